Context: an optimization exercise on an open-source flow, tuned for small area. The choices shown serve that exercise and are no tape-out recipe. RTL that was checked went through simulation tests only; none was proved equivalent to the original. Order is by start time. A run may have started before the one above it ended, and the first run may already hold edits. Some runs may be left out. An edit can pass the tests and still lose a function that they never use. Function not checked in runs 2, 3, 22 and 28: the RTL went through the layout flow alone. Power and IR drop assume default switching activity.

`flow/run.sh`:
```
#!/bin/bash
# synth_recipe.tcl (not shown) runs the flow's synth.tcl, then flattens the netlist and writes it again
# the make line also repeats each setting of config.mk as NAME=value (left out here)
make -C /OpenROAD-flow-scripts/flow DESIGN_CONFIG=/design/flow/config.mk WORK_HOME=/design/flow/orfs CLKGATE_MAP_FILE= SYNTH_SCRIPT=/design/flow/synth_recipe.tcl finish
```
`flow/config.mk`:
```
export PLATFORM = sky130hd
export DESIGN_NAME = Datapath
export DESIGN_NICKNAME = Datapath
export VERILOG_FILES = /design/flow/design.v
export SDC_FILE = /design/flow/constraint.sdc
export NUM_CORES = 4
export LEC_CHECK = 0
export CAP_MARGIN = 20
export CORE_MARGIN = 2
export CORE_UTILIZATION = 40
export SLEW_MARGIN = 20
```
`flow/constraint.sdc`:
```
create_clock -name core_clock -period 45.0 [get_ports {clk}]
set_input_delay 9.0000 -clock core_clock [delete_from_list [all_inputs] [get_ports {clk}]]
set_output_delay 9.0000 -clock core_clock [all_outputs]
set_load 0.01 [all_outputs]
```
`flow/design.v`:
```
`timescale 1ns / 1ps
module PC(
    input clk,                  
    input rst,                  
    input load,                 
    input [15:0] data,          
    output reg [15:0] count     
);
    always @(posedge clk or posedge rst) begin
        if (rst) begin
            count <= 16'b0;     
        end else if (load) begin
            count <= data;      
        end else begin
            count <= count + 1;  
        end
    end
endmodule
module ControlUnit (
    input [3:0] opcode,       
    output reg mem_read,      
    output reg mem_write,     
    output reg reg_write,     
    output reg [3:0] alu_op,  
    output reg pc_write,      
    output reg branch_eq,     
    output reg branch_ne,     
    output reg imm_load       
);
    always @(*) begin
        mem_read = 0;
        mem_write = 0;
        reg_write = 0;
        alu_op = 4'b0000;
        pc_write = 0;
        branch_eq = 0;
        branch_ne = 0;
        imm_load = 0;
        case (opcode)
            4'b0000: begin  
                alu_op = 4'b0000;  
                reg_write = 1;
            end
            4'b0001: begin  
                alu_op = 4'b0001;  
                reg_write = 1;
            end
            4'b0010: begin  
                alu_op = 4'b0010;  
                reg_write = 1;
            end
            4'b0011: begin  
                alu_op = 4'b0011;  
                reg_write = 1;
            end
            4'b0100: begin  
                alu_op = 4'b0100;  
                reg_write = 1;
            end
            4'b0101: begin  
                alu_op = 4'b0101;  
                reg_write = 1;
            end
            4'b0110: begin  
                alu_op = 4'b0110;  
                reg_write = 1;
            end
            4'b0111: begin  
                alu_op = 4'b0111;  
                reg_write = 1;
            end
            4'b1000: begin  
                alu_op = 4'b1000;  
                mem_read = 1;
                reg_write = 1;
            end
            4'b1001: begin  
                alu_op = 4'b1001;  
                mem_write = 1;
            end
            4'b1010: begin  
                alu_op = 4'b1010;  
                reg_write = 1;
            end
            4'b1011: begin  
                imm_load = 1;
                reg_write = 1;
            end
            4'b1100: begin  
                alu_op = 4'b1100;  
                pc_write = 1;
            end
            4'b1101: begin  
                alu_op = 4'b1101;  
                branch_eq = 1;
            end
            4'b1110: begin  
                alu_op = 4'b1110;  
                branch_ne = 1;
            end
            4'b1111: begin  
            end
            default: begin
                alu_op = 4'b0000;
            end
        endcase
        if (mem_write) begin
            pc_write = 0;  
        end
        if (mem_read) begin
            pc_write = 0;  
        end
    end
endmodule
`timescale 1ns / 1ps
module RegisterFile(
    input clk,                      
    input rst,                      
    input [3:0] read_addr1,         
    input [3:0] read_addr2,         
    input [3:0] write_addr,         
    input [15:0] write_data,        
    input write_enable,             
    output reg [15:0] read_data1,   
    output reg [15:0] read_data2    
);
    reg [15:0] registers [0:15];
    always @(*) begin
        read_data1 = registers[read_addr1];
        read_data2 = registers[read_addr2];
    end
    always @(posedge clk or posedge rst) begin
        if (rst) begin
         integer i;
            for (i = 0; i < 16; i = i + 1) begin
                registers[i] <= 16'b0;
            end
        end else if (write_enable) begin
            registers[write_addr] <= write_data;
        end
    end
endmodule
`timescale 1ns / 1ps
module alu(
    input clk,                
    input rst,                
    input load,               
    input en,                 
    input wr_en,              
    input [3:0] OPsel,        
    input [15:0] A,           
    input [15:0] B,           
    output reg [15:0] result,  
    output reg Z,             
    output reg N,             
    output reg C,             
    output reg V,             
    output [15:0] pc_out,     
    output [15:0] mem_data,   
    output        mem_en,      
    output        mem_wr_en,   
    output [15:0] mem_addr,    
    output [15:0] mem_wr_data, 
    input  [15:0] mem_rd_data  
);
    reg pc_load;  
    PC pc_inst(
        .clk(clk),
        .rst(rst),
        .load(pc_load),
        .data(B),        
        .count(pc_out)   
    );
    reg [15:0] wr_data;  
    assign mem_en      = en;
    assign mem_wr_en   = wr_en;
    assign mem_addr    = B;        
    assign mem_wr_data = wr_data;
    assign mem_data    = mem_rd_data;  
    always @(*) begin
        result = 16'b0;
        wr_data = A;
        pc_load = 0;
        Z = 0;
        N = 0;
        C = 0;
        V = 0;
        case (OPsel)
            4'b0000: begin  
                {C, result} = A + B;                 
                V = (~A[15] & ~B[15] & result[15]) | (A[15] & B[15] & ~result[15]);  
            end
            4'b0001: begin  
                {C, result} = A - B;                 
                V = (A[15] & ~B[15] & ~result[15]) | (~A[15] & B[15] & result[15]);  
            end
            4'b0010: result = A * B;                 
            4'b0011: result = (B != 0) ? A / B : 16'b0;  
            4'b0100: result = A & B;                 
            4'b0101: result = A | B;                 
            4'b0110: result = A ^ B;                 
            4'b0111: result = ~A;                    
            4'b1000: result = mem_data;              
            4'b1001: wr_data = A;                    
            4'b1100: begin                           
                pc_load = 1;                         
            end
            4'b1101: begin                           
                if (!Z)
                    pc_load = 1;                     
            end
            4'b1110: begin                           
                if (Z)
                    pc_load = 1;                     
            end
            4'b1111: ;                               
            default: result = 16'b0;                 
        endcase
        Z = (result == 16'b0) ? 1'b1 : 1'b0;   
        N = result[15];                        
    end
endmodule
`timescale 1ns / 1ps
module Datapath(
    input clk,
    input rst,
    input [15:0] gpio_in,
    output [15:0] gpio_out,
    output [15:0] imem_addr,
    input  [15:0] imem_rdata,
    output        dmem_en,
    output        dmem_we,
    output [15:0] dmem_addr,
    output [15:0] dmem_wdata,
    input  [15:0] dmem_rdata
);
    wire [15:0] instruction;
    wire [3:0] opcode;
    wire [3:0] rs1, rs2, rd;
    wire [15:0] imm;
    wire [15:0] A, B;
    wire [15:0] alu_result;
    wire [15:0] mem_data;
    wire [15:0] pc_out;
    wire mem_read, mem_write, reg_write, pc_write, branch_eq, branch_ne, imm_load;
    wire [3:0] alu_op;
    PC pc_inst (
        .clk(clk),
        .rst(rst),
        .load(pc_write),
        .data(alu_result),    
        .count(pc_out)
    );
    assign imem_addr = pc_out;
    assign instruction = imem_rdata;
    assign opcode = instruction[15:12];
    assign rs1 = instruction[11:8];
    assign rs2 = instruction[7:4];
    assign rd = instruction[3:0];
    assign imm = instruction[7:0];  
    ControlUnit cu (
        .opcode(opcode),
        .mem_read(mem_read),
        .mem_write(mem_write),
        .reg_write(reg_write),
        .alu_op(alu_op),
        .pc_write(pc_write),
        .branch_eq(branch_eq),
        .branch_ne(branch_ne),
        .imm_load(imm_load)
    );
    RegisterFile rf (
        .clk(clk),
        .rst(rst),
        .read_addr1(rs1),
        .read_addr2(rs2),
        .write_addr(rd),
        .write_data(alu_result),    
        .write_enable(reg_write),
        .read_data1(A),
        .read_data2(B)
    );
    alu alu_inst (
        .clk(clk),
        .rst(rst),
        .load(pc_write),
        .en(mem_read | mem_write),
        .wr_en(mem_write),
        .OPsel(alu_op),
        .A(A),
        .B(B),
        .result(alu_result),
        .Z(),
        .N(),
        .C(),
        .V(),
        .pc_out(),      
        .mem_data(mem_data),
        .mem_en(dmem_en),
        .mem_wr_en(dmem_we),
        .mem_addr(dmem_addr),
        .mem_wr_data(dmem_wdata),
        .mem_rd_data(dmem_rdata)
    );
    assign gpio_out = A;   
endmodule
```
==> results of run 1 <==
[cells by family after synthesis]
group | share of synthesized area
XOR/XNOR | 0.0380
adder cells (fa/ha/maj) | 0.162
AO/OA/AOI/OAI | 0.242
multiplexers | 0.0547
buffers and inverters | 0.0709
flip-flops | 0.241
AND/OR/NAND/NOR | 0.192
[cell type report]
type	count	area, um^2	share of cell area
repair buffers	238	2060	0.0653
inverters	215	821	0.0260
multi-input cells	2732	19700	0.623
diodes	4	10.0	0.000317
clock buffers	36	802	0.0254
clock inverters	16	221	0.00702
flip-flops and latches	272	6810	0.216
well taps	940	1180	0.0373
[worst register-to-register path: cells and delay by family (launching register included)]
| kind | cells | cell delay [ns] |
|---|---|---|
| compound gates | 85 | 19.11 |
| fa+ha+maj | 15 | 4.74 |
| buf+inv | 8 | 1.50 |
| flops | 1 | 0.41 |
| mux | 5 | 1.44 |
| simple gates | 30 | 6.34 |
[per-stage QoR]
step	hold slack, ns	cells	setup TNS (ns)	setup slack [ns]
finish	0.502	4453	0	2.37
global route	0.527	4449	-1.22	-0.120
CTS	0.501	4443	0	1.60
detailed placement	0.486	4391	0	1.21
global placement	0.478	4391	0	1.37
floorplan	0.458	3449	0	5.12
[state kept, by name, indices dropped and copies added (netlist names)]
register and cells:
pc_inst.count 16, rf.registers 256
[routing by layer]
metal  part of all wire  wire (um)  vias to the layer above
met2               0.43      48600                     1461
li1                   -          -                    12486
met5           0.000062          7                        -
met4              0.043       4880                        2
met1               0.43      48600                    13362
met3              0.095      10700                      297
[placed cells by master (no fill, tap or decap), types with 12 or more instances in the layout]
master             n
xnor2_1           75
o211ai_1          14
nor3_1            79
inv_1            197
o22ai_1           22
buf_4            134
nand3b_1          52
nor2b_1           41
nand2_1          399
clkbuf_16         29
fa_1              81
a32o_1            12
a32oi_1           14
or2_2             19
nor2_1           294
mux4_2            14
xor2_1            33
o21a_1            59
and2_1            18
and3_1            22
a22o_1            20
dfrtp_1          272
mux2_2            51
nand4_1           16
a22oi_1           40
a21oi_1          218
nand2b_1          26
clkdlybuf4s50_1   91
a221oi_1          31
or3_1             25
o21ai_1           14
a211oi_1          15
o21ai_0          307
nand3_1           66
ha_1             236
a31oi_1           34
a21o_1            34
mux2i_1           62
[worst min path at each step]
stage,from,slack (ns),cells past startpoint,endpoint
2_1_floorplan,rf.registers[6][8]$_DFFE_PP0P_,0.46,2,rf.registers[6][8]$_DFFE_PP0P_
3_3_place_gp,rf.registers[4][9]$_DFFE_PP0P_,0.48,2,rf.registers[4][9]$_DFFE_PP0P_
3_5_place_dp,rf.registers[6][8]$_DFFE_PP0P_,0.49,2,rf.registers[6][8]$_DFFE_PP0P_
4_1_cts,rf.registers[6][8]$_DFFE_PP0P_,0.50,2,rf.registers[6][8]$_DFFE_PP0P_
5_1_grt,rf.registers[7][5]$_DFFE_PP0P_,0.53,2,rf.registers[7][5]$_DFFE_PP0P_
6_report,rf.registers[6][8]$_DFFE_PP0P_,0.50,2,rf.registers[6][8]$_DFFE_PP0P_
[repair_timing]
action	CTS	global route
buffers inserted	0	5
gates resized for setup	0	24
endpoints found under the setup margin	0	16
==> impl_metrics.env, run 1 <==
export IMPL_async_flop_share=1.00
export IMPL_hold_buffers=0
export IMPL_clk_path_buf_depth=3
export IMPL_synthFlopType="dfrtp_1"
export IMPL_critPathLaunch="imem_rdata[7]"
export IMPL_synth_top_area_frac=0.241
export IMPL_hold_violations=0
export IMPL_yosysMostFrequentCell="nand2_1"
export IMPL_syn_area_um2=28300
export IMPL_place_congestion=0.968
export IMPL_synth_cell_type_count=120
export IMPL_synth_cells=3449
export IMPL_numCtsBuffers=28
export IMPL_seq_area_frac_synth=0.241
export IMPL_grt_pass1_wl_um=169000
export IMPL_final_area_um2=31600
export IMPL_grt_max_degree=139
export IMPL_end_kind="flop"
export IMPL_period_minus_slack_ns=42.63
export IMPL_drt_iter0_markers=3092
export IMPL_dp_hpwl_um=78500
export IMPL_cp_max_fo=60
export IMPL_yosys_warnings=5
export IMPL_vias=27608
export IMPL_ant_nets=0
export IMPL_drv_cap=0
export IMPL_worst_path_buf_inv=13
export IMPL_endpoint="rf.registers[7][0]$_DFFE_PP0P_"
export IMPL_r2r_setup_slack_ns=11.35
export IMPL_track_usage=0.302
export IMPL_fin_util=0.451
export IMPL_critPathTopFamily="compound AO/OA/AOI/OAI gates"
export IMPL_arrival_ns=43.05
export IMPL_cp_required_ns=45.43
export IMPL_fp_row_count=97
export IMPL_top_usage_layer="met2"
export IMPL_slew_violations=0
export IMPL_coreArea_um2=70000
export IMPL_cts_tree="yes"
export IMPL_reg2reg_to="rf.registers[7][0]$_DFFE_PP0P_"
export IMPL_htreeDepth=1
export IMPL_crit_top_cell="o21a_1"
export IMPL_synth_edf_count=0
export IMPL_use_met2=0.459
export IMPL_slowest_stage="a2111oi_1"
export IMPL_clk_pin_slew_ns=0.07
export IMPL_max_stage_delay_ns=0.56
export IMPL_regToRegStartpoint="rf.registers[13][5]$_DFFE_PP0P_"
export IMPL_drt_first_pass_iters=6
export IMPL_critical_path_class="input pin to flop"
export IMPL_root_buffer="clkbuf_16"
export IMPL_grt_remaining_overflow=0
export IMPL_drt_wl_total_um=113000
export IMPL_grt_pass1_vias=26226
export IMPL_synth_seq_cells=272
export IMPL_rr_worst_depth=143
export IMPL_start_kind="input pin"
export IMPL_chipHeight_um=270
export IMPL_grtUsageMet1=0.424
export IMPL_ys_top_cells_by_count="400 x nand2_1, 309 x o21ai_0, 296 x nor2_1, 272 x dfrtp_1, 236 x ha_1"
export IMPL_fmax_mhz=23.5
export IMPL_yosysTopAreaCell="dfrtp_1"
export IMPL_place_area_um2=30400
export IMPL_finClkSkew_ns=0.0316
export IMPL_worstSetupPathDepth=148
export IMPL_viasPerCell=6.20
export IMPL_cts_sinks=272
export IMPL_min_path_type="flop to flop"
export IMPL_met3_usage=0.0553
export IMPL_tightest_slew_ns=1.16
export IMPL_start_util=0.404
export IMPL_synthTopCellsByArea="dfrtp_1 24%, ha_1 10%, fa_1 5.7%"
export IMPL_drive_gt1_frac=0.108
export IMPL_insertion_delay_ns=0.59
export IMPL_io_buffers=99
export IMPL_finalSetupViolations=0
export IMPL_die_w_um=270
export IMPL_grt_antenna_before_repair=3
export IMPL_period_share=0.947
export IMPL_synth_area_per_cell_um2=8.20
export IMPL_area_delta_synth_final_pct=11.5
export IMPL_status="finished clean"
export IMPL_relSlewSlack=0.223
export IMPL_wl_per_cell_um=25.3
export IMPL_ios=116
export IMPL_nets=3854
export IMPL_syn_num_nets=3816
export IMPL_fp_dieArea_um2=72900
export IMPL_drc=0
export IMPL_fillCellCount=6980
Power of run 1 is not shown: the default activity estimate is doubtful for this run.
==> inputs of run 2 (changes only) <==
==> flow/design.v (replaced) <==
`timescale 1ns / 1ps
module PC(
    input clk,
    input rst,
    input jmp,
    output reg [15:0] count
);
    always @(posedge clk or posedge rst) begin
        if (rst)
            count <= 16'b0;
        else if (jmp)
            count <= 16'b0;
        else
            count <= count + 16'd1;
    end
endmodule
module ControlUnit (
    input  [3:0] opcode,
    output reg_write,    
    output addsub,       
    output inv,          
    output sel_mul,
    output sel_div,
    output sel_arr,      
    output sel_and,
    output sel_or,
    output sel_xor,
    output sel_not,
    output sel_ld,
    output mem_en,
    output mem_we,
    output jmp
);
    wire [15:0] d = 16'b1 << opcode;
    assign addsub    = d[0] | d[1] | d[11];
    assign inv       = d[1] | d[3];
    assign sel_mul   = d[2];
    assign sel_div   = d[3];
    assign sel_arr   = d[0] | d[1] | d[2] | d[11];
    assign sel_and   = d[4];
    assign sel_or    = d[5];
    assign sel_xor   = d[6];
    assign sel_not   = d[7];
    assign sel_ld    = d[8];
    assign mem_en    = d[8] | d[9];
    assign mem_we    = d[9];
    assign jmp       = d[12];
    assign reg_write = ~(d[9] | d[12] | d[13] | d[14] | d[15]);
endmodule
`timescale 1ns / 1ps
module RegisterFile(
    input clk,
    input rst,
    input [3:0] read_addr1,
    input [3:0] read_addr2,
    input [3:0] write_addr,
    input [15:0] write_data,
    input write_enable,
    output [15:0] read_data1,
    output [15:0] read_data2
);
    reg [15:0] registers [0:15];
    reg [15:0] valid;
    wire [15:0] wsel = write_enable ? (16'b1 << write_addr) : 16'b0;
    wire [15:0] r1sel = (16'b1 << read_addr1) & valid;
    wire [15:0] r2sel = (16'b1 << read_addr2) & valid;
    always @(posedge clk or posedge rst) begin
        if (rst)
            valid <= 16'b0;
        else
            valid <= valid | wsel;
    end
    integer k;
    always @(posedge clk) begin
        for (k = 0; k < 16; k = k + 1)
            if (wsel[k]) registers[k] <= write_data;
    end
    reg [15:0] d1, d2;
    always @(*) begin
        d1 = 16'b0;
        d2 = 16'b0;
        for (k = 0; k < 16; k = k + 1) begin
            d1 = d1 | (registers[k] & {16{r1sel[k]}});
            d2 = d2 | (registers[k] & {16{r2sel[k]}});
        end
    end
    assign read_data1 = d1;
    assign read_data2 = d2;
endmodule
`timescale 1ns / 1ps
module addrow #(parameter W = 16) (
    input  [W-1:0] x,
    input  [W-1:0] y,
    input  cin,
    output [W-1:0] s,
    output cout
);
    localparam integer L = (W <= 1) ? 0 : $clog2(W);
    wire [W-1:0] p = x ^ y;
    wire [W-1:0] g0 = x & y;
    wire [W-1:0] G [0:L];
    wire [W-1:0] P [0:L];
    assign G[0] = {g0[W-1:1], g0[0] | (p[0] & cin)};
    assign P[0] = p;
    genvar l, j;
    generate
        for (l = 0; l < L; l = l + 1) begin : g_lvl
            for (j = 0; j < W; j = j + 1) begin : g_bit
                if (j & (1 << l)) begin : g_comb
                    localparam integer K = ((j >> (l + 1)) << (l + 1)) + (1 << l) - 1;
                    assign G[l+1][j] = G[l][j] | (P[l][j] & G[l][K]);
                    assign P[l+1][j] = P[l][j] & P[l][K];
                end else begin : g_pass
                    assign G[l+1][j] = G[l][j];
                    assign P[l+1][j] = P[l][j];
                end
            end
        end
    endgenerate
    wire [W:0] c = {G[L], cin};
    assign s = p ^ c[W-1:0];
    assign cout = c[W];
endmodule
module muldiv(
    input  [15:0] A,
    input  [15:0] B,
    input  mul,
    input  div,
    input  addsub,
    input  inv,
    output [15:0] v0,    
    output [15:0] q      
);
    wire [15:0] by = B ^ {16{inv}};
    wire [16:0] hz;
    assign hz[16] = 1'b1;
    genvar i, j;
    generate
        for (i = 15; i >= 0; i = i - 1) begin : g_hz
            assign hz[i] = hz[i+1] & ~B[i];
        end
    endgenerate
    wire [15:0] v [0:16];
    assign v[16] = 16'b0;
    wire [15:0] qq;
    generate
        for (i = 15; i >= 0; i = i - 1) begin : g_row
            localparam integer W = 16 - i;
            wire xin = A[i] & ~mul;
            wire [W-1:0] x;
            if (W == 1) begin : g_x1
                assign x = xin;
            end else begin : g_xn
                assign x = {v[i+1][W-2:0], xin};
            end
            wire [W-1:0] s;
            wire co;
            addrow #(.W(W)) u_add(.x(x), .y(by[W-1:0]), .cin(inv), .s(s), .cout(co));
            assign qq[i] = hz[W] & co;
            wire take;
            if (i > 0) begin : g_tk
                assign take = div ? qq[i] : mul ? A[i] : ~addsub;
            end else begin : g_tk0
                assign take = div ? qq[i] : mul ? A[i] : 1'b1;
            end
            wire [W-1:0] r = take ? s : x;
            if (W < 16) begin : g_r
                assign v[i][15:W] = 0;
            end
            assign v[i][W-1:0] = r;
        end
    endgenerate
    assign v0 = v[0];
    assign q = qq & {16{~hz[0]}};
endmodule
module alu(
    input  [15:0] A,
    input  [15:0] B,
    input  [15:0] mem_rd_data,
    input  addsub, inv, sel_mul, sel_div, sel_arr, sel_and, sel_or, sel_xor, sel_not, sel_ld,
    output [15:0] result
);
    wire [15:0] v0, quot;
    muldiv u_md(.A(A), .B(B), .mul(sel_mul), .div(sel_div), .addsub(addsub), .inv(inv),
                .v0(v0), .q(quot));
    assign result = ({16{sel_arr}} & v0)
                  | ({16{sel_div}} & quot)
                  | ({16{sel_and}} & (A & B))
                  | ({16{sel_or}}  & (A | B))
                  | ({16{sel_xor}} & (A ^ B))
                  | ({16{sel_not}} & ~A)
                  | ({16{sel_ld}}  & mem_rd_data);
endmodule
`timescale 1ns / 1ps
module Datapath(
    input clk,
    input rst,
    input [15:0] gpio_in,
    output [15:0] gpio_out,
    output [15:0] imem_addr,
    input  [15:0] imem_rdata,
    output        dmem_en,
    output        dmem_we,
    output [15:0] dmem_addr,
    output [15:0] dmem_wdata,
    input  [15:0] dmem_rdata
);
    wire [3:0] opcode = imem_rdata[15:12];
    wire [3:0] rs1 = imem_rdata[11:8];
    wire [3:0] rs2 = imem_rdata[7:4];
    wire [3:0] rd  = imem_rdata[3:0];
    wire [15:0] A, B, result;
    wire reg_write, addsub, inv, sel_mul, sel_div, sel_arr;
    wire sel_and, sel_or, sel_xor, sel_not, sel_ld, jmp;
    ControlUnit cu(
        .opcode(opcode), .reg_write(reg_write), .addsub(addsub), .inv(inv),
        .sel_mul(sel_mul), .sel_div(sel_div), .sel_arr(sel_arr),
        .sel_and(sel_and), .sel_or(sel_or), .sel_xor(sel_xor), .sel_not(sel_not),
        .sel_ld(sel_ld), .mem_en(dmem_en), .mem_we(dmem_we), .jmp(jmp)
    );
    PC pc_inst(.clk(clk), .rst(rst), .jmp(jmp), .count(imem_addr));
    RegisterFile rf(
        .clk(clk), .rst(rst),
        .read_addr1(rs1), .read_addr2(rs2), .write_addr(rd),
        .write_data(result), .write_enable(reg_write),
        .read_data1(A), .read_data2(B)
    );
    alu alu_inst(
        .A(A), .B(B), .mem_rd_data(dmem_rdata),
        .addsub(addsub), .inv(inv), .sel_mul(sel_mul), .sel_div(sel_div), .sel_arr(sel_arr),
        .sel_and(sel_and), .sel_or(sel_or), .sel_xor(sel_xor), .sel_not(sel_not),
        .sel_ld(sel_ld), .result(result)
    );
    assign gpio_out   = A;
    assign dmem_addr  = B;
    assign dmem_wdata = A;
endmodule
==> run 2 against run 1 <==
Net effect:
- largest cell class unchanged
- critical endpoint is now rf.registers[7][9]$_DFFE_PP_
- global-route usage up 2.0 points
- fmax down 1.2%
- final cell count down 27%
- critical path type unchanged
==> impl_metrics.env, run 2 <==
export IMPL_track_usage=0.323
export IMPL_synth_cells=2226
export IMPL_synth_top_area_frac=0.352
export IMPL_final_common_cell="buf_4"
export IMPL_area_delta_synth_final_pct=23.5
export IMPL_critical_path_class="input pin to flop"
export IMPL_max_stage_delay_ns=0.59
export IMPL_ys_top_cells_by_count="256 x edfxtp_1, 233 x nand2_1, 161 x nor2_1, 135 x ha_1, 92 x a22oi_1"
export IMPL_finalWorstSetupSlack_ns=1.86
export IMPL_seq_area_frac_synth=0.388
export IMPL_yosysTopAreaCell="edfxtp_1"
export IMPL_hold_violations=0
export IMPL_synth_area_per_cell_um2=9.82
export IMPL_fmax_mhz=23.2
export IMPL_ios=116
export IMPL_status="finished clean"
export IMPL_fp_dieArea_um2=56500
export IMPL_clk_path_buf_depth=3
export IMPL_rr_worst_depth=162
export IMPL_die_w_um=238
export IMPL_relSlewSlack=0.259
export IMPL_yosysMostFrequentCell="edfxtp_1"
export IMPL_synth_seq_cells=288
export IMPL_grt_pass1_wl_um=135000
export IMPL_syn_area_um2=21900
export IMPL_grt_remaining_overflow=0
export IMPL_dp_hpwl_um=68100
export IMPL_top_regs="rf.registers (256), pc_inst.count (16), rf.valid (16)"
export IMPL_clk_pin_slew_ns=0.06
export IMPL_root_buffer="clkbuf_16"
export IMPL_async_flop_share=0.111
export IMPL_synth_edf_count=256
export IMPL_cp_max_fo=18
export IMPL_coreArea_um2=53900
export IMPL_wl_per_cell_um=28.5
export IMPL_syn_num_nets=2460
export IMPL_chipHeight_um=238
export IMPL_grt_max_degree=33
export IMPL_cts_sinks=288
export IMPL_drv_cap=0
export IMPL_slew_violations=0
export IMPL_nets=2773
export IMPL_fp_row_count=85
export IMPL_cp_required_ns=45.32
export IMPL_mostFrequentLayoutCells="305 x buf_4, 256 x edfxtp_1, 232 x nand2_1"
export IMPL_drive_gt1_frac=0.197
export IMPL_place_congestion=1.01
export IMPL_stdcell_count=3259
export IMPL_dp_slack_ns=-0.865
export IMPL_vias=21065
export IMPL_finalSetupViolations=0
export IMPL_drt_iter0_markers=2819
export IMPL_synthTopCellsByArea="edfxtp_1 35%, ha_1 7.7%, fa_1 4.5%"
export IMPL_fillCellCount=4839
export IMPL_numCtsBuffers=30
export IMPL_ant_nets=0
export IMPL_drc=0
export IMPL_cts_tree="yes"
export IMPL_arrival_ns=43.45
export IMPL_start_kind="input pin"
export IMPL_drt_wl_total_um=92900
export IMPL_place_inst=3193
export IMPL_start_util=0.405
export IMPL_top_register="rf.registers"
export IMPL_insertion_delay_ns=0.62
export IMPL_min_path_type="flop to flop"
export IMPL_viasPerCell=6.46
export IMPL_hold_depth=1
export IMPL_period_share=0.959
export IMPL_finClkSkew_ns=0.0574
export IMPL_tightest_slew_ns=1.11
export IMPL_largest_reg_flops=256
export IMPL_synth_cell_type_count=108
export IMPL_period_minus_slack_ns=43.14
export IMPL_critPathTopFamily="compound AO/OA/AOI/OAI gates"
export IMPL_drt_first_pass_iters=6
export IMPL_register_area_um2=8490
export IMPL_multi_input_area_um2=12800
export IMPL_end_kind="flop"
export IMPL_grt_antenna_before_repair=1
export IMPL_yosys_warnings=21
export IMPL_synthFlopType="edfxtp_1"
export IMPL_io_buffers=99
export IMPL_worst_path_buf_inv=19
export IMPL_htreeDepth=1
export IMPL_worstSetupPathDepth=163
export IMPL_slowest_stage="or4_1"
export IMPL_grt_pass1_vias=20674
==> run 2: routing by layer <==
metal | track usage | routed length (um)
met1 | 0.403 | 34300
met2 | 0.518 | 41800
met3 | 0.0743 | 10800
met4 | 0.176 | 5980
met5 | 0 | 0
==> run 2: final timing paths <==
check	start	to	slack, ns
min in group asynchronous	rst	rf.valid[12]$_DFF_PP0_	8.82
max in group asynchronous	rst	rf.valid[7]$_DFF_PP0_	35.81
max reg2reg	rf.valid[11]$_DFF_PP0_	rf.registers[7][9]$_DFFE_PP_	10.07
min reg2reg	pc_inst.count[0]$_DFF_PP0_	pc_inst.count[0]$_DFF_PP0_	0.51
min	pc_inst.count[0]$_DFF_PP0_	pc_inst.count[0]$_DFF_PP0_	0.51
max	imem_rdata[7]	rf.registers[7][9]$_DFFE_PP_	1.86
==> run 2: per-stage QoR <==
stage | setup TNS [ns] | util | hold WS [ns] | cell area (um^2)
after global placement | -92.44 | 0.476 | 0.493 | 25600
after CTS | 0 | 0.495 | 0.514 | 26700
after global routing | -0.158 | 0.500 | 0.544 | 27000
after detailed placement | -181.46 | 0.476 | 0.505 | 25700
after floorplan | 0 | - | 0.499 | 21900
final | 0 | 0.501 | 0.509 | 27000
==> run 2: cells by family (layout without fill, tap and decap cells) <==
kind of cell,Yosys count,after routing,synth area share
XOR/XNOR,98,98,0.0393
adder cells (fa/ha/maj),184,184,0.122
flip-flops,288,288,0.388
buffers and inverters,222,557,0.0433
other,0,2,0
AND/OR/NAND/NOR,776,776,0.187
multiplexers,32,32,0.0156
AO/OA/AOI/OAI,626,626,0.205
==> run 2: worst register-to-register path: cells and delay by family (launching register included) <==
family | cells | cell delay (ns)
AO/OA/AOI/OAI | 79 | 15.54
multiplexers | 4 | 1.22
adder cells (fa/ha/maj) | 18 | 6.05
flip-flops | 1 | 0.79
buffers and inverters | 19 | 3.03
AND/OR/NAND/NOR | 42 | 7.98
==> run 2: timing repair <==
action / CTS / global route
setup buffers: 0 / 10
endpoints found under the setup margin: 256 / 256
pin swaps: 0 / 6
hold buffers: 0 / 0
resized for setup: 9 / 58
==> run 2: cell type report <==
cell class / instances / share of cell area
multi-input combinational: 1716 / 0.474
sequential: 288 / 0.314
timing repair buffer: 417 / 0.131
tap: 696 / 0.0323
clock buffer: 38 / 0.0297
inverter: 86 / 0.0120
clock inverter: 16 / 0.00644
antenna: 2 / 0.000185
Power of run 2 is not shown: default switching activity piles up to over one toggle a cycle in this logic, so the estimate is an artifact.
==> inputs of run 3 (changes only) <==
--- a/flow/config.mk
+++ b/flow/config.mk
@@ -7,2 +7,3 @@
 export LEC_CHECK = 0
+export ABC_AREA = 1
 export CAP_MARGIN = 20
==> run 3 against run 2 <==
Net effect:
- sequential share of layout area increased by 2.5 points
- final cell count increased by 3.9%
- via count decreased by 6.9%
- register-to-register slack improved by 0.78 ns
- first-iteration DRC count decreased by 21%
- utilization decreased by 2.5 points
- hold slack got worse by 0.023 ns
- count of clock-buffer cells in the layout decreased by 4
- flip-flop and latch count unchanged
- fmax increased by 1.5%
- synthesized area decreased by 2.9%
- worst setup slack improved by 0.63 ns
==> impl_metrics.env, run 3 <==
export IMPL_status="finished clean"
export IMPL_final_area_um2=25000
export IMPL_cts_sinks=288
export IMPL_finClkSkew_ns=0.0155
export IMPL_fmax_mhz=23.5
export IMPL_synthFlopType="edfxtp_1"
export IMPL_rr_worst_depth=211
export IMPL_vias=19616
export IMPL_track_usage=0.301
export IMPL_ant_nets=0
export IMPL_drt_first_pass_iters=6
export IMPL_crit_top_cell="nand2_1"
export IMPL_mostFrequentLayoutCells="640 x nand2_1, 256 x edfxtp_1, 251 x inv_1"
export IMPL_synth_cells=2481
export IMPL_fin_util=0.475
export IMPL_relSlewSlack=0.176
export IMPL_final_common_cell="nand2_1"
export IMPL_grt_pass1_wl_um=121000
export IMPL_critical_path_class="input pin to flop"
export IMPL_regToRegStartpoint="rf.valid[5]$_DFF_PP0_"
export IMPL_slowest_stage="clkdlybuf4s50_1"
export IMPL_htreeDepth=1
export IMPL_r2r_setup_slack_ns=10.85
export IMPL_dp_hpwl_um=58600
export IMPL_finalSetupViolations=0
export IMPL_ys_top_cells_by_count="645 x nand2_1, 256 x edfxtp_1, 251 x inv_1, 177 x nor2_1, 144 x nand3_1"
export IMPL_die_w_um=234
export IMPL_period_share=0.945
export IMPL_viasPerCell=5.79
export IMPL_hold_start="pc_inst.count[0]$_DFF_PP0_"
export IMPL_ios=116
export IMPL_synth_cell_type_count=59
export IMPL_yosysTopAreaCell="edfxtp_1"
export IMPL_synth_edf_count=256
export IMPL_worst_path_buf_inv=21
export IMPL_async_flop_share=0.111
export IMPL_grt_pass1_vias=19333
export IMPL_wl_per_cell_um=24.5
export IMPL_chipHeight_um=234
export IMPL_syn_area_um2=21200
export IMPL_root_buffer="clkbuf_16"
export IMPL_drv_cap=0
export IMPL_tightest_slew_ns=1.23
export IMPL_largest_reg_flops=256
export IMPL_arrival_ns=42.74
export IMPL_area_delta_synth_final_pct=17.7
export IMPL_fp_dieArea_um2=54900
export IMPL_cp_max_fo=16
export IMPL_reg2reg_to="rf.registers[14][14]$_DFFE_PP_"
export IMPL_top_regs="rf.registers (256), pc_inst.count (16), rf.valid (16)"
export IMPL_place_area_um2=23800
export IMPL_clk_path_buf_depth=3
export IMPL_fillCellCount=5017
export IMPL_min_path_type="flop to flop"
export IMPL_insertion_delay_ns=0.59
export IMPL_max_stage_delay_ns=0.61
export IMPL_hold_violations=0
export IMPL_critPathTopFamily="compound AO/OA/AOI/OAI gates"
export IMPL_drt_wl_total_um=82800
export IMPL_synthTopCellsByArea="edfxtp_1 36%, nand2_1 11%, ha_1 8.0%"
export IMPL_hold_depth=1
export IMPL_synth_seq_cells=288
export IMPL_place_congestion=0.969
export IMPL_drc=0
export IMPL_nets=2909
export IMPL_holdPathEnd="pc_inst.count[0]$_DFF_PP0_"
export IMPL_drive_gt1_frac=0.146
export IMPL_io_buffers=99
export IMPL_clk_pin_slew_ns=0.06
export IMPL_period_minus_slack_ns=42.51
export IMPL_finalSetupTns_ns=0
export IMPL_fp_row_count=84
export IMPL_grt_max_degree=33
export IMPL_coreArea_um2=52600
export IMPL_start_kind="input pin"
export IMPL_synth_top_area_frac=0.362
export IMPL_drt_iter0_markers=2235
export IMPL_synth_area_per_cell_um2=8.55
export IMPL_grt_remaining_overflow=0
export IMPL_slew_violations=0
export IMPL_grt_antenna_before_repair=1
export IMPL_numCtsBuffers=30
export IMPL_cp_required_ns=45.24
export IMPL_yosys_warnings=21
export IMPL_syn_num_nets=2715
export IMPL_yosysMostFrequentCell="nand2_1"
export IMPL_start_util=0.404
export IMPL_top_register="rf.registers"
export IMPL_cts_tree="yes"
export IMPL_seq_area_frac_synth=0.400
export IMPL_end_kind="flop"
[run 3: cell count changes in the layout (fill, tap and decap cells not counted), moves of 41 or more]
cell	delta
a21oi_1	-41
a22oi_1	-76
buf_4	-166
inv_1	+166
nand2_1	+408
nand3_1	+82
o22ai_1	-44
[run 3: final cells by class]
| cell class | count | area (um^2) | area share |
|---|---|---|---|
| clock inverter | 19 | 181 | 0.00727 |
| multi-input combinational | 1842 | 11600 | 0.464 |
| clock buffer | 34 | 766 | 0.0307 |
| inverter | 272 | 1020 | 0.0409 |
| tap | 688 | 861 | 0.0345 |
| antenna | 1 | 2.50 | 0.000100 |
| sequential | 288 | 8490 | 0.340 |
| timing repair buffer | 241 | 2060 | 0.0826 |
[run 3: how the worst max path moves through the flow]
stage,from,cells past startpoint,endpoint,slack (ns)
final,imem_rdata[9],209,rf.registers[14][14]$_DFFE_PP_,2.49
after global routing,imem_rdata[5],220,rf.registers[12][6]$_DFFE_PP_,-0.05
after CTS,imem_rdata[6],211,rf.registers[3][5]$_DFFE_PP_,0.13
after detailed placement,imem_rdata[6],213,rf.registers[3][5]$_DFFE_PP_,-0.37
after global placement,imem_rdata[7],215,rf.registers[1][10]$_DFFE_PP_,-0.09
after floorplan,imem_rdata[5],206,rf.registers[0][5]$_DFFE_PP_,4.55
[run 3: metal layers]
layer | GRT usage | up-vias | wire length [um]
met5 | 0 | - | 0
met4 | 0.174 | 0 | 5250
met3 | 0.0569 | 296 | 8680
met2 | 0.489 | 1154 | 37600
met1 | 0.374 | 9340 | 31300
li1 | - | 8826 | -
[run 3: cells by family (layout without fill, tap and decap cells)]
logic type      after synthesis  in the layout  synth area share
compound gates              367            367             0.113
other cells                   0              1                 0
flops                       288            288             0.400
xor+xnor                     86             86            0.0355
simple gates               1204           1205             0.256
buf+inv                     352            566            0.0693
fa+ha+maj                   184            184             0.126
[run 3: timing repair]
item | 4_1_cts | 5_1_grt
hold buffers | 0 | 0
setup endpoints to repair | 0 | 256
buffers inserted | 0 | 8
resized for setup | 0 | 64
[run 3: per-stage QoR]
stage                     hold WS (ns)  setup WS [ns]  instances
after floorplan                  0.433           4.55       2481
after global placement           0.471        -0.0898       3321
after detailed placement         0.482         -0.367       3321
after CTS                        0.490          0.134       3374
after global routing             0.515        -0.0460       3384
final                            0.486           2.49       3385
[run 3: worst register-to-register path, delay by kind of cell (launching register included)]
kind	cells	cell delay [ns]
compound gates	78	13.21
xor+xnor	3	0.48
fa+ha+maj	18	6.31
buf+inv	19	2.29
flops	1	0.42
simple gates	93	11.11
Power of run 3 is left out for the same reason.
==> inputs of run 4 (changes only) <==
--- a/flow/design.v
+++ b/flow/design.v
@@ -97,3 +97,3 @@
 );
-    localparam integer L = (W <= 1) ? 0 : $clog2(W);
+    localparam integer L = (W > 8) ? 4 : (W > 4) ? 3 : (W > 2) ? 2 : (W > 1) ? 1 : 0;
     wire [W-1:0] p = x ^ y;
==> run 4 against run 3 <==
Net effect:
- hold slack is the same
- synthesized cell count stayed put
- critical path depth unchanged
- via count did not move
- final cell count unchanged
- critical endpoint unchanged
- highest routed layer unchanged
==> impl_metrics.env, run 4 <==
export IMPL_cp_max_fo=16
export IMPL_synth_cell_type_count=59
export IMPL_grt_pass1_vias=19333
export IMPL_drive_gt1_frac=0.146
export IMPL_largest_reg_flops=256
export IMPL_grt_antenna_before_repair=1
export IMPL_syn_area_um2=21200
export IMPL_coreArea_um2=52600
export IMPL_period_minus_slack_ns=42.51
export IMPL_worst_path_buf_inv=21
export IMPL_status="finished clean"
export IMPL_critPathTopFamily="compound AO/OA/AOI/OAI gates"
export IMPL_ant_nets=0
export IMPL_chipHeight_um=234
export IMPL_synthFlopType="edfxtp_1"
export IMPL_period_share=0.945
export IMPL_track_usage=0.301
export IMPL_clk_pin_slew_ns=0.06
export IMPL_cp_required_ns=45.24
export IMPL_drt_wl_total_um=82800
export IMPL_relSlewSlack=0.176
export IMPL_synth_area_per_cell_um2=8.55
export IMPL_grt_remaining_overflow=0
export IMPL_ys_top_cells_by_count="645 x nand2_1, 256 x edfxtp_1, 251 x inv_1, 177 x nor2_1, 144 x nand3_1"
export IMPL_die_w_um=234
export IMPL_vias=19616
export IMPL_mostFrequentLayoutCells="640 x nand2_1, 256 x edfxtp_1, 251 x inv_1"
export IMPL_fp_dieArea_um2=54900
export IMPL_arrival_ns=42.74
export IMPL_start_util=0.404
export IMPL_place_area_um2=23800
export IMPL_synthTopCellsByArea="edfxtp_1 36%, nand2_1 11%, ha_1 8.0%"
export IMPL_synth_top_area_frac=0.362
export IMPL_cts_tree="yes"
export IMPL_hold_violations=0
export IMPL_critical_path_class="input pin to flop"
export IMPL_syn_num_nets=2715
export IMPL_clk_path_buf_depth=3
export IMPL_start_kind="input pin"
export IMPL_htreeDepth=1
export IMPL_grt_pass1_wl_um=121000
export IMPL_top_register="rf.registers"
export IMPL_io_buffers=99
export IMPL_drt_iter0_markers=2235
export IMPL_cts_sinks=288
export IMPL_drt_first_pass_iters=6
export IMPL_fillCellCount=5017
export IMPL_finalSetupViolations=0
export IMPL_area_delta_synth_final_pct=17.7
export IMPL_register_area_um2=8490
export IMPL_place_congestion=0.969
export IMPL_finClkSkew_ns=0.0155
export IMPL_final_common_cell="nand2_1"
export IMPL_nets=2909
export IMPL_yosys_warnings=21
export IMPL_synth_seq_cells=288
export IMPL_slowest_stage="clkdlybuf4s50_1"
export IMPL_fmax_mhz=23.5
export IMPL_drv_cap=0
export IMPL_grt_max_degree=33
export IMPL_final_area_um2=25000
export IMPL_synth_edf_count=256
export IMPL_top_regs="rf.registers (256), pc_inst.count (16), rf.valid (16)"
export IMPL_tightest_slew_ns=1.23
export IMPL_yosysTopAreaCell="edfxtp_1"
export IMPL_dp_hpwl_um=58600
export IMPL_yosysMostFrequentCell="nand2_1"
export IMPL_numCtsBuffers=30
export IMPL_min_path_type="flop to flop"
export IMPL_ios=116
export IMPL_crit_top_cell="nand2_1"
export IMPL_viasPerCell=5.79
export IMPL_hold_buffers=0
export IMPL_async_flop_share=0.111
export IMPL_seq_area_frac_synth=0.400
export IMPL_drc=0
export IMPL_end_kind="flop"
export IMPL_fp_row_count=84
export IMPL_synth_cells=2481
export IMPL_slew_violations=0
export IMPL_multi_input_area_um2=11600
export IMPL_max_stage_delay_ns=0.61
export IMPL_insertion_delay_ns=0.59
export IMPL_wl_per_cell_um=24.5
export IMPL_root_buffer="clkbuf_16"
## run 4: cell counts after synthesis
Identical to the previous run, type by type.
## run 4: area by class of cell
class,instances,share of cell area
Multi-Input combinational cell,1842,0.464
Clock buffer,34,0.0307
Timing Repair Buffer,241,0.0826
Clock inverter,19,0.00727
Tap cell,688,0.0345
Inverter,272,0.0409
Antenna cell,1,0.000100
Sequential cell,288,0.340
## run 4: stage by stage
step                utilization  std cells  TNS, ns  hold WS [ns]  setup WS, ns
floorplan                     -       2481        0         0.433          4.55
global placement          0.452       3321    -1.43         0.471       -0.0898
global route              0.475       3384   -0.750         0.515       -0.0460
detailed placement        0.452       3321   -27.94         0.482        -0.367
CTS                       0.470       3374        0         0.490         0.134
finish                    0.475       3385        0         0.486          2.49
## run 4: logic make-up (layout without fill, tap and decap cells)
kind of cell	Yosys count	in the layout	share of synthesized area
buf+inv	352	566	0.0693
fa+ha+maj	184	184	0.126
simple gates	1204	1205	0.256
flops	288	288	0.400
xor+xnor	86	86	0.0355
other cells	0	1	0
compound gates	367	367	0.113
## run 4: worst reg2reg max path: cells and delay by family (launching register included)
kind,cells,cell delay (ns)
flops,1,0.42
xor+xnor,3,0.48
fa+ha+maj,18,6.31
buf+inv,19,2.29
compound gates,78,13.21
simple gates,93,11.11
## run 4: repair_timing
item                       in CTS  in global routing
setup endpoints to repair       0                256
buffers inserted                0                  8
resized for setup               0                 64
## run 4: per-layer routing
metal,track usage,vias up,routed length [um]
li1,-,8826,-
met1,0.374,9340,31300
met2,0.489,1154,37600
met3,0.0569,296,8680
met4,0.174,0,5250
met5,0,-,0
## run 4: worst paths after layout
kind,startpoint,end,slack [ns],depth (start not counted)
max,imem_rdata[9],rf.registers[14][14]$_DFFE_PP_,2.49,209
min in group asynchronous,rst,pc_inst.count[15]$_DFF_PP0_,8.82,3
min,pc_inst.count[0]$_DFF_PP0_,pc_inst.count[0]$_DFF_PP0_,0.49,1
max reg2reg,rf.valid[5]$_DFF_PP0_,rf.registers[14][14]$_DFFE_PP_,10.85,211
max in group asynchronous,rst,rf.valid[10]$_DFF_PP0_,35.86,3
min reg2reg,pc_inst.count[0]$_DFF_PP0_,pc_inst.count[0]$_DFF_PP0_,0.49,1
Power of run 4 is left out for the same reason.
==> inputs of run 5 (changes only) <==
--- a/flow/config.mk
+++ b/flow/config.mk
@@ -10,3 +10,4 @@
 export CORE_MARGIN = 2
-export CORE_UTILIZATION = 40
+export CORE_UTILIZATION = 55
+export CTS_BUF_LIST = sky130_fd_sc_hd__clkbuf_8
 export SLEW_MARGIN = 20
==> run 5 against run 4 <==
Net effect:
- clock skew is 0.014 ns higher
- still clean on timing, DRC and antenna
- sequential share of layout area hardly changed
- via count is 1.7% higher
- flip-flop and latch count stayed put
==> impl_metrics.env, run 5 <==
export IMPL_min_path_type="flop to flop"
export IMPL_stdcell_count=3256
export IMPL_track_usage=0.400
export IMPL_ys_top_cells_by_count="645 x nand2_1, 256 x edfxtp_1, 251 x inv_1, 177 x nor2_1, 144 x nand3_1"
export IMPL_grt_pass1_wl_um=119000
export IMPL_hold_violations=0
export IMPL_finalSetupViolations=0
export IMPL_hold_start="pc_inst.count[0]$_DFF_PP0_"
export IMPL_cp_max_fo=18
export IMPL_root_buffer="clkbuf_8"
export IMPL_period_minus_slack_ns=42.52
export IMPL_synth_area_per_cell_um2=8.55
export IMPL_coreArea_um2=37800
export IMPL_synth_cell_type_count=59
export IMPL_synth_cells=2481
export IMPL_grt_remaining_overflow=0
export IMPL_period_share=0.945
export IMPL_yosysMostFrequentCell="nand2_1"
export IMPL_clk_pin_slew_ns=0.06
export IMPL_largest_reg_flops=256
export IMPL_slowest_stage="clkdlybuf4s50_1"
export IMPL_chipHeight_um=200
export IMPL_diodes=0
export IMPL_grt_pass1_vias=19220
export IMPL_drc=0
export IMPL_clk_path_buf_depth=3
export IMPL_io_buffers=99
export IMPL_htreeDepth=2
export IMPL_grt_max_degree=33
export IMPL_place_congestion=0.964
export IMPL_fp_row_count=71
export IMPL_syn_num_nets=2715
export IMPL_finClkSkew_ns=0.0291
export IMPL_relSlewSlack=0.126
export IMPL_synth_edf_count=256
export IMPL_synthFlopType="edfxtp_1"
export IMPL_viasPerCell=6.12
export IMPL_drt_iter0_markers=2612
export IMPL_start_util=0.561
export IMPL_use_met2=0.652
export IMPL_fmax_mhz=23.5
export IMPL_numCtsBuffers=48
export IMPL_seq_area_frac_synth=0.400
export IMPL_met3_usage=0.0869
export IMPL_yosys_warnings=21
export IMPL_syn_area_um2=21200
export IMPL_end_kind="flop"
export IMPL_fp_dieArea_um2=40200
export IMPL_place_inst=3157
export IMPL_vias=19942
export IMPL_crit_top_cell="nand2_1"
export IMPL_fin_hold_ws_ns=0.500
export IMPL_tightest_slew_ns=1.31
export IMPL_max_stage_delay_ns=0.55
export IMPL_start_kind="input pin"
export IMPL_ant_nets=0
export IMPL_ios=116
export IMPL_insertion_delay_ns=0.64
export IMPL_top_usage_layer="met2"
export IMPL_mostFrequentLayoutCells="638 x nand2_1, 265 x inv_1, 256 x edfxtp_1"
export IMPL_dp_hpwl_um=57200
export IMPL_top_register="rf.registers"
export IMPL_regToRegStartpoint="rf.valid[6]$_DFF_PP0_"
export IMPL_drt_wl_total_um=82000
export IMPL_synth_seq_cells=288
export IMPL_rr_worst_depth=220
export IMPL_hold_depth=1
export IMPL_final_common_cell="nand2_1"
export IMPL_hold_buffers=0
export IMPL_grtUsageMet1=0.489
export IMPL_grt_antenna_before_repair=3
export IMPL_die_w_um=200
export IMPL_synthTopCellsByArea="edfxtp_1 36%, nand2_1 11%, ha_1 8.0%"
export IMPL_async_flop_share=0.111
export IMPL_nets=2948
export IMPL_status="finished clean"
export IMPL_drive_gt1_frac=0.157
export IMPL_fillCellCount=3260
export IMPL_drt_first_pass_iters=7
export IMPL_wl_per_cell_um=25.2
export IMPL_top_regs="rf.registers (256), pc_inst.count (16), rf.valid (16)"
export IMPL_cts_tree="yes"
export IMPL_critical_path_class="input pin to flop"
export IMPL_critPathLaunch="imem_rdata[4]"
export IMPL_synth_top_area_frac=0.362
export IMPL_drv_cap=0
export IMPL_cp_required_ns=45.48
export IMPL_cts_sinks=288
export IMPL_arrival_ns=43.01
export IMPL_slew_violations=0
export IMPL_area_delta_synth_final_pct=17.7
export IMPL_yosysTopAreaCell="edfxtp_1"
==> run 5: cell counts after synthesis <==
No cell type changed its count.
==> run 5: cell type report <==
type / count / area (um^2) / share of cell area
inverter: 272 / 1030 / 0.0412
clock inverter: 33 / 175 / 0.00702
timing repair inverter: 2 / 15.0 / 0.000602
sequential: 288 / 8490 / 0.340
clock buffer: 48 / 661 / 0.0265
multi-input combinational: 1844 / 11700 / 0.470
tap: 511 / 639 / 0.0256
timing repair buffer: 258 / 2230 / 0.0895
==> run 5: metrics by stage <==
stage,instance area [um^2],worst slack (ns),util,setup TNS [ns]
global route,25000,-0.227,0.660,-28.75
global placement,23600,0.0568,0.624,0
finish,25000,2.48,0.660,0
CTS,24500,0.0228,0.647,0
floorplan,21200,4.55,-,0
detailed placement,23600,-0.822,0.625,-116.14
==> run 5: worst max-delay path, delay by kind of cell <==
kind / cells / cell delay (ns)
AOI/OAI and AO/OA: 82 / 13.25
and+or+nand+nor: 93 / 10.23
adders and majority gates: 18 / 6.38
buffers and inverters: 26 / 3.93
xor gates and xnor gates: 1 / 0.12
==> run 5: final timing paths <==
path / to / slack [ns]
setup / recovery: rf.registers[8][7]$_DFFE_PP_ / 2.48
hold / removal: pc_inst.count[0]$_DFF_PP0_ / 0.50
setup reg to reg: rf.registers[8][7]$_DFFE_PP_ / 11.09
hold reg to reg: pc_inst.count[0]$_DFF_PP0_ / 0.50
max in group asynchronous: pc_inst.count[13]$_DFF_PP0_ / 35.86
min in group asynchronous: rf.valid[11]$_DFF_PP0_ / 8.81
==> run 5: kinds of logic (layout without fill, tap and decap cells) <==
| logic type | after synthesis | count (layout) | synth area share |
|---|---|---|---|
| compound gates | 367 | 370 | 0.113 |
| flops | 288 | 288 | 0.400 |
| fa+ha+maj | 184 | 184 | 0.126 |
| buf+inv | 352 | 613 | 0.0693 |
| simple gates | 1204 | 1204 | 0.256 |
| xor+xnor | 86 | 86 | 0.0355 |
==> run 5: metal layers <==
layer,share of wire,vias up
met3,0.12,363
met2,0.45,1358
li1,-,8908
met4,0.071,2
met1,0.36,9311
met5,0.00016,-
==> run 5: repair_timing <==
action                                  CTS  global route
buffers inserted                          0            12
pin swaps                                 0            17
resized for setup                         2            85
gates cloned                              0             6
endpoints found under the setup margin   96           256
Power of run 5 is left out for the same reason.
==> inputs of run 6 (changes only) <==
==> flow/flow/run.sh (new file) <==
#!/bin/bash
# The standard layout, except that ports are buffered with
# sky130_fd_sc_hd__buf_1 instead of ORFS's default buffer choice.
# The make/ORFS output goes to standard.log here (and ORFS's own logs/).
set -euo pipefail
W=$(pwd)
bash "$W/standard.sh" "BUFFER_PORTS_ARGS=-buffer_cell sky130_fd_sc_hd__buf_1" finish > "$W/standard.log" 2>&1
==> flow/standard.sh (new file) <==
#!/bin/bash
# synth_recipe.tcl (not shown) runs the flow's synth.tcl, then flattens the netlist and writes it again
# the make line also repeats each setting of config.mk as NAME=value (left out here)
make -C /OpenROAD-flow-scripts/flow DESIGN_CONFIG=/design/flow/config.mk WORK_HOME=/design/flow/orfs CLKGATE_MAP_FILE= SYNTH_SCRIPT=/design/flow/synth_recipe.tcl "${@:-finish}"
removed: flow/run.sh
==> run 6 against run 5 <==
Net effect:
- fmax barely moved
- first-iteration DRC count decreased by 9.0%
- synthesized cell count unchanged
- global-route usage grew 0.12 points
- wire length fell by 0.55%
- flip-flop and latch count is the same
- non-clock buffer count fell by 21
- worst setup slack improved by 0.023 ns
- die area is the same
- critical path depth fell by 16
- critical path type unchanged
==> impl_metrics.env, run 6 <==
export IMPL_status="finished clean"
export IMPL_relSlewSlack=0.232
export IMPL_min_path_type="flop to flop"
export IMPL_period_minus_slack_ns=42.50
export IMPL_slowest_stage="fa_1"
export IMPL_regToRegStartpoint="rf.valid[7]$_DFF_PP0_"
export IMPL_grt_max_degree=33
export IMPL_synth_cell_type_count=59
export IMPL_ios=116
export IMPL_fp_dieArea_um2=40200
export IMPL_area_delta_synth_final_pct=13.8
export IMPL_start_kind="input pin"
export IMPL_coreArea_um2=37800
export IMPL_viasPerCell=6.14
export IMPL_holdPathEnd="pc_inst.count[0]$_DFF_PP0_"
export IMPL_largest_reg_flops=256
export IMPL_yosys_warnings=21
export IMPL_finClkSkew_ns=0.0470
export IMPL_seq_area_frac_synth=0.400
export IMPL_place_congestion=0.976
export IMPL_synth_compound_area_frac=0.113
export IMPL_insertion_delay_ns=0.66
export IMPL_synth_adder_area_share=0.126
export IMPL_critical_path_class="input pin to flop"
export IMPL_async_flop_share=0.111
export IMPL_mostFrequentLayoutCells="638 x nand2_1, 265 x inv_1, 256 x edfxtp_1"
export IMPL_synth_top_area_frac=0.362
export IMPL_end_kind="flop"
export IMPL_yosysMostFrequentCell="nand2_1"
export IMPL_htreeDepth=2
export IMPL_fillCellCount=3396
export IMPL_critPathTopFamily="compound AO/OA/AOI/OAI gates"
export IMPL_period_share=0.944
export IMPL_arrival_ns=42.81
export IMPL_dp_hpwl_um=57200
export IMPL_grt_pass1_wl_um=119000
export IMPL_fmax_mhz=23.5
export IMPL_synth_cells=2481
export IMPL_hold_depth=1
export IMPL_worst_path_buf_inv=16
export IMPL_tightest_slew_ns=1.15
export IMPL_final_common_cell="nand2_1"
export IMPL_top_register="rf.registers"
export IMPL_rr_worst_depth=208
export IMPL_io_buffers=99
export IMPL_cts_tree="yes"
export IMPL_top_regs="rf.registers (256), pc_inst.count (16), rf.valid (16)"
export IMPL_synth_edf_count=256
export IMPL_synth_area_per_cell_um2=8.55
export IMPL_ys_top_cells_by_count="645 x nand2_1, 256 x edfxtp_1, 251 x inv_1, 177 x nor2_1, 144 x nand3_1"
export IMPL_drive_gt1_frac=0.149
export IMPL_synth_xor_area_frac=0.0355
export IMPL_drt_first_pass_iters=6
export IMPL_root_buffer="clkbuf_8"
export IMPL_fp_row_count=71
export IMPL_register_area_um2=8490
export IMPL_syn_num_nets=2715
export IMPL_wl_per_cell_um=25.2
export IMPL_cp_required_ns=45.31
export IMPL_hold_start="pc_inst.count[0]$_DFF_PP0_"
export IMPL_synthMuxAreaShare=0
export IMPL_synthTopCellsByArea="edfxtp_1 36%, nand2_1 11%, ha_1 8.0%"
export IMPL_r2r_setup_slack_ns=10.58
export IMPL_syn_area_um2=21200
export IMPL_numCtsBuffers=50
export IMPL_track_usage=0.401
export IMPL_diodes=0
export IMPL_grt_remaining_overflow=0
export IMPL_clk_pin_slew_ns=0.06
export IMPL_drt_wl_total_um=81600
export IMPL_slew_violations=0
export IMPL_grt_pass1_vias=19147
export IMPL_drv_cap=0
export IMPL_finalSetupViolations=0
export IMPL_hold_violations=0
export IMPL_vias=19880
export IMPL_reg2reg_to="rf.registers[13][14]$_DFFE_PP_"
export IMPL_chipHeight_um=200
export IMPL_max_stage_delay_ns=0.47
export IMPL_synth_top_family_by_area="simple AND/OR/NAND/NOR gates"
export IMPL_nets=2924
export IMPL_drc=0
export IMPL_start_util=0.561
export IMPL_synthFlopType="edfxtp_1"
export IMPL_clk_path_buf_depth=3
export IMPL_finalSetupTns_ns=0
export IMPL_die_w_um=200
export IMPL_rsz0062_at_grt="false"
export IMPL_multi_input_area_um2=11600
export IMPL_yosysTopAreaCell="edfxtp_1"
export IMPL_cts_sinks=288
export IMPL_crit_top_cell="nand2_1"
export IMPL_synth_simple_area_share=0.256
export IMPL_grt_antenna_before_repair=0
export IMPL_ant_nets=0
export IMPL_drt_iter0_markers=2376
export IMPL_synth_seq_cells=288
export IMPL_cp_max_fo=16
[run 6: cell counts after synthesis]
Identical to the previous run, type by type.
[run 6: cell type report]
cell class | count | share of cell area
repair buffers | 237 | 0.0588
well taps | 511 | 0.0265
inverters | 272 | 0.0423
clock inverters | 41 | 0.0109
multi-input cells | 1841 | 0.481
flip-flops and latches | 288 | 0.352
clock buffers | 50 | 0.0285
[run 6: how the worst max path moves through the flow]
stage               slack, ns  cells after the start          start                             end
finish                   2.50                    204  imem_rdata[5]  rf.registers[13][14]$_DFFE_PP_
floorplan                4.55                    206  imem_rdata[5]    rf.registers[0][5]$_DFFE_PP_
global route             0.03                    218  imem_rdata[7]    rf.registers[7][6]$_DFFE_PP_
global placement       -0.006                    209  imem_rdata[5]    rf.registers[5][9]$_DFFE_PP_
detailed placement      -0.60                    207  imem_rdata[5]   rf.registers[12][9]$_DFFE_PP_
CTS                      0.22                    207  imem_rdata[5]   rf.registers[15][9]$_DFFE_PP_
[run 6: metrics by stage]
stage               instances  setup slack [ns]  area [um^2]  hold WS, ns  utilization
CTS                      3227             0.216        23800        0.496        0.629
detailed placement       3136            -0.600        22900        0.484        0.604
finish                   3240              2.50        24100        0.500        0.638
global route             3240            0.0315        24100        0.521        0.638
floorplan                2481              4.55        21200        0.433            -
global placement         3136          -0.00615        22800        0.471        0.604
[run 6: timing repair]
action / in CTS / in global routing
resized for setup: 1 / 59
setup endpoints to repair: 32 / 256
cloned: 0 / 0
endpoints found under the hold margin: 0 / 0
pin swaps: 0 / 6
hold buffers: 0 / 0
setup buffers: 0 / 13
[run 6: cells by family after synthesis]
kind of cell,Yosys count
AOI/OAI and AO/OA,367
xor gates and xnor gates,86
adders and majority gates,184
buffers and inverters,352
DFF,288
and+or+nand+nor,1204
[run 6: per-layer routing]
metal | GRT usage | vias to the layer above | share of wire
met4 | 0.252 | 0 | 0.075
met1 | 0.501 | 9361 | 0.36
met2 | 0.647 | 1279 | 0.46
met3 | 0.0737 | 375 | 0.11
li1 | - | 8865 | -
met5 | 0 | - | 0
[run 6: worst reg2reg max path, delay by kind of cell, from the launching register on]
family | cells | cell delay [ns]
buffers and inverters | 16 | 1.99
AO/OA/AOI/OAI | 76 | 12.93
flip-flops | 1 | 0.36
XOR/XNOR | 7 | 1.12
AND/OR/NAND/NOR | 91 | 10.50
adder cells (fa/ha/maj) | 18 | 7.11
Power of run 6 is left out for the same reason.
==> inputs of run 7 (changes only) <==
--- a/flow/design.v
+++ b/flow/design.v
@@ -95,3 +95,5 @@
     output [W-1:0] s,
-    output cout
+    output cout,
+    output [W-1:0] pp,    
+    output [W-1:0] gg     
 );
@@ -119,2 +121,4 @@
     endgenerate
+    assign pp = p;
+    assign gg = g0;
     wire [W:0] c = {G[L], cin};
@@ -128,6 +132,8 @@
     input  div,
-    input  addsub,
     input  inv,
     output [15:0] v0,    
-    output [15:0] q      
+    output [15:0] q,     
+    output [15:0] px,    
+    output [15:0] gx,    
+    output bnz           
 );
@@ -155,5 +161,6 @@
             end
-            wire [W-1:0] s;
+            wire [W-1:0] s, rp, rg;
             wire co;
-            addrow #(.W(W)) u_add(.x(x), .y(by[W-1:0]), .cin(inv), .s(s), .cout(co));
+            addrow #(.W(W)) u_add(.x(x), .y(by[W-1:0]), .cin(inv), .s(s), .cout(co),
+                                  .pp(rp), .gg(rg));
             assign qq[i] = hz[W] & co;
@@ -161,5 +168,7 @@
             if (i > 0) begin : g_tk
-                assign take = div ? qq[i] : mul ? A[i] : ~addsub;
+                assign take = (div & qq[i]) | (mul & A[i]);
             end else begin : g_tk0
-                assign take = div ? qq[i] : mul ? A[i] : 1'b1;
+                assign take = ~mul | A[i];
+                assign px = rp;
+                assign gx = rg;
             end
@@ -173,3 +182,4 @@
     assign v0 = v[0];
-    assign q = qq & {16{~hz[0]}};
+    assign q = qq;
+    assign bnz = ~hz[0];
 endmodule
@@ -182,10 +192,11 @@
 );
-    wire [15:0] v0, quot;
-    muldiv u_md(.A(A), .B(B), .mul(sel_mul), .div(sel_div), .addsub(addsub), .inv(inv),
-                .v0(v0), .q(quot));
+    wire [15:0] v0, quot, px, gx;
+    wire bnz;
+    muldiv u_md(.A(A), .B(B), .mul(sel_mul), .div(sel_div), .inv(inv),
+                .v0(v0), .q(quot), .px(px), .gx(gx), .bnz(bnz));
     assign result = ({16{sel_arr}} & v0)
-                  | ({16{sel_div}} & quot)
-                  | ({16{sel_and}} & (A & B))
-                  | ({16{sel_or}}  & (A | B))
-                  | ({16{sel_xor}} & (A ^ B))
+                  | ({16{sel_div & bnz}} & quot)
+                  | ({16{sel_and}} & gx)
+                  | ({16{sel_or}}  & (px | gx))
+                  | ({16{sel_xor}} & px)
                   | ({16{sel_not}} & ~A)
==> flow/flow/run.sh (replaced) <==
#!/bin/bash
# The standard layout with two changes:
#  - synthesis is the standard flow's own script (synth_recipe.tcl and ORFS's synth.tcl),
#    except that ABC maps the logic with flow/area.script (area-oriented
#    mapping, then ABC's buffering and sizing) instead of ORFS's script;
#  - ports are buffered with sky130_fd_sc_hd__buf_1.
# make/ORFS output goes to standard.log here (and to ORFS's logs/).
set -euo pipefail
W=$(pwd)
F=$W/flow
sed "s|log_cmd abc {\*}\$abc_args|log_cmd abc {*}[lreplace \$abc_args 1 1 $F/area.script]|" \
    "$FLOW_HOME/scripts/synth.tcl" > "$W/synth_custom.tcl"
grep -q "$F/area.script" "$W/synth_custom.tcl"
sed "s|\$::env(SCRIPTS_DIR)/synth.tcl|$W/synth_custom.tcl|" "$W/synth_recipe.tcl" > "$W/my_synth.tcl"
grep -q "synth_custom.tcl" "$W/my_synth.tcl"
bash "$W/standard.sh" SYNTH_SCRIPT="$W/my_synth.tcl" \
    "BUFFER_PORTS_ARGS=-buffer_cell sky130_fd_sc_hd__buf_1" finish > "$W/standard.log" 2>&1
==> flow/flow/area.script (new file) <==
strash
dch
map -a
topo
buffer -c
upsize -c
dnsize -c
stime -c
--- a/flow/config.mk
+++ b/flow/config.mk
@@ -11,3 +11,4 @@
 export CORE_UTILIZATION = 55
-export CTS_BUF_LIST = sky130_fd_sc_hd__clkbuf_8
+export CTS_BUF_LIST = sky130_fd_sc_hd__clkbuf_16
+export CTS_CLUSTER_SIZE = 30
 export SLEW_MARGIN = 20
==> run 7 against run 6 <==
Net effect:
- register-to-register slack worse by 0.31 ns
- flip-flop and latch count stayed put
- final cell count is 6.0% lower
- critical path depth is 35 higher
- synthesized cell count is 18% lower
- sequential share of layout area is 1.9 points lower
- fmax is 1.2% lower
- via count is 6.0% lower
- wire length is 13% lower
- die area is 8.3% lower
- non-clock buffer count is 341 higher
==> impl_metrics.env, run 7 <==
export IMPL_cp_required_ns=45.32
export IMPL_swShare=0.351
export IMPL_numCtsBuffers=31
export IMPL_viasPerCell=6.14
export IMPL_final_common_cell="buf_4"
export IMPL_r2r_setup_slack_ns=10.27
export IMPL_crit_top_cell="nor2_1"
export IMPL_die_w_um=192
export IMPL_drt_wl_total_um=71100
export IMPL_tightest_slew_ns=1.19
export IMPL_track_usage=0.383
export IMPL_synth_cell_type_count=62
export IMPL_finalSetupViolations=0
export IMPL_regToRegStartpoint="rf.valid[1]$_DFF_PP0_"
export IMPL_fin_hold_ws_ns=0.493
export IMPL_ios=116
export IMPL_power_frac_seq=0.306
export IMPL_vias=18683
export IMPL_dp_hpwl_um=51200
export IMPL_seq_area_frac_synth=0.437
export IMPL_p_leak_uw=0.0108
export IMPL_area_delta_synth_final_pct=31.5
export IMPL_syn_num_nets=2254
export IMPL_period_minus_slack_ns=43.03
export IMPL_ys_top_cells_by_count="327 x nand2_1, 256 x edfxtp_1, 220 x inv_1, 156 x nor2_1, 121 x ha_1"
export IMPL_insertion_delay_ns=0.59
export IMPL_cts_tree="yes"
export IMPL_synth_seq_cells=288
export IMPL_critical_path_class="input pin to flop"
export IMPL_hold_violations=0
export IMPL_top_register="rf.registers"
export IMPL_place_congestion=0.964
export IMPL_p_int_uw=693
export IMPL_fmax_mhz=23.2
export IMPL_start_kind="input pin"
export IMPL_start_util=0.561
export IMPL_finClkSkew_ns=0.0254
export IMPL_relSlewSlack=0.208
export IMPL_drive_gt1_frac=0.299
export IMPL_clk_pin_slew_ns=0.06
export IMPL_drv_cap=0
export IMPL_root_buffer="clkbuf_16"
export IMPL_grt_pass1_wl_um=105000
export IMPL_hold_depth=2
export IMPL_rr_worst_depth=237
export IMPL_synth_top_area_frac=0.396
export IMPL_fin_util=0.737
export IMPL_drt_iter0_markers=1840
export IMPL_peakVddDrop_uv=35.9
export IMPL_largest_reg_flops=256
export IMPL_cts_sinks=288
export IMPL_yosysTopAreaCell="edfxtp_1"
export IMPL_nets=2785
export IMPL_coreArea_um2=34600
export IMPL_reg2reg_to="rf.registers[6][14]$_DFFE_PP_"
export IMPL_clkPwrFrac=0.241
export IMPL_critPathLaunch="imem_rdata[6]"
export IMPL_synth_area_per_cell_um2=9.55
export IMPL_fp_dieArea_um2=36800
export IMPL_htreeDepth=1
export IMPL_power_share_combinational=0.453
export IMPL_p_sw_uw=375
export IMPL_async_flop_share=0.111
export IMPL_grt_max_degree=33
export IMPL_arrival_ns=43.35
export IMPL_clk_path_buf_depth=3
export IMPL_chipHeight_um=192
export IMPL_wl_per_cell_um=23.4
export IMPL_grt_remaining_overflow=0
export IMPL_drt_first_pass_iters=8
export IMPL_mostFrequentLayoutCells="464 x buf_4, 317 x nand2_1, 256 x edfxtp_1"
export IMPL_endpoint="rf.registers[6][14]$_DFFE_PP_"
export IMPL_yosysMostFrequentCell="nand2_1"
export IMPL_min_path_type="flop to flop"
export IMPL_drc=0
export IMPL_top_regs="rf.registers (256), pc_inst.count (16), rf.valid (16)"
export IMPL_power_uw=1070
export IMPL_power_density_nw_per_um2=41.8
export IMPL_grt_antenna_before_repair=0
export IMPL_diodes=0
export IMPL_synthFlopType="edfxtp_1"
export IMPL_period_share=0.956
export IMPL_status="finished clean"
export IMPL_fp_row_count=68
export IMPL_max_stage_delay_ns=0.39
export IMPL_synth_cells=2034
export IMPL_cp_max_fo=16
export IMPL_yosys_warnings=21
export IMPL_synthTopCellsByArea="edfxtp_1 40%, ha_1 7.8%, nand2_1 6.3%"
export IMPL_end_kind="flop"
export IMPL_syn_area_um2=19400
export IMPL_ant_nets=0
export IMPL_grt_pass1_vias=18088
export IMPL_io_buffers=99
export IMPL_slowest_stage="fa_2"
export IMPL_synth_edf_count=256
export IMPL_slew_violations=0
run 7: changes by cell type in the layout (fill, tap and decap cells not counted), sizes merged, moves of 44 or more:
cell | before | now
buf | 234 | 575
nand2 | 667 | 335
nand3 | 157 | 35
a22oi | 16 | 109
inv | 287 | 236
nor2 | 205 | 161
run 7: cell families after synthesis:
| group | synth area share |
|---|---|
| xor gates and xnor gates | 0.0338 |
| and+or+nand+nor | 0.145 |
| muxes | 0.00696 |
| AOI/OAI and AO/OA | 0.184 |
| buffers and inverters | 0.0651 |
| DFF | 0.437 |
| adders and majority gates | 0.128 |
run 7: what timing repair did:
action                     in CTS  in global routing
buffers inserted                4                 47
hold buffers                    0                  0
hold endpoints to repair        0                  0
cloned                          0                  1
setup endpoints to repair     192                256
gates resized for setup        24                166
pin swaps                       6                 72
run 7: layer usage:
layer | vias to the layer above | track usage | routed length [um]
met1 | 8982 | 0.482 | 26700
met4 | 0 | 0.175 | 3540
met2 | 1101 | 0.636 | 33600
met3 | 234 | 0.0817 | 7220
li1 | 8366 | - | -
met5 | - | 0 | 0
run 7: power groups by stage:
stage | logic, uW | registers (uW) | clock network, uW
2_1_floorplan | 234 | 333 | 0
3_3_place_gp | 417 | 332 | 0
5_1_grt | 532 | 328 | 267
3_5_place_dp | 434 | 332 | 0
6_report | 484 | 327 | 257
4_1_cts | 441 | 327 | 258
run 7: cell type report:
type / instances / area [um^2]
clock buffers: 31 / 776
multi-input cells: 1431 / 10500
clock inverters: 26 / 250
flip-flops and latches: 288 / 8490
repair buffers: 578 / 4100
inverters: 235 / 891
well taps: 455 / 569
fillers: 2547 / 9090
run 7: per-stage QoR:
stage,TNS [ns],area (um^2),setup slack [ns],std cells
5_1_grt,-22.64,25500,-0.460,3044
3_5_place_dp,-238.92,23500,-2.03,2935
6_report,0,25500,1.97,3044
4_1_cts,0,24600,0.00547,2996
3_3_place_gp,-99.49,23500,-1.20,2934
2_1_floorplan,0,19400,0.666,2034
run 7: worst min-delay path by stage:
stage                      startpoint                endpoint  slack (ns)
4_1_cts        rf.valid[12]$_DFF_PP0_  rf.valid[12]$_DFF_PP0_        0.50
2_1_floorplan   rf.valid[2]$_DFF_PP0_   rf.valid[2]$_DFF_PP0_        0.44
3_5_place_dp   rf.valid[12]$_DFF_PP0_  rf.valid[12]$_DFF_PP0_        0.48
6_report       rf.valid[12]$_DFF_PP0_  rf.valid[12]$_DFF_PP0_        0.49
5_1_grt         rf.valid[7]$_DFF_PP0_   rf.valid[7]$_DFF_PP0_        0.55
3_3_place_gp   rf.valid[12]$_DFF_PP0_  rf.valid[12]$_DFF_PP0_        0.48
run 7: critical path, delay by kind of cell:
family	cells	cell delay (ns)
mux	3	0.94
simple gates	95	9.45
compound gates	91	14.68
buf+inv	28	3.17
xor+xnor	4	0.68
fa+ha+maj	18	5.33
==> inputs of run 8 (changes only) <==
--- a/flow/flow/run.sh
+++ b/flow/flow/run.sh
@@ -1,6 +1,7 @@
 #!/bin/bash
-# The standard layout with two changes:
+# The standard layout with these changes:
 #  - synthesis is the standard flow's own script (synth_recipe.tcl and ORFS's synth.tcl),
 #    except that ABC maps the logic with flow/area.script (area-oriented
-#    mapping, then ABC's buffering and sizing) instead of ORFS's script;
+#    mapping) instead of ORFS's script, and ORFS's full-adder extraction is
+#    off (ADDER_MAP_FILE empty), so ABC maps the adders too;
 #  - ports are buffered with sky130_fd_sc_hd__buf_1.
@@ -15,3 +16,3 @@
 grep -q "synth_custom.tcl" "$W/my_synth.tcl"
-bash "$W/standard.sh" SYNTH_SCRIPT="$W/my_synth.tcl" \
+bash "$W/standard.sh" SYNTH_SCRIPT="$W/my_synth.tcl" ADDER_MAP_FILE= \
     "BUFFER_PORTS_ARGS=-buffer_cell sky130_fd_sc_hd__buf_1" finish > "$W/standard.log" 2>&1
==> flow/flow/area.script (replaced) <==
strash
dch
map -a
topo
stime -c
==> run 8 against run 7 <==
Net effect:
- still clean on timing, DRC and antenna
- cell area fell by 13%
- global-route usage is essentially flat
- combinational power down about 20%
- synthesized cell count increased by 20%
- sequential share of layout area grew 4.8 points
- total power is 10% lower
- largest cell class unchanged
==> impl_metrics.env, run 8 <==
export IMPL_yosysTopAreaCell="edfxtp_1"
export IMPL_clk_pin_slew_ns=0.06
export IMPL_largest_reg_flops=256
export IMPL_max_stage_delay_ns=0.51
export IMPL_peakVddDrop_uv=38.2
export IMPL_synth_cell_type_count=43
export IMPL_reg2reg_to="rf.registers[7][14]$_DFFE_PP_"
export IMPL_critical_path_class="input pin to flop"
export IMPL_ios=116
export IMPL_seq_area_frac_synth=0.439
export IMPL_area_delta_synth_final_pct=15.5
export IMPL_crit_top_cell="nand2_1"
export IMPL_cts_tree="yes"
export IMPL_async_flop_share=0.111
export IMPL_end_kind="flop"
export IMPL_slowest_stage="o41ai_4"
export IMPL_top_register="rf.registers"
export IMPL_hold_violations=0
export IMPL_cts_sinks=288
export IMPL_fin_hold_ws_ns=0.483
export IMPL_yosysMostFrequentCell="nand2_1"
export IMPL_tightest_slew_ns=1.11
export IMPL_die_w_um=191
export IMPL_relSlewSlack=0.256
export IMPL_status="finished clean"
export IMPL_drt_first_pass_iters=7
export IMPL_track_usage=0.383
export IMPL_register_area_um2=8490
export IMPL_htreeDepth=1
export IMPL_period_share=0.920
export IMPL_regToRegStartpoint="rf.valid[0]$_DFF_PP0_"
export IMPL_arrival_ns=41.71
export IMPL_drt_wl_total_um=70800
export IMPL_grt_antenna_before_repair=0
export IMPL_synth_edf_count=256
export IMPL_place_congestion=1.01
export IMPL_io_buffers=99
export IMPL_fp_dieArea_um2=36700
export IMPL_diodes=0
export IMPL_drc=0
export IMPL_final_common_cell="nand2_1"
export IMPL_grt_pass1_wl_um=105000
export IMPL_fillCellCount=2958
export IMPL_holdPathEnd="pc_inst.count[0]$_DFF_PP0_"
export IMPL_syn_num_nets=2484
export IMPL_dp_hpwl_um=49500
export IMPL_synth_seq_cells=288
export IMPL_worst_path_buf_inv=40
export IMPL_fin_util=0.646
export IMPL_finClkSkew_ns=0.0203
export IMPL_chipHeight_um=191
export IMPL_grt_remaining_overflow=0
export IMPL_numCtsBuffers=29
export IMPL_start_util=0.560
export IMPL_top_regs="rf.registers (256), pc_inst.count (16), rf.valid (16)"
export IMPL_synthTopCellsByArea="edfxtp_1 40%, nand2_1 9.9%, nor2_1 7.3%"
export IMPL_r2r_setup_slack_ns=12.17
export IMPL_drive_gt1_frac=0.102
export IMPL_hold_start="pc_inst.count[0]$_DFF_PP0_"
export IMPL_yosys_warnings=21
export IMPL_nets=2694
export IMPL_root_buffer="clkbuf_16"
export IMPL_finalSetupViolations=0
export IMPL_viasPerCell=6.31
export IMPL_multi_input_area_um2=9980
export IMPL_cp_max_fo=21
export IMPL_start_kind="input pin"
export IMPL_period_minus_slack_ns=41.42
export IMPL_coreArea_um2=34500
export IMPL_synthFlopType="edfxtp_1"
export IMPL_final_area_um2=22300
export IMPL_stdcell_count=3121
export IMPL_syn_area_um2=19300
export IMPL_hold_depth=1
export IMPL_place_area_um2=21100
export IMPL_cp_required_ns=45.29
export IMPL_synth_cells=2434
export IMPL_ys_top_cells_by_count="511 x nand2_1, 378 x nor2_1, 316 x clkinv_1, 256 x edfxtp_1, 170 x o21ai_0"
export IMPL_critPathTopFamily="compound AO/OA/AOI/OAI gates"
export IMPL_clk_path_buf_depth=3
export IMPL_rr_worst_depth=187
export IMPL_power_frac_seq=0.337
export IMPL_fmax_mhz=24.1
export IMPL_p_sw_uw=367
export IMPL_vias=19703
export IMPL_p_leak_uw=0.00836
export IMPL_grt_max_degree=33
export IMPL_min_path_type="flop to flop"
export IMPL_mostFrequentLayoutCells="510 x nand2_1, 368 x nor2_1, 318 x clkinv_1"
export IMPL_swShare=0.383
export IMPL_synth_area_per_cell_um2=7.94
export IMPL_insertion_delay_ns=0.56
export IMPL_fp_row_count=68
export IMPL_place_inst=3063
export IMPL_clkPwrFrac=0.262
export IMPL_wl_per_cell_um=22.7
export IMPL_drv_cap=0
export IMPL_power_share_combinational=0.401
export IMPL_p_int_uw=592
export IMPL_ant_nets=0
export IMPL_power_density_nw_per_um2=43.0
export IMPL_drt_iter0_markers=2049
export IMPL_grt_pass1_vias=18317
export IMPL_synth_top_area_frac=0.398
export IMPL_slew_violations=0
==> run 8: changes by cell type after synthesis, sizes merged, moves of 19 or more <==
cell,previous run,this run
inv,228,0
fa,49,0
clkinv,7,316
nand2,335,511
a22oi,109,141
nor2,161,378
ha,121,0
a21oi,68,112
o21ai,151,170
xor2,57,95
clkbuf,49,0
==> run 8: layout make-up <==
class,count,area share
clock buffers,29,0.0325
repair buffers,195,0.0495
inverters,316,0.0535
multi-input cells,1814,0.447
flip-flops and latches,288,0.380
clock inverters,24,0.0117
well taps,455,0.0255
==> run 8: through the flow <==
step,worst slack [ns],setup TNS (ns),power (uW)
after floorplan,4.83,0,589
after CTS,0.335,0,940
final,3.58,0,959
after global routing,-0.00573,-0.0217,1010
after detailed placement,-0.0221,-0.348,692
after global placement,0.225,0,681
==> run 8: logic make-up after synthesis <==
group / share of synthesized area
AOI/OAI and AO/OA: 0.207
xor gates and xnor gates: 0.0571
adders and majority gates: 0.00104
buffers and inverters: 0.0676
DFF: 0.439
muxes: 0.000518
and+or+nand+nor: 0.227
==> run 8: power groups by stage <==
stage / logic (uW) / clock network, uW / registers [uW]
after detailed placement: 363 / 0 / 329
after global placement: 352 / 0 / 329
after global routing: 424 / 262 / 324
final: 385 / 251 / 323
after floorplan: 260 / 0 / 329
after CTS: 365 / 251 / 323
==> run 8: per-layer routing <==
metal / track usage / vias up / routed length [um]
li1: - / 9021 / -
met1: 0.463 / 9240 / 26000
met2: 0.634 / 1154 / 33100
met3: 0.0613 / 288 / 6880
met4: 0.252 / 0 / 4880
met5: 0 / - / 0
==> run 8: worst max path at each step <==
stage	startpoint	endpoint	depth (start not counted)
final	imem_rdata[7]	rf.registers[7][14]$_DFFE_PP_	187
after floorplan	imem_rdata[6]	rf.registers[0][14]$_DFFE_PP_	178
after detailed placement	imem_rdata[7]	rf.registers[6][0]$_DFFE_PP_	178
after global placement	imem_rdata[7]	rf.registers[7][14]$_DFFE_PP_	182
after global routing	imem_rdata[6]	rf.registers[7][14]$_DFFE_PP_	196
after CTS	imem_rdata[7]	rf.registers[0][0]$_DFFE_PP_	178
==> run 8: what timing repair did <==
action                     in CTS  in global routing
hold buffers                    0                  0
buffers inserted                0                  5
setup endpoints to repair       0                256
gates resized for setup         0                 70
==> inputs of run 9 (changes only) <==
==> flow/flow/area.script (replaced) <==
strash
dch
map -a
topo
buffer -c
upsize -c
dnsize -c
stime -c
==> run 9 against run 8 <==
Net effect:
- global-route usage fell by 1.5 points
- hold slack improved by 0.0035 ns
- largest power group unchanged
- critical path depth fell by 10
- highest routed layer unchanged
- clock skew fell by 0.0012 ns
- still clean on timing, DRC and antenna
==> impl_metrics.env, run 9 <==
export IMPL_cts_tree="yes"
export IMPL_fp_dieArea_um2=37900
export IMPL_synth_cell_type_count=76
export IMPL_drc=0
export IMPL_dp_hpwl_um=49700
export IMPL_synth_seq_cells=288
export IMPL_syn_area_um2=20000
export IMPL_yosys_warnings=21
export IMPL_finalSetupViolations=0
export IMPL_synth_edf_count=256
export IMPL_drt_wl_total_um=70900
export IMPL_cp_required_ns=45.15
export IMPL_holdPathEnd="pc_inst.count[0]$_DFF_PP0_"
export IMPL_status="finished clean"
export IMPL_nets=2674
export IMPL_synth_top_area_frac=0.384
export IMPL_drive_gt1_frac=0.109
export IMPL_synth_cells=2512
export IMPL_rr_worst_depth=177
export IMPL_r2r_setup_slack_ns=11.64
export IMPL_io_buffers=99
export IMPL_hold_depth=1
export IMPL_multi_input_area_um2=10100
export IMPL_cts_sinks=288
export IMPL_grt_pass1_vias=18292
export IMPL_largest_reg_flops=256
export IMPL_end_kind="flop"
export IMPL_critical_path_class="input pin to flop"
export IMPL_register_area_um2=8490
export IMPL_p_leak_uw=0.00932
export IMPL_slew_violations=0
export IMPL_rsz0062_at_grt="false"
export IMPL_hold_buffers=0
export IMPL_ant_nets=0
export IMPL_finClkSkew_ns=0.0190
export IMPL_coreArea_um2=35700
export IMPL_fmax_mhz=23.9
export IMPL_grt_max_degree=33
export IMPL_mostFrequentLayoutCells="505 x nand2_1, 357 x nor2_1, 278 x inv_1"
export IMPL_insertion_delay_ns=0.57
export IMPL_finalSetupTns_ns=0
export IMPL_drt_first_pass_iters=8
export IMPL_top_register="rf.registers"
export IMPL_yosysTopAreaCell="edfxtp_1"
export IMPL_power_density_nw_per_um2=41.9
export IMPL_async_flop_share=0.111
export IMPL_synthFlopType="edfxtp_1"
export IMPL_min_path_type="flop to flop"
export IMPL_cts_setup_buffers=0
export IMPL_syn_num_nets=2562
export IMPL_start_kind="input pin"
export IMPL_ios=116
export IMPL_grt_antenna_before_repair=0
export IMPL_drt_iter0_markers=1907
export IMPL_fillCellCount=3199
export IMPL_seq_area_frac_synth=0.424
export IMPL_synthTopCellsByArea="edfxtp_1 38%, nand2_1 9.5%, nor2_1 6.9%"
export IMPL_vias=19449
export IMPL_tightest_slew_ns=1.16
export IMPL_period_share=0.930
export IMPL_die_w_um=195
export IMPL_fin_util=0.622
export IMPL_track_usage=0.368
export IMPL_crit_top_cell="nand2_1"
export IMPL_htreeDepth=1
export IMPL_hold_start="pc_inst.count[0]$_DFF_PP0_"
export IMPL_post_cts_resized=0
export IMPL_numCtsBuffers=30
export IMPL_grt_remaining_overflow=0
export IMPL_peakVddDrop_uv=33.6
export IMPL_start_util=0.560
export IMPL_clk_pin_slew_ns=0.06
export IMPL_regToRegStartpoint="rf.valid[0]$_DFF_PP0_"
export IMPL_clk_path_buf_depth=3
export IMPL_hold_violations=0
export IMPL_wl_per_cell_um=22.8
export IMPL_max_stage_delay_ns=0.62
export IMPL_diodes=0
export IMPL_yosysMostFrequentCell="nand2_1"
export IMPL_final_common_cell="nand2_1"
export IMPL_slowest_stage="o41ai_2"
export IMPL_drv_cap=0
export IMPL_cp_max_fo=26
export IMPL_viasPerCell=6.26
export IMPL_place_congestion=0.961
export IMPL_period_minus_slack_ns=41.83
export IMPL_arrival_ns=41.98
export IMPL_area_delta_synth_final_pct=11.0
export IMPL_fp_row_count=69
export IMPL_grt_pass1_wl_um=106000
export IMPL_ys_top_cells_by_count="505 x nand2_1, 366 x nor2_1, 271 x inv_1, 256 x edfxtp_1, 138 x a22oi_1"
export IMPL_chipHeight_um=195
export IMPL_relSlewSlack=0.226
export IMPL_synth_area_per_cell_um2=7.97
export IMPL_reg2reg_to="rf.registers[10][0]$_DFFE_PP_"
export IMPL_top_regs="rf.registers (256), pc_inst.count (16), rf.valid (16)"
export IMPL_root_buffer="clkbuf_16"
export IMPL_fin_hold_ws_ns=0.487
run 9: cell families after synthesis:
group	after synthesis	synth area share
buffers and inverters	410	0.0824
AND/OR/NAND/NOR	1079	0.224
flip-flops	288	0.424
XOR/XNOR	126	0.0551
adder cells (fa/ha/maj)	2	0.00106
multiplexers	1	0.000500
AO/OA/AOI/OAI	606	0.213
run 9: worst max-delay path, delay by kind of cell:
kind                     cells  cell delay (ns)
buffers and inverters       26             3.15
adder cells (fa/ha/maj)      1             0.36
XOR/XNOR                     2             0.45
AO/OA/AOI/OAI               68            17.19
AND/OR/NAND/NOR             80            11.70
run 9: worst max-delay path by stage:
stage                              from                       endpoint  slack, ns
final                     imem_rdata[7]  rf.registers[10][0]$_DFFE_PP_       3.17
after global routing      imem_rdata[7]   rf.registers[7][0]$_DFFE_PP_       0.41
after CTS                 imem_rdata[7]   rf.registers[6][0]$_DFFE_PP_       3.66
after detailed placement  imem_rdata[7]  rf.registers[0][15]$_DFFE_PP_       3.18
after global placement    imem_rdata[7]   rf.registers[6][0]$_DFFE_PP_       4.03
after floorplan           imem_rdata[7]  rf.registers[0][14]$_DFFE_PP_      12.55
run 9: final cells by class:
class,instances,area share
Sequential cell,288,0.382
Timing Repair Buffer,174,0.0421
Tap cell,461,0.0260
Clock inverter,24,0.00586
Inverter,316,0.0535
Clock buffer,31,0.0349
Multi-Input combinational cell,1814,0.456
run 9: stage by stage:
stage | instance area, um^2 | setup slack, ns | total power [uW] | std cells
floorplan | 20000 | 12.55 | 606 | 2512
global placement | 21300 | 4.03 | 690 | 3052
detailed placement | 21300 | 3.18 | 701 | 3052
CTS | 22200 | 3.66 | 928 | 3107
global route | 22200 | 0.413 | 986 | 3108
finish | 22200 | 3.17 | 932 | 3108
run 9: metal layers:
layer / share of wire / routed length [um] / track usage / vias to the layer above
li1: - / - / - / 8985
met1: 0.38 / 26900 / 0.459 / 9108
met2: 0.46 / 32700 / 0.613 / 1095
met3: 0.097 / 6860 / 0.0576 / 261
met4: 0.063 / 4440 / 0.209 / 0
met5: 0 / 0 / 0 / -
run 9: where the power goes:
group | switching, uW | internal (uW) | leakage (uW) | total [uW]
combinational | 259 | 120 | 0.00614 | 379
clock | 104 | 125 | 0.000473 | 229
sequential | 5.64 | 318 | 0.00270 | 324
==> inputs of run 10 (changes only) <==
==> flow/flow/run.sh (replaced) <==
#!/bin/bash
# The standard layout, except that ports are buffered with
# sky130_fd_sc_hd__buf_1 instead of ORFS's default buffer choice.
# The make/ORFS output goes to standard.log here (and ORFS's own logs/).
set -euo pipefail
W=$(pwd)
bash "$W/standard.sh" "BUFFER_PORTS_ARGS=-buffer_cell sky130_fd_sc_hd__buf_1" finish > "$W/standard.log" 2>&1
removed: flow/flow/area.script
==> run 10 against run 9 <==
Net effect:
- still clean on timing, DRC and antenna
- global-route usage rose by 2.1 points
- register-to-register slack got worse by 0.47 ns
- final cell count fell by 1.6%
- utilization is 0.65 points higher
- synthesized area increased by 4.4%
- total power up 5.7%
- critical endpoint is now rf.registers[13][15]$_DFFE_PP_
- largest power group unchanged
==> impl_metrics.env, run 10 <==
export IMPL_p_leak_uw=0.0101
export IMPL_peakVddDrop_uv=35.1
export IMPL_area_delta_synth_final_pct=12.9
export IMPL_numCtsBuffers=30
export IMPL_top_register="rf.registers"
export IMPL_arrival_ns=42.43
export IMPL_wl_per_cell_um=25.0
export IMPL_ios=116
export IMPL_met3_usage=0.0649
export IMPL_finClkSkew_ns=0.0241
export IMPL_seq_area_frac_synth=0.406
export IMPL_yosysMostFrequentCell="nand2_1"
export IMPL_fp_dieArea_um2=39600
export IMPL_diodes=0
export IMPL_dp_slack_ns=0.440
export IMPL_mostFrequentLayoutCells="535 x nand2_1, 278 x inv_1, 256 x edfxtp_1"
export IMPL_min_path_type="flop to flop"
export IMPL_drt_iter0_markers=2118
export IMPL_start_kind="input pin"
export IMPL_async_flop_share=0.111
export IMPL_coreArea_um2=37600
export IMPL_critPathTopFamily="simple AND/OR/NAND/NOR gates"
export IMPL_drt_first_pass_iters=6
export IMPL_hold_violations=0
export IMPL_syn_num_nets=2581
export IMPL_dp_hpwl_um=54600
export IMPL_synth_cell_type_count=69
export IMPL_start_util=0.556
export IMPL_relSlewSlack=0.187
export IMPL_drc=0
export IMPL_end_kind="flop"
export IMPL_period_minus_slack_ns=42.19
export IMPL_cts_sinks=288
export IMPL_period_share=0.938
export IMPL_finalSetupViolations=0
export IMPL_finalWorstSetupSlack_ns=2.81
export IMPL_slowest_stage="fa_1"
export IMPL_crit_top_cell="nand2_1"
export IMPL_insertion_delay_ns=0.58
export IMPL_ant_nets=0
export IMPL_grt_antenna_before_repair=0
export IMPL_grt_max_degree=33
export IMPL_largest_reg_flops=256
export IMPL_final_common_cell="nand2_1"
export IMPL_viasPerCell=6.12
export IMPL_cts_tree="yes"
export IMPL_grt_remaining_overflow=0
export IMPL_chipHeight_um=199
export IMPL_synthFlopType="edfxtp_1"
export IMPL_power_density_nw_per_um2=41.7
export IMPL_top_usage_layer="met2"
export IMPL_grtUsageMet1=0.500
export IMPL_clk_path_buf_depth=3
export IMPL_yosysTopAreaCell="edfxtp_1"
export IMPL_slew_violations=0
export IMPL_critical_path_class="input pin to flop"
export IMPL_drt_wl_total_um=76400
export IMPL_cp_required_ns=45.23
export IMPL_clk_pin_slew_ns=0.06
export IMPL_root_buffer="clkbuf_16"
export IMPL_synth_top_area_frac=0.368
export IMPL_io_buffers=99
export IMPL_tightest_slew_ns=1.21
export IMPL_worst_path_buf_inv=23
export IMPL_htreeDepth=1
export IMPL_synth_seq_cells=288
export IMPL_place_inst=2982
export IMPL_place_congestion=0.976
export IMPL_yosys_warnings=21
export IMPL_fp_row_count=71
export IMPL_power_uw=985
export IMPL_top_regs="rf.registers (256), pc_inst.count (16), rf.valid (16)"
export IMPL_ys_top_cells_by_count="537 x nand2_1, 282 x inv_1, 256 x edfxtp_1, 154 x nor2_1, 121 x ha_1"
export IMPL_max_stage_delay_ns=0.48
export IMPL_synth_edf_count=256
export IMPL_grt_pass1_vias=17758
export IMPL_cp_max_fo=16
export IMPL_finalSetupTns_ns=0
export IMPL_synth_area_per_cell_um2=8.86
export IMPL_synthTopCellsByArea="edfxtp_1 37%, nand2_1 9.6%, ha_1 7.2%"
export IMPL_grt_pass1_wl_um=111000
export IMPL_status="finished clean"
export IMPL_drive_gt1_frac=0.151
export IMPL_rsz0062_at_grt="false"
export IMPL_track_usage=0.390
export IMPL_fmax_mhz=23.7
export IMPL_stdcell_count=3057
export IMPL_use_met2=0.629
export IMPL_vias=18700
export IMPL_syn_area_um2=20900
export IMPL_drv_cap=0
export IMPL_synth_cells=2361
export IMPL_nets=2745
export IMPL_die_w_um=199
-- run 10: cell count changes in the layout (fill, tap and decap cells not counted), moves of 58 or more --
cell     delta
nand3_1    +78
o21ai_1    -58
nor2_1    -220
a22oi_1   -111
ha_1      +121
xor2_1     -63
-- run 10: layout make-up --
| class | count | area (um^2) |
|---|---|---|
| Clock buffer | 33 | 826 |
| Sequential cell | 288 | 8490 |
| Inverter | 312 | 1200 |
| Tap cell | 511 | 639 |
| Fill cell | 3320 | 14000 |
| Multi-Input combinational cell | 1695 | 11000 |
| Clock inverter | 20 | 209 |
| Timing Repair Buffer | 198 | 1200 |
-- run 10: cells by family after synthesis --
| logic type | share of synthesized area |
|---|---|
| fa+ha+maj | 0.119 |
| mux | 0.000658 |
| compound gates | 0.137 |
| xor+xnor | 0.0300 |
| buf+inv | 0.0765 |
| flops | 0.406 |
| simple gates | 0.230 |
-- run 10: layer usage --
metal	vias to the layer above	part of all wire	routed length, um
li1	8446	-	-
met2	1150	0.45	34500
met5	-	0	0
met1	8784	0.37	28600
met4	0	0.070	5360
met3	320	0.11	8050
-- run 10: final timing paths --
| path | depth (start not counted) | from | slack [ns] | end |
|---|---|---|---|---|
| worst min-delay path | 1 | pc_inst.count[15]$_DFF_PP0_ | 0.46 | pc_inst.count[15]$_DFF_PP0_ |
| worst max-delay path | 210 | imem_rdata[5] | 2.81 | rf.registers[13][15]$_DFFE_PP_ |
| worst min register to register | 1 | pc_inst.count[15]$_DFF_PP0_ | 0.46 | pc_inst.count[15]$_DFF_PP0_ |
| max in group asynchronous | 3 | rst | 36.18 | rf.valid[13]$_DFF_PP0_ |
| worst max register to register | 208 | rf.valid[0]$_DFF_PP0_ | 11.17 | rf.registers[13][15]$_DFFE_PP_ |
| min in group asynchronous | 3 | rst | 8.49 | pc_inst.count[15]$_DFF_PP0_ |
-- run 10: repair_timing --
item                                    in CTS  in global routing
hold buffers                                 0                  0
resized for setup                            0                 47
buffers inserted                             0                 22
endpoints found under the setup margin       0                240
-- run 10: per-stage QoR --
step	util	hold WS, ns	area, um^2
after detailed placement	0.590	0.460	22200
after global placement	0.590	0.446	22200
after floorplan	-	0.439	20900
final	0.628	0.463	23600
after global routing	0.628	0.499	23600
after CTS	0.618	0.468	23200
-- run 10: report_power, final --
part / leakage [uW] / switching, uW / internal, uW
registers: 0.00271 / 7.17 / 328
logic: 0.00688 / 253 / 136
clock network: 0.000522 / 106 / 154
total: 0.0101 / 366 / 619
-- run 10: worst register-to-register path, delay by kind of cell (launching register included) --
family          cells  cell delay (ns)
buf+inv            24             2.68
fa+ha+maj          18             7.29
xor+xnor            3             0.56
simple gates       93            11.25
flops               1             0.34
compound gates     70            11.34
==> inputs of run 11 (changes only) <==
--- a/flow/design.v
+++ b/flow/design.v
@@ -7,2 +7,11 @@
 );
+    wire [16:0] c;
+    assign c[0] = 1'b1;
+    genvar i;
+    generate
+        for (i = 0; i < 16; i = i + 1) begin : g_inc
+            assign c[i+1] = c[i] & count[i];
+        end
+    endgenerate
+    wire [15:0] next = count ^ c[15:0];
     always @(posedge clk or posedge rst) begin
@@ -13,3 +22,3 @@
         else
-            count <= count + 16'd1;
+            count <= next;
     end
@@ -104,3 +113,4 @@
     wire [W-1:0] P [0:L];
-    assign G[0] = {g0[W-1:1], g0[0] | (p[0] & cin)};
+    wire [W-1:0] cinv = cin;
+    assign G[0] = g0 | (p & cinv);
     assign P[0] = p;
==> flow/flow/run.sh (replaced) <==
#!/bin/bash
# The standard layout with these changes:
#  - synthesis is the standard flow's own script (synth_recipe.tcl and ORFS's synth.tcl),
#    except that ABC maps the logic with flow/area.script (area-oriented
#    mapping) instead of ORFS's script, and ORFS's full-adder extraction is
#    off (ADDER_MAP_FILE empty), so ABC maps the adders too;
#  - ports are buffered with sky130_fd_sc_hd__buf_1.
# make/ORFS output goes to standard.log here (and to ORFS's logs/).
set -euo pipefail
W=$(pwd)
F=$W/flow
sed "s|log_cmd abc {\*}\$abc_args|log_cmd abc {*}[lreplace \$abc_args 1 1 $F/area.script]|" \
    "$FLOW_HOME/scripts/synth.tcl" > "$W/synth_custom.tcl"
grep -q "$F/area.script" "$W/synth_custom.tcl"
sed "s|\$::env(SCRIPTS_DIR)/synth.tcl|$W/synth_custom.tcl|" "$W/synth_recipe.tcl" > "$W/my_synth.tcl"
grep -q "synth_custom.tcl" "$W/my_synth.tcl"
bash "$W/standard.sh" SYNTH_SCRIPT="$W/my_synth.tcl" ADDER_MAP_FILE= \
    "BUFFER_PORTS_ARGS=-buffer_cell sky130_fd_sc_hd__buf_1" finish > "$W/standard.log" 2>&1
==> flow/flow/area.script (new file) <==
strash
dch
map -a
topo
buffer -c
upsize -c
dnsize -c
stime -c
--- a/flow/config.mk
+++ b/flow/config.mk
@@ -11,4 +11,5 @@
 export CORE_UTILIZATION = 55
-export CTS_BUF_LIST = sky130_fd_sc_hd__clkbuf_16
-export CTS_CLUSTER_SIZE = 30
+export CTS_BUF_LIST = sky130_fd_sc_hd__clkbuf_8
+export CTS_CLUSTER_DIAMETER = 200
+export CTS_CLUSTER_SIZE = 12
 export SLEW_MARGIN = 20
==> run 11 against run 10 <==
Net effect:
- still clean
- hold slack better by 0.022 ns
- register-to-register slack better by 1.0 ns
- total power down 12%
- critical path depth down 19
- combinational power up 2%
- critical path type unchanged
- critical endpoint is now rf.registers[4][14]$_DFFE_PP_
- largest power group unchanged
==> impl_metrics.env, run 11 <==
export IMPL_grt_pass1_vias=18389
export IMPL_place_area_um2=21700
export IMPL_ys_top_cells_by_count="495 x nand2_1, 375 x nor2_1, 256 x edfxtp_1, 236 x inv_1, 134 x a22oi_1"
export IMPL_area_delta_synth_final_pct=7.24
export IMPL_synth_cell_type_count=89
export IMPL_track_usage=0.362
export IMPL_slowest_stage="o41ai_2"
export IMPL_grt_max_degree=33
export IMPL_yosys_warnings=20
export IMPL_final_common_cell="nand2_1"
export IMPL_rr_worst_depth=191
export IMPL_drc=0
export IMPL_drive_gt1_frac=0.139
export IMPL_numCtsBuffers=28
export IMPL_diodes=0
export IMPL_syn_area_um2=20700
export IMPL_final_area_um2=22200
export IMPL_synth_edf_count=256
export IMPL_wl_per_cell_um=22.5
export IMPL_period_minus_slack_ns=41.47
export IMPL_start_kind="input pin"
export IMPL_drv_cap=0
export IMPL_synth_cells=2526
export IMPL_post_cts_resized=0
export IMPL_grt_remaining_overflow=0
export IMPL_die_w_um=198
export IMPL_finClkSkew_ns=0.0198
export IMPL_status="finished clean"
export IMPL_root_buffer="clkbuf_8"
export IMPL_max_stage_delay_ns=0.75
export IMPL_ant_nets=0
export IMPL_top_regs="rf.registers (256), pc_inst.count (16), rf.valid (16)"
export IMPL_insertion_delay_ns=0.61
export IMPL_critPathLaunch="imem_rdata[7]"
export IMPL_finalSetupViolations=0
export IMPL_yosysTopAreaCell="edfxtp_1"
export IMPL_async_flop_share=0.111
export IMPL_drt_iter0_markers=1740
export IMPL_relSlewSlack=0.241
export IMPL_io_buffers=99
export IMPL_cts_sinks=288
export IMPL_fp_row_count=71
export IMPL_drt_wl_total_um=71200
export IMPL_power_density_nw_per_um2=39.1
export IMPL_ios=116
export IMPL_yosysMostFrequentCell="nand2_1"
export IMPL_cts_tree="yes"
export IMPL_grt_pass1_wl_um=106000
export IMPL_regToRegStartpoint="rf.valid[1]$_DFF_PP0_"
export IMPL_htreeDepth=1
export IMPL_seq_area_frac_synth=0.410
export IMPL_synthFlopType="edfxtp_1"
export IMPL_r2r_setup_slack_ns=12.21
export IMPL_hold_violations=0
export IMPL_peakVddDrop_uv=26.5
export IMPL_rsz0062_at_grt="false"
export IMPL_top_register="rf.registers"
export IMPL_fp_dieArea_um2=39200
export IMPL_grt_antenna_before_repair=0
export IMPL_synthTopCellsByArea="edfxtp_1 37%, nand2_1 9.0%, nor2_1 6.8%"
export IMPL_clk_pin_slew_ns=0.08
export IMPL_cp_max_fo=25
export IMPL_cp_required_ns=45.34
export IMPL_slew_violations=0
export IMPL_stdcell_count=3160
export IMPL_largest_reg_flops=256
export IMPL_start_util=0.554
export IMPL_syn_num_nets=2576
export IMPL_mostFrequentLayoutCells="495 x nand2_1, 373 x nor2_1, 256 x edfxtp_1"
export IMPL_synth_area_per_cell_um2=8.20
export IMPL_cts_setup_buffers=0
export IMPL_min_path_type="flop to flop"
export IMPL_crit_top_cell="nand2_1"
export IMPL_period_share=0.922
export IMPL_synth_top_area_frac=0.371
export IMPL_hold_buffers=0
export IMPL_nets=2689
export IMPL_chipHeight_um=198
export IMPL_tightest_slew_ns=1.13
export IMPL_fmax_mhz=24.1
export IMPL_critical_path_class="input pin to flop"
export IMPL_vias=19185
export IMPL_fin_hold_ws_ns=0.485
export IMPL_p_leak_uw=0.00903
export IMPL_synth_seq_cells=288
export IMPL_endpoint="rf.registers[4][14]$_DFFE_PP_"
export IMPL_viasPerCell=6.07
export IMPL_arrival_ns=41.81
export IMPL_coreArea_um2=37400
export IMPL_clk_path_buf_depth=3
export IMPL_end_kind="flop"
export IMPL_place_inst=3119
export IMPL_reg2reg_to="rf.registers[4][14]$_DFFE_PP_"
export IMPL_place_congestion=0.949
export IMPL_drt_first_pass_iters=6
export IMPL_dp_hpwl_um=50200
export IMPL_finalSetupTns_ns=0
## run 11: cell count changes after synthesis, sizes merged, moves of 22 or more
cell,change
nor2,+221
ha,-121
a22oi,+107
nand3,-90
a21oi,+59
xor2,+51
fa,-49
nand2,-47
o21ai,+40
clkbuf,+37
nor3,+30
o22ai,-25
a21o,-24
or2,-22
## run 11: critical path: cells and delay by family
kind	cells	cell delay (ns)
simple gates	87	12.02
buf+inv	27	3.36
compound gates	74	16.37
xor+xnor	1	0.21
fa+ha+maj	2	0.73
## run 11: routing by layer
metal  vias up  wire [um]  GRT usage
met5         -          0          0
met4         0       3960      0.194
met3       233       5660     0.0475
met2       889      33900      0.622
met1      9078      27700      0.444
li1       8985          -          -
## run 11: final cells by class
class / instances / area [um^2]
sequential: 288 / 8490
clock inverter: 12 / 81.3
tap: 511 / 639
multi-input combinational: 1832 / 10400
timing repair buffer: 174 / 935
clock buffer: 28 / 385
fill: 3387 / 15200
inverter: 315 / 1240
## run 11: worst min-delay path by stage
stage | start | depth (start not counted) | to | slack [ns]
after floorplan | rf.valid[10]$_DFF_PP0_ | 2 | rf.valid[10]$_DFF_PP0_ | 0.44
final | pc_inst.count[0]$_DFF_PP0_ | 1 | pc_inst.count[0]$_DFF_PP0_ | 0.49
after global routing | rf.valid[13]$_DFF_PP0_ | 2 | rf.valid[13]$_DFF_PP0_ | 0.52
after detailed placement | rf.valid[13]$_DFF_PP0_ | 2 | rf.valid[13]$_DFF_PP0_ | 0.48
after global placement | pc_inst.count[0]$_DFF_PP0_ | 1 | pc_inst.count[0]$_DFF_PP0_ | 0.48
after CTS | pc_inst.count[0]$_DFF_PP0_ | 1 | pc_inst.count[0]$_DFF_PP0_ | 0.49
## run 11: kinds of logic (layout without fill, tap and decap cells)
group | after synthesis | in the layout | synth area share
fa+ha+maj | 4 | 4 | 0.00211
flops | 288 | 288 | 0.410
simple gates | 1105 | 1105 | 0.232
compound gates | 606 | 606 | 0.212
buf+inv | 406 | 529 | 0.0935
xor+xnor | 117 | 117 | 0.0506
## run 11: metrics by stage
stage | total power, uW | setup WS (ns) | util
floorplan | 621 | 12.02 | -
global placement | 704 | 3.93 | 0.581
detailed placement | 715 | 3.48 | 0.581
CTS | 864 | 4.03 | 0.593
global route | 921 | 0.624 | 0.594
finish | 869 | 3.53 | 0.594
## run 11: where the power goes
group          leakage (uW)  switching, uW  internal, uW
clock network      0.000272           88.9          63.0
logic               0.00606            271           124
registers           0.00270           5.23           317
total               0.00903            365           504
==> inputs of run 12 (changes only) <==
==> flow/flow/area.script (replaced) <==
strash
dch
map -a
topo
stime -c
==> run 12 against run 11 <==
Net effect:
- still clean
- utilization is 4.0 points higher
- fmax is 2.1% lower
- synthesized area is 6.8% lower
- critical path type unchanged
==> impl_metrics.env, run 12 <==
export IMPL_slew_violations=0
export IMPL_fmax_mhz=23.6
export IMPL_power_share_combinational=0.447
export IMPL_die_w_um=191
export IMPL_synth_seq_cells=288
export IMPL_r2r_setup_slack_ns=11.12
export IMPL_start_util=0.559
export IMPL_area_delta_synth_final_pct=13.5
export IMPL_rr_worst_depth=186
export IMPL_diodes=0
export IMPL_syn_num_nets=2501
export IMPL_track_usage=0.397
export IMPL_critical_path_class="input pin to flop"
export IMPL_finalWorstSetupSlack_ns=2.66
export IMPL_drive_gt1_frac=0.104
export IMPL_hold_violations=0
export IMPL_drv_cap=0
export IMPL_top_register="rf.registers"
export IMPL_cp_required_ns=45.32
export IMPL_clkPwrFrac=0.175
export IMPL_p_sw_uw=355
export IMPL_end_kind="flop"
export IMPL_drt_wl_total_um=73900
export IMPL_place_inst=3094
export IMPL_grt_max_degree=33
export IMPL_fillCellCount=3003
export IMPL_max_stage_delay_ns=0.63
export IMPL_clk_path_buf_depth=3
export IMPL_cp_max_fo=17
export IMPL_synth_top_area_frac=0.398
export IMPL_drt_iter0_markers=1873
export IMPL_nets=2731
export IMPL_synth_area_per_cell_um2=7.88
export IMPL_drc=0
export IMPL_viasPerCell=6.29
export IMPL_yosysTopAreaCell="edfxtp_1"
export IMPL_synth_edf_count=256
export IMPL_wl_per_cell_um=23.5
export IMPL_arrival_ns=42.67
export IMPL_hold_buffers=0
export IMPL_syn_area_um2=19300
export IMPL_p_leak_uw=0.00817
export IMPL_coreArea_um2=34500
export IMPL_status="finished clean"
export IMPL_htreeDepth=1
export IMPL_cts_tree="yes"
export IMPL_root_buffer="clkbuf_8"
export IMPL_start_kind="input pin"
export IMPL_period_minus_slack_ns=42.34
export IMPL_yosysMostFrequentCell="nand2_1"
export IMPL_period_share=0.941
export IMPL_fp_row_count=68
export IMPL_mostFrequentLayoutCells="521 x nand2_1, 389 x nor2_1, 310 x clkinv_1"
export IMPL_ant_nets=0
export IMPL_grt_remaining_overflow=0
export IMPL_cts_sinks=288
export IMPL_synthTopCellsByArea="edfxtp_1 40%, nand2_1 10%, nor2_1 7.8%"
export IMPL_largest_reg_flops=256
export IMPL_place_congestion=0.942
export IMPL_finClkSkew_ns=0.0657
export IMPL_slowest_stage="nand4_1"
export IMPL_insertion_delay_ns=0.64
export IMPL_peakVddDrop_uv=31.9
export IMPL_io_buffers=99
export IMPL_reg2reg_to="rf.registers[1][14]$_DFFE_PP_"
export IMPL_min_path_type="flop to flop"
export IMPL_finalSetupViolations=0
export IMPL_numCtsBuffers=28
export IMPL_synth_cells=2451
export IMPL_grt_pass1_vias=18305
export IMPL_hold_start="pc_inst.count[0]$_DFF_PP0_"
export IMPL_dp_hpwl_um=51400
export IMPL_ios=116
export IMPL_grt_pass1_wl_um=108000
export IMPL_vias=19789
export IMPL_seq_area_frac_synth=0.440
export IMPL_top_regs="rf.registers (256), pc_inst.count (16), rf.valid (16)"
export IMPL_ys_top_cells_by_count="524 x nand2_1, 399 x nor2_1, 315 x clkinv_1, 256 x edfxtp_1, 175 x o21ai_0"
export IMPL_holdPathEnd="pc_inst.count[0]$_DFF_PP0_"
export IMPL_dp_slack_ns=-1.20
export IMPL_swShare=0.416
export IMPL_relSlewSlack=0.216
export IMPL_fp_dieArea_um2=36600
export IMPL_synthFlopType="edfxtp_1"
export IMPL_stdcell_count=3147
export IMPL_chipHeight_um=191
export IMPL_regToRegStartpoint="rf.valid[0]$_DFF_PP0_"
export IMPL_power_density_nw_per_um2=38.9
export IMPL_yosys_warnings=20
export IMPL_grt_antenna_before_repair=0
export IMPL_async_flop_share=0.111
export IMPL_clk_pin_slew_ns=0.08
export IMPL_tightest_slew_ns=1.17
export IMPL_crit_top_cell="nand2_1"
export IMPL_final_common_cell="nand2_1"
export IMPL_hold_depth=1
export IMPL_drt_first_pass_iters=5
export IMPL_p_int_uw=498
export IMPL_synth_cell_type_count=43
export IMPL_power_frac_seq=0.378
==> run 12: changes by cell type in the layout (fill, tap and decap cells not counted), moves of 15 or more <==
cell / before / now
nor2_1: 373 / 389
buf_4: 74 / 113
nor2_2: 24 / 9
inv_2: 43 / 1
nand2_2: 23 / 3
o21ai_2: 31 / 1
o21ai_0: 70 / 136
nand2_1: 495 / 521
clkinv_1: 23 / 310
inv_1: 245 / 10
o21ai_1: 70 / 38
==> run 12: stage by stage <==
step	total power (uW)	TNS (ns)	instance area [um^2]	hold slack, ns	util
after global placement	675	-4.57	21100	0.462	0.611
after floorplan	584	0	19300	0.481	-
after detailed placement	687	-46.59	21100	0.468	0.612
after CTS	833	0	21600	0.481	0.626
final	853	0	21900	0.478	0.634
after global routing	902	-7.82	21900	0.509	0.634
==> run 12: what timing repair did <==
action                     4_1_cts  5_1_grt
setup endpoints to repair       32      256
gates cloned                     0        1
setup buffers                    2        7
resized for setup                3       82
pin swaps                        2        2
==> run 12: critical path: cells and delay by family <==
kind	cells	cell delay [ns]
compound gates	56	12.08
simple gates	91	14.15
fa+ha+maj	1	0.41
xor+xnor	2	0.61
buf+inv	38	6.25
==> run 12: cell type report <==
class	count	area, um^2	area share
clock inverter	11	48.8	0.00223
multi-input combinational	1833	9940	0.454
timing repair buffer	215	1250	0.0571
sequential	288	8490	0.387
clock buffer	30	413	0.0188
inverter	315	1190	0.0545
tap	455	569	0.0260
==> run 12: cell families (layout without fill, tap and decap cells) <==
| group | count (synthesis) | in the layout | share of synthesized area |
|---|---|---|---|
| and+or+nand+nor | 1105 | 1105 | 0.231 |
| AOI/OAI and AO/OA | 606 | 607 | 0.206 |
| buffers and inverters | 331 | 571 | 0.0675 |
| DFF | 288 | 288 | 0.440 |
| xor gates and xnor gates | 117 | 117 | 0.0531 |
| adders and majority gates | 4 | 4 | 0.00207 |
==> run 12: power groups by stage <==
stage,clock [uW],sequential (uW),combinational (uW)
floorplan,0,329,255
global placement,0,328,347
detailed placement,0,328,358
CTS,150,322,361
global route,159,323,420
finish,150,322,381
==> run 12: layer usage <==
metal / vias to the layer above / share of wire / wire, um / global-route usage
li1: 9089 / - / - / -
met1: 9122 / 0.35 / 26200 / 0.478
met2: 1240 / 0.45 / 33400 / 0.638
met3: 338 / 0.11 / 8260 / 0.0821
met4: 0 / 0.081 / 6000 / 0.278
met5: - / 0 / 0 / 0
==> run 12: how the worst max path moves through the flow <==
stage                             start                            end  slack [ns]  cells after the start
final                     imem_rdata[6]  rf.registers[1][14]$_DFFE_PP_        2.66                    188
after global routing      imem_rdata[6]  rf.registers[2][14]$_DFFE_PP_       -0.34                    204
after CTS                 imem_rdata[7]  rf.registers[2][14]$_DFFE_PP_        0.04                    193
after detailed placement  imem_rdata[7]  rf.registers[5][14]$_DFFE_PP_       -1.20                    186
after global placement    imem_rdata[7]  rf.registers[1][14]$_DFFE_PP_       -0.29                    188
after floorplan           imem_rdata[6]  rf.registers[0][14]$_DFFE_PP_        4.67                    190
==> inputs of run 13 (changes only) <==
--- a/flow/flow/run.sh
+++ b/flow/flow/run.sh
@@ -6,3 +6,4 @@
 #    off (ADDER_MAP_FILE empty), so ABC maps the adders too;
-#  - ports are buffered with sky130_fd_sc_hd__buf_1.
+#  - ports are buffered with sky130_fd_sc_hd__buf_1;
+#  - after global routing, non-critical cells are downsized (RECOVER_POWER).
 # make/ORFS output goes to standard.log here (and to ORFS's logs/).
@@ -16,3 +17,3 @@
 grep -q "synth_custom.tcl" "$W/my_synth.tcl"
-bash "$W/standard.sh" SYNTH_SCRIPT="$W/my_synth.tcl" ADDER_MAP_FILE= \
+bash "$W/standard.sh" SYNTH_SCRIPT="$W/my_synth.tcl" ADDER_MAP_FILE= RECOVER_POWER=100 \
     "BUFFER_PORTS_ARGS=-buffer_cell sky130_fd_sc_hd__buf_1" finish > "$W/standard.log" 2>&1
==> run 13 against run 12 <==
Net effect:
- the layout now fails its checks (capacitance limit, slew limit)
- count of clock-buffer cells in the layout did not move
- cell area fell by 0.49%
- synthesized cell count did not move
- clock skew fell by 0.013 ns
- worst setup slack got worse by 0.071 ns
- critical path depth rose by 2
- largest cell class unchanged
==> impl_metrics.env, run 13 <==
export IMPL_mostFrequentLayoutCells="521 x nand2_1, 391 x nor2_1, 310 x clkinv_1"
export IMPL_p_leak_uw=0.00807
export IMPL_drt_iter0_markers=1984
export IMPL_drive_gt1_frac=0.0936
export IMPL_viasPerCell=6.28
export IMPL_start_kind="input pin"
export IMPL_insertion_delay_ns=0.63
export IMPL_clk_pin_slew_ns=0.08
export IMPL_swShare=0.416
export IMPL_slowest_stage="nor3_1"
export IMPL_synthFlopType="edfxtp_1"
export IMPL_async_flop_share=0.111
export IMPL_root_buffer="clkbuf_8"
export IMPL_p_int_uw=498
export IMPL_max_stage_delay_ns=1.60
export IMPL_clkPwrFrac=0.176
export IMPL_status="complete, but fails checks"
export IMPL_grt_antenna_before_repair=0
export IMPL_fmax_mhz=23.6
export IMPL_area_delta_synth_final_pct=12.9
export IMPL_peakVddDrop_uv=32.2
export IMPL_drt_wl_total_um=73800
export IMPL_drt_first_pass_iters=8
export IMPL_ios=116
export IMPL_largest_reg_flops=256
export IMPL_end_kind="flop"
export IMPL_chipHeight_um=191
export IMPL_fp_dieArea_um2=36600
export IMPL_fillCellCount=3029
export IMPL_wl_per_cell_um=23.4
export IMPL_vias=19774
export IMPL_start_util=0.559
export IMPL_cts_sinks=288
export IMPL_grt_pass1_wl_um=108000
export IMPL_fp_row_count=68
export IMPL_dp_hpwl_um=51400
export IMPL_synth_cells=2451
export IMPL_tightest_slew_ns=2.07
export IMPL_min_path_type="flop to flop"
export IMPL_power_frac_seq=0.379
export IMPL_finalSetupTns_ns=0
export IMPL_coreArea_um2=34500
export IMPL_so_faults="capacitance limit, slew limit"
export IMPL_worst_path_buf_inv=39
export IMPL_synth_top_area_frac=0.398
export IMPL_seq_area_frac_synth=0.440
export IMPL_drv_cap=9
export IMPL_hold_violations=0
export IMPL_top_regs="rf.registers (256), pc_inst.count (16), rf.valid (16)"
export IMPL_final_common_cell="nand2_1"
export IMPL_yosysMostFrequentCell="nand2_1"
export IMPL_synth_cell_type_count=43
export IMPL_power_density_nw_per_um2=39.1
export IMPL_numCtsBuffers=28
export IMPL_arrival_ns=42.74
export IMPL_top_register="rf.registers"
export IMPL_cts_tree="yes"
export IMPL_critical_path_class="input pin to flop"
export IMPL_grt_pass1_vias=18305
export IMPL_synthTopCellsByArea="edfxtp_1 40%, nand2_1 10%, nor2_1 7.8%"
export IMPL_synth_area_per_cell_um2=7.88
export IMPL_clk_path_buf_depth=3
export IMPL_finClkSkew_ns=0.0530
export IMPL_synth_edf_count=256
export IMPL_yosys_warnings=20
export IMPL_cp_required_ns=45.33
export IMPL_ys_top_cells_by_count="524 x nand2_1, 399 x nor2_1, 315 x clkinv_1, 256 x edfxtp_1, 175 x o21ai_0"
export IMPL_io_buffers=99
export IMPL_cp_max_fo=17
export IMPL_period_share=0.943
export IMPL_crit_top_cell="nand2_1"
export IMPL_place_congestion=0.942
export IMPL_relSlewSlack=-0.383
export IMPL_finalSetupViolations=0
export IMPL_drc=0
export IMPL_ant_nets=0
export IMPL_slew_violations=108
export IMPL_die_w_um=191
export IMPL_grt_remaining_overflow=0
export IMPL_synth_seq_cells=288
export IMPL_stdcell_count=3147
export IMPL_period_minus_slack_ns=42.41
export IMPL_power_share_combinational=0.446
export IMPL_yosysTopAreaCell="edfxtp_1"
export IMPL_hold_buffers=0
export IMPL_syn_num_nets=2501
export IMPL_fin_hold_ws_ns=0.478
export IMPL_nets=2731
export IMPL_p_sw_uw=354
export IMPL_grt_max_degree=33
export IMPL_htreeDepth=1
export IMPL_place_inst=3094
export IMPL_syn_area_um2=19300
export IMPL_critPathTopFamily="simple AND/OR/NAND/NOR gates"
export IMPL_track_usage=0.397
export IMPL_diodes=0
[run 13: worst paths after layout]
check	startpoint	endpoint	slack (ns)	cells after the start
worst min register to register	pc_inst.count[0]$_DFF_PP0_	pc_inst.count[0]$_DFF_PP0_	0.48	1
max in group asynchronous	rst	pc_inst.count[0]$_DFF_PP0_	35.60	2
min in group asynchronous	rst	pc_inst.count[15]$_DFF_PP0_	8.68	2
worst min-delay path	pc_inst.count[0]$_DFF_PP0_	pc_inst.count[0]$_DFF_PP0_	0.48	1
worst max-delay path	imem_rdata[7]	rf.registers[7][14]$_DFFE_PP_	2.59	190
worst max register to register	rf.valid[10]$_DFF_PP0_	rf.registers[7][14]$_DFFE_PP_	11.28	189
[run 13: layer usage]
layer  routed length, um  part of all wire  global-route usage  up-vias
li1                    -                 -                   -     9088
met1               26200              0.36               0.478     9131
met2               33100              0.45               0.638     1208
met3                8250              0.11              0.0821      347
met4                6150             0.083               0.278        0
met5                   0                 0                   0        -
[run 13: timing repair]
action / 4_1_cts / 5_1_grt
cloned: 0 / 1
resized for setup: 3 / 82
setup endpoints to repair: 32 / 256
setup buffers: 2 / 7
pin swaps: 2 / 2
[run 13: cells by family after synthesis]
kind of cell,count (synthesis),synth area share
compound gates,606,0.206
xor+xnor,117,0.0531
fa+ha+maj,4,0.00207
buf+inv,331,0.0675
flops,288,0.440
simple gates,1105,0.231
[run 13: through the flow]
| step | utilization | cell area [um^2] | power, uW | setup WS [ns] |
|---|---|---|---|---|
| after floorplan | - | 19300 | 584 | 4.67 |
| after global placement | 0.611 | 21100 | 675 | -0.286 |
| after detailed placement | 0.612 | 21100 | 687 | -1.20 |
| after CTS | 0.626 | 21600 | 833 | 0.0415 |
| after global routing | 0.631 | 21800 | 901 | -0.338 |
| final | 0.631 | 21800 | 852 | 2.59 |
[run 13: cell type report]
class	instances	area, um^2	share of cell area
clock inverters	11	48.8	0.00224
multi-input cells	1833	9920	0.455
inverters	315	1190	0.0548
flip-flops and latches	288	8490	0.389
well taps	455	569	0.0261
repair buffers	215	1160	0.0534
clock buffers	30	413	0.0189
[run 13: worst register-to-register path, delay by kind of cell, from the launching register on]
kind / cells / cell delay [ns]
XOR/XNOR: 1 / 0.30
AND/OR/NAND/NOR: 96 / 14.67
AO/OA/AOI/OAI: 53 / 11.54
buffers and inverters: 38 / 6.06
adder cells (fa/ha/maj): 1 / 0.41
flip-flops: 1 / 0.34
[run 13: power by group through the flow]
| stage | clock network (uW) | logic, uW | registers, uW |
|---|---|---|---|
| 5_1_grt | 159 | 419 | 323 |
| 3_5_place_dp | 0 | 358 | 328 |
| 3_3_place_gp | 0 | 347 | 328 |
| 2_1_floorplan | 0 | 255 | 329 |
| 6_report | 150 | 380 | 323 |
| 4_1_cts | 150 | 361 | 322 |
==> inputs of run 14 (changes only) <==
--- a/flow/flow/run.sh
+++ b/flow/flow/run.sh
@@ -6,4 +6,3 @@
 #    off (ADDER_MAP_FILE empty), so ABC maps the adders too;
-#  - ports are buffered with sky130_fd_sc_hd__buf_1;
-#  - after global routing, non-critical cells are downsized (RECOVER_POWER).
+#  - ports are buffered with sky130_fd_sc_hd__buf_1.
 # make/ORFS output goes to standard.log here (and to ORFS's logs/).
@@ -17,3 +16,3 @@
 grep -q "synth_custom.tcl" "$W/my_synth.tcl"
-bash "$W/standard.sh" SYNTH_SCRIPT="$W/my_synth.tcl" ADDER_MAP_FILE= RECOVER_POWER=100 \
+bash "$W/standard.sh" SYNTH_SCRIPT="$W/my_synth.tcl" ADDER_MAP_FILE= \
     "BUFFER_PORTS_ARGS=-buffer_cell sky130_fd_sc_hd__buf_1" finish > "$W/standard.log" 2>&1
--- a/flow/config.mk
+++ b/flow/config.mk
@@ -14,2 +14,3 @@
 export CTS_CLUSTER_SIZE = 12
+export GPL_TIMING_DRIVEN = 0
 export SLEW_MARGIN = 20
==> run 14 against run 13 <==
Net effect:
- the run now finishes clean
- count of clock-buffer cells in the layout shrank 3
- register-to-register slack lost 0.50 ns
- global-route usage shrank 0.48 points
- worst setup slack lost 0.23 ns
- hold slack gained 0.0081 ns
- via count grew 0.64%
- critical path type unchanged
- critical endpoint is now rf.registers[8][14]$_DFFE_PP_
- largest power group unchanged
==> impl_metrics.env, run 14 <==
export IMPL_htreeDepth=1
export IMPL_endpoint="rf.registers[8][14]$_DFFE_PP_"
export IMPL_critPathLaunch="imem_rdata[6]"
export IMPL_area_delta_synth_final_pct=15.5
export IMPL_synth_adder_area_share=0.00207
export IMPL_drc=0
export IMPL_reg2reg_to="rf.registers[8][14]$_DFFE_PP_"
export IMPL_fin_hold_ws_ns=0.486
export IMPL_track_usage=0.392
export IMPL_nets=2725
export IMPL_status="finished clean"
export IMPL_ant_nets=0
export IMPL_regToRegStartpoint="rf.valid[0]$_DFF_PP0_"
export IMPL_seq_area_frac_synth=0.440
export IMPL_synth_area_per_cell_um2=7.88
export IMPL_diodes=0
export IMPL_peakVddDrop_uv=30.1
export IMPL_cts_tree="yes"
export IMPL_vias=19900
export IMPL_synth_edf_count=256
export IMPL_die_w_um=191
export IMPL_grt_antenna_before_repair=0
export IMPL_period_share=0.948
export IMPL_synth_cell_type_count=43
export IMPL_ios=116
export IMPL_clk_pin_slew_ns=0.09
export IMPL_grt_remaining_overflow=0
export IMPL_fin_util=0.646
export IMPL_wl_per_cell_um=23.3
export IMPL_chipHeight_um=191
export IMPL_end_kind="flop"
export IMPL_finClkSkew_ns=0.0553
export IMPL_cp_max_fo=22
export IMPL_place_congestion=0.930
export IMPL_yosysMostFrequentCell="nand2_1"
export IMPL_r2r_setup_slack_ns=10.78
export IMPL_drv_cap=0
export IMPL_final_area_um2=22300
export IMPL_hold_start="pc_inst.count[0]$_DFF_PP0_"
export IMPL_tightest_slew_ns=1.29
export IMPL_synth_simple_area_share=0.231
export IMPL_synth_xor_area_frac=0.0531
export IMPL_grt_pass1_wl_um=107000
export IMPL_min_path_type="flop to flop"
export IMPL_drt_iter0_markers=1979
export IMPL_top_regs="rf.registers (256), pc_inst.count (16), rf.valid (16)"
export IMPL_max_stage_delay_ns=0.52
export IMPL_slowest_stage="o41ai_2"
export IMPL_rr_worst_depth=183
export IMPL_insertion_delay_ns=0.62
export IMPL_synth_top_area_frac=0.398
export IMPL_fmax_mhz=23.4
export IMPL_fp_row_count=68
export IMPL_coreArea_um2=34500
export IMPL_start_kind="input pin"
export IMPL_grt_pass1_vias=18500
export IMPL_top_register="rf.registers"
export IMPL_final_common_cell="nand2_1"
export IMPL_p_leak_uw=0.00823
export IMPL_yosys_warnings=20
export IMPL_place_area_um2=21300
export IMPL_worst_path_buf_inv=30
export IMPL_dp_hpwl_um=53500
export IMPL_synth_top_family_by_area="simple AND/OR/NAND/NOR gates"
export IMPL_async_flop_share=0.111
export IMPL_clk_path_buf_depth=3
export IMPL_synthMuxAreaShare=0
export IMPL_slew_violations=0
export IMPL_yosysTopAreaCell="edfxtp_1"
export IMPL_relSlewSlack=0.137
export IMPL_fp_dieArea_um2=36600
export IMPL_synth_cells=2451
export IMPL_largest_reg_flops=256
export IMPL_synth_compound_area_frac=0.206
export IMPL_root_buffer="clkbuf_8"
export IMPL_synth_seq_cells=288
export IMPL_synthFlopType="edfxtp_1"
export IMPL_start_util=0.559
export IMPL_synthTopCellsByArea="edfxtp_1 40%, nand2_1 10%, nor2_1 7.8%"
export IMPL_crit_top_cell="nand2_1"
export IMPL_period_minus_slack_ns=42.64
export IMPL_critical_path_class="input pin to flop"
export IMPL_drt_first_pass_iters=6
export IMPL_hold_violations=0
export IMPL_io_buffers=99
export IMPL_finalWorstSetupSlack_ns=2.36
export IMPL_cts_sinks=288
export IMPL_syn_area_um2=19300
export IMPL_syn_num_nets=2501
export IMPL_viasPerCell=6.34
export IMPL_cp_required_ns=45.33
export IMPL_worstSetupPathDepth=185
export IMPL_numCtsBuffers=27
export IMPL_ys_top_cells_by_count="524 x nand2_1, 399 x nor2_1, 315 x clkinv_1, 256 x edfxtp_1, 175 x o21ai_0"
export IMPL_finalSetupViolations=0
export IMPL_hold_buffers=0
export IMPL_critPathTopFamily="simple AND/OR/NAND/NOR gates"
export IMPL_drt_wl_total_um=73000
export IMPL_power_density_nw_per_um2=38.2
export IMPL_drive_gt1_frac=0.122
export IMPL_grt_max_degree=33
export IMPL_arrival_ns=42.97
export IMPL_mostFrequentLayoutCells="518 x nand2_1, 369 x nor2_1, 309 x clkinv_1"
export IMPL_dp_slack_ns=-7.21
## run 14: changes by cell type in the layout (fill, tap and decap cells not counted), sizes merged
cell / delta
clkbuf: -30
buf: +21
clkinvlp: -4
inv: +3
a21boi: -1
a21oi: +1
clkinv: +1
nand2: +1
## run 14: cell families (layout without fill, tap and decap cells)
family	Yosys count	count (layout)
AND/OR/NAND/NOR	1105	1106
AO/OA/AOI/OAI	606	607
buffers and inverters	331	562
flip-flops	288	288
XOR/XNOR	117	117
adder cells (fa/ha/maj)	4	4
## run 14: power breakdown
| group | leakage [uW] | switching [uW] | internal, uW |
|---|---|---|---|
| combinational | 0.00528 | 265 | 122 |
| sequential | 0.00270 | 5.33 | 317 |
| clock | 0.000253 | 87.0 | 54.6 |
| total | 0.00823 | 357 | 494 |
## run 14: routing by layer
metal | global-route usage | wire length [um] | vias up
met2 | 0.644 | 33300 | 1186
met3 | 0.0716 | 7760 | 329
met1 | 0.476 | 26400 | 9304
met5 | 0 | 0 | -
met4 | 0.253 | 5590 | 0
li1 | - | - | 9081
## run 14: timing repair
| item | CTS | global route |
|---|---|---|
| gates resized for setup | 46 | 86 |
| buffers inserted | 4 | 15 |
| cloned | 0 | 2 |
| pin swaps | 2 | 11 |
| setup endpoints to repair | 256 | 256 |
## run 14: final cells by class
class                      count  area [um^2]
fill                        2970        12200
multi-input combinational   1834        10300
clock inverter                11         41.3
inverter                     315         1190
tap                          455          569
buffer                        16          120
clock buffer                  27          372
timing repair buffer         193         1170
sequential                   288         8490
## run 14: worst min-delay path by stage
stage	endpoint	cells after the start
6_report	pc_inst.count[0]$_DFF_PP0_	1
5_1_grt	pc_inst.count[0]$_DFF_PP0_	1
4_1_cts	pc_inst.count[0]$_DFF_PP0_	1
3_3_place_gp	pc_inst.count[0]$_DFF_PP0_	1
2_1_floorplan	rf.valid[0]$_DFF_PP0_	2
3_5_place_dp	pc_inst.count[0]$_DFF_PP0_	1
## run 14: per-stage QoR
| stage | setup TNS (ns) | total power, uW | instances |
|---|---|---|---|
| after detailed placement | -1563.28 | 686 | 3080 |
| after floorplan | 0 | 584 | 2451 |
| after global routing | -5.74 | 900 | 3139 |
| final | 0 | 852 | 3139 |
| after global placement | -2320.41 | 668 | 3005 |
| after CTS | 0 | 829 | 3122 |
==> inputs of run 15 (changes only) <==
==> flow/flow/area.script (replaced) <==
strash
dc2
dch -f
map -a
topo
upsize -c
dnsize -c
stime -c
--- a/flow/config.mk
+++ b/flow/config.mk
@@ -14,3 +14,2 @@
 export CTS_CLUSTER_SIZE = 12
-export GPL_TIMING_DRIVEN = 0
 export SLEW_MARGIN = 20
==> run 15 against run 14 <==
Net effect:
- clock skew down 0.0067 ns
- worst setup slack better by 0.029 ns
- register-to-register slack worse by 0.11 ns
- combinational power about the same
- synthesized cell count down 8.6%
- total power up 0.27%
- count of clock-buffer cells in the layout unchanged
- non-clock buffer count up 11
- clock power about the same
- via count down 5.1%
- critical path depth up 86
- global-route usage up 0.28 points
- largest power group unchanged
==> impl_metrics.env, run 15 <==
export IMPL_period_minus_slack_ns=42.62
export IMPL_critical_path_class="input pin to flop"
export IMPL_coreArea_um2=34700
export IMPL_status="finished clean"
export IMPL_slowest_stage="or4_4"
export IMPL_grt_pass1_vias=17378
export IMPL_p_leak_uw=0.00824
export IMPL_tightest_slew_ns=1.23
export IMPL_async_flop_share=0.111
export IMPL_stdcell_count=2939
export IMPL_place_area_um2=21100
export IMPL_fp_dieArea_um2=37000
export IMPL_synth_area_per_cell_um2=8.70
export IMPL_chipHeight_um=192
export IMPL_numCtsBuffers=27
export IMPL_hold_depth=1
export IMPL_drt_wl_total_um=74300
export IMPL_vias=18886
export IMPL_syn_num_nets=2290
export IMPL_finalSetupTns_ns=0
export IMPL_seq_area_frac_synth=0.436
export IMPL_grt_max_degree=33
export IMPL_die_w_um=192
export IMPL_dp_slack_ns=0.422
export IMPL_hold_start="pc_inst.count[0]$_DFF_PP0_"
export IMPL_grt_antenna_before_repair=0
export IMPL_synthFlopType="edfxtp_1"
export IMPL_fmax_mhz=23.5
export IMPL_drive_gt1_frac=0.203
export IMPL_ant_nets=0
export IMPL_hold_violations=0
export IMPL_r2r_setup_slack_ns=10.67
export IMPL_io_buffers=99
export IMPL_grt_pass1_wl_um=106000
export IMPL_htreeDepth=1
export IMPL_critPathLaunch="imem_rdata[7]"
export IMPL_start_util=0.561
export IMPL_min_path_type="flop to flop"
export IMPL_yosysTopAreaCell="edfxtp_1"
export IMPL_final_area_um2=22100
export IMPL_finalSetupViolations=0
export IMPL_drt_iter0_markers=2110
export IMPL_ios=116
export IMPL_holdPathEnd="pc_inst.count[0]$_DFF_PP0_"
export IMPL_synth_edf_count=256
export IMPL_drt_first_pass_iters=6
export IMPL_crit_top_cell="nand2_2"
export IMPL_slew_violations=0
export IMPL_reg2reg_to="rf.registers[15][15]$_DFFE_PP_"
export IMPL_largest_reg_flops=256
export IMPL_cts_sinks=288
export IMPL_diodes=0
export IMPL_end_kind="flop"
export IMPL_drv_cap=0
export IMPL_yosys_warnings=20
export IMPL_nets=2525
export IMPL_dp_hpwl_um=49800
export IMPL_top_register="rf.registers"
export IMPL_grt_remaining_overflow=0
export IMPL_synthTopCellsByArea="edfxtp_1 39%, nand2_1 8.8%, a22oi_1 6.6%"
export IMPL_regToRegStartpoint="rf.valid[9]$_DFF_PP0_"
export IMPL_place_congestion=0.944
export IMPL_synth_cells=2240
export IMPL_start_kind="input pin"
export IMPL_synth_cell_type_count=82
export IMPL_synth_seq_cells=288
export IMPL_track_usage=0.395
export IMPL_clk_pin_slew_ns=0.08
export IMPL_period_share=0.947
export IMPL_cp_max_fo=14
export IMPL_mostFrequentLayoutCells="453 x nand2_1, 256 x edfxtp_1, 219 x nor2_1"
export IMPL_top_regs="rf.registers (256), pc_inst.count (16), rf.valid (16)"
export IMPL_cts_tree="yes"
export IMPL_clk_path_buf_depth=3
export IMPL_root_buffer="clkbuf_8"
export IMPL_final_common_cell="nand2_1"
export IMPL_place_inst=2860
export IMPL_relSlewSlack=0.178
export IMPL_wl_per_cell_um=25.3
export IMPL_fp_row_count=68
export IMPL_max_stage_delay_ns=0.63
export IMPL_area_delta_synth_final_pct=13.3
export IMPL_finClkSkew_ns=0.0486
export IMPL_yosysMostFrequentCell="nand2_1"
export IMPL_insertion_delay_ns=0.62
export IMPL_power_density_nw_per_um2=38.7
export IMPL_syn_area_um2=19500
export IMPL_ys_top_cells_by_count="457 x nand2_1, 256 x edfxtp_1, 239 x nor2_1, 201 x clkinv_1, 172 x a22oi_1"
export IMPL_rr_worst_depth=270
export IMPL_drc=0
export IMPL_arrival_ns=42.92
export IMPL_synth_top_area_frac=0.394
export IMPL_peakVddDrop_uv=31.0
export IMPL_finalWorstSetupSlack_ns=2.38
export IMPL_cp_required_ns=45.30
export IMPL_viasPerCell=6.43
## run 15: cell types whose count changed after synthesis, sizes merged, moves of 28 or more
| cell | delta |
|---|---|
| nor2 | -137 |
| a221oi | -28 |
| a21oi | -48 |
| inv | +48 |
| a22oi | +37 |
| clkinv | -113 |
## run 15: worst max-delay path by stage
stage,to,slack [ns],cells after the start
floorplan,rf.registers[0][14]$_DFFE_PP_,6.81,261
global placement,rf.registers[12][13]$_DFFE_PP_,1.41,263
detailed placement,rf.registers[12][13]$_DFFE_PP_,0.42,263
CTS,rf.registers[9][0]$_DFFE_PP_,0.92,264
global route,rf.registers[8][15]$_DFFE_PP_,-0.15,273
finish,rf.registers[15][15]$_DFFE_PP_,2.38,271
## run 15: power breakdown
part / internal (uW) / leakage [uW] / switching [uW]
Combinational: 131 / 0.00529 / 254
Clock: 54.5 / 0.000253 / 86.3
Sequential: 322 / 0.00270 / 5.57
## run 15: worst max-delay path: cells and delay by family
family	cells	cell delay, ns
compound gates	69	11.88
fa+ha+maj	3	0.85
xor+xnor	9	1.36
simple gates	163	17.13
buf+inv	27	2.49
## run 15: through the flow
| stage | total power, uW | utilization | hold WS [ns] |
|---|---|---|---|
| after floorplan | 601 | - | 0.499 |
| after global placement | 683 | 0.606 | 0.456 |
| after detailed placement | 694 | 0.606 | 0.474 |
| after CTS | 831 | 0.618 | 0.486 |
| after global routing | 899 | 0.636 | 0.513 |
| final | 854 | 0.636 | 0.486 |
## run 15: cells by family (layout without fill, tap and decap cells)
family	count (synthesis)	after routing	synth area share
AO/OA/AOI/OAI	545	545	0.199
XOR/XNOR	136	136	0.0611
adder cells (fa/ha/maj)	4	4	0.00231
buffers and inverters	266	508	0.0558
flip-flops	288	288	0.436
AND/OR/NAND/NOR	1001	1003	0.246
## run 15: area by class of cell
class                      count  area [um^2]
sequential                   288         8490
inverter                     250          977
clock inverter                11         41.3
timing repair buffer         220         1290
fill                        2946        12600
tap                          455          569
multi-input combinational   1688        10300
clock buffer                  27          372
## run 15: timing repair
item | CTS | global route
buffers inserted | 0 | 37
endpoints found under the hold margin | 0 | 0
endpoints found under the setup margin | 0 | 256
gates resized for setup | 0 | 63
hold buffers | 0 | 0
## run 15: routing by layer
layer | up-vias | track usage | routed length, um
li1 | 8400 | - | -
met1 | 8812 | 0.478 | 26300
met2 | 1329 | 0.634 | 33200
met3 | 345 | 0.0842 | 8850
met4 | 0 | 0.270 | 6020
met5 | - | 0 | 0
==> inputs of run 16 (changes only) <==
==> flow/flow/area.script (replaced) <==
strash
dch
map -a
topo
upsize -c
dnsize -c
stime -c
==> run 16 against run 15 <==
Net effect:
- global-route usage is 0.99 points lower
- fmax grew 0.72%
- sequential share of layout area rose by 0.60 points
- via count up 3.4%
- combinational power about the same
- hold slack better by 0.0027 ns
- count of clock-buffer cells in the layout is the same
- first-iteration DRC count decreased by 13%
==> impl_metrics.env, run 16 <==
export IMPL_cp_max_fo=19
export IMPL_p_sw_uw=356
export IMPL_async_flop_share=0.111
export IMPL_clk_pin_slew_ns=0.08
export IMPL_power_density_nw_per_um2=39.0
export IMPL_nets=2693
export IMPL_synth_xor_area_frac=0.0521
export IMPL_insertion_delay_ns=0.63
export IMPL_power_uw=848
export IMPL_numCtsBuffers=27
export IMPL_yosysMostFrequentCell="nand2_1"
export IMPL_synth_area_per_cell_um2=8.02
export IMPL_diodes=0
export IMPL_dp_hpwl_um=51000
export IMPL_top_regs="rf.registers (256), pc_inst.count (16), rf.valid (16)"
export IMPL_register_area_um2=8490
export IMPL_drt_first_pass_iters=8
export IMPL_fmax_mhz=23.6
export IMPL_hold_violations=0
export IMPL_p_int_uw=491
export IMPL_grt_antenna_before_repair=2
export IMPL_grt_remaining_overflow=0
export IMPL_ios=116
export IMPL_synth_seq_cells=288
export IMPL_drv_cap=0
export IMPL_multi_input_area_um2=10100
export IMPL_grt_pass1_vias=18416
export IMPL_final_common_cell="nand2_1"
export IMPL_yosys_warnings=20
export IMPL_drc=0
export IMPL_area_delta_synth_final_pct=10.5
export IMPL_seq_area_frac_synth=0.432
export IMPL_drt_iter0_markers=1842
export IMPL_min_path_type="flop to flop"
export IMPL_finalSetupViolations=0
export IMPL_drive_gt1_frac=0.121
export IMPL_die_w_um=193
export IMPL_synth_cell_type_count=71
export IMPL_fin_hold_ws_ns=0.489
export IMPL_viasPerCell=6.28
export IMPL_syn_num_nets=2501
export IMPL_worst_path_buf_inv=28
export IMPL_coreArea_um2=35400
export IMPL_largest_reg_flops=256
export IMPL_start_kind="input pin"
export IMPL_finalSetupTns_ns=0
export IMPL_chipHeight_um=193
export IMPL_mostFrequentLayoutCells="504 x nand2_1, 377 x nor2_1, 256 x edfxtp_1"
export IMPL_finalWorstSetupSlack_ns=2.69
export IMPL_place_congestion=0.933
export IMPL_dp_slack_ns=1.90
export IMPL_arrival_ns=42.62
export IMPL_synth_simple_area_share=0.235
export IMPL_cts_sinks=288
export IMPL_synthTopCellsByArea="edfxtp_1 39%, nand2_1 9.6%, nor2_1 7.4%"
export IMPL_synth_top_family_by_area="simple AND/OR/NAND/NOR gates"
export IMPL_p_leak_uw=0.00825
export IMPL_vias=19536
export IMPL_peakVddDrop_uv=29.1
export IMPL_power_frac_seq=0.380
export IMPL_tightest_slew_ns=1.15
export IMPL_critPathTopFamily="compound AO/OA/AOI/OAI gates"
export IMPL_rsz0062_at_grt="false"
export IMPL_synth_top_area_frac=0.391
export IMPL_ys_top_cells_by_count="504 x nand2_1, 387 x nor2_1, 256 x edfxtp_1, 214 x clkinv_1, 135 x a22oi_1"
export IMPL_root_buffer="clkbuf_8"
export IMPL_place_area_um2=21300
export IMPL_top_register="rf.registers"
export IMPL_drt_wl_total_um=72600
export IMPL_start_util=0.555
export IMPL_synth_cells=2451
export IMPL_slowest_stage="o311ai_1"
export IMPL_fillCellCount=3186
export IMPL_htreeDepth=1
export IMPL_swShare=0.420
export IMPL_end_kind="flop"
export IMPL_synth_edf_count=256
export IMPL_cts_setup_buffers=0
export IMPL_finClkSkew_ns=0.0669
export IMPL_synth_compound_area_frac=0.212
export IMPL_io_buffers=99
export IMPL_max_stage_delay_ns=0.64
export IMPL_track_usage=0.385
export IMPL_synth_adder_area_share=0.00216
export IMPL_hold_buffers=0
export IMPL_grt_max_degree=33
export IMPL_syn_area_um2=19700
export IMPL_synthFlopType="edfxtp_1"
export IMPL_cts_tree="yes"
export IMPL_clk_path_buf_depth=3
export IMPL_relSlewSlack=0.234
export IMPL_yosysTopAreaCell="edfxtp_1"
export IMPL_wl_per_cell_um=23.3
export IMPL_status="finished clean"
export IMPL_power_share_combinational=0.454
export IMPL_cp_required_ns=45.31
export IMPL_grt_pass1_wl_um=107000
export IMPL_fp_row_count=69
export IMPL_period_share=0.940
export IMPL_critical_path_class="input pin to flop"
export IMPL_fp_dieArea_um2=37300
export IMPL_clkPwrFrac=0.166
export IMPL_slew_violations=0
export IMPL_synthMuxAreaShare=0
export IMPL_final_area_um2=21700
export IMPL_period_minus_slack_ns=42.31
export IMPL_ant_nets=0
==> run 16: path summary, 6_finish.rpt <==
check / start / end / slack, ns / cells past startpoint
hold / removal: pc_inst.count[0]$_DFF_PP0_ / pc_inst.count[0]$_DFF_PP0_ / 0.49 / 1
min in group asynchronous: rst / rf.valid[6]$_DFF_PP0_ / 8.38 / 2
max in group asynchronous: rst / rf.valid[0]$_DFF_PP0_ / 36.23 / 2
setup / recovery: imem_rdata[7] / rf.registers[4][14]$_DFFE_PP_ / 2.69 / 189
setup reg to reg: rf.valid[1]$_DFF_PP0_ / rf.registers[4][14]$_DFFE_PP_ / 11.15 / 189
hold reg to reg: pc_inst.count[0]$_DFF_PP0_ / pc_inst.count[0]$_DFF_PP0_ / 0.49 / 1
==> run 16: worst register-to-register path: cells and delay by family, from the launching register on <==
kind                       cells  cell delay (ns)
DFF                            1             0.38
adders and majority gates      2             0.73
AOI/OAI and AO/OA             75            17.51
xor gates and xnor gates       2             0.44
buffers and inverters         28             2.75
and+or+nand+nor               82            11.71
==> run 16: area by class of cell <==
cell class                      count  share of cell area
Clock buffer                       27              0.0171
Tap cell                          461              0.0265
Timing Repair Buffer              178              0.0446
Sequential cell                   288               0.391
Multi-Input combinational cell   1833               0.464
Inverter                          315              0.0554
Clock inverter                     11             0.00190
==> run 16: through the flow <==
step            util  instances
3_3_place_gp   0.600       3071
3_5_place_dp   0.601       3072
4_1_cts        0.613       3110
6_report       0.614       3113
2_1_floorplan      -       2451
5_1_grt        0.614       3113
==> run 16: metal layers <==
metal	GRT usage	share of wire	vias up	wire (um)
li1	-	-	9009	-
met1	0.461	0.37	9113	26600
met2	0.648	0.47	1123	34100
met3	0.0789	0.10	289	7500
met4	0.219	0.061	2	4460
met5	0	0.00011	-	8
==> run 16: what timing repair did <==
action,CTS,global route
gates resized for setup,0,3
endpoints found under the setup margin,0,111
hold endpoints to repair,0,0
==> run 16: cell families (layout without fill, tap and decap cells) <==
logic type | after synthesis | in the layout
compound gates | 606 | 607
xor+xnor | 117 | 117
flops | 288 | 288
fa+ha+maj | 4 | 4
buf+inv | 331 | 531
simple gates | 1105 | 1105
==> run 16: power by group through the flow <==
stage,sequential [uW],combinational (uW),clock [uW]
after CTS,322,376,141
after floorplan,329,273,0
after global routing,323,426,150
after global placement,328,364,0
final,322,385,141
after detailed placement,328,374,0
==> inputs of run 17 (changes only) <==
--- a/flow/config.mk
+++ b/flow/config.mk
@@ -14,2 +14,3 @@
 export CTS_CLUSTER_SIZE = 12
+export PLACE_DENSITY = 0.75
 export SLEW_MARGIN = 20
==> run 17 against run 16 <==
Net effect:
- final cell count did not move
- fmax decreased by 0.11%
- die area is the same
- critical endpoint is now rf.registers[0][14]$_DFFE_PP_
==> impl_metrics.env, run 17 <==
export IMPL_status="finished clean"
export IMPL_fin_util=0.614
export IMPL_io_buffers=99
export IMPL_fp_dieArea_um2=37300
export IMPL_area_delta_synth_final_pct=10.5
export IMPL_rsz0062_at_grt="false"
export IMPL_start_util=0.555
export IMPL_track_usage=0.380
export IMPL_yosys_warnings=20
export IMPL_finalSetupTns_ns=0
export IMPL_drive_gt1_frac=0.120
export IMPL_insertion_delay_ns=0.60
export IMPL_yosysMostFrequentCell="nand2_1"
export IMPL_cts_setup_buffers=0
export IMPL_synth_cells=2451
export IMPL_synth_seq_cells=288
export IMPL_period_share=0.941
export IMPL_place_area_um2=21200
export IMPL_peakVddDrop_uv=36.5
export IMPL_final_area_um2=21700
export IMPL_place_inst=3070
export IMPL_grtUsageMet1=0.444
export IMPL_fmax_mhz=23.6
export IMPL_synthTopCellsByArea="edfxtp_1 39%, nand2_1 9.6%, nor2_1 7.4%"
export IMPL_fin_hold_ws_ns=0.484
export IMPL_synth_edf_count=256
export IMPL_async_flop_share=0.111
export IMPL_power_frac_seq=0.379
export IMPL_met3_usage=0.0827
export IMPL_die_w_um=193
export IMPL_root_buffer="clkbuf_8"
export IMPL_top_usage_layer="met2"
export IMPL_nets=2692
export IMPL_tightest_slew_ns=1.08
export IMPL_critical_path_class="input pin to flop"
export IMPL_period_minus_slack_ns=42.36
export IMPL_grt_remaining_overflow=0
export IMPL_clk_path_buf_depth=3
export IMPL_finClkSkew_ns=0.0267
export IMPL_htreeDepth=1
export IMPL_cts_sinks=288
export IMPL_syn_num_nets=2501
export IMPL_synth_cell_type_count=71
export IMPL_slowest_stage="a2111oi_2"
export IMPL_use_met2=0.641
export IMPL_top_regs="rf.registers (256), pc_inst.count (16), rf.valid (16)"
export IMPL_viasPerCell=6.36
export IMPL_min_path_type="flop to flop"
export IMPL_cts_tree="yes"
export IMPL_largest_reg_flops=256
export IMPL_arrival_ns=42.68
export IMPL_vias=19797
export IMPL_power_share_combinational=0.455
export IMPL_p_int_uw=492
export IMPL_wl_per_cell_um=23.0
export IMPL_clkPwrFrac=0.166
export IMPL_p_sw_uw=360
export IMPL_grt_pass1_vias=18551
export IMPL_hold_violations=0
export IMPL_swShare=0.422
export IMPL_end_kind="flop"
export IMPL_mostFrequentLayoutCells="504 x nand2_1, 384 x nor2_1, 256 x edfxtp_1"
export IMPL_stdcell_count=3113
export IMPL_grt_antenna_before_repair=2
export IMPL_syn_area_um2=19700
export IMPL_synthFlopType="edfxtp_1"
export IMPL_grt_max_degree=33
export IMPL_power_density_nw_per_um2=39.2
export IMPL_drv_cap=0
export IMPL_numCtsBuffers=27
export IMPL_seq_area_frac_synth=0.432
export IMPL_start_kind="input pin"
export IMPL_cp_required_ns=45.32
export IMPL_ant_nets=0
export IMPL_max_stage_delay_ns=0.61
export IMPL_relSlewSlack=0.271
export IMPL_synth_top_area_frac=0.391
export IMPL_drc=0
export IMPL_drt_first_pass_iters=7
export IMPL_clk_pin_slew_ns=0.08
export IMPL_dp_hpwl_um=50200
export IMPL_drt_wl_total_um=71700
export IMPL_drt_iter0_markers=2087
export IMPL_synth_area_per_cell_um2=8.02
export IMPL_slew_violations=0
export IMPL_coreArea_um2=35400
export IMPL_fp_row_count=69
export IMPL_fillCellCount=3100
export IMPL_top_register="rf.registers"
export IMPL_place_congestion=0.984
export IMPL_finalSetupViolations=0
export IMPL_final_common_cell="nand2_1"
export IMPL_p_leak_uw=0.00826
export IMPL_cp_max_fo=19
export IMPL_chipHeight_um=193
export IMPL_ios=116
export IMPL_crit_top_cell="nand2_1"
export IMPL_grt_pass1_wl_um=106000
export IMPL_ys_top_cells_by_count="504 x nand2_1, 387 x nor2_1, 256 x edfxtp_1, 214 x clkinv_1, 135 x a22oi_1"
export IMPL_yosysTopAreaCell="edfxtp_1"
## run 17: worst paths after layout
check                                                start                            end  depth (start not counted)  slack (ns)
worst max register to register       rf.valid[1]$_DFF_PP0_  rf.registers[0][14]$_DFFE_PP_                        187       11.00
max in group asynchronous                              rst     pc_inst.count[5]$_DFF_PP0_                          2       36.22
worst min register to register  pc_inst.count[0]$_DFF_PP0_     pc_inst.count[0]$_DFF_PP0_                          1        0.48
worst min-delay path            pc_inst.count[0]$_DFF_PP0_     pc_inst.count[0]$_DFF_PP0_                          1        0.48
min in group asynchronous                              rst         rf.valid[13]$_DFF_PP0_                          2        8.41
worst max-delay path                         imem_rdata[6]  rf.registers[0][14]$_DFFE_PP_                        189        2.64
## run 17: what timing repair did
| action | 4_1_cts | 5_1_grt |
|---|---|---|
| hold buffers | 0 | 0 |
| endpoints found under the setup margin | 0 | 93 |
| gates resized for setup | 0 | 4 |
## run 17: final cells by class
type | instances | area, um^2 | area share
multi-input cells | 1833 | 10100 | 0.464
flip-flops and latches | 288 | 8490 | 0.391
inverters | 315 | 1200 | 0.0554
repair buffers | 177 | 958 | 0.0441
well taps | 461 | 577 | 0.0265
clock buffers | 27 | 372 | 0.0171
clock inverters | 10 | 41.3 | 0.00190
diodes | 2 | 5.00 | 0.000230
## run 17: power groups by stage
stage	combinational [uW]	clock [uW]	sequential, uW
after floorplan	273	0	329
after global placement	360	0	328
after detailed placement	373	0	329
after CTS	375	141	323
after global routing	425	150	324
final	388	141	323
## run 17: stage by stage
stage               setup WS, ns  total power [uW]
finish                      2.64               851
global route              0.0877               898
CTS                         2.01               838
detailed placement          1.49               702
global placement            2.31               689
floorplan                  10.65               601
## run 17: cells by family after synthesis
family / synth area share
AO/OA/AOI/OAI: 0.212
flip-flops: 0.432
adder cells (fa/ha/maj): 0.00216
XOR/XNOR: 0.0521
buffers and inverters: 0.0673
AND/OR/NAND/NOR: 0.235
## run 17: routing by layer
metal,up-vias,share of wire
met5,-,0
li1,8999,-
met1,9220,0.35
met4,0,0.072
met3,336,0.11
met2,1242,0.46
## run 17: critical path: cells and delay by family
family,cells,cell delay [ns]
xor+xnor,2,0.54
compound gates,73,16.94
buf+inv,26,2.59
fa+ha+maj,2,0.72
simple gates,86,12.74
==> inputs of run 18 (changes only) <==
--- a/flow/config.mk
+++ b/flow/config.mk
@@ -10,3 +10,3 @@
 export CORE_MARGIN = 2
-export CORE_UTILIZATION = 55
+export CORE_UTILIZATION = 70
 export CTS_BUF_LIST = sky130_fd_sc_hd__clkbuf_8
@@ -14,3 +14,2 @@
 export CTS_CLUSTER_SIZE = 12
-export PLACE_DENSITY = 0.75
 export SLEW_MARGIN = 20
==> run 18 against run 17 <==
Net effect:
- synthesized area unchanged
- cell area down 0.72%
- hold slack worse by 0.0067 ns
- critical endpoint is now rf.registers[11][14]$_DFFE_PP_
==> impl_metrics.env, run 18 <==
export IMPL_p_leak_uw=0.00824
export IMPL_tightest_slew_ns=1.22
export IMPL_seq_area_frac_synth=0.432
export IMPL_grt_remaining_overflow=0
export IMPL_power_density_nw_per_um2=39.2
export IMPL_cts_tree="yes"
export IMPL_finClkSkew_ns=0.0515
export IMPL_critical_path_class="input pin to flop"
export IMPL_period_share=0.927
export IMPL_top_regs="rf.registers (256), pc_inst.count (16), rf.valid (16)"
export IMPL_yosys_warnings=20
export IMPL_grt_antenna_before_repair=4
export IMPL_status="finished clean"
export IMPL_dp_hpwl_um=47900
export IMPL_htreeDepth=1
export IMPL_drc=0
export IMPL_grt_max_degree=33
export IMPL_relSlewSlack=0.183
export IMPL_slowest_stage="a2111oi_1"
export IMPL_synth_seq_cells=288
export IMPL_fp_row_count=61
export IMPL_finalSetupViolations=0
export IMPL_wl_per_cell_um=23.8
export IMPL_viasPerCell=6.82
export IMPL_cp_max_fo=25
export IMPL_io_buffers=99
export IMPL_synthTopCellsByArea="edfxtp_1 39%, nand2_1 9.6%, nor2_1 7.4%"
export IMPL_crit_top_cell="nand2_1"
export IMPL_hold_violations=0
export IMPL_ys_top_cells_by_count="504 x nand2_1, 387 x nor2_1, 256 x edfxtp_1, 214 x clkinv_1, 135 x a22oi_1"
export IMPL_ant_nets=0
export IMPL_rsz0062_at_grt="false"
export IMPL_grt_pass1_vias=19365
export IMPL_synth_top_area_frac=0.391
export IMPL_clk_path_buf_depth=3
export IMPL_stdcell_count=3028
export IMPL_period_minus_slack_ns=41.72
export IMPL_cts_sinks=288
export IMPL_synth_area_per_cell_um2=8.02
export IMPL_min_path_type="flop to flop"
export IMPL_fmax_mhz=24.0
export IMPL_chipHeight_um=172
export IMPL_root_buffer="clkbuf_8"
export IMPL_arrival_ns=42.02
export IMPL_mostFrequentLayoutCells="504 x nand2_1, 383 x nor2_1, 256 x edfxtp_1"
export IMPL_vias=20646
export IMPL_die_w_um=172
export IMPL_peakVddDrop_uv=36.1
export IMPL_area_delta_synth_final_pct=9.75
export IMPL_ios=116
export IMPL_synth_cells=2451
export IMPL_place_inst=2985
export IMPL_max_stage_delay_ns=0.79
export IMPL_finalSetupTns_ns=0
export IMPL_end_kind="flop"
export IMPL_start_util=0.710
export IMPL_insertion_delay_ns=0.61
export IMPL_largest_reg_flops=256
export IMPL_numCtsBuffers=27
export IMPL_coreArea_um2=27700
export IMPL_dp_slack_ns=3.72
export IMPL_hold_buffers=0
export IMPL_yosysTopAreaCell="edfxtp_1"
export IMPL_track_usage=0.494
export IMPL_post_cts_resized=0
export IMPL_start_kind="input pin"
export IMPL_cts_setup_buffers=0
export IMPL_nets=2688
export IMPL_finalWorstSetupSlack_ns=3.28
export IMPL_synth_edf_count=256
export IMPL_drt_first_pass_iters=8
export IMPL_drv_cap=0
export IMPL_place_congestion=0.985
export IMPL_clk_pin_slew_ns=0.09
export IMPL_drt_wl_total_um=72100
export IMPL_slew_violations=0
export IMPL_syn_area_um2=19700
export IMPL_drt_iter0_markers=3285
export IMPL_top_register="rf.registers"
export IMPL_grt_pass1_wl_um=108000
export IMPL_fp_dieArea_um2=29400
export IMPL_drive_gt1_frac=0.118
export IMPL_cp_required_ns=45.31
export IMPL_syn_num_nets=2501
export IMPL_synth_cell_type_count=71
export IMPL_async_flop_share=0.111
export IMPL_yosysMostFrequentCell="nand2_1"
export IMPL_final_common_cell="nand2_1"
export IMPL_synthFlopType="edfxtp_1"
==> run 18: worst paths after layout <==
kind | endpoint | slack [ns] | cells past startpoint | from
worst max-delay path | rf.registers[11][14]$_DFFE_PP_ | 3.28 | 186 | imem_rdata[7]
worst min-delay path | pc_inst.count[0]$_DFF_PP0_ | 0.48 | 1 | pc_inst.count[0]$_DFF_PP0_
worst max register to register | rf.registers[11][14]$_DFFE_PP_ | 11.78 | 186 | rf.valid[1]$_DFF_PP0_
worst min register to register | pc_inst.count[0]$_DFF_PP0_ | 0.48 | 1 | pc_inst.count[0]$_DFF_PP0_
max in group asynchronous | rf.valid[8]$_DFF_PP0_ | 36.21 | 2 | rst
min in group asynchronous | pc_inst.count[11]$_DFF_PP0_ | 8.41 | 2 | rst
==> run 18: kinds of logic (layout without fill, tap and decap cells) <==
group	count (synthesis)	after routing	synth area share
flip-flops	288	288	0.432
other	0	3	0
AND/OR/NAND/NOR	1105	1105	0.235
XOR/XNOR	117	117	0.0521
AO/OA/AOI/OAI	606	606	0.212
adder cells (fa/ha/maj)	4	4	0.00216
buffers and inverters	331	527	0.0673
==> run 18: critical path, delay by kind of cell <==
kind	cells	cell delay [ns]
AO/OA/AOI/OAI	73	17.18
AND/OR/NAND/NOR	82	11.34
buffers and inverters	27	3.13
adder cells (fa/ha/maj)	2	0.73
XOR/XNOR	2	0.52
==> run 18: cell type report <==
cell class / instances / area, um^2
diodes: 3 / 7.51
clock buffers: 27 / 372
clock inverters: 11 / 41.3
fillers: 1974 / 6130
inverters: 315 / 1200
multi-input cells: 1832 / 10100
flip-flops and latches: 288 / 8490
well taps: 378 / 473
repair buffers: 174 / 932
==> run 18: power by group <==
part	switching (uW)	leakage, uW	internal [uW]
Sequential	5.52	0.00270	317
Combinational	265	0.00528	118
Clock	84.4	0.000253	54.5
Total	355	0.00824	490
==> run 18: per-stage QoR <==
step	hold WS (ns)	area (um^2)	util	total power, uW
2_1_floorplan	0.443	19700	-	601
3_3_place_gp	0.459	21100	0.761	680
3_5_place_dp	0.471	21100	0.762	696
4_1_cts	0.483	21500	0.777	828
5_1_grt	0.514	21600	0.779	889
6_report	0.477	21600	0.779	845
==> run 18: routing by layer <==
layer,part of all wire,global-route usage,up-vias
met5,0.00018,0.0278,-
met4,0.096,0.371,2
met3,0.16,0.177,580
met2,0.43,0.743,1858
met1,0.32,0.579,9208
li1,-,-,8998
==> inputs of run 19 (changes only) <==
--- a/flow/design.v
+++ b/flow/design.v
@@ -103,5 +103,6 @@
     input  cin,
-    output [W-1:0] s,
+    input  take,
+    output [W-1:0] r,
     output cout,
-    output [W-1:0] pp,    
+    output [W-1:0] tt,    
     output [W-1:0] gg     
@@ -109,4 +110,6 @@
     localparam integer L = (W > 8) ? 4 : (W > 4) ? 3 : (W > 2) ? 2 : (W > 1) ? 1 : 0;
-    wire [W-1:0] p = x ^ y;
+    wire [W-1:0] t = x | y;
     wire [W-1:0] g0 = x & y;
+    assign tt = t;
+    assign gg = g0;
     wire [W-1:0] G [0:L];
@@ -114,4 +117,4 @@
     wire [W-1:0] cinv = cin;
-    assign G[0] = g0 | (p & cinv);
-    assign P[0] = p;
+    assign G[0] = g0 | (t & cinv);
+    assign P[0] = t;
     genvar l, j;
@@ -131,6 +134,4 @@
     endgenerate
-    assign pp = p;
-    assign gg = g0;
     wire [W:0] c = {G[L], cin};
-    assign s = p ^ c[W-1:0];
+    assign r = x ^ ({W{take}} & (y ^ c[W-1:0]));
     assign cout = c[W];
@@ -171,8 +172,8 @@
             end
-            wire [W-1:0] s, rp, rg;
+            wire [W-1:0] r, rt, rg;
             wire co;
-            addrow #(.W(W)) u_add(.x(x), .y(by[W-1:0]), .cin(inv), .s(s), .cout(co),
-                                  .pp(rp), .gg(rg));
+            wire take;
+            addrow #(.W(W)) u_add(.x(x), .y(by[W-1:0]), .cin(inv), .take(take), .r(r),
+                                  .cout(co), .tt(rt), .gg(rg));
             assign qq[i] = hz[W] & co;
-            wire take;
             if (i > 0) begin : g_tk
@@ -181,6 +182,5 @@
                 assign take = ~mul | A[i];
-                assign px = rp;
+                assign px = rt & ~rg;
                 assign gx = rg;
             end
-            wire [W-1:0] r = take ? s : x;
             if (W < 16) begin : g_r
==> flow/flow/area.script (replaced) <==
strash
dch
map -a
topo
stime -c
--- a/flow/config.mk
+++ b/flow/config.mk
@@ -10,3 +10,3 @@
 export CORE_MARGIN = 2
-export CORE_UTILIZATION = 70
+export CORE_UTILIZATION = 55
 export CTS_BUF_LIST = sky130_fd_sc_hd__clkbuf_8
==> run 19 against run 18 <==
Net effect:
- wire length is 1.3% lower
- synthesized cell count shrank 6.4%
- clock skew fell by 0.018 ns
- largest power group unchanged
- hold slack better by 0.012 ns
- still clean
- utilization down 15 points
- clock power grew 6%
- cell area decreased by 1.7%
==> impl_metrics.env, run 19 <==
export IMPL_seq_area_frac_synth=0.449
export IMPL_ys_top_cells_by_count="420 x nand2_1, 363 x nor2_1, 291 x clkinv_1, 256 x edfxtp_1, 165 x xor2_1"
export IMPL_clkPwrFrac=0.176
export IMPL_fmax_mhz=24.1
export IMPL_rr_worst_depth=200
export IMPL_holdPathEnd="pc_inst.count[0]$_DFF_PP0_"
export IMPL_final_area_um2=21200
export IMPL_r2r_setup_slack_ns=12.02
export IMPL_start_kind="input pin"
export IMPL_place_inst=2916
export IMPL_clk_pin_slew_ns=0.08
export IMPL_htreeDepth=1
export IMPL_synth_top_area_frac=0.407
export IMPL_largest_reg_flops=256
export IMPL_clk_path_buf_depth=3
export IMPL_relSlewSlack=0.285
export IMPL_grt_pass1_vias=17147
export IMPL_synth_edf_count=256
export IMPL_hold_depth=1
export IMPL_viasPerCell=6.34
export IMPL_status="finished clean"
export IMPL_synthTopCellsByArea="edfxtp_1 41%, nand2_1 8.3%, xor2_1 7.6%"
export IMPL_crit_top_cell="nor2_1"
export IMPL_hold_violations=0
export IMPL_ios=116
export IMPL_drt_iter0_markers=2001
export IMPL_tightest_slew_ns=1.05
export IMPL_arrival_ns=41.78
export IMPL_area_delta_synth_final_pct=12.3
export IMPL_hold_start="pc_inst.count[0]$_DFF_PP0_"
export IMPL_p_int_uw=492
export IMPL_die_w_um=189
export IMPL_start_util=0.561
export IMPL_finalSetupViolations=0
export IMPL_cts_sinks=288
export IMPL_drt_first_pass_iters=7
export IMPL_top_register="rf.registers"
export IMPL_critical_path_class="input pin to flop"
export IMPL_synthFlopType="edfxtp_1"
export IMPL_track_usage=0.390
export IMPL_drive_gt1_frac=0.0867
export IMPL_cp_max_fo=16
export IMPL_numCtsBuffers=28
export IMPL_place_congestion=0.939
export IMPL_synth_area_per_cell_um2=8.24
export IMPL_reg2reg_to="rf.registers[5][14]$_DFFE_PP_"
export IMPL_power_share_combinational=0.426
export IMPL_dp_hpwl_um=49100
export IMPL_min_path_type="flop to flop"
export IMPL_grt_remaining_overflow=0
export IMPL_coreArea_um2=33700
export IMPL_syn_area_um2=18900
export IMPL_root_buffer="clkbuf_8"
export IMPL_period_share=0.922
export IMPL_top_regs="rf.registers (256), pc_inst.count (16), rf.valid (16)"
export IMPL_drv_cap=0
export IMPL_nets=2553
export IMPL_regToRegStartpoint="rf.valid[1]$_DFF_PP0_"
export IMPL_diodes=0
export IMPL_max_stage_delay_ns=0.68
export IMPL_synth_seq_cells=288
export IMPL_stdcell_count=2962
export IMPL_vias=18781
export IMPL_mostFrequentLayoutCells="419 x nand2_1, 343 x nor2_1, 289 x clkinv_1"
export IMPL_cp_required_ns=45.29
export IMPL_synth_cells=2294
export IMPL_fin_hold_ws_ns=0.489
export IMPL_chipHeight_um=189
export IMPL_p_sw_uw=342
export IMPL_place_area_um2=20600
export IMPL_fp_row_count=67
export IMPL_power_density_nw_per_um2=39.3
export IMPL_fp_dieArea_um2=35900
export IMPL_peakVddDrop_uv=34.4
export IMPL_final_common_cell="nand2_1"
export IMPL_slew_violations=0
export IMPL_syn_num_nets=2344
export IMPL_power_uw=834
export IMPL_io_buffers=99
export IMPL_fin_util=0.629
export IMPL_grt_pass1_wl_um=104000
export IMPL_ant_nets=0
export IMPL_wl_per_cell_um=24.0
export IMPL_grt_max_degree=33
export IMPL_end_kind="flop"
export IMPL_fillCellCount=3031
export IMPL_yosysTopAreaCell="edfxtp_1"
export IMPL_finClkSkew_ns=0.0340
export IMPL_p_leak_uw=0.00753
export IMPL_synth_cell_type_count=37
export IMPL_swShare=0.411
export IMPL_period_minus_slack_ns=41.49
export IMPL_async_flop_share=0.111
export IMPL_drc=0
export IMPL_yosysMostFrequentCell="nand2_1"
export IMPL_yosys_warnings=20
export IMPL_grt_antenna_before_repair=0
export IMPL_slowest_stage="or4_4"
export IMPL_power_frac_seq=0.398
export IMPL_insertion_delay_ns=0.61
export IMPL_drt_wl_total_um=71100
export IMPL_cts_tree="yes"
run 19: changes by cell type after synthesis, moves of 19 or more:
| cell | previous run | this run |
|---|---|---|
| clkinv_1 | 214 | 291 |
| inv_1 | 37 | 0 |
| inv_2 | 58 | 0 |
| nand2_1 | 504 | 420 |
| nand3_1 | 53 | 73 |
| nor2_1 | 387 | 363 |
| o21ai_0 | 87 | 106 |
| o21ai_1 | 73 | 0 |
| o22ai_1 | 11 | 31 |
| xor2_1 | 86 | 165 |
run 19: through the flow:
step	setup slack, ns	TNS [ns]
5_1_grt	-0.0527	-1.25
6_report	3.51	0
4_1_cts	1.39	0
3_5_place_dp	0.947	0
2_1_floorplan	8.49	0
3_3_place_gp	1.52	0
run 19: worst max-delay path by stage:
stage                             start                       endpoint  slack [ns]  cells after the start
final                     imem_rdata[7]  rf.registers[5][14]$_DFFE_PP_        3.51                    200
after global routing      imem_rdata[6]   rf.registers[3][8]$_DFFE_PP_       -0.05                    210
after CTS                 imem_rdata[7]  rf.registers[1][14]$_DFFE_PP_        1.39                    202
after detailed placement  imem_rdata[7]  rf.registers[0][14]$_DFFE_PP_        0.95                    202
after global placement    imem_rdata[7]  rf.registers[0][14]$_DFFE_PP_        1.52                    202
after floorplan           imem_rdata[6]  rf.registers[0][14]$_DFFE_PP_        8.49                    190
run 19: layer usage:
metal	track usage	routed length (um)	vias to the layer above
li1	-	-	8507
met3	0.0756	7720	279
met1	0.480	25800	8845
met5	0	0	-
met2	0.641	32700	1150
met4	0.231	4970	0
run 19: cell type report:
cell class / instances / area [um^2] / share of cell area
clock inverters: 12 / 53.8 / 0.00254
well taps: 448 / 561 / 0.0264
clock buffers: 29 / 399 / 0.0188
inverters: 291 / 1100 / 0.0517
multi-input cells: 1699 / 9520 / 0.449
repair buffers: 195 / 1090 / 0.0515
flip-flops and latches: 288 / 8490 / 0.400
run 19: power by group through the flow:
stage,registers [uW],clock network [uW],logic [uW]
floorplan,339,0,235
global placement,337,0,333
detailed placement,337,0,341
CTS,331,148,343
global route,333,157,391
finish,332,147,356
run 19: critical path: cells and delay by family:
kind / cells / cell delay, ns
AO/OA/AOI/OAI: 58 / 10.25
adder cells (fa/ha/maj): 1 / 0.41
buffers and inverters: 38 / 6.12
XOR/XNOR: 13 / 2.83
AND/OR/NAND/NOR: 90 / 13.03
run 19: cells by family (layout without fill, tap and decap cells):
family | Yosys count | in the layout | synth area share
AND/OR/NAND/NOR | 988 | 988 | 0.215
AO/OA/AOI/OAI | 521 | 521 | 0.183
buffers and inverters | 307 | 527 | 0.0642
flip-flops | 288 | 288 | 0.449
XOR/XNOR | 188 | 188 | 0.0871
adder cells (fa/ha/maj) | 2 | 2 | 0.00106
run 19: timing repair:
| item | CTS | global route |
|---|---|---|
| hold buffers | 0 | 0 |
| setup endpoints to repair | 0 | 256 |
| buffers inserted | 0 | 4 |
| resized for setup | 0 | 18 |
| hold endpoints to repair | 0 | 0 |
==> inputs of run 20 (changes only) <==
==> flow/flow/area.script (replaced) <==
strash
dch
map -a
strash
dch
map -a
topo
stime -c
==> run 20 against run 19 <==
Net effect:
- via count decreased by 0.39%
- still clean on timing, DRC and antenna
- clock skew shrank 0.0027 ns
- worst setup slack worse by 0.089 ns
- count of clock-buffer cells in the layout fell by 2
- flip-flop and latch count is the same
- fmax shrank 0.21%
- utilization down 0.19 points
- critical endpoint is now rf.registers[13][15]$_DFFE_PP_
- highest routed layer unchanged
- synthesized area decreased by 1.5%
- critical path depth grew 9
- sequential power shrank 3%
==> impl_metrics.env, run 20 <==
export IMPL_period_minus_slack_ns=41.58
export IMPL_slew_violations=0
export IMPL_drt_first_pass_iters=8
export IMPL_fmax_mhz=24.1
export IMPL_die_w_um=188
export IMPL_min_path_type="flop to flop"
export IMPL_synthFlopType="edfxtp_1"
export IMPL_track_usage=0.406
export IMPL_top_regs="rf.registers (256), pc_inst.count (16), rf.valid (16)"
export IMPL_start_kind="input pin"
export IMPL_worst_path_buf_inv=35
export IMPL_drt_wl_total_um=73500
export IMPL_tightest_slew_ns=1.04
export IMPL_met3_usage=0.0917
export IMPL_status="finished clean"
export IMPL_coreArea_um2=33400
export IMPL_crit_top_cell="nand2_1"
export IMPL_final_common_cell="nand2_1"
export IMPL_synth_cells=2237
export IMPL_ys_top_cells_by_count="384 x nand2_1, 315 x nor2_1, 296 x clkinv_1, 256 x edfxtp_1, 155 x o21ai_0"
export IMPL_drc=0
export IMPL_synthTopCellsByArea="edfxtp_1 41%, nand2_1 7.7%, xor2_1 6.5%"
export IMPL_arrival_ns=41.84
export IMPL_grtUsageMet1=0.503
export IMPL_yosysMostFrequentCell="nand2_1"
export IMPL_seq_area_frac_synth=0.456
export IMPL_mostFrequentLayoutCells="380 x nand2_1, 293 x clkinv_1, 293 x nor2_1"
export IMPL_async_flop_share=0.111
export IMPL_synth_area_per_cell_um2=8.32
export IMPL_syn_area_um2=18600
export IMPL_cp_max_fo=16
export IMPL_io_buffers=99
export IMPL_hold_violations=0
export IMPL_insertion_delay_ns=0.61
export IMPL_hold_start="pc_inst.count[0]$_DFF_PP0_"
export IMPL_area_delta_synth_final_pct=12.8
export IMPL_drv_cap=0
export IMPL_fin_hold_ws_ns=0.477
export IMPL_relSlewSlack=0.306
export IMPL_rsz0062_at_grt="false"
export IMPL_final_area_um2=21000
export IMPL_grt_antenna_before_repair=2
export IMPL_finClkSkew_ns=0.0312
export IMPL_finalSetupTns_ns=0
export IMPL_r2r_setup_slack_ns=11.86
export IMPL_period_share=0.924
export IMPL_regToRegStartpoint="rf.valid[0]$_DFF_PP0_"
export IMPL_grt_pass1_vias=17049
export IMPL_cp_required_ns=45.27
export IMPL_yosys_warnings=20
export IMPL_drt_iter0_markers=2378
export IMPL_top_usage_layer="met2"
export IMPL_synth_cell_type_count=37
export IMPL_critical_path_class="input pin to flop"
export IMPL_cts_tree="yes"
export IMPL_clk_pin_slew_ns=0.08
export IMPL_clk_path_buf_depth=3
export IMPL_ant_nets=0
export IMPL_ios=116
export IMPL_place_congestion=0.973
export IMPL_synth_seq_cells=288
export IMPL_max_stage_delay_ns=0.62
export IMPL_top_register="rf.registers"
export IMPL_cts_sinks=288
export IMPL_vias=18708
export IMPL_syn_num_nets=2287
export IMPL_grt_max_degree=33
export IMPL_critPathTopFamily="compound AO/OA/AOI/OAI gates"
export IMPL_grt_pass1_wl_um=106000
export IMPL_root_buffer="clkbuf_8"
export IMPL_start_util=0.556
export IMPL_grt_remaining_overflow=0
export IMPL_peakVddDrop_uv=30.8
export IMPL_reg2reg_to="rf.registers[13][15]$_DFFE_PP_"
export IMPL_htreeDepth=1
export IMPL_slowest_stage="a211oi_1"
export IMPL_finalSetupViolations=0
export IMPL_fp_dieArea_um2=35300
export IMPL_chipHeight_um=188
export IMPL_critPathLaunch="imem_rdata[6]"
export IMPL_p_leak_uw=0.00732
export IMPL_largest_reg_flops=256
export IMPL_viasPerCell=6.42
export IMPL_rr_worst_depth=207
export IMPL_yosysTopAreaCell="edfxtp_1"
export IMPL_synth_edf_count=256
export IMPL_fp_row_count=67
export IMPL_end_kind="flop"
export IMPL_nets=2506
export IMPL_wl_per_cell_um=25.2
export IMPL_dp_hpwl_um=50300
export IMPL_place_area_um2=20400
export IMPL_power_density_nw_per_um2=37.3
export IMPL_use_met2=0.647
export IMPL_drive_gt1_frac=0.0925
export IMPL_synth_top_area_frac=0.413
export IMPL_hold_depth=1
export IMPL_numCtsBuffers=27
export IMPL_holdPathEnd="pc_inst.count[0]$_DFF_PP0_"
## run 20: changes by cell type after synthesis, moves of 5 or more
cell,before,now
a211oi_1,3,8
xor2_1,165,139
nand4_1,35,29
o21ai_0,106,155
nor2_1,363,315
o211ai_1,17,9
clkinv_1,291,296
nand2_1,420,384
a21oi_1,107,138
a311oi_1,6,0
a22oi_1,145,134
xnor2_1,23,37
nand3_1,73,54
## run 20: kinds of logic after synthesis
kind of cell	count (synthesis)	synth area share
buffers and inverters	312	0.0662
DFF	288	0.456
adders and majority gates	3	0.00161
and+or+nand+nor	867	0.190
AOI/OAI and AO/OA	591	0.203
xor gates and xnor gates	176	0.0828
## run 20: layer usage
| metal | routed length [um] | share of wire | vias up |
|---|---|---|---|
| li1 | - | - | 8350 |
| met1 | 25900 | 0.35 | 8735 |
| met2 | 33100 | 0.45 | 1287 |
| met3 | 9150 | 0.12 | 336 |
| met4 | 5300 | 0.072 | 0 |
| met5 | 0 | 0 | - |
## run 20: worst max path at each step
stage	end	slack [ns]	cells past startpoint
CTS	rf.registers[0][10]$_DFFE_PP_	0.95	203
finish	rf.registers[13][15]$_DFFE_PP_	3.42	209
detailed placement	rf.registers[13][10]$_DFFE_PP_	0.54	206
global placement	rf.registers[13][10]$_DFFE_PP_	1.13	205
global route	rf.registers[13][15]$_DFFE_PP_	0.08	206
floorplan	rf.registers[0][14]$_DFFE_PP_	7.42	194
## run 20: cell type report
cell class              count  area [um^2]
repair buffers            206         1180
clock inverters            11         45.0
fillers                  2883        12500
multi-input cells        1637         9220
diodes                      1         2.50
flip-flops and latches    288         8490
clock buffers              27          372
inverters                 296         1120
well taps                 448          561
## run 20: report_power, final
part           internal (uW)  switching, uW
Combinational           96.3            224
Clock                   54.6           86.0
Sequential               318           5.30
## run 20: timing repair
action	4_1_cts	5_1_grt
gates resized for setup	0	26
hold buffers	0	0
buffers inserted	0	8
setup endpoints to repair	0	256
## run 20: through the flow
| stage | power [uW] | instances | setup WS (ns) | util |
|---|---|---|---|---|
| floorplan | 542 | 2237 | 7.42 | - |
| global placement | 628 | 2866 | 1.13 | 0.610 |
| detailed placement | 635 | 2866 | 0.539 | 0.610 |
| CTS | 772 | 2904 | 0.955 | 0.623 |
| global route | 824 | 2913 | 0.0773 | 0.627 |
| finish | 784 | 2914 | 3.42 | 0.628 |
==> inputs of run 21 (changes only) <==
==> flow/flow/area.script (replaced) <==
strash
dch
map -a
strash
dch
map -a
strash
dch
map -a
topo
stime -c
==> run 21 against run 20 <==
Net effect:
- still clean on timing, DRC and antenna
- clock power barely moved
- worst setup slack got worse by 0.047 ns
- register-to-register slack better by 0.02 ns
- global-route usage increased by 1.4 points
- total power increased by 2.2%
- utilization increased by 0.42 points
- cell area grew 0.16%
- hold slack gained 0.0017 ns
- via count hardly changed
- critical path type unchanged
- critical endpoint is now rf.registers[4][15]$_DFFE_PP_
- largest cell class unchanged
- highest routed layer is now met5
==> impl_metrics.env, run 21 <==
export IMPL_htreeDepth=1
export IMPL_power_uw=801
export IMPL_cts_tree="yes"
export IMPL_seq_area_frac_synth=0.459
export IMPL_tightest_slew_ns=1.32
export IMPL_hold_depth=1
export IMPL_synthFlopType="edfxtp_1"
export IMPL_finClkSkew_ns=0.0542
export IMPL_syn_area_um2=18500
export IMPL_synthTopCellsByArea="edfxtp_1 42%, nand2_1 7.0%, nor2_1 6.3%"
export IMPL_start_util=0.555
export IMPL_period_share=0.925
export IMPL_place_congestion=0.983
export IMPL_vias=18692
export IMPL_coreArea_um2=33300
export IMPL_drive_gt1_frac=0.103
export IMPL_place_inst=2864
export IMPL_numCtsBuffers=27
export IMPL_yosysTopAreaCell="edfxtp_1"
export IMPL_synth_cells=2201
export IMPL_slew_violations=0
export IMPL_drv_cap=0
export IMPL_diodes=0
export IMPL_synth_cell_type_count=40
export IMPL_drt_first_pass_iters=9
export IMPL_yosys_warnings=20
export IMPL_crit_top_cell="nand2_1"
export IMPL_final_common_cell="nand2_1"
export IMPL_grt_max_degree=33
export IMPL_grt_remaining_overflow=0
export IMPL_fin_util=0.632
export IMPL_top_regs="rf.registers (256), pc_inst.count (16), rf.valid (16)"
export IMPL_start_kind="input pin"
export IMPL_rr_worst_depth=221
export IMPL_area_delta_synth_final_pct=13.8
export IMPL_finalSetupViolations=0
export IMPL_yosysMostFrequentCell="nand2_1"
export IMPL_largest_reg_flops=256
export IMPL_drt_wl_total_um=75300
export IMPL_nets=2496
export IMPL_grt_pass1_wl_um=109000
export IMPL_min_path_type="flop to flop"
export IMPL_drt_iter0_markers=2463
export IMPL_mostFrequentLayoutCells="342 x nand2_1, 308 x clkinv_1, 292 x nor2_1"
export IMPL_slowest_stage="nor4_1"
export IMPL_synth_area_per_cell_um2=8.40
export IMPL_hold_buffers=0
export IMPL_cts_setup_buffers=0
export IMPL_io_buffers=99
export IMPL_wl_per_cell_um=25.9
export IMPL_viasPerCell=6.44
export IMPL_cts_sinks=288
export IMPL_fp_dieArea_um2=35100
export IMPL_chipHeight_um=187
export IMPL_track_usage=0.420
export IMPL_relSlewSlack=0.109
export IMPL_insertion_delay_ns=0.61
export IMPL_p_leak_uw=0.00734
export IMPL_critical_path_class="input pin to flop"
export IMPL_finalWorstSetupSlack_ns=3.38
export IMPL_cp_required_ns=45.30
export IMPL_multi_input_area_um2=9030
export IMPL_synth_seq_cells=288
export IMPL_fmax_mhz=24.0
export IMPL_cp_max_fo=16
export IMPL_top_register="rf.registers"
export IMPL_dp_hpwl_um=51600
export IMPL_hold_violations=0
export IMPL_period_minus_slack_ns=41.62
export IMPL_synth_edf_count=256
export IMPL_power_density_nw_per_um2=38.1
export IMPL_stdcell_count=2903
export IMPL_clk_path_buf_depth=3
export IMPL_drc=0
export IMPL_syn_num_nets=2251
export IMPL_synth_top_area_frac=0.416
export IMPL_grt_pass1_vias=17389
export IMPL_fp_row_count=67
export IMPL_max_stage_delay_ns=1.11
export IMPL_async_flop_share=0.111
export IMPL_clk_pin_slew_ns=0.07
export IMPL_end_kind="flop"
export IMPL_status="finished clean"
export IMPL_finalSetupTns_ns=0
export IMPL_arrival_ns=41.92
export IMPL_ios=116
export IMPL_grt_antenna_before_repair=0
export IMPL_ys_top_cells_by_count="344 x nand2_1, 312 x nor2_1, 309 x clkinv_1, 256 x edfxtp_1, 160 x o21ai_0"
export IMPL_ant_nets=0
export IMPL_die_w_um=187
export IMPL_dp_slack_ns=1.47
export IMPL_fillCellCount=2929
export IMPL_peakVddDrop_uv=37.8
export IMPL_register_area_um2=8490
export IMPL_root_buffer="clkbuf_8"
==> run 21: changes by cell type after synthesis, moves of 8 or more <==
cell and delta:
clkinv_1 +13, nand3_1 -19, o22ai_1 +14, a21oi_1 +10, nand2_1 -40, o221ai_1 -8
==> run 21: timing repair <==
action | in CTS | in global routing
resized for setup | 0 | 25
setup endpoints to repair | 0 | 208
endpoints found under the hold margin | 0 | 0
==> run 21: worst max-delay path: cells and delay by family <==
| kind | cells | cell delay, ns |
|---|---|---|
| AOI/OAI and AO/OA | 81 | 13.14 |
| and+or+nand+nor | 93 | 11.77 |
| buffers and inverters | 39 | 5.60 |
| xor gates and xnor gates | 6 | 1.39 |
| adders and majority gates | 3 | 1.00 |
==> run 21: area by class of cell <==
cell class,instances,area share
inverter,309,0.0552
timing repair buffer,232,0.0652
tap,448,0.0267
clock buffer,27,0.0177
sequential,288,0.404
clock inverter,11,0.00196
multi-input combinational,1588,0.430
==> run 21: cell families (layout without fill, tap and decap cells) <==
group / after synthesis / in the layout / synth area share
compound gates: 609 / 609 / 0.210
xor+xnor: 175 / 175 / 0.0829
fa+ha+maj: 3 / 3 / 0.00163
buf+inv: 325 / 579 / 0.0693
flops: 288 / 288 / 0.459
simple gates: 801 / 801 / 0.177
==> run 21: stage by stage <==
step | hold slack, ns | cell area (um^2)
2_1_floorplan | 0.481 | 18500
3_3_place_gp | 0.462 | 20500
3_5_place_dp | 0.474 | 20500
4_1_cts | 0.485 | 20900
5_1_grt | 0.519 | 21000
6_report | 0.479 | 21000
==> run 21: worst paths after layout <==
check	from	to	slack, ns
setup / recovery	imem_rdata[7]	rf.registers[4][15]$_DFFE_PP_	3.38
hold / removal	pc_inst.count[0]$_DFF_PP0_	pc_inst.count[0]$_DFF_PP0_	0.48
setup reg to reg	rf.valid[12]$_DFF_PP0_	rf.registers[4][15]$_DFFE_PP_	11.88
hold reg to reg	pc_inst.count[0]$_DFF_PP0_	pc_inst.count[0]$_DFF_PP0_	0.48
max in group asynchronous	rst	pc_inst.count[9]$_DFF_PP0_	36.24
min in group asynchronous	rst	pc_inst.count[8]$_DFF_PP0_	8.43
==> run 21: report_power, final <==
group / internal, uW / switching, uW / total [uW]
clock network: 54.4 / 86.3 / 141
logic: 103 / 228 / 331
registers: 324 / 5.36 / 329
==> run 21: layer usage <==
layer | routed length (um) | GRT usage
met3 | 9440 | 0.0889
met4 | 7100 | 0.315
met5 | 35 | 0.00824
met2 | 33100 | 0.667
met1 | 25600 | 0.505
==> inputs of run 22 (changes only) <==
--- a/flow/design.v
+++ b/flow/design.v
@@ -134,3 +134,13 @@
     endgenerate
-    wire [W:0] c = {G[L], cin};
+    wire [W:0] c;
+    generate
+        if (W <= 6) begin : g_rip
+            assign c[0] = cin;
+            for (j = 0; j < W; j = j + 1) begin : g_c
+                assign c[j+1] = g0[j] | (t[j] & c[j]);
+            end
+        end else begin : g_pfx
+            assign c = {G[L], cin};
+        end
+    endgenerate
     assign r = x ^ ({W{take}} & (y ^ c[W-1:0]));
==> run 22 against run 21 <==
Net effect:
- still clean on timing, DRC and antenna
- via count shrank 1.2%
- wire length down 3.4%
- cell area up 0.43%
- critical path depth rose by 4
- combinational power is essentially flat
==> impl_metrics.env, run 22 <==
export IMPL_finalSetupViolations=0
export IMPL_period_share=0.931
export IMPL_critPathLaunch="imem_rdata[7]"
export IMPL_reg2reg_to="rf.registers[0][15]$_DFFE_PP_"
export IMPL_slew_violations=0
export IMPL_drv_cap=0
export IMPL_mostFrequentLayoutCells="362 x nand2_1, 259 x nor2_1, 257 x clkinv_1"
export IMPL_fmax_mhz=23.9
export IMPL_synth_top_area_frac=0.419
export IMPL_hold_violations=0
export IMPL_hold_buffers=0
export IMPL_power_density_nw_per_um2=38.0
export IMPL_finalSetupTns_ns=0
export IMPL_viasPerCell=6.48
export IMPL_regToRegStartpoint="rf.valid[5]$_DFF_PP0_"
export IMPL_final_area_um2=21100
export IMPL_start_util=0.561
export IMPL_peakVddDrop_uv=28.8
export IMPL_final_common_cell="nand2_1"
export IMPL_min_path_type="flop to flop"
export IMPL_place_congestion=0.988
export IMPL_seq_area_frac_synth=0.462
export IMPL_drt_iter0_markers=2239
export IMPL_largest_reg_flops=256
export IMPL_vias=18469
export IMPL_top_regs="rf.registers (256), pc_inst.count (16), rf.valid (16)"
export IMPL_grt_remaining_overflow=0
export IMPL_drt_first_pass_iters=6
export IMPL_cp_max_fo=16
export IMPL_tightest_slew_ns=1.04
export IMPL_p_leak_uw=0.00744
export IMPL_synth_cells=2158
export IMPL_yosys_warnings=20
export IMPL_root_buffer="clkbuf_8"
export IMPL_cp_required_ns=45.34
export IMPL_cts_sinks=288
export IMPL_cts_tree="yes"
export IMPL_ant_nets=0
export IMPL_clk_path_buf_depth=3
export IMPL_stdcell_count=2851
export IMPL_nets=2450
export IMPL_synth_cell_type_count=40
export IMPL_syn_num_nets=2208
export IMPL_htreeDepth=1
export IMPL_endpoint="rf.registers[0][15]$_DFFE_PP_"
export IMPL_synth_area_per_cell_um2=8.51
export IMPL_finClkSkew_ns=0.0523
export IMPL_critical_path_class="input pin to flop"
export IMPL_drc=0
export IMPL_yosysTopAreaCell="edfxtp_1"
export IMPL_wl_per_cell_um=25.5
export IMPL_synthFlopType="edfxtp_1"
export IMPL_area_delta_synth_final_pct=15.0
export IMPL_synthTopCellsByArea="edfxtp_1 42%, nand2_1 7.4%, a22oi_1 6.8%"
export IMPL_async_flop_share=0.111
export IMPL_grt_max_degree=33
export IMPL_place_area_um2=20300
export IMPL_crit_top_cell="nand2_1"
export IMPL_insertion_delay_ns=0.62
export IMPL_start_kind="input pin"
export IMPL_clk_pin_slew_ns=0.08
export IMPL_fp_dieArea_um2=34900
export IMPL_drt_wl_total_um=72700
export IMPL_arrival_ns=42.21
export IMPL_place_inst=2802
export IMPL_fp_row_count=66
export IMPL_track_usage=0.403
export IMPL_period_minus_slack_ns=41.87
export IMPL_numCtsBuffers=27
export IMPL_yosysMostFrequentCell="nand2_1"
export IMPL_slowest_stage="a211oi_1"
export IMPL_grt_pass1_vias=17123
export IMPL_die_w_um=187
export IMPL_dp_hpwl_um=49800
export IMPL_r2r_setup_slack_ns=11.43
export IMPL_rr_worst_depth=227
export IMPL_grt_antenna_before_repair=1
export IMPL_status="finished clean"
export IMPL_io_buffers=99
export IMPL_syn_area_um2=18400
export IMPL_diodes=0
export IMPL_top_register="rf.registers"
export IMPL_relSlewSlack=0.304
export IMPL_max_stage_delay_ns=0.64
export IMPL_synth_seq_cells=288
export IMPL_drive_gt1_frac=0.122
export IMPL_end_kind="flop"
export IMPL_ys_top_cells_by_count="363 x nand2_1, 282 x nor2_1, 264 x clkinv_1, 256 x edfxtp_1, 167 x a22oi_1"
export IMPL_ios=116
export IMPL_chipHeight_um=187
export IMPL_coreArea_um2=32700
export IMPL_grt_pass1_wl_um=105000
export IMPL_synth_edf_count=256
## run 22: changes by cell type in the layout (fill, tap and decap cells not counted), moves of 7 or more
cell / delta
a22oi_1: +39
a2111oi_0: -8
o22ai_1: -34
clkinv_1: -51
a21oi_2: +7
a21oi_1: -32
nor2_1: -33
nand3_1: +26
nand2_1: +20
## run 22: routing by layer
metal  global-route usage  vias up  wire, um
met5                    0        -         0
met3               0.0935      365      9200
met4                0.261        0      5690
met2                0.648     1337     32600
met1                0.489     8588     25200
li1                     -     8179         -
## run 22: power by group
group | leakage [uW] | switching [uW] | internal (uW)
combinational | 0.00448 | 229 | 102
sequential | 0.00270 | 5.74 | 323
clock | 0.000253 | 87.6 | 54.5
## run 22: worst min path at each step
stage / start / endpoint / slack, ns / cells past startpoint
CTS: pc_inst.count[0]$_DFF_PP0_ / pc_inst.count[0]$_DFF_PP0_ / 0.48 / 1
global route: pc_inst.count[0]$_DFF_PP0_ / pc_inst.count[0]$_DFF_PP0_ / 0.51 / 1
detailed placement: pc_inst.count[0]$_DFF_PP0_ / pc_inst.count[0]$_DFF_PP0_ / 0.47 / 1
finish: pc_inst.count[0]$_DFF_PP0_ / pc_inst.count[0]$_DFF_PP0_ / 0.49 / 1
floorplan: rf.valid[0]$_DFF_PP0_ / rf.valid[0]$_DFF_PP0_ / 0.48 / 2
global placement: pc_inst.count[0]$_DFF_PP0_ / pc_inst.count[0]$_DFF_PP0_ / 0.46 / 1
## run 22: critical path, delay by kind of cell
family,cells,cell delay (ns)
adder cells (fa/ha/maj),3,1.04
AND/OR/NAND/NOR,82,10.18
AO/OA/AOI/OAI,92,14.98
XOR/XNOR,10,1.89
buffers and inverters,39,5.00
## run 22: cells by family after synthesis
logic type | Yosys count | synth area share
simple gates | 827 | 0.186
compound gates | 580 | 0.203
flops | 288 | 0.462
buf+inv | 280 | 0.0605
xor+xnor | 180 | 0.0859
fa+ha+maj | 3 | 0.00164
## run 22: timing repair
item                                    in CTS  in global routing
gates resized for setup                      0                 81
endpoints found under the setup margin       0                256
buffers inserted                             0                 11
## run 22: stage by stage
stage | worst slack [ns] | utilization | total power (uW) | hold slack, ns
final | 3.13 | 0.646 | 803 | 0.486
after floorplan | 5.71 | - | 543 | 0.481
after CTS | 0.0305 | 0.635 | 780 | 0.485
after global routing | -0.267 | 0.646 | 844 | 0.515
after detailed placement | -0.493 | 0.622 | 643 | 0.473
after global placement | 0.359 | 0.621 | 635 | 0.460
## run 22: final cells by class
class	count	area, um^2
clock inverters	11	41.3
clock buffers	27	372
multi-input cells	1590	9280
well taps	442	553
flip-flops and latches	288	8490
fillers	2815	11600
inverters	264	995
repair buffers	229	1390
==> inputs of run 23 (changes only) <==
--- a/flow/design.v
+++ b/flow/design.v
@@ -134,13 +134,3 @@
     endgenerate
-    wire [W:0] c;
-    generate
-        if (W <= 6) begin : g_rip
-            assign c[0] = cin;
-            for (j = 0; j < W; j = j + 1) begin : g_c
-                assign c[j+1] = g0[j] | (t[j] & c[j]);
-            end
-        end else begin : g_pfx
-            assign c = {G[L], cin};
-        end
-    endgenerate
+    wire [W:0] c = {G[L], cin};
     assign r = x ^ ({W{take}} & (y ^ c[W-1:0]));
--- a/flow/flow/run.sh
+++ b/flow/flow/run.sh
@@ -6,3 +6,6 @@
 #    off (ADDER_MAP_FILE empty), so ABC maps the adders too;
-#  - ports are buffered with sky130_fd_sc_hd__buf_1.
+#  - ports are buffered with sky130_fd_sc_hd__buf_1;
+#  - buf_4 and larger plain buffers are added to the platform's don't-use
+#    list (make appends the platform's list to this one), so repairs use
+#    buf_1/buf_2.
 # make/ORFS output goes to standard.log here (and to ORFS's logs/).
@@ -16,3 +19,4 @@
 grep -q "synth_custom.tcl" "$W/my_synth.tcl"
-bash "$W/standard.sh" SYNTH_SCRIPT="$W/my_synth.tcl" ADDER_MAP_FILE= \
+export DONT_USE_CELLS="sky130_fd_sc_hd__buf_4 sky130_fd_sc_hd__buf_6 sky130_fd_sc_hd__buf_8 sky130_fd_sc_hd__buf_12 sky130_fd_sc_hd__buf_16"
+bash "$W/standard.sh" SYNTH_SCRIPT="$W/my_synth.tcl" ADDER_MAP_FILE= "MIN_BUF_CELL_AND_PORTS=sky130_fd_sc_hd__buf_2 A X" \
     "BUFFER_PORTS_ARGS=-buffer_cell sky130_fd_sc_hd__buf_1" finish > "$W/standard.log" 2>&1
==> flow/flow/area.script (replaced) <==
strash
dch
map -a
strash
dch
map -a
topo
stime -c
==> run 23 against run 22 <==
Net effect:
- still clean on timing, DRC and antenna
- count of clock-buffer cells in the layout is the same
- hold slack gained 0.0093 ns
- total power shrank 2.2%
- synthesized cell count grew 3.7%
- cell area shrank 0.80%
- sequential power shrank 2%
- utilization shrank 1.8 points
- critical endpoint unchanged
- largest power group is now registers
==> impl_metrics.env, run 23 <==
export IMPL_place_congestion=0.992
export IMPL_slew_violations=0
export IMPL_synth_xor_area_frac=0.0830
export IMPL_dp_hpwl_um=50700
export IMPL_insertion_delay_ns=0.62
export IMPL_synth_simple_area_share=0.191
export IMPL_cts_sinks=288
export IMPL_grt_pass1_vias=17036
export IMPL_period_share=0.928
export IMPL_ys_top_cells_by_count="384 x nand2_1, 315 x nor2_1, 296 x clkinv_1, 256 x edfxtp_1, 155 x o21ai_0"
export IMPL_grt_antenna_before_repair=1
export IMPL_top_regs="rf.registers (256), pc_inst.count (16), rf.valid (16)"
export IMPL_ios=116
export IMPL_synth_top_family_by_area="compound AO/OA/AOI/OAI gates"
export IMPL_period_minus_slack_ns=41.77
export IMPL_tightest_slew_ns=1.06
export IMPL_ant_nets=0
export IMPL_max_stage_delay_ns=0.50
export IMPL_io_buffers=99
export IMPL_clk_path_buf_depth=3
export IMPL_drv_cap=0
export IMPL_yosys_warnings=20
export IMPL_grt_max_degree=33
export IMPL_fp_dieArea_um2=35200
export IMPL_critPathLaunch="imem_rdata[7]"
export IMPL_finClkSkew_ns=0.0572
export IMPL_cp_max_fo=16
export IMPL_hold_violations=0
export IMPL_synth_edf_count=256
export IMPL_grt_pass1_wl_um=106000
export IMPL_finalSetupTns_ns=0
export IMPL_track_usage=0.406
export IMPL_chipHeight_um=188
export IMPL_fmax_mhz=23.9
export IMPL_end_kind="flop"
export IMPL_critical_path_class="input pin to flop"
export IMPL_peakVddDrop_uv=34.2
export IMPL_cp_required_ns=45.32
export IMPL_wl_per_cell_um=25.2
export IMPL_synthTopCellsByArea="edfxtp_1 41%, nand2_1 7.8%, xor2_1 6.6%"
export IMPL_synth_compound_area_frac=0.203
export IMPL_diodes=0
export IMPL_viasPerCell=6.41
export IMPL_synthMuxAreaShare=0
export IMPL_finalSetupViolations=0
export IMPL_cts_tree="yes"
export IMPL_yosysTopAreaCell="edfxtp_1"
export IMPL_crit_top_cell="nand2_1"
export IMPL_synth_area_per_cell_um2=8.30
export IMPL_syn_num_nets=2287
export IMPL_place_area_um2=20400
export IMPL_synth_cell_type_count=37
export IMPL_synth_seq_cells=288
export IMPL_vias=18642
export IMPL_mostFrequentLayoutCells="382 x nand2_1, 296 x nor2_1, 294 x clkinv_1"
export IMPL_rsz0062_at_grt="false"
export IMPL_area_delta_synth_final_pct=12.8
export IMPL_drive_gt1_frac=0.0898
export IMPL_arrival_ns=42.09
export IMPL_async_flop_share=0.111
export IMPL_slowest_stage="a2111oi_1"
export IMPL_final_common_cell="nand2_1"
export IMPL_power_density_nw_per_um2=37.5
export IMPL_largest_reg_flops=256
export IMPL_synth_top_area_frac=0.414
export IMPL_drc=0
export IMPL_root_buffer="clkbuf_8"
export IMPL_syn_area_um2=18600
export IMPL_start_util=0.557
export IMPL_coreArea_um2=33400
export IMPL_htreeDepth=1
export IMPL_start_kind="input pin"
export IMPL_drt_wl_total_um=73300
export IMPL_fp_row_count=67
export IMPL_grt_remaining_overflow=0
export IMPL_yosysMostFrequentCell="nand2_1"
export IMPL_drt_iter0_markers=2151
export IMPL_hold_buffers=0
export IMPL_relSlewSlack=0.293
export IMPL_fin_hold_ws_ns=0.495
export IMPL_numCtsBuffers=27
export IMPL_die_w_um=188
export IMPL_synthFlopType="edfxtp_1"
export IMPL_drt_first_pass_iters=6
export IMPL_hold_start="pc_inst.count[0]$_DFF_PP0_"
export IMPL_p_leak_uw=0.00732
export IMPL_synth_adder_area_share=0.00162
export IMPL_nets=2503
export IMPL_regToRegStartpoint="rf.valid[6]$_DFF_PP0_"
export IMPL_min_path_type="flop to flop"
export IMPL_top_register="rf.registers"
export IMPL_status="finished clean"
export IMPL_synth_cells=2237
export IMPL_clk_pin_slew_ns=0.08
export IMPL_final_area_um2=20900
export IMPL_seq_area_frac_synth=0.457
-- run 23: worst paths after layout --
kind                                                  to  slack (ns)  cells after the start
hold reg to reg               pc_inst.count[0]$_DFF_PP0_        0.49                      1
max in group asynchronous          rf.valid[6]$_DFF_PP0_       36.26                      3
setup / recovery           rf.registers[0][15]$_DFFE_PP_        3.23                    211
min in group asynchronous    pc_inst.count[13]$_DFF_PP0_        8.42                      3
hold / removal                pc_inst.count[0]$_DFF_PP0_        0.49                      1
setup reg to reg           rf.registers[0][15]$_DFFE_PP_       11.57                    210
-- run 23: per-layer routing --
layer | track usage | share of wire | vias to the layer above
met4 | 0.266 | 0.079 | 2
met3 | 0.0840 | 0.12 | 344
met1 | 0.493 | 0.35 | 8693
met5 | 0 | 0.00018 | -
met2 | 0.657 | 0.45 | 1260
li1 | - | - | 8343
-- run 23: critical path, delay by kind of cell --
kind,cells,cell delay (ns)
AO/OA/AOI/OAI,79,14.13
AND/OR/NAND/NOR,86,11.56
buffers and inverters,37,5.15
XOR/XNOR,7,1.37
adder cells (fa/ha/maj),2,0.76
-- run 23: logic make-up after synthesis --
| logic type | count (synthesis) |
|---|---|
| adder cells (fa/ha/maj) | 3 |
| buffers and inverters | 312 |
| XOR/XNOR | 176 |
| AND/OR/NAND/NOR | 867 |
| AO/OA/AOI/OAI | 591 |
| flip-flops | 288 |
-- run 23: final cells by class --
class                      instances  area [um^2]
tap                              448          561
fill                            2987        12400
sequential                       288         8490
clock buffer                      27          372
inverter                         296         1120
timing repair buffer             203         1160
clock inverter                    11         41.3
multi-input combinational       1637         9200
-- run 23: where the power goes --
group          switching, uW  internal, uW
Sequential              5.28           318
Combinational            224          96.4
Clock                   87.2          54.5
Total                    316           469
-- run 23: per-stage QoR --
step	worst slack (ns)	power [uW]	std cells	util
6_report	3.23	785	2910	0.628
5_1_grt	0.00383	825	2910	0.628
4_1_cts	1.35	773	2906	0.624
3_5_place_dp	0.906	636	2868	0.612
3_3_place_gp	1.53	628	2867	0.612
2_1_floorplan	7.42	540	2237	-
-- run 23: what timing repair did --
item	in CTS	in global routing
setup buffers	0	3
resized for setup	0	20
hold endpoints to repair	0	0
setup endpoints to repair	0	256
==> inputs of run 24 (changes only) <==
--- a/flow/flow/run.sh
+++ b/flow/flow/run.sh
@@ -6,6 +6,3 @@
 #    off (ADDER_MAP_FILE empty), so ABC maps the adders too;
-#  - ports are buffered with sky130_fd_sc_hd__buf_1;
-#  - buf_4 and larger plain buffers are added to the platform's don't-use
-#    list (make appends the platform's list to this one), so repairs use
-#    buf_1/buf_2.
+#  - ports are buffered with sky130_fd_sc_hd__buf_1.
 # make/ORFS output goes to standard.log here (and to ORFS's logs/).
@@ -19,4 +16,3 @@
 grep -q "synth_custom.tcl" "$W/my_synth.tcl"
-export DONT_USE_CELLS="sky130_fd_sc_hd__buf_4 sky130_fd_sc_hd__buf_6 sky130_fd_sc_hd__buf_8 sky130_fd_sc_hd__buf_12 sky130_fd_sc_hd__buf_16"
-bash "$W/standard.sh" SYNTH_SCRIPT="$W/my_synth.tcl" ADDER_MAP_FILE= "MIN_BUF_CELL_AND_PORTS=sky130_fd_sc_hd__buf_2 A X" \
+bash "$W/standard.sh" SYNTH_SCRIPT="$W/my_synth.tcl" ADDER_MAP_FILE= \
     "BUFFER_PORTS_ARGS=-buffer_cell sky130_fd_sc_hd__buf_1" finish > "$W/standard.log" 2>&1
==> flow/flow/area.script (replaced) <==
strash
&get -n
&dch -f
&nf -R 1000
&put
topo
stime -c
==> run 24 against run 23 <==
Net effect:
- clock power fell by 5%
- fmax is 0.70% lower
- cell area fell by 0.54%
- critical path type unchanged
- largest cell class unchanged
- largest power group is now combinational cells
- highest routed layer is now met4
==> impl_metrics.env, run 24 <==
export IMPL_status="finished clean"
export IMPL_p_int_uw=536
export IMPL_fin_util=0.640
export IMPL_drv_cap=0
export IMPL_top_layer_used="met4"
export IMPL_synth_top_area_frac=0.422
export IMPL_top_regs="rf.registers (256), pc_inst.count (16), rf.valid (16)"
export IMPL_grt_pass1_vias=15643
export IMPL_syn_area_um2=18200
export IMPL_insertion_delay_ns=0.57
export IMPL_grt_remaining_overflow=0
export IMPL_vias=16366
export IMPL_synth_xor_area_frac=0.125
export IMPL_numCtsBuffers=27
export IMPL_drt_iter0_markers=1793
export IMPL_m1WireLength_um=23200
export IMPL_slew_violations=0
export IMPL_grt_max_degree=37
export IMPL_ios=116
export IMPL_finalSetupTns_ns=0
export IMPL_critical_path_class="input pin to flop"
export IMPL_async_flop_share=0.111
export IMPL_place_congestion=0.899
export IMPL_register_area_um2=8490
export IMPL_synthTopCellsByArea="edfxtp_1 42%, xnor2_1 9.6%, nand2_1 7.4%"
export IMPL_synth_adder_area_share=0.00990
export IMPL_root_buffer="clkbuf_8"
export IMPL_power_frac_seq=0.388
export IMPL_hold_depth=1
export IMPL_drive_gt1_frac=0.0992
export IMPL_hold_violations=0
export IMPL_cp_max_fo=16
export IMPL_cp_required_ns=45.30
export IMPL_synth_simple_area_share=0.206
export IMPL_wl_per_cell_um=22.8
export IMPL_yosysMostFrequentCell="nand2_1"
export IMPL_fmax_mhz=23.8
export IMPL_finalSetupViolations=0
export IMPL_drt_wl_total_um=59000
export IMPL_viasPerCell=6.32
export IMPL_seq_area_frac_synth=0.466
export IMPL_swShare=0.380
export IMPL_power_density_nw_per_um2=41.5
export IMPL_mostFrequentLayoutCells="358 x nand2_1, 256 x edfxtp_1, 195 x xnor2_1"
export IMPL_nets=2189
export IMPL_period_minus_slack_ns=42.07
export IMPL_dp_hpwl_um=42600
export IMPL_synth_edf_count=256
export IMPL_arrival_ns=42.37
export IMPL_reg2reg_to="rf.registers[0][15]$_DFFE_PP_"
export IMPL_cts_setup_buffers=0
export IMPL_drc=0
export IMPL_p_sw_uw=329
export IMPL_start_kind="input pin"
export IMPL_period_share=0.935
export IMPL_start_util=0.560
export IMPL_die_w_um=186
export IMPL_htreeDepth=1
export IMPL_drt_first_pass_iters=10
export IMPL_tightest_slew_ns=1.02
export IMPL_fp_dieArea_um2=34600
export IMPL_stdcell_count=2590
export IMPL_diodes=0
export IMPL_synth_area_per_cell_um2=9.71
export IMPL_place_area_um2=20400
export IMPL_synth_cells=1875
export IMPL_synth_seq_cells=288
export IMPL_end_kind="flop"
export IMPL_clk_path_buf_depth=3
export IMPL_cts_sinks=288
export IMPL_rsz0062_at_grt="false"
export IMPL_multi_input_area_um2=9680
export IMPL_syn_num_nets=1925
export IMPL_area_delta_synth_final_pct=14.4
export IMPL_final_area_um2=20800
export IMPL_fillCellCount=2734
export IMPL_regToRegStartpoint="rf.valid[2]$_DFF_PP0_"
export IMPL_min_path_type="flop to flop"
export IMPL_final_common_cell="nand2_1"
export IMPL_relSlewSlack=0.317
export IMPL_wl_met3_um=4520
export IMPL_yosys_warnings=20
export IMPL_synth_top_family_by_area="simple AND/OR/NAND/NOR gates"
export IMPL_hold_start="rf.valid[9]$_DFF_PP0_"
export IMPL_grt_antenna_before_repair=0
export IMPL_synthMuxAreaShare=0
export IMPL_fin_hold_ws_ns=0.503
export IMPL_ant_nets=0
export IMPL_largest_reg_flops=256
export IMPL_peakVddDrop_uv=29.2
export IMPL_io_buffers=99
export IMPL_finClkSkew_ns=0.0240
export IMPL_chipHeight_um=186
export IMPL_fp_row_count=66
export IMPL_routed_wl_met2_um=28500
export IMPL_track_usage=0.342
export IMPL_p_leak_uw=0.00712
export IMPL_synthFlopType="edfxtp_1"
export IMPL_max_stage_delay_ns=0.46
export IMPL_slowest_stage="or3_1"
export IMPL_yosysTopAreaCell="edfxtp_1"
export IMPL_holdPathEnd="rf.valid[9]$_DFF_PP0_"
export IMPL_synth_compound_area_frac=0.181
export IMPL_r2r_setup_slack_ns=11.43
export IMPL_synth_cell_type_count=55
export IMPL_clk_pin_slew_ns=0.09
export IMPL_clkPwrFrac=0.156
export IMPL_top_register="rf.registers"
export IMPL_coreArea_um2=32500
export IMPL_ys_top_cells_by_count="358 x nand2_1, 256 x edfxtp_1, 199 x xnor2_1, 175 x nor2_1, 97 x o21ai_0"
export IMPL_grt_pass1_wl_um=89300
export IMPL_power_share_combinational=0.456
export IMPL_place_inst=2552
export IMPL_cts_tree="yes"
export IMPL_rr_worst_depth=168
## run 24: per-layer routing
| layer | GRT usage | up-vias |
|---|---|---|
| met5 | 0 | - |
| met2 | 0.584 | 775 |
| met1 | 0.429 | 7817 |
| met3 | 0.0454 | 153 |
| li1 | - | 7621 |
| met4 | 0.167 | 0 |
## run 24: worst max-delay path by stage
stage | slack (ns) | depth (start not counted) | end | from
floorplan | 6.42 | 161 | rf.registers[0][15]$_DFFE_PP_ | imem_rdata[5]
global placement | 1.74 | 169 | rf.registers[0][15]$_DFFE_PP_ | imem_rdata[7]
detailed placement | 1.43 | 170 | rf.registers[0][15]$_DFFE_PP_ | imem_rdata[7]
CTS | 1.79 | 170 | rf.registers[0][15]$_DFFE_PP_ | imem_rdata[7]
global route | 0.07 | 172 | rf.registers[5][15]$_DFFE_PP_ | imem_rdata[7]
finish | 2.93 | 170 | rf.registers[0][15]$_DFFE_PP_ | imem_rdata[7]
## run 24: metrics by stage
step                      worst slack, ns  total power (uW)
after floorplan                      6.42               595
after global placement               1.74               718
after detailed placement             1.43               727
after CTS                            1.79               862
after global routing               0.0703               916
final                                2.93               865
## run 24: final cells by class
cell class,instances,share of cell area
Sequential cell,288,0.407
Multi-Input combinational cell,1542,0.464
Clock inverter,11,0.00216
Clock buffer,27,0.0178
Inverter,29,0.00523
Tap cell,442,0.0265
Timing Repair Buffer,251,0.0763
## run 24: worst max-delay path, delay by kind of cell
| kind | cells | cell delay (ns) |
|---|---|---|
| fa+ha+maj | 8 | 2.97 |
| buf+inv | 15 | 2.40 |
| simple gates | 62 | 10.41 |
| xor+xnor | 16 | 2.95 |
| compound gates | 69 | 14.54 |
## run 24: what timing repair did
| item | CTS | global route |
|---|---|---|
| hold buffers | 0 | 0 |
| setup endpoints to repair | 0 | 240 |
| gates resized for setup | 0 | 13 |
## run 24: cells by family after synthesis
| group | after synthesis |
|---|---|
| AOI/OAI and AO/OA | 447 |
| DFF | 288 |
| and+or+nand+nor | 818 |
| buffers and inverters | 45 |
| adders and majority gates | 18 |
| xor gates and xnor gates | 259 |
## run 24: power by group through the flow
stage          combinational (uW)  clock (uW)  sequential (uW)
6_report                      394         135              336
4_1_cts                       387         139              335
5_1_grt                       431         148              337
2_1_floorplan                 254           0              342
3_5_place_dp                  386           0              341
3_3_place_gp                  378           0              340
==> inputs of run 25 (changes only) <==
==> flow/flow/area.script (replaced) <==
strash
&get -n
&dch -f
&nf -R 1000
&put
strash
&get -n
&dch -f
&nf -R 1000
&put
topo
stime -c
==> run 25 against run 24 <==
Net effect:
- still clean on timing, DRC and antenna
- cell area fell by 0.48%
- sequential share of layout area rose by 0.20 points
- critical path depth is 4 higher
- worst setup slack got worse by 0.71 ns
- first-iteration DRC count is 42% higher
- synthesized cell count fell by 3.6%
- via count up 2.2%
- utilization grew 0.18 points
- clock skew rose by 0.017 ns
- synthesized area down 1.8%
- sequential power shrank 3%
- fmax is 1.7% lower
- critical path type unchanged
==> impl_metrics.env, run 25 <==
export IMPL_status="finished clean"
export IMPL_end_kind="flop"
export IMPL_fin_util=0.642
export IMPL_hold_start="pc_inst.count[15]$_DFF_PP0_"
export IMPL_fp_row_count=66
export IMPL_relSlewSlack=0.213
export IMPL_seq_area_frac_synth=0.475
export IMPL_slowest_stage="or4_1"
export IMPL_r2r_setup_slack_ns=10.63
export IMPL_largest_reg_flops=256
export IMPL_synthMuxAreaShare=0
export IMPL_grt_remaining_overflow=0
export IMPL_clk_pin_slew_ns=0.09
export IMPL_io_buffers=99
export IMPL_ios=116
export IMPL_numCtsBuffers=27
export IMPL_synth_top_area_frac=0.430
export IMPL_drt_wl_total_um=64000
export IMPL_area_delta_synth_final_pct=16.0
export IMPL_mostFrequentLayoutCells="262 x nor2_1, 256 x edfxtp_1, 221 x nand2_1"
export IMPL_grt_max_degree=33
export IMPL_cp_max_fo=16
export IMPL_holdPathEnd="pc_inst.count[15]$_DFF_PP0_"
export IMPL_syn_area_um2=17900
export IMPL_wl_per_cell_um=25.0
export IMPL_fin_hold_ws_ns=0.469
export IMPL_synth_cell_type_count=53
export IMPL_regToRegStartpoint="rf.valid[6]$_DFF_PP0_"
export IMPL_cts_tree="yes"
export IMPL_clk_path_buf_depth=3
export IMPL_track_usage=0.374
export IMPL_die_w_um=184
export IMPL_synthFlopType="edfxtp_1"
export IMPL_fp_dieArea_um2=34000
export IMPL_slew_violations=0
export IMPL_max_stage_delay_ns=0.53
export IMPL_min_path_type="flop to flop"
export IMPL_tightest_slew_ns=1.17
export IMPL_diodes=0
export IMPL_period_share=0.951
export IMPL_finalSetupViolations=0
export IMPL_worst_path_buf_inv=17
export IMPL_drt_iter0_markers=2552
export IMPL_grt_antenna_before_repair=1
export IMPL_yosys_warnings=20
export IMPL_power_density_nw_per_um2=39.9
export IMPL_start_kind="input pin"
export IMPL_crit_top_cell="nor2_1"
export IMPL_insertion_delay_ns=0.59
export IMPL_finClkSkew_ns=0.0409
export IMPL_reg2reg_to="rf.registers[0][15]$_DFFE_PP_"
export IMPL_period_minus_slack_ns=42.77
export IMPL_final_common_cell="nor2_1"
export IMPL_drc=0
export IMPL_yosysTopAreaCell="edfxtp_1"
export IMPL_cts_sinks=288
export IMPL_synth_area_per_cell_um2=9.89
export IMPL_peakVddDrop_uv=32.0
export IMPL_synthTopCellsByArea="edfxtp_1 43%, xnor2_1 11%, nor2_1 5.5%"
export IMPL_p_leak_uw=0.00718
export IMPL_hold_depth=1
export IMPL_chipHeight_um=184
export IMPL_arrival_ns=43.09
export IMPL_drv_cap=0
export IMPL_async_flop_share=0.111
export IMPL_syn_num_nets=1858
export IMPL_fmax_mhz=23.4
export IMPL_top_regs="rf.registers (256), pc_inst.count (16), rf.valid (16)"
export IMPL_rr_worst_depth=171
export IMPL_place_congestion=0.954
export IMPL_root_buffer="clkbuf_8"
export IMPL_synth_cells=1808
export IMPL_synth_edf_count=256
export IMPL_start_util=0.554
export IMPL_top_register="rf.registers"
export IMPL_drt_first_pass_iters=9
export IMPL_synth_compound_area_frac=0.188
export IMPL_hold_violations=0
export IMPL_ys_top_cells_by_count="262 x nor2_1, 256 x edfxtp_1, 221 x nand2_1, 219 x xnor2_1, 97 x a222oi_1"
export IMPL_viasPerCell=6.54
export IMPL_critPathTopFamily="compound AO/OA/AOI/OAI gates"
export IMPL_vias=16729
export IMPL_synth_simple_area_share=0.185
export IMPL_coreArea_um2=32300
export IMPL_dp_hpwl_um=45500
export IMPL_htreeDepth=1
export IMPL_cp_required_ns=45.31
export IMPL_grt_pass1_vias=16019
export IMPL_nets=2158
export IMPL_synth_xor_area_frac=0.128
export IMPL_synth_top_family_by_area="compound AO/OA/AOI/OAI gates"
export IMPL_grt_pass1_wl_um=94700
export IMPL_drive_gt1_frac=0.119
export IMPL_synth_adder_area_share=0.0123
export IMPL_yosysMostFrequentCell="nor2_1"
export IMPL_critical_path_class="input pin to flop"
export IMPL_ant_nets=0
export IMPL_synth_seq_cells=288
run 25: changes by cell type after synthesis, sizes merged, moves of 20 or more:
| cell | change |
|---|---|
| a221o | -44 |
| nand2 | -137 |
| and2 | -22 |
| xnor2 | +20 |
| a222oi | +25 |
| nor2 | +87 |
| a22oi | +40 |
run 25: cell type report:
cell class              count  area, um^2
multi-input cells        1479        9380
fillers                  2731       11600
repair buffers            287        1800
clock buffers              27         372
clock inverters            11        45.0
flip-flops and latches    288        8490
inverters                  25        95.1
well taps                 442         553
run 25: cells by family (layout without fill, tap and decap cells):
| kind of cell | after synthesis | count (layout) |
|---|---|---|
| compound gates | 463 | 463 |
| xor+xnor | 261 | 261 |
| fa+ha+maj | 22 | 22 |
| buf+inv | 41 | 350 |
| flops | 288 | 288 |
| simple gates | 733 | 733 |
run 25: stage by stage:
step / std cells / total power (uW) / setup WS, ns / setup TNS, ns / area (um^2)
6_report: 2559 / 827 / 2.23 / 0 / 20700
5_1_grt: 2559 / 871 / -0.0445 / -1.12 / 20700
4_1_cts: 2555 / 818 / 0.582 / 0 / 20600
3_5_place_dp: 2517 / 684 / 0.119 / 0 / 20200
3_3_place_gp: 2517 / 677 / 0.358 / 0 / 20200
2_1_floorplan: 1808 / 560 / 3.01 / 0 / 17900
run 25: repair_timing:
item,4_1_cts,5_1_grt
endpoints found under the setup margin,0,256
buffers inserted,0,3
gates resized for setup,0,28
hold buffers,0,0
run 25: per-layer routing:
metal / up-vias / track usage / wire [um]
met5: - / 0 / 10
met4: 2 / 0.220 / 4000
met3: 219 / 0.0642 / 6310
met2: 1024 / 0.621 / 30100
met1: 7966 / 0.462 / 23500
li1: 7518 / - / -
run 25: report_power, final:
group          switching (uW)  internal, uW  total [uW]  leakage (uW)
clock                    82.0          54.6         137      0.000248
sequential               7.20           320         327       0.00272
combinational             222           141         363       0.00421
run 25: worst max path at each step:
stage / cells after the start / end / start
detailed placement: 169 / rf.registers[2][15]$_DFFE_PP_ / imem_rdata[7]
global route: 176 / rf.registers[6][13]$_DFFE_PP_ / imem_rdata[7]
CTS: 172 / rf.registers[0][15]$_DFFE_PP_ / imem_rdata[7]
floorplan: 159 / rf.registers[0][11]$_DFFE_PP_ / imem_rdata[6]
global placement: 173 / rf.registers[0][15]$_DFFE_PP_ / imem_rdata[7]
finish: 174 / rf.registers[0][15]$_DFFE_PP_ / imem_rdata[7]
==> inputs of run 26 (changes only) <==
--- a/flow/flow/area.script
+++ b/flow/flow/area.script
@@ -1 +1,6 @@
+strash
+&get -n
+&dch -f
+&nf -R 1000
+&put
 strash
==> run 26 against run 25 <==
Net effect:
- first-iteration DRC count shrank 1.6%
- worst setup slack lost 0.16 ns
- synthesized cell count shrank 3.2%
- count of clock-buffer cells in the layout is the same
- global-route usage grew 1.7 points
- register-to-register slack lost 0.14 ns
- critical path depth grew 12
- wire length grew 4.5%
- clock power is essentially flat
- sequential power is essentially flat
- hold slack gained 0.042 ns
- critical endpoint is now rf.registers[0][0]$_DFFE_PP_
==> impl_metrics.env, run 26 <==
export IMPL_top_register="rf.registers"
export IMPL_diodes=0
export IMPL_slowest_stage="or4_4"
export IMPL_place_congestion=0.993
export IMPL_root_buffer="clkbuf_8"
export IMPL_drive_gt1_frac=0.120
export IMPL_drc=0
export IMPL_fp_dieArea_um2=33500
export IMPL_r2r_setup_slack_ns=10.49
export IMPL_top_regs="rf.registers (256), pc_inst.count (16), rf.valid (16)"
export IMPL_crit_top_cell="nor2_1"
export IMPL_start_util=0.558
export IMPL_io_buffers=99
export IMPL_area_delta_synth_final_pct=15.0
export IMPL_regToRegStartpoint="rf.valid[7]$_DFF_PP0_"
export IMPL_arrival_ns=43.24
export IMPL_holdPathEnd="rf.valid[7]$_DFF_PP0_"
export IMPL_final_area_um2=20300
export IMPL_fp_row_count=65
export IMPL_coreArea_um2=31600
export IMPL_die_w_um=183
export IMPL_relSlewSlack=0.217
export IMPL_grt_max_degree=25
export IMPL_drt_wl_total_um=66800
export IMPL_period_minus_slack_ns=42.93
export IMPL_largest_reg_flops=256
export IMPL_dp_hpwl_um=48200
export IMPL_start_kind="input pin"
export IMPL_slew_violations=0
export IMPL_min_path_type="flop to flop"
export IMPL_syn_num_nets=1801
export IMPL_p_leak_uw=0.00691
export IMPL_ys_top_cells_by_count="256 x edfxtp_1, 242 x nand2_1, 208 x nor2_1, 201 x xnor2_1, 104 x a222oi_1"
export IMPL_synth_simple_area_share=0.171
export IMPL_cp_required_ns=45.32
export IMPL_track_usage=0.392
export IMPL_drt_iter0_markers=2510
export IMPL_yosysMostFrequentCell="edfxtp_1"
export IMPL_rr_worst_depth=184
export IMPL_vias=16640
export IMPL_cts_tree="yes"
export IMPL_synth_edf_count=256
export IMPL_peakVddDrop_uv=40.0
export IMPL_clk_pin_slew_ns=0.08
export IMPL_insertion_delay_ns=0.58
export IMPL_place_area_um2=19700
export IMPL_drv_cap=0
export IMPL_cp_max_fo=16
export IMPL_period_share=0.954
export IMPL_clk_path_buf_depth=3
export IMPL_synthFlopType="edfxtp_1"
export IMPL_synth_cell_type_count=50
export IMPL_synth_top_family_by_area="compound AO/OA/AOI/OAI gates"
export IMPL_viasPerCell=6.84
export IMPL_synthTopCellsByArea="edfxtp_1 44%, xnor2_1 10%, a222oi_1 5.9%"
export IMPL_status="finished clean"
export IMPL_ant_nets=0
export IMPL_drt_first_pass_iters=10
export IMPL_hold_start="rf.valid[7]$_DFF_PP0_"
export IMPL_tightest_slew_ns=1.17
export IMPL_grt_remaining_overflow=0
export IMPL_ios=116
export IMPL_fmax_mhz=23.3
export IMPL_syn_area_um2=17600
export IMPL_max_stage_delay_ns=0.57
export IMPL_cts_sinks=288
export IMPL_finalSetupTns_ns=0
export IMPL_synth_cells=1751
export IMPL_htreeDepth=1
export IMPL_yosys_warnings=20
export IMPL_mostFrequentLayoutCells="256 x edfxtp_1, 242 x nand2_1, 194 x xnor2_1"
export IMPL_power_density_nw_per_um2=39.2
export IMPL_hold_buffers=0
export IMPL_synth_top_area_frac=0.436
export IMPL_synth_xor_area_frac=0.128
export IMPL_synth_area_per_cell_um2=10.1
export IMPL_critical_path_class="input pin to flop"
export IMPL_async_flop_share=0.111
export IMPL_grt_antenna_before_repair=1
export IMPL_fillCellCount=2654
export IMPL_reg2reg_to="rf.registers[0][0]$_DFFE_PP_"
export IMPL_hold_depth=1
export IMPL_synth_seq_cells=288
export IMPL_grt_pass1_wl_um=96700
export IMPL_grt_pass1_vias=15748
export IMPL_synth_compound_area_frac=0.196
export IMPL_final_common_cell="edfxtp_1"
export IMPL_nets=2073
export IMPL_wl_per_cell_um=27.5
export IMPL_seq_area_frac_synth=0.482
export IMPL_synth_adder_area_share=0.0136
export IMPL_numCtsBuffers=27
export IMPL_synthMuxAreaShare=0
export IMPL_hold_violations=0
export IMPL_end_kind="flop"
export IMPL_finalSetupViolations=0
export IMPL_chipHeight_um=183
export IMPL_yosysTopAreaCell="edfxtp_1"
export IMPL_finClkSkew_ns=0.0125
[run 26: changes by cell type after synthesis, sizes merged, moves of 7 or more]
cell	delta
o221ai	-8
nor2	-54
nand2b	-9
xor2	+14
a222oi	+7
and3	+9
nand2	+21
nand3	-15
a21oi	+10
a21boi	+7
clkinv	-7
xnor2	-18
nor3	-9
[run 26: cell families after synthesis]
kind of cell | after synthesis
simple gates | 670
buf+inv | 34
xor+xnor | 257
compound gates | 478
flops | 288
fa+ha+maj | 24
[run 26: final cells by class]
| cell class | count | area [um^2] | area share |
|---|---|---|---|
| flip-flops and latches | 288 | 8490 | 0.419 |
| clock buffers | 27 | 372 | 0.0183 |
| well taps | 402 | 503 | 0.0248 |
| inverters | 18 | 67.6 | 0.00333 |
| clock inverters | 11 | 41.3 | 0.00204 |
| repair buffers | 259 | 1610 | 0.0793 |
| multi-input cells | 1429 | 9190 | 0.453 |
[run 26: how the worst max path moves through the flow]
| stage | startpoint | end | slack [ns] |
|---|---|---|---|
| final | imem_rdata[5] | rf.registers[0][0]$_DFFE_PP_ | 2.07 |
| after global routing | imem_rdata[6] | rf.registers[0][0]$_DFFE_PP_ | -0.14 |
| after CTS | imem_rdata[6] | rf.registers[4][0]$_DFFE_PP_ | 0.37 |
| after detailed placement | imem_rdata[6] | rf.registers[7][14]$_DFFE_PP_ | -0.48 |
| after global placement | imem_rdata[6] | rf.registers[3][14]$_DFFE_PP_ | 0.05 |
| after floorplan | imem_rdata[6] | rf.registers[0][15]$_DFFE_PP_ | 1.79 |
[run 26: per-stage QoR]
stage               setup WS (ns)  hold WS, ns  instances   util  total power [uW]
floorplan                    1.79        0.449       1751      -               549
global placement           0.0479        0.480       2391  0.623               644
detailed placement         -0.484        0.477       2393  0.624               650
CTS                         0.366        0.499       2432  0.638               783
global route               -0.141        0.523       2434  0.642               830
finish                       2.07        0.511       2434  0.642               794
[run 26: timing repair]
action	CTS	global route
setup buffers	1	2
endpoints found under the setup margin	16	256
pin swaps	1	3
gates resized for setup	0	46
[run 26: worst max-delay path, delay by kind of cell]
kind | cells | cell delay [ns]
adders and majority gates | 17 | 6.30
buffers and inverters | 14 | 2.41
AOI/OAI and AO/OA | 75 | 13.85
xor gates and xnor gates | 10 | 1.74
and+or+nand+nor | 70 | 9.92
[run 26: metal layers]
metal / GRT usage / vias to the layer above / wire, um
met3: 0.0643 / 310 / 7220
met5: 0 / - / 0
li1: - / 7303 / -
met2: 0.650 / 1176 / 31000
met4: 0.275 / 0 / 5410
met1: 0.466 / 7851 / 23200
[run 26: power breakdown]
group          switching [uW]  total, uW  internal [uW]
Combinational             208        329            121
Sequential               7.67        328            320
Clock                    82.4        137           54.4
Total                     298        794            496
==> inputs of run 27 (changes only) <==
--- a/flow/flow/area.script
+++ b/flow/flow/area.script
@@ -1 +1,6 @@
+strash
+&get -n
+&dch -f
+&nf -R 1000
+&put
 strash
==> run 27 against run 26 <==
Net effect:
- via count is 3.7% higher
- sequential power hardly changed
- wire length is 1.3% higher
- critical path type unchanged
- largest power group unchanged
- count of clock-buffer cells in the layout stayed put
- clock skew is 0.0090 ns higher
- hold slack worse by 0.0054 ns
- critical endpoint is now rf.registers[9][15]$_DFFE_PP_
==> impl_metrics.env, run 27 <==
export IMPL_peakVddDrop_uv=32.3
export IMPL_drt_wl_total_um=67700
export IMPL_synth_seq_cells=288
export IMPL_max_stage_delay_ns=0.50
export IMPL_power_density_nw_per_um2=39.0
export IMPL_cts_sinks=288
export IMPL_synth_edf_count=256
export IMPL_crit_top_cell="nor2_1"
export IMPL_fp_dieArea_um2=33200
export IMPL_diodes=0
export IMPL_seq_area_frac_synth=0.487
export IMPL_drive_gt1_frac=0.223
export IMPL_yosysMostFrequentCell="edfxtp_1"
export IMPL_top_register="rf.registers"
export IMPL_top_regs="rf.registers (256), pc_inst.count (16), rf.valid (16)"
export IMPL_clk_path_buf_depth=3
export IMPL_synthTopCellsByArea="edfxtp_1 44%, xnor2_1 9.4%, a222oi_1 6.4%"
export IMPL_die_w_um=182
export IMPL_place_inst=2564
export IMPL_drt_first_pass_iters=13
export IMPL_io_buffers=99
export IMPL_numCtsBuffers=27
export IMPL_synthFlopType="edfxtp_1"
export IMPL_synth_adder_area_share=0.0155
export IMPL_syn_area_um2=17400
export IMPL_ios=116
export IMPL_drt_iter0_markers=2975
export IMPL_grt_antenna_before_repair=2
export IMPL_wl_per_cell_um=25.9
export IMPL_yosysTopAreaCell="edfxtp_1"
export IMPL_finalWorstSetupSlack_ns=2.16
export IMPL_grt_remaining_overflow=0
export IMPL_largest_reg_flops=256
export IMPL_root_buffer="clkbuf_8"
export IMPL_slew_violations=0
export IMPL_synthMuxAreaShare=0
export IMPL_clk_pin_slew_ns=0.08
export IMPL_grt_pass1_wl_um=99300
export IMPL_synth_cells=1719
export IMPL_chipHeight_um=182
export IMPL_p_leak_uw=0.00795
export IMPL_final_common_cell="buf_4"
export IMPL_grt_pass1_vias=16532
export IMPL_ant_nets=0
export IMPL_cts_tree="yes"
export IMPL_synth_top_family_by_area="compound AO/OA/AOI/OAI gates"
export IMPL_arrival_ns=43.16
export IMPL_synth_cell_type_count=49
export IMPL_place_congestion=0.974
export IMPL_nets=2251
export IMPL_ys_top_cells_by_count="256 x edfxtp_1, 245 x nor2_1, 198 x nand2_1, 188 x xnor2_1, 112 x a222oi_1"
export IMPL_dp_hpwl_um=47200
export IMPL_status="finished clean"
export IMPL_cp_required_ns=45.32
export IMPL_area_delta_synth_final_pct=25.2
export IMPL_fmax_mhz=23.3
export IMPL_grt_max_degree=33
export IMPL_critical_path_class="input pin to flop"
export IMPL_tightest_slew_ns=1.06
export IMPL_insertion_delay_ns=0.59
export IMPL_viasPerCell=6.60
export IMPL_async_flop_share=0.111
export IMPL_synth_top_area_frac=0.441
export IMPL_synth_area_per_cell_um2=10.1
export IMPL_coreArea_um2=31400
export IMPL_drc=0
export IMPL_syn_num_nets=1769
export IMPL_track_usage=0.402
export IMPL_hold_violations=0
export IMPL_synth_compound_area_frac=0.190
export IMPL_synth_simple_area_share=0.171
export IMPL_synth_xor_area_frac=0.125
export IMPL_start_util=0.556
export IMPL_mostFrequentLayoutCells="365 x buf_4, 256 x edfxtp_1, 228 x nor2_1"
export IMPL_slowest_stage="or4_1"
export IMPL_yosys_warnings=20
export IMPL_finClkSkew_ns=0.0214
export IMPL_stdcell_count=2612
export IMPL_start_kind="input pin"
export IMPL_dp_slack_ns=-0.844
export IMPL_fp_row_count=65
export IMPL_cp_max_fo=8
export IMPL_period_share=0.952
export IMPL_finalSetupViolations=0
export IMPL_min_path_type="flop to flop"
export IMPL_hold_buffers=0
export IMPL_htreeDepth=1
export IMPL_vias=17251
export IMPL_relSlewSlack=0.288
export IMPL_drv_cap=0
export IMPL_end_kind="flop"
export IMPL_period_minus_slack_ns=42.84
==> run 27: kinds of logic (layout without fill, tap and decap cells) <==
logic type	count (synthesis)	in the layout
compound gates	451	451
xor+xnor	249	249
buf+inv	39	530
flops	288	288
simple gates	665	665
fa+ha+maj	27	27
==> run 27: layer usage <==
metal,routed length (um),part of all wire,vias to the layer above,GRT usage
li1,-,-,7594,-
met1,23900,0.35,8104,0.498
met2,31000,0.46,1243,0.661
met3,7870,0.12,308,0.0766
met4,4880,0.072,2,0.239
met5,15,0.00022,-,0
==> run 27: final cells by class <==
type	instances	area, um^2
fillers	2462	9550
multi-input cells	1392	9180
flip-flops and latches	288	8490
repair buffers	469	3170
well taps	402	503
clock buffers	27	372
inverters	23	88.8
clock inverters	11	45.0
==> run 27: repair_timing <==
item | 4_1_cts | 5_1_grt
pin swaps | 0 | 28
setup buffers | 0 | 9
endpoints found under the setup margin | 80 | 256
endpoints found under the hold margin | 0 | 0
cloned | 0 | 1
resized for setup | 7 | 94
==> run 27: path summary, 6_finish.rpt <==
| check | start | cells after the start | slack, ns | to |
|---|---|---|---|---|
| max reg2reg | rf.valid[1]$_DFF_PP0_ | 207 | 10.53 | rf.registers[9][15]$_DFFE_PP_ |
| max in group asynchronous | rst | 2 | 36.23 | rf.valid[10]$_DFF_PP0_ |
| max | imem_rdata[4] | 209 | 2.16 | rf.registers[9][15]$_DFFE_PP_ |
| min | rf.valid[12]$_DFF_PP0_ | 1 | 0.51 | rf.valid[12]$_DFF_PP0_ |
| min in group asynchronous | rst | 2 | 8.42 | rf.valid[11]$_DFF_PP0_ |
| min reg2reg | rf.valid[12]$_DFF_PP0_ | 1 | 0.51 | rf.valid[12]$_DFF_PP0_ |
==> run 27: worst max-delay path: cells and delay by family <==
family	cells	cell delay [ns]
AO/OA/AOI/OAI	80	11.25
XOR/XNOR	13	2.11
adder cells (fa/ha/maj)	20	7.14
buffers and inverters	18	2.83
AND/OR/NAND/NOR	78	10.66
==> run 27: through the flow <==
stage,TNS (ns),area (um^2),utilization,hold WS [ns],total power [uW]
CTS,0,21500,0.684,0.502,833
global placement,-23.87,21000,0.670,0.470,690
finish,0,21800,0.696,0.506,853
floorplan,0,17400,-,0.449,542
global route,-3.66,21800,0.696,0.532,893
detailed placement,-69.76,21100,0.671,0.479,699
==> run 27: where the power goes <==
group	leakage, uW	switching (uW)	total (uW)	internal [uW]
sequential	0.00272	7.62	328	320
clock	0.000248	83.6	138	54.6
combinational	0.00498	218	386	168
==> inputs of run 28 (changes only) <==
--- a/flow/design.v
+++ b/flow/design.v
@@ -134,3 +134,13 @@
     endgenerate
-    wire [W:0] c = {G[L], cin};
+    wire [W:0] c;
+    generate
+        if (W <= 6) begin : g_rip
+            assign c[0] = cin;
+            for (j = 0; j < W; j = j + 1) begin : g_c
+                assign c[j+1] = g0[j] | (t[j] & c[j]);
+            end
+        end else begin : g_pfx
+            assign c = {G[L], cin};
+        end
+    endgenerate
     assign r = x ^ ({W{take}} & (y ^ c[W-1:0]));
--- a/flow/flow/area.script
+++ b/flow/flow/area.script
@@ -1,6 +1 @@
-strash
-&get -n
-&dch -f
-&nf -R 1000
-&put
 strash
==> run 28 against run 27 <==
Net effect:
- sequential share of layout area up 1.6 points
- non-clock buffer count down 127
- fmax up 0.56%
- register-to-register slack better by 0.20 ns
- final cell count down 4.2%
- hold slack worse by 0.0094 ns
- total power down 4.6%
- sequential power about the same
==> impl_metrics.env, run 28 <==
export IMPL_finClkSkew_ns=0.0495
export IMPL_fp_dieArea_um2=33400
export IMPL_top_regs="rf.registers (256), pc_inst.count (16), rf.valid (16)"
export IMPL_insertion_delay_ns=0.60
export IMPL_regToRegStartpoint="rf.valid[1]$_DFF_PP0_"
export IMPL_min_path_type="flop to flop"
export IMPL_coreArea_um2=31600
export IMPL_top_register="rf.registers"
export IMPL_wl_per_cell_um=26.4
export IMPL_grt_pass1_vias=15692
export IMPL_die_w_um=183
export IMPL_slew_violations=0
export IMPL_vias=16905
export IMPL_cts_tree="yes"
export IMPL_seq_area_frac_synth=0.483
export IMPL_r2r_setup_slack_ns=10.73
export IMPL_synthFlopType="edfxtp_1"
export IMPL_syn_num_nets=1785
export IMPL_finalSetupTns_ns=0
export IMPL_mostFrequentLayoutCells="256 x edfxtp_1, 239 x buf_4, 232 x nor2_1"
export IMPL_synth_cells=1735
export IMPL_grt_pass1_wl_um=94800
export IMPL_chipHeight_um=183
export IMPL_area_delta_synth_final_pct=19.5
export IMPL_largest_reg_flops=256
export IMPL_period_minus_slack_ns=42.60
export IMPL_ant_nets=0
export IMPL_power_uw=813
export IMPL_stdcell_count=2501
export IMPL_io_buffers=99
export IMPL_critPathLaunch="imem_rdata[6]"
export IMPL_synthTopCellsByArea="edfxtp_1 44%, xnor2_1 9.7%, a222oi_1 5.7%"
export IMPL_grt_remaining_overflow=0
export IMPL_status="finished clean"
export IMPL_grt_antenna_before_repair=2
export IMPL_start_util=0.557
export IMPL_drc=0
export IMPL_final_common_cell="edfxtp_1"
export IMPL_fp_row_count=65
export IMPL_drive_gt1_frac=0.172
export IMPL_clk_path_buf_depth=3
export IMPL_cp_required_ns=45.40
export IMPL_track_usage=0.382
export IMPL_critical_path_class="input pin to flop"
export IMPL_clk_pin_slew_ns=0.09
export IMPL_fmax_mhz=23.5
export IMPL_rr_worst_depth=195
export IMPL_synth_top_area_frac=0.437
export IMPL_htreeDepth=1
export IMPL_start_kind="input pin"
export IMPL_ys_top_cells_by_count="256 x edfxtp_1, 250 x nor2_1, 195 x xnor2_1, 192 x nand2_1, 100 x a222oi_1"
export IMPL_fin_util=0.666
export IMPL_arrival_ns=43.00
export IMPL_cts_sinks=288
export IMPL_syn_area_um2=17600
export IMPL_synth_cell_type_count=49
export IMPL_place_congestion=0.948
export IMPL_yosysMostFrequentCell="edfxtp_1"
export IMPL_drt_iter0_markers=2617
export IMPL_hold_buffers=0
export IMPL_max_stage_delay_ns=0.44
export IMPL_ios=116
export IMPL_finalWorstSetupSlack_ns=2.40
export IMPL_synth_edf_count=256
export IMPL_numCtsBuffers=27
export IMPL_relSlewSlack=0.323
export IMPL_endpoint="rf.registers[4][10]$_DFFE_PP_"
export IMPL_yosys_warnings=20
export IMPL_grt_max_degree=33
export IMPL_synth_area_per_cell_um2=10.1
export IMPL_yosysTopAreaCell="edfxtp_1"
export IMPL_power_density_nw_per_um2=38.7
export IMPL_hold_violations=0
export IMPL_peakVddDrop_uv=30.0
export IMPL_async_flop_share=0.111
export IMPL_dp_hpwl_um=45900
export IMPL_p_leak_uw=0.00739
export IMPL_root_buffer="clkbuf_8"
export IMPL_dp_slack_ns=-0.0424
export IMPL_place_inst=2447
export IMPL_drt_first_pass_iters=11
export IMPL_period_share=0.947
export IMPL_slowest_stage="o21ai_0"
export IMPL_cp_max_fo=16
export IMPL_tightest_slew_ns=1.01
export IMPL_finalSetupViolations=0
export IMPL_reg2reg_to="rf.registers[4][10]$_DFFE_PP_"
export IMPL_nets=2140
export IMPL_end_kind="flop"
export IMPL_drv_cap=0
export IMPL_viasPerCell=6.76
export IMPL_synth_seq_cells=288
export IMPL_fillCellCount=2558
export IMPL_crit_top_cell="nor2_1"
export IMPL_drt_wl_total_um=66000
## run 28: cell types whose count changed in the layout (fill, tap and decap cells not counted), moves of 6 or more
cell,delta
a222oi_1,-12
and2_0,+6
a21oi_1,+6
nand2_1,-7
nand4_1,+11
a31oi_1,+6
buf_4,-126
o21ai_0,-7
nor3_1,-7
## run 28: final cells by class
class	count	area, um^2	area share
multi-input combinational	1405	9290	0.442
sequential	288	8490	0.404
timing repair buffer	342	2210	0.105
tap	402	503	0.0240
clock buffer	27	372	0.0177
inverter	26	97.6	0.00465
clock inverter	10	37.5	0.00179
antenna	1	2.50	0.000119
## run 28: how the worst min path moves through the flow
| stage | slack [ns] | endpoint | cells past startpoint | start |
|---|---|---|---|---|
| 3_3_place_gp | 0.48 | rf.valid[10]$_DFF_PP0_ | 1 | rf.valid[10]$_DFF_PP0_ |
| 3_5_place_dp | 0.48 | rf.valid[7]$_DFF_PP0_ | 1 | rf.valid[7]$_DFF_PP0_ |
| 6_report | 0.50 | rf.valid[7]$_DFF_PP0_ | 1 | rf.valid[7]$_DFF_PP0_ |
| 2_1_floorplan | 0.45 | rf.valid[4]$_DFF_PP0_ | 1 | rf.valid[4]$_DFF_PP0_ |
| 4_1_cts | 0.50 | rf.valid[7]$_DFF_PP0_ | 1 | rf.valid[7]$_DFF_PP0_ |
| 5_1_grt | 0.52 | rf.valid[8]$_DFF_PP0_ | 1 | rf.valid[8]$_DFF_PP0_ |
## run 28: layer usage
metal	vias up	wire (um)	global-route usage
li1	7402	-	-
met1	8032	23500	0.463
met2	1197	31400	0.648
met3	274	7390	0.0794
met4	0	3750	0.197
met5	-	0	0
## run 28: report_power, final
group | switching [uW] | total [uW] | internal (uW)
clock network | 84.1 | 139 | 54.4
registers | 7.05 | 326 | 319
logic | 210 | 349 | 139
## run 28: timing repair
action	in CTS	in global routing
setup buffers	0	13
setup endpoints to repair	0	256
gates resized for setup	0	86
## run 28: worst max-delay path, delay by kind of cell
family / cells / cell delay, ns
and+or+nand+nor: 71 / 10.05
buffers and inverters: 18 / 2.89
adders and majority gates: 23 / 7.72
xor gates and xnor gates: 13 / 2.29
AOI/OAI and AO/OA: 73 / 10.95
## run 28: logic make-up after synthesis
| logic type | share of synthesized area |
|---|---|
| AOI/OAI and AO/OA | 0.190 |
| and+or+nand+nor | 0.172 |
| DFF | 0.483 |
| adders and majority gates | 0.0177 |
| xor gates and xnor gates | 0.125 |
| buffers and inverters | 0.0124 |
## run 28: through the flow
step,hold slack (ns),cell area (um^2)
2_1_floorplan,0.449,17600
3_3_place_gp,0.478,20200
3_5_place_dp,0.477,20200
4_1_cts,0.496,20600
5_1_grt,0.521,21000
6_report,0.497,21000

re-timing with driven ports:
No port has a modelled driver above. Below, the same layouts with a new extraction and two added sets of constraints.
Step 1, drivers: a clkbuf_16 drives clk and a buf_2 each remaining input, both assumed.
Step 2 adds t to the input delays and takes it off the output delays; t is the mean of the earliest and latest rising clock arrival at the registers after step 1. Input paths then give back, and output paths get back, about the clock's delay inside the block.
Slacks: ideal / step 1 / step 2; pairs: ideal / step 1.
| run | t (ns) | slack for setup (ns) | worst slew at a driven data input, ns |
|---|---|---|---|
| run 1 | 0.628 | 2.374 / 2.384 / 1.756 | 0.07 |
| run 2 | 0.647 | 1.863 / 1.900 / 1.252 | 0.04 |
| run 3 | 0.641 | 2.494 / 2.519 / 1.878 | 0.05 |
| run 4 | 0.641 | 2.494 / 2.519 / 1.878 | 0.05 |
| run 5 | 0.680 | 2.477 / 2.509 / 1.828 | 0.04 |
| run 6 | 0.688 | 2.500 / 2.530 / 1.843 | 0.05 |
| run 7 | 0.629 | 1.973 / 2.004 / 1.375 | 0.04 |
| run 8 | 0.601 | 3.580 / 3.610 / 3.010 | 0.06 |
| run 9 | 0.617 | 3.165 / 3.196 / 2.578 | 0.04 |
| run 10 | 0.622 | 2.805 / 2.836 / 2.214 | 0.04 |
| run 11 | 0.656 | 3.530 / 3.556 / 2.900 | 0.03 |
| run 12 | 0.654 | 2.658 / 2.681 / 2.027 | 0.03 |
| run 13 | 0.653 | 2.587 / 2.613 / 1.960 | 0.03 |
| run 14 | 0.643 | 2.355 / 2.378 / 1.736 | 0.05 |
| run 15 | 0.651 | 2.384 / 2.418 / 1.766 | 0.04 |
| run 16 | 0.647 | 2.688 / 2.714 / 2.066 | 0.07 |
| run 17 | 0.627 | 2.640 / 2.655 / 2.028 | 0.04 |
| run 18 | 0.635 | 3.284 / 3.308 / 2.673 | 0.05 |
| run 19 | 0.640 | 3.513 / 3.542 / 2.902 | 0.04 |
| run 20 | 0.645 | 3.424 / 3.448 / 2.804 | 0.04 |
| run 21 | 0.635 | 3.377 / 3.405 / 2.770 | 0.04 |
| run 22 | 0.639 | 3.125 / 3.155 / 2.516 | 0.04 |
| run 23 | 0.645 | 3.229 / 3.254 / 2.610 | 0.03 |
| run 24 | 0.600 | 2.933 / 2.948 / 2.348 | 0.06 |
| run 25 | 0.609 | 2.225 / 2.239 / 1.630 | 0.07 |
| run 26 | 0.615 | 2.070 / 2.078 / 1.463 | 0.04 |
| run 27 | 0.623 | 2.162 / 2.186 / 1.563 | 0.07 |
| run 28 | 0.627 | 2.399 / 2.426 / 1.799 | 0.04 |
For run 6, which loses most, drivers alone change the setup slack by +0.030 ns; drivers and shift together by -0.657 ns.
